This design comes from an exercise in tuning for small area, a short achievable clock period and few clock cycles on the open sky130 flow, not from production work.
RTL that was checked went through simulation tests only; none was proved equivalent to the original.
Order is by start time. A run may have started before the one above it ended, and the first run may already hold edits.
Some runs may be left out. An edit can pass the tests and still lose a function that they never use.
The RTL of runs 3 to 6 and 9 was laid out without a check of its function.

--- design.v ---
module isb350c(input clk, input rst,
    output fetchEnable, output [15:0]fetchAddr,
    input fetchReady, input [15:0]fetchData,
    output loadEnable, output [15:0]loadAddr,
    input loadReady, input [15:0]loadData,
    output done, output [255:0]regs_out);
    localparam S_START = 3'd0, S_EXEC = 3'd1, S_LDATA = 3'd2, S_LADDR = 3'd3, S_HALT = 3'd4;
    reg [2:0]st;
    reg [9:0]pc;       
    reg [3:0]tgt;      
    reg [9:0]areg;     
    reg redirect;      
    reg [9:0]jtgt;     
    reg halted;
    reg [15:0]r[0:15];
    wire [15:0]inst = fetchData;
    wire [2:0]op = inst[14:12];
    wire [3:0]ra = inst[11:8];
    wire [3:0]rb = inst[7:4];
    wire [3:0]rt = inst[3:0];
    wire [15:0]va = r[ra];
    wire [15:0]vb = r[rb];
    wire [15:0]sum = va + vb;
    wire [9:0]pc1 = pc + 10'd1;
    wire exec = st == S_EXEC && !redirect;
    reg [9:0]req;
    always @(*) begin
        req = pc1;
        case (st)
            S_START: req = 10'd0;
            S_LADDR: req = areg;
            S_EXEC: if (redirect) req = jtgt;
                    else case (op)
                        3'd2: req = inst[9:0];         
                        3'd4: req = {2'b00, inst[11:4]};  
                        default: req = pc1;
                    endcase
            default: req = pc1;
        endcase
    end
    reg we;
    reg [3:0]wt;
    reg [15:0]wd;
    always @(*) begin
        we = 0;
        wt = rt;
        wd = sum;
        if (st == S_LDATA) begin
            we = 1;
            wt = tgt;
            wd = fetchData;
        end else if (exec) begin
            we = op == 3'd0 || op == 3'd1;
            wd = op == 3'd0 ? {8'h00, inst[11:4]} : sum;
        end
    end
    integer k;
    always @(posedge clk) begin
        for (k = 0; k < 16; k = k + 1)
            if (rst)
                r[k] <= 16'h0000;
            else if (we && wt == k)
                r[k] <= wd;
    end
    always @(posedge clk) begin
        if (rst) begin
            st <= S_START;
            redirect <= 0;
            halted <= 0;
        end else begin
            case (st)
                S_START: begin
                    st <= S_EXEC;
                    pc <= 10'd0;
                end
                S_LADDR: st <= S_LDATA;
                S_LDATA: begin
                    st <= S_EXEC;
                    pc <= pc1;
                end
                S_EXEC: begin
                    redirect <= 0;
                    if (redirect) begin
                        pc <= jtgt;
                    end else case (op)
                        3'd0, 3'd1: pc <= pc1;
                        3'd2: pc <= inst[9:0];
                        3'd3: begin st <= S_HALT; halted <= 1; end
                        3'd4: st <= S_LDATA;
                        3'd5: st <= S_LADDR;
                        3'd6: begin
                            pc <= pc1;
                            redirect <= va == vb;
                        end
                        default: ;
                    endcase
                end
                default: ;
            endcase
        end
        if (st == S_EXEC) tgt <= rt;
        areg <= sum[9:0];
        jtgt <= pc + {6'd0, inst[3:0]};
    end
    assign fetchEnable = 1'b1;
    assign fetchAddr = {6'd0, req};
    assign loadEnable = 1'b0;
    assign loadAddr = 16'h0000;
    assign done = !rst && (halted || (exec && op == 3'd3));
    genvar g;
    generate
        for (g = 0; g < 16; g = g + 1) begin : regs_out_g
            assign regs_out[16*g +: 16] = r[g];
        end
    endgenerate
endmodule
--- run.sh ---
#!/bin/bash
# synth_recipe.tcl (not shown) runs the flow's synth.tcl, then flattens the netlist and writes it again
# the make line also repeats each setting of config.mk as NAME=value (left out here)
make -C /OpenROAD-flow-scripts/flow DESIGN_CONFIG=/design/flow/config.mk WORK_HOME=/design/flow/orfs CLKGATE_MAP_FILE= SYNTH_SCRIPT=/design/flow/synth_recipe.tcl finish
--- config.mk ---
export PLATFORM = sky130hd
export DESIGN_NAME = isb350c
export DESIGN_NICKNAME = isb350c
export VERILOG_FILES = /design/flow/design.v
export SDC_FILE = /design/flow/constraint.sdc
export NUM_CORES = 4
export LEC_CHECK = 0
export CAP_MARGIN = 20
export CORE_MARGIN = 2
export CORE_UTILIZATION = 35
export SLEW_MARGIN = 20
--- constraint.sdc ---
create_clock -name core_clock -period 12.0 [get_ports {clk}]
set_input_delay 2.4000 -clock core_clock [delete_from_list [all_inputs] [get_ports {clk}]]
set_output_delay 2.4000 -clock core_clock [all_outputs]
set_load 0.01 [all_outputs]
==> flow_summary_export.csv, run 1 <==
group,metric,value,unit
status,outcome,"complete, no violations",
floorplan,coreArea,0.04646,mm^2
yosys,synthArstFlopShare,0,
worst_setup_path,path_cells,"clkdlybuf4s50_1 -> clkinv_1 -> nand2_1 -> nor2_1 -> buf_4 -> a222oi_1 -> o21ai_0 -> nor3_1 -> nor2_1 -> ha_1 -> inv_1 -> fa_1 -> nor2b_1 -> o21ai_0 -> a21boi_1 -> o31ai_1 -> a21o_1 -> nor3b_1 -> o41a_1 -> a211oi_1",
final_layout,mostFrequentLayoutCells,"285 x nand2_1, 281 x dfxtp_1, 278 x clkdlybuf4s50_1",
clock_tree,cts.sinks,295,
final_layout,final_common_cell,"nand2_1",
hold_path,hp-class,"flip-flop to flip-flop",
route,wire_per_inst,32.44,um
clock_tree,ctsHoldBuffers,0,
global_route,grtUsageTotal,0.3875,
timing,drv_slew,0,
route,route.vias.total,19570,
floorplan,start_util,0.3538,
yosys,ys_seq_area_frac,0.3678,
placement,place_hpwl,67.21,mm
route,first_pass_iters,7,
final_layout,areaGrowthSynthToFinish,28.22,%
floorplan,floorplan.die_area,0.04871,mm^2
timing,setup_viol,0,
worst_setup_path,arrival,9.21,ns
clock_tree,post_cts_buffers,0,
yosys,synthesis.area,0.01644,mm^2
worst_setup_path,path_max_fanout,16,
worst_setup_path,crit_type,"input pin to flip-flop",
worst_setup_path,cp_slowest_stage_delay,1.23,ns
floorplan,rows,79,
timing,tns,0,ns
timing,slew_headroom,0.1945,
placement,place_congestion,1.036,
floorplan,die_y,220.7,um
global_route,grt_pass1_wl,134.5,mm
worst_setup_path,crit_path_end_kind,"flip-flop",
final_layout,drive_gt1_frac,0.08084,
worst_setup_path,cp.required,12.40,ns
worst_setup_path,critPathLaunchType,"input pin",
placement,port_buffers,284,
route,drc,0,
yosys,synth-warning-count,2,
floorplan,die_width,220.7,um
global_route,grt_pass1_vias,18090,
flow_run,maxCapViolations,0,
clock_tree,ctsRootBufferMaster,"clkbuf_16",
clock_tree,cts_max_path_buffers,3,
yosys,synth_top_area_share,0.3422,
timing,timing.final.hold_violations,0,
clock_tree,htree_num_levels,2,
timing,finClkSkew,0.01349,ns
timing,post-route-min-period,8.812,ns
timing,fmax,113.5,MHz
global_route,antenna_found_initial,1,
route,drt_wl_total,96.77,mm
yosys,synth_flop_cell,"dfxtp_1",
final_layout,nets,2407,
clock_tree,tritoncts,"done",
yosys,synth_top_area_cell,"dfxtp_1",
timing,rsz0062_at_grt,"false",
yosys,ys_top_cells_by_area,"dfxtp_1 34%, a21oi_1 7.7%, nand2_1 6.5%",
yosys,synth_area_per_cell,7.681,um^2
yosys,synth_edf_count,14,
timing,worstMarginPinSlew,1.204,ns
route,drt_iter0_markers,3931,
route,vias_per_cell,6.559,
clock_tree,cts_made_buffers,35,
clock_tree,path_clk_slew,0.06,ns
yosys,ys_seq_elements,295,
global_route,grt_overflow,0,
global_route,grt_max_degree,87,
floorplan,ios,327,
worst_setup_path,crit_path_top_delay_cell,"clkdlybuf4s50_1",
timing,period_share,0.7343,
clock_tree,clock_latency,0.57,ns
clock_tree,cts-resized-gates,0,
yosys,ys_types,85,
route,postRouteAntennaNets,0,
yosys,synth_cells,2140,
cell usage after synthesis, types with 26 or more instances:
cell type and number:
mux2i_1 30, a21oi_1 254, o21ai_0 157, clkbuf_1 125, nand3_1 85, buf_4 28
a211oi_1 31, a22oi_1 97, nand2_1 285, dfxtp_1 281, inv_1 26, nor2_1 222
buf_2 32, and3_1 28
through the flow:
stage / worst slack, ns / instance area, um^2 / std cells / util / hold WS [ns]
2_1_floorplan: 5.708 / 16520 / 2162 / - / 0.4239
3_3_place_gp: 2.949 / 19730 / 2917 / 0.4248 / 0.4382
3_5_place_dp: 2.942 / 19770 / 2919 / 0.4255 / 0.4587
4_1_cts: 3.503 / 21050 / 2982 / 0.4531 / 0.4713
5_1_grt: 2.985 / 21070 / 2982 / 0.4536 / 0.4890
6_report: 3.188 / 21080 / 2983 / 0.4536 / 0.4751
critical path: cells and delay by family:
kind                     cells  cell delay (ns)
buffers and inverters        4             2.44
AO/OA/AOI/OAI                8             2.37
AND/OR/NAND/NOR              6             1.48
adder cells (fa/ha/maj)      2             0.47
worst paths after layout:
kind           startpoint         to  slack (ns)  depth (start not counted)
max          fetchData[6]  r[13][10]        3.19                         20
min                halted     halted        0.48                          2
max reg2reg       r[5][1]  r[15][15]        7.48                         15
min reg2reg        halted     halted        0.48                          2
state kept, by name (all words and copies together), names as in the netlist:
name	flops
r	256
areg	10
jtgt	10
pc	10
tgt	4
st	3
halted	1
redirect	1
layer usage:
layer	part of all wire	GRT usage
met1	0.39	0.5105
met2	0.41	0.5625
met3	0.12	0.1049
met5	0.00012	0
met4	0.075	0.2353
logic make-up after synthesis:
| logic type | count (synthesis) | synth area share |
|---|---|---|
| AO/OA/AOI/OAI | 796 | 0.3163 |
| XOR/XNOR | 24 | 0.01279 |
| adder cells (fa/ha/maj) | 22 | 0.01766 |
| buffers and inverters | 231 | 0.06341 |
| flip-flops | 295 | 0.3678 |
| multiplexers | 40 | 0.02527 |
| other | 2 | 0.0004569 |
| AND/OR/NAND/NOR | 730 | 0.1963 |
final cells by class:
cell class | count | area (um^2)
fill | 4640 | 25380
multi-input combinational | 1636 | 9542
sequential | 295 | 6046
timing repair buffer | 351 | 3329
clock buffer | 48 | 1037
tap | 607 | 759.5
clock inverter | 15 | 245.2
inverter | 30 | 113.9
antenna | 1 | 2.502
Testbench counts, summed over its fixed seeds: cycles 20,718.
Power of run 1 is not shown: the default activity estimate is doubtful for this run.
==> run 2, diff against run 1 <==
==> design.v (replaced) <==
module isb350c(input clk, input rst,
    output fetchEnable, output [15:0]fetchAddr,
    input fetchReady, input [15:0]fetchData,
    output loadEnable, output [15:0]loadAddr,
    input loadReady, input [15:0]loadData,
    output done, output [255:0]regs_out);
    localparam K_NONE = 2'd0, K_INSTR = 2'd1, K_DATA = 2'd2;
    reg [9:0]faddr;
    reg [1:0]fkind;
    reg [3:0]ftgt;
    reg [9:0]apc;
    reg [1:0]akind;
    reg [3:0]atgt;
    reg [9:0]fpc;
    reg irv;
    reg [15:0]ir;
    reg [9:0]irpc;
    reg ldv;
    reg [15:0]ldd;
    reg [3:0]ldtgt;
    reg halted;
    reg [15:0]r[0:15];
    wire [2:0]op = ir[14:12];
    wire [3:0]ra = ir[11:8];
    wire [3:0]rb = ir[7:4];
    wire [3:0]rt = ir[3:0];
    wire [15:0]va = r[ra];
    wire [15:0]vb = r[rb];
    wire [15:0]sum = va + vb;
    wire is_mov = op == 3'd0;
    wire is_add = op == 3'd1;
    wire is_hlt = op == 3'd3;
    wire is_ld  = op == 3'd4;
    wire is_ldr = op == 3'd5;
    wire is_jeq = op == 3'd6;
    wire fbusy = fkind == K_DATA;
    wire abusy = akind == K_DATA;
    wire busy_a = (fbusy && ftgt == ra) || (abusy && atgt == ra);
    wire busy_b = (fbusy && ftgt == rb) || (abusy && atgt == rb);
    wire busy_t = (fbusy && ftgt == rt) || (abusy && atgt == rt);
    wire ev = irv && !halted;
    wire hazard = ((is_add || is_ldr || is_jeq) && (busy_a || busy_b)) ||
                  ((is_mov || is_add) && busy_t);
    wire taken = is_jeq && va == vb;
    wire eredir = ev && (hazard || taken);
    wire [9:0]etarget = hazard ? irpc : irpc + {6'd0, ir[3:0]};
    wire eload = ev && !hazard && (is_ld || is_ldr);
    wire [9:0]laddr = is_ld ? {2'b00, ir[11:4]} : sum[9:0];
    wire ehalt = ev && !hazard && is_hlt;
    wire ewrite = ev && !hazard && (is_mov || is_add);
    wire aok = akind == K_INSTR && !eredir && !ehalt && !halted;
    wire djmp = aok && fetchData[14:12] == 3'd2;
    wire [9:0]jtarget = fetchData[9:0];
    wire kill = eredir || djmp || ehalt || halted;
    wire we = ldv || ewrite;
    wire [3:0]wt = ldv ? ldtgt : rt;
    wire [15:0]wd = ldv ? ldd : is_mov ? {8'h00, ir[11:4]} : sum;
    integer k;
    always @(posedge clk) begin
        for (k = 0; k < 16; k = k + 1)
            if (rst)
                r[k] <= 16'h0000;
            else if (we && wt == k)
                r[k] <= wd;
    end
    always @(posedge clk) begin
        if (rst) begin
            faddr <= 10'd0;
            fkind <= K_INSTR;
            fpc <= 10'd1;
            akind <= K_NONE;
            irv <= 0;
            ldv <= 0;
            halted <= 0;
        end else begin
            if (halted || ehalt) begin
                fkind <= K_NONE;
            end else if (eredir) begin
                faddr <= etarget;
                fkind <= K_INSTR;
                fpc <= etarget + 10'd1;
            end else if (eload) begin
                faddr <= laddr;
                fkind <= K_DATA;
                if (djmp) fpc <= jtarget;
            end else if (djmp) begin
                faddr <= jtarget;
                fkind <= K_INSTR;
                fpc <= jtarget + 10'd1;
            end else begin
                faddr <= fpc;
                fkind <= K_INSTR;
                fpc <= fpc + 10'd1;
            end
            akind <= (kill && fkind == K_INSTR) ? K_NONE : fkind;
            irv <= aok && !djmp;
            ldv <= akind == K_DATA;
            if (ehalt) halted <= 1;
        end
        ftgt <= rt;
        apc <= faddr;
        atgt <= ftgt;
        ir <= fetchData;
        irpc <= apc;
        ldd <= fetchData;
        ldtgt <= atgt;
    end
    assign fetchEnable = 1'b1;
    assign fetchAddr = {6'd0, faddr};
    assign loadEnable = 1'b0;
    assign loadAddr = 16'h0000;
    assign done = halted && !fbusy && !abusy && !ldv;
    genvar g;
    generate
        for (g = 0; g < 16; g = g + 1) begin : regs_out_g
            assign regs_out[16*g +: 16] = r[g];
        end
    endgenerate
endmodule
==> run 2 against run 1 <==
Compared with the run above:
- still clean on timing, DRC and antenna
- non-clock buffer count shrank 1
- area after synthesis grew 2.1%
- setup slack better by 2.7 ns
- hold slack got worse by 0.15 ns
- flip-flop and latch count up 36
- utilization down 0.23 points
- maximum frequency increased by 43%
- sequential share of layout area increased by 2.2 points
- die area up 2.1%
- via count decreased by 11%
- clock-buffer cell count up 4
- register-to-register slack got worse by 1.6 ns
- critical path type is now flip-flop to flip-flop
- largest cell class unchanged
==> flow_summary_export.csv, run 2 <==
group,metric,value,unit
floorplan,ios,327,
worst_setup_path,crit_path_end_kind,"flip-flop",
timing,worstMarginPinSlew,1.217,ns
yosys,synthTopCellsByCount,"331 x dfxtp_1, 303 x nor2_1, 157 x mux2i_1",
final_layout,nets,2216,
timing,timing.final.hold_violations,0,
yosys,synth_edf_count,0,
hold_path,hp-class,"flip-flop to flip-flop",
yosys,ys_types,74,
yosys,ys_seq_elements,331,
timing,finClkSkew,0.03033,ns
timing,drv_slew,0,
yosys,yosysMostFrequentCell,"dfxtp_1",
clock_tree,path_clk_slew,0.06,ns
route,drt_iter0_markers,2435,
yosys,synth_top_family_by_area,"compound AO/OA/AOI/OAI gates",
yosys,ys_seq_area_frac,0.3947,
yosys,synthXorXnorAreaFrac,0.03183,
final_layout,final_common_cell,"dfxtp_1",
placement,place_congestion,0.9773,
route,drt_wl_total,78.87,mm
placement,place_ws,6.155,ns
timing,setup_ws,5.856,ns
floorplan,die_width,223.0,um
yosys,synth-compound-area-share,0.2313,
final_layout,mostFrequentLayoutCells,"331 x dfxtp_1, 299 x nor2_1, 283 x clkdlybuf4s50_1",
floorplan,start_util,0.3531,
clock_tree,cts.sinks,331,
global_route,grt_pass1_wl,113.9,mm
route,vias_per_cell,6.217,
final_layout,areaGrowthSynthToFinish,27.85,%
yosys,synthesis.area,0.01679,mm^2
clock_tree,ctsRootBufferMaster,"clkbuf_16",
yosys,synth_top_area_cell,"dfxtp_1",
final_layout,largest_register_ffs,256,
global_route,grt_max_degree,97,
final_layout,reg_top3,"r (256), ldd (16)",
clock_tree,cts_max_path_buffers,3,
route,route.vias.total,17400,
clock_tree,htree_num_levels,2,
placement,place_hpwl,54.68,mm
worst_setup_path,path_max_fanout,17,
clock_tree,tritoncts,"done",
timing,slew_headroom,0.1859,
worst_setup_path,cp.required,12.37,ns
clock_tree,clock_latency,0.57,ns
global_route,grtUsageTotal,0.3074,
route,first_pass_iters,9,
global_route,grt_overflow,0,
worst_setup_path,critPathLaunchType,"flip-flop",
final_layout,drive_gt1_frac,0.08200,
status,outcome,"complete, no violations",
global_route,grt_pass1_vias,16300,
placement,port_buffers,284,
floorplan,die_y,223.0,um
route,postRouteAntennaNets,0,
final_layout,utilization,0.4514,
clock_tree,cts-resized-gates,0,
yosys,ys_top_cells_by_area,"dfxtp_1 39%, mux2i_1 9.4%, a22oi_1 7.0%",
floorplan,rows,80,
worst_setup_path,arrival,6.51,ns
clock_tree,cts_made_buffers,38,
yosys,synth_area_per_cell,8.734,um^2
yosys,yosys.area_share.simple,0.1716,
yosys,synth_cells,1922,
yosys,synth_mux_area_frac,0.09697,
floorplan,coreArea,0.04755,mm^2
timing,period_share,0.5120,
yosys,synthArstFlopShare,0,
timing,whs,0.3241,ns
yosys,synth_fa_ha_area_frac,0.01729,
route,wire_per_inst,28.18,um
final_layout,regMostFlops,"r",
route,drc,0,
clock_tree,ctsHoldBuffers,0,
timing,setup_viol,0,
timing,rsz0062_at_grt,"false",
yosys,synth_flop_cell,"dfxtp_1",
timing,fmax,162.8,MHz
yosys,synth-warning-count,2,
global_route,antenna_found_initial,0,
floorplan,floorplan.die_area,0.04973,mm^2
yosys,synth_top_area_share,0.3947,
worst_setup_path,crit_type,"flip-flop to flip-flop",
clock_tree,post_cts_buffers,0,
timing,tns,0,ns
timing,post-route-min-period,6.144,ns
flow_run,maxCapViolations,0,
-- run 2: cell families (layout without fill, tap and decap cells) --
logic type                 count (synthesis)  in the layout
buffers and inverters                    192            431
other                                      2             25
adders and majority gates                 22             22
DFF                                      331            331
and+or+nand+nor                          623            623
xor gates and xnor gates                  61             61
AOI/OAI and AO/OA                        529            529
muxes                                    162            162
-- run 2: metal layers --
layer | wire (um) | global-route usage | vias to the layer above
li1 | - | - | 7525
met1 | 31060 | 0.3925 | 8317
met4 | 4339 | 0.1481 | 0
met5 | 0 | 0 | -
met2 | 34560 | 0.4818 | 1254
met3 | 8904 | 0.08165 | 305
-- run 2: path summary, 6_finish.rpt --
| kind | end | slack [ns] | cells after the start | from |
|---|---|---|---|---|
| worst max-delay path | r[9][15] | 5.86 | 19 | ldd[8] |
| worst min-delay path | irpc[2] | 0.32 | 0 | apc[2] |
| worst max register to register | r[9][15] | 5.86 | 19 | ldd[8] |
| worst min register to register | irpc[2] | 0.32 | 0 | apc[2] |
-- run 2: stage by stage --
stage                     area (um^2)  std cells
final                           21460       2799
after global routing            21460       2798
after CTS                       21440       2797
after detailed placement        20210       2732
after global placement          20200       2731
after floorplan                 16870       1944
-- run 2: layout make-up --
cell class                 count  area, um^2
fill                        4586       26080
antenna                        1       2.502
clock inverter                13       168.9
timing repair buffer         350        3349
clock buffer                  52        1065
tap                          615       769.5
multi-input combinational   1421        9420
inverter                      16       60.06
sequential                   331        6626
-- run 2: critical path, stage by stage, from the launching register on --
cell,delay [ns]
dfxtp_1,0.30
buf_4,0.29
nand2b_1,0.25
nor2_1,0.87
buf_4,0.41
a22o_1,0.17
a221oi_1,0.05
nand3_1,0.20
o22a_1,0.18
ha_1,0.32
a21oi_1,0.36
o21ai_1,0.14
or4_1,0.44
a41o_1,0.30
a21oi_2,0.19
o21ai_1,0.11
o31ai_1,0.39
xnor2_1,0.14
a22oi_2,0.67
a211oi_1,0.17
Testbench counts for the RTL of run 2, summed over its fixed seeds: cycles 19,779.
Power of run 2 is not shown: the default activity estimate is doubtful for this run.
==> run 3, diff against run 2 <==
--- a/design.v
+++ b/design.v
@@ -12,5 +12,7 @@
     reg [1:0]akind;
     reg [3:0]atgt;
-    reg [9:0]fpc;
+    reg [9:0]lpc;
+    reg jv;
+    reg [9:0]jpc, jtgt;
     reg irv;
     reg [15:0]ir;
@@ -53,14 +55,15 @@
     wire [9:0]jtarget = fetchData[9:0];
     wire kill = eredir || djmp || ehalt || halted;
+    wire [9:0]seq = lpc + 10'd1;
+    wire [9:0]seqf = (jv && seq == jpc) ? jtgt : seq;
     wire we = ldv || ewrite;
     wire [3:0]wt = ldv ? ldtgt : rt;
     wire [15:0]wd = ldv ? ldd : is_mov ? {8'h00, ir[11:4]} : sum;
+    wire [15:0]wdr = rst ? 16'h0000 : wd;
     integer k;
     always @(posedge clk) begin
         for (k = 0; k < 16; k = k + 1)
-            if (rst)
-                r[k] <= 16'h0000;
-            else if (we && wt == k)
-                r[k] <= wd;
+            if (rst || (we && wt == k))
+                r[k] <= wdr;
     end
     always @(posedge clk) begin
@@ -68,5 +71,6 @@
             faddr <= 10'd0;
             fkind <= K_INSTR;
-            fpc <= 10'd1;
+            lpc <= 10'd0;
+            jv <= 0;
             akind <= K_NONE;
             irv <= 0;
@@ -79,17 +83,22 @@
                 faddr <= etarget;
                 fkind <= K_INSTR;
-                fpc <= etarget + 10'd1;
+                lpc <= etarget;
             end else if (eload) begin
                 faddr <= laddr;
                 fkind <= K_DATA;
-                if (djmp) fpc <= jtarget;
+                if (djmp) lpc <= irpc;
             end else if (djmp) begin
                 faddr <= jtarget;
                 fkind <= K_INSTR;
-                fpc <= jtarget + 10'd1;
+                lpc <= jtarget;
             end else begin
-                faddr <= fpc;
+                faddr <= seqf;
                 fkind <= K_INSTR;
-                fpc <= fpc + 10'd1;
+                lpc <= seqf;
+            end
+            if (djmp && !eload) begin
+                jv <= 1;
+                jpc <= apc;
+                jtgt <= jtarget;
             end
             akind <= (kill && fkind == K_INSTR) ? K_NONE : fkind;
--- a/config.mk
+++ b/config.mk
@@ -6,4 +6,5 @@
 export NUM_CORES = 4
 export LEC_CHECK = 0
+export ABC_CLOCK_PERIOD_IN_PS = 3000
 export CAP_MARGIN = 20
 export CORE_MARGIN = 2
==> run 3 against run 2 <==
Compared with the run above:
- flip-flop and latch count rose by 21
- still clean
- sequential share of layout area rose by 14 points
- utilization rose by 0.88 points
- clock skew rose by 0.0040 ns
- first-iteration DRC count fell by 2.3%
- register-to-register slack got worse by 0.11 ns
- hold slack improved by 0.020 ns
- largest cell class is now registers
==> flow_summary_export.csv, run 3 <==
group,metric,value,unit
timing,slew_headroom,0.2830,
floorplan,rows,80,
final_layout,antenna_cells,0,
route,drt_iter0_markers,2378,
route,vias_per_cell,6.397,
placement,place_hpwl,48.89,mm
placement,place_inst,2258,
clock_tree,path_clk_slew,0.06,ns
clock_tree,ctsHoldBuffers,0,
route,drc,0,
flow_run,maxCapViolations,0,
floorplan,coreArea,0.04755,mm^2
route,postRouteAntennaNets,0,
yosys,ys_seq_elements,352,
final_layout,regMostFlops,"r",
final_layout,areaGrowthSynthToFinish,30.19,%
yosys,synth_cells,1381,
worst_setup_path,critPathLaunchType,"flip-flop",
status,outcome,"complete, no violations",
timing,finClkSkew,0.03437,ns
timing,timing.final.hold_violations,0,
timing,setup_viol,0,
worst_setup_path,r2r_slack,5.75,ns
clock_tree,cts_made_buffers,41,
clock_tree,cts.sinks,352,
placement,place_ws,5.924,ns
clock_tree,clock_latency,0.58,ns
placement,port_buffers,284,
yosys,synth_area_per_cell,12.17,um^2
final_layout,final_cells,2334,
final_layout,reg_top3,"r (256), ldd (16)",
yosys,synth-warning-count,2,
clock_tree,post_cts_buffers,0,
yosys,ys_types,84,
worst_setup_path,cpMostUsedCell,"nor2_1",
timing,post-route-min-period,6.253,ns
worst_setup_path,worst-path-buf-inv,2,
global_route,grt_pass1_vias,14320,
route,route.vias.total,14930,
yosys,synth_edf_count,276,
yosys,synthArstFlopShare,0,
timing,fmax,159.9,MHz
clock_tree,ctsRootBufferMaster,"clkbuf_16",
worst_setup_path,crit_path_end_kind,"flip-flop",
worst_setup_path,cp.required,12.23,ns
worst_setup_path,crit_family,"compound AO/OA/AOI/OAI gates",
timing,setup_ws,5.747,ns
clock_tree,tritoncts,"done",
timing,period_share,0.5211,
floorplan,floorplan.die_area,0.04979,mm^2
yosys,yosysMostFrequentCell,"edfxtp_1",
global_route,grt_pass1_wl,102.6,mm
yosys,synth_top_area_cell,"edfxtp_1",
global_route,antenna_found_initial,0,
yosys,synthesis.area,0.01681,mm^2
yosys,ys_top_cells_by_area,"edfxtp_1 49%, dfxtp_1 9.1%, a22oi_1 6.3%",
yosys,synth_top_area_share,0.4931,
timing,rsz0062_at_grt,"false",
floorplan,ios,327,
floorplan,die_y,223.1,um
yosys,synth_flop_cell,"edfxtp_1",
final_layout,final_common_cell,"clkdlybuf4s50_1",
clock_tree,htree_num_levels,2,
yosys,ys_seq_area_frac,0.5836,
final_layout,drive_gt1_frac,0.1024,
route,wire_per_inst,31.28,um
yosys,synthTopCellsByCount,"276 x edfxtp_1, 140 x a22oi_1, 76 x dfxtp_1",
floorplan,die_width,223.1,um
route,drt_wl_total,73.01,mm
global_route,grtUsageTotal,0.2851,
worst_setup_path,path_cells,"inv_1 -> nand2_1 -> nor2_1 -> buf_4 -> a22o_1 -> a221oi_1 -> nand3_1 -> o22a_1 -> ha_1 -> fa_1 -> a21o_1 -> a21oi_1 -> nand2b_1 -> a211oi_1 -> o31ai_1 -> xnor2_1 -> a22oi_1 -> nor2_1",
final_layout,nets,1745,
worst_setup_path,crit_path_top_delay_cell,"dfxtp_1",
clock_tree,cts-resized-gates,0,
worst_setup_path,path_max_fanout,21,
hold_path,hp-class,"flip-flop to flip-flop",
timing,tns,0,ns
final_layout,largest_register_ffs,256,
global_route,grt_overflow,0,
timing,drv_slew,0,
global_route,grt_max_degree,50,
worst_setup_path,arrival,6.48,ns
placement,place_congestion,0.9002,
route,first_pass_iters,10,
timing,worstMarginPinSlew,1.075,ns
clock_tree,cts_max_path_buffers,3,
floorplan,start_util,0.3535,
worst_setup_path,crit_type,"flip-flop to flip-flop",
final_layout,mostFrequentLayoutCells,"283 x clkdlybuf4s50_1, 276 x edfxtp_1, 140 x a22oi_1",
worst_setup_path,cp_slowest_stage_delay,1.01,ns
-- run 3: worst register-to-register path, delay by kind of cell (launching register included) --
kind | cells | cell delay [ns]
flip-flops | 1 | 1.01
AND/OR/NAND/NOR | 5 | 1.52
adder cells (fa/ha/maj) | 2 | 0.77
AO/OA/AOI/OAI | 8 | 1.79
XOR/XNOR | 1 | 0.18
buffers and inverters | 2 | 0.64
-- run 3: worst paths after layout --
kind / start / endpoint / cells past startpoint
min reg2reg: apc[3] / irpc[3] / 0
max: ldd[6] / r[14][12] / 18
min: apc[3] / irpc[3] / 0
max reg2reg: ldd[6] / r[14][12] / 18
-- run 3: metal layers --
metal	part of all wire	GRT usage	vias to the layer above
li1	-	-	6104
met1	0.37	0.3704	7143
met3	0.13	0.08086	318
met4	0.058	0.1355	0
met5	0	0	-
met2	0.44	0.4396	1366
-- run 3: through the flow --
step / cell area (um^2) / hold slack (ns) / util
after floorplan: 16890 / 0.3265 / -
after global placement: 20480 / 0.3329 / 0.4308
after detailed placement: 20480 / 0.3338 / 0.4308
after CTS: 21860 / 0.3450 / 0.4598
after global routing: 21880 / 0.3559 / 0.4602
final: 21880 / 0.3443 / 0.4602
-- run 3: logic make-up after synthesis --
group	count (synthesis)	share of synthesized area
other cells	2	0.0004468
flops	352	0.5836
mux	29	0.01928
compound gates	431	0.1943
simple gates	362	0.1161
buf+inv	122	0.03633
xor+xnor	61	0.03261
fa+ha+maj	22	0.01727
-- run 3: layout make-up --
type	instances	area (um^2)
multi-input combinational	929	6554
fill	4234	25660
timing repair buffer	347	3314
sequential	352	9809
clock buffer	56	1154
tap	615	769.5
inverter	16	60.06
clock inverter	19	221.5
Power of run 3 is not shown: the default activity estimate is doubtful for this run.
==> run 4, diff against run 3 <==
==> design.v (replaced) <==
module isb350c(input clk, input rst,
    output fetchEnable, output [15:0]fetchAddr,
    input fetchReady, input [15:0]fetchData,
    output loadEnable, output [15:0]loadAddr,
    input loadReady, input [15:0]loadData,
    output done, output [255:0]regs_out);
    localparam K_NONE = 2'd0, K_INSTR = 2'd1, K_DATA = 2'd2;
    reg [9:0]faddr;
    reg [1:0]fkind;
    reg [3:0]ftgt;
    reg [9:0]npc;           
    reg jv;                 
    reg [9:0]jpc, jtgt;
    reg [9:0]apc;
    reg [1:0]akind;
    reg [3:0]atgt;
    reg irv;                
    reg irl;                
    reg [15:0]ir;
    reg [9:0]irpc;
    reg [3:0]irt;
    reg e2v;                
    reg e2w;                
    reg e2ld, e2jeq, e2hlt;
    reg [3:0]e2rt;
    reg [15:0]va, vb;
    reg [9:0]e2tgt;         
    reg halted;
    reg done_r;
    reg [15:0]r[0:15];
    wire [15:0]sum = va + vb;
    wire e2we = e2w;
    wire e2redir = e2v && e2jeq && va == vb;
    wire e2load = e2v && e2ld;
    wire e2halt = e2v && e2hlt;
    wire stop = halted || e2halt;
    wire [2:0]op = ir[14:12];
    wire [3:0]ra = ir[11:8];
    wire [3:0]rb = ir[7:4];
    wire [3:0]rt = ir[3:0];
    wire is_imm = op == 3'd0 || op == 3'd4;    
    wire rd_ab = op == 3'd1 || op == 3'd5 || op == 3'd6;    
    wire wr_t = op == 3'd0 || op == 3'd1;     
    wire p2 = e2load;
    wire pf = fkind == K_DATA;
    wire pa = akind == K_DATA;
    function pend(input [3:0]x);
        pend = (p2 && e2rt == x) || (pf && ftgt == x) || (pa && atgt == x);
    endfunction
    wire hazard = (rd_ab && (pend(ra) || pend(rb))) || (wr_t && pend(rt));
    wire e1ok = irv && !e2redir && !stop;
    wire e1replay = e1ok && hazard;
    wire e1go = e1ok && !hazard;
    wire fwd_a = e2we && e2rt == ra;
    wire fwd_b = e2we && e2rt == rb;
    wire [15:0]rva = fwd_a ? sum : r[ra];
    wire [15:0]rvb = fwd_b ? sum : r[rb];
    wire aok = akind == K_INSTR && !e2redir && !e1replay && !stop;
    wire djmp = aok && fetchData[14:12] == 3'd2;
    wire [9:0]jtarget = fetchData[9:0];
    wire kill = e2redir || e1replay || djmp || stop;
    wire [15:0]wdr = rst ? 16'h0000 : sum;
    integer k;
    always @(posedge clk) begin
        for (k = 0; k < 16; k = k + 1)
            if (rst || (e2we && e2rt == k))
                r[k] <= wdr;
    end
    wire fold = jv && npc == jpc;
    always @(posedge clk) begin
        if (rst) begin
            faddr <= 10'd0;
            fkind <= K_INSTR;
            npc <= 10'd1;
            jv <= 0;
            akind <= K_NONE;
            irv <= 0;
            irl <= 0;
            e2v <= 0;
            e2w <= 0;
            halted <= 0;
            done_r <= 0;
        end else begin
            if (stop) begin
                fkind <= K_NONE;
            end else if (e2redir) begin
                faddr <= e2tgt;
                fkind <= K_INSTR;
                npc <= e2tgt + 10'd1;
            end else if (e2load) begin
                faddr <= sum[9:0];
                fkind <= K_DATA;
                if (e1replay) npc <= irpc;
                else if (djmp) npc <= jtarget;
            end else if (e1replay) begin
                faddr <= irpc;
                fkind <= K_INSTR;
                npc <= irpc + 10'd1;
            end else if (djmp) begin
                faddr <= jtarget;
                fkind <= K_INSTR;
                npc <= jtarget + 10'd1;
            end else if (fold) begin
                faddr <= jtgt;
                fkind <= K_INSTR;
                npc <= jtgt + 10'd1;
            end else begin
                faddr <= npc;
                fkind <= K_INSTR;
                npc <= npc + 10'd1;
            end
            if (djmp) begin
                jv <= 1;
                jpc <= apc;
                jtgt <= jtarget;
            end
            akind <= (kill && fkind == K_INSTR) ? K_NONE : fkind;
            irv <= aok && !djmp;
            irl <= akind == K_DATA;
            e2v <= e1go;
            e2w <= irl || (e1go && wr_t);
            if (e2halt) halted <= 1;
            done_r <= stop && fkind != K_DATA && akind != K_DATA && !irl;
        end
        ftgt <= e2rt;
        apc <= faddr;
        atgt <= ftgt;
        ir <= fetchData;
        irpc <= apc;
        irt <= atgt;
        e2ld <= !irl && (op == 3'd4 || op == 3'd5);
        e2jeq <= !irl && op == 3'd6;
        e2hlt <= !irl && op == 3'd3;
        e2rt <= irl ? irt : rt;
        va <= irl ? ir : is_imm ? {8'h00, ir[11:4]} : rva;
        vb <= (irl || is_imm) ? 16'h0000 : rvb;
        e2tgt <= irpc + {6'd0, ir[3:0]};
    end
    assign fetchEnable = 1'b1;
    assign fetchAddr = {6'd0, faddr};
    assign loadEnable = 1'b0;
    assign loadAddr = 16'h0000;
    assign done = done_r;
    genvar g;
    generate
        for (g = 0; g < 16; g = g + 1) begin : regs_out_g
            assign regs_out[16*g +: 16] = r[g];
        end
    endgenerate
endmodule
==> flow/run.sh (new file) <==
#!/bin/bash
export SETUP_SLACK_MARGIN=8.5
export BUFFER_PORTS_ARGS="-buffer_cell sky130_fd_sc_hd__buf_1"
bash standard.sh > standard.log 2>&1
==> standard.sh (new file) <==
#!/bin/bash
# synth_recipe.tcl (not shown) runs the flow's synth.tcl, then flattens the netlist and writes it again
# the make line also repeats each setting of config.mk as NAME=value (left out here)
make -C /OpenROAD-flow-scripts/flow DESIGN_CONFIG=/design/flow/config.mk WORK_HOME=/design/flow/orfs CLKGATE_MAP_FILE= SYNTH_SCRIPT=/design/flow/synth_recipe.tcl "${@:-finish}"
--- a/config.mk
+++ b/config.mk
@@ -6,7 +6,7 @@
 export NUM_CORES = 4
 export LEC_CHECK = 0
-export ABC_CLOCK_PERIOD_IN_PS = 3000
 export CAP_MARGIN = 20
 export CORE_MARGIN = 2
 export CORE_UTILIZATION = 35
 export SLEW_MARGIN = 20
+export TNS_END_PERCENT = 0
removed: run.sh
==> run 4 against run 3 <==
Compared with the run above:
- still clean on timing, DRC and antenna
- wire length increased by 11%
- global-route usage increased by 0.77 points
- synthesized cell count increased by 11%
- area after synthesis increased by 8.1%
- die area increased by 8.0%
- critical path type is now input pin to flip-flop
- largest cell class unchanged
- highest routed layer unchanged
==> flow_summary_export.csv, run 4 <==
group,metric,value,unit
status,outcome,"complete, no violations",
worst_setup_path,crit_path_end_kind,"flip-flop",
timing,drv_slew,0,
clock_tree,cts_made_buffers,43,
floorplan,rows,83,
route,postRouteAntennaNets,0,
final_layout,areaGrowthSynthToFinish,20.36,%
final_layout,mostFrequentLayoutCells,"283 x buf_1, 276 x edfxtp_1, 138 x a22oi_1",
hold_path,hp-class,"flip-flop to flip-flop",
timing,timing.final.hold_violations,0,
clock_tree,cts_max_path_buffers,3,
clock_tree,ctsRootBufferMaster,"clkbuf_16",
yosys,yosysMostFrequentCell,"edfxtp_1",
final_layout,fin_area,0.02187,mm^2
final_layout,nets,1894,
yosys,synth_flop_cell,"edfxtp_1",
global_route,grt_max_degree,38,
worst_setup_path,cp.required,12.47,ns
route,vias_per_cell,6.474,
yosys,synth_top_family_by_area,"compound AO/OA/AOI/OAI gates",
global_route,grt_overflow,0,
floorplan,die_width,231.8,um
route,drt_iter0_markers,2510,
worst_setup_path,crit_family,"simple AND/OR/NAND/NOR gates",
final_layout,antenna_cells,0,
placement,place_hpwl,53.16,mm
worst_setup_path,cp_slowest_stage_delay,0.53,ns
yosys,synth-warning-count,2,
final_layout,largest_register_ffs,256,
global_route,grtUsageTotal,0.2928,
yosys,ys_top_cells_by_area,"edfxtp_1 46%, dfxtp_1 14%, a22oi_1 5.7%",
worst_setup_path,crit_type,"input pin to flip-flop",
yosys,synthTopCellsByCount,"276 x edfxtp_1, 138 x a22oi_1, 128 x dfxtp_1",
yosys,ys_types,73,
yosys,synth_edf_count,276,
final_layout,multi_input_area,0.007161,mm^2
yosys,synth_cells,1533,
timing,finClkSkew,0.03454,ns
placement,place_area,0.02028,mm^2
yosys,synth_top_area_share,0.4561,
placement,place_inst,2455,
yosys,ys_seq_elements,404,
worst_setup_path,critPathLaunchType,"input pin",
timing,fmax,216.8,MHz
worst_setup_path,crit_path_top_delay_cell,"or4_4",
final_layout,final_cells,2551,
flow_run,maxCapViolations,0,
floorplan,coreArea,0.05130,mm^2
yosys,synth_fa_ha_area_frac,0.01598,
worst_setup_path,arrival,5.09,ns
final_layout,fill_cells,4809,
route,route.vias.total,16520,
timing,slew_headroom,0.1878,
timing,period_share,0.3844,
floorplan,ios,327,
clock_tree,path_clk_slew,0.06,ns
timing,rsz0062_at_grt,"true",
route,first_pass_iters,9,
yosys,synth_area_per_cell,11.85,um^2
yosys,ys_seq_area_frac,0.5972,
timing,setup_viol,0,
yosys,synth-compound-area-share,0.1924,
timing,post-route-min-period,4.613,ns
worst_setup_path,path_max_fanout,5,
clock_tree,tritoncts,"done",
floorplan,floorplan.die_area,0.05375,mm^2
route,drt_wl_total,80.96,mm
route,drc,0,
global_route,grt_pass1_wl,112.8,mm
yosys,synthArstFlopShare,0,
worst_setup_path,path_cells,"buf_1 -> or3b_4 -> or3_4 -> a21o_4 -> a31oi_4 -> nand2_1 -> mux2_4 -> or4_4 -> o22ai_2 -> nor3_1 -> a32o_1",
floorplan,die_y,231.8,um
global_route,grt_pass1_vias,15640,
yosys,synth_mux_area_frac,0.01763,
timing,worstMarginPinSlew,1.214,ns
final_layout,final_common_cell,"buf_1",
clock_tree,cts.sinks,404,
global_route,antenna_found_initial,0,
yosys,synthXorXnorAreaFrac,0.03904,
yosys,synthesis.area,0.01817,mm^2
final_layout,ff_latch_area,0.01085,mm^2
yosys,yosys.area_share.simple,0.1054,
timing,tns,0,ns
clock_tree,clock_latency,0.61,ns
floorplan,start_util,0.3542,
worst_setup_path,worst-path-buf-inv,1,
final_layout,drive_gt1_frac,0.1064,
yosys,synth_top_area_cell,"edfxtp_1",
placement,port_buffers,284,
placement,place_congestion,0.9612,
route,wire_per_inst,31.74,um
clock_tree,htree_num_levels,2,
final_layout,regMostFlops,"r",
==> run 4: changes by cell type after synthesis, moves of 17 or more <==
| cell | delta |
|---|---|
| a21oi_1 | +31 |
| clkbuf_1 | +20 |
| dfxtp_1 | +52 |
| nand2_1 | +17 |
| nor2_1 | +24 |
| o21ai_0 | +28 |
| o22a_1 | -29 |
| o22ai_1 | +18 |
| xnor2_1 | +25 |
==> run 4: worst paths after layout <==
kind | start | end | slack (ns) | cells past startpoint
setup / recovery | fetchData[14] | npc[5] | 7.39 | 11
hold / removal | apc[2] | irpc[2] | 0.35 | 0
setup reg to reg | va[9] | npc[5] | 7.86 | 13
hold reg to reg | apc[2] | irpc[2] | 0.35 | 0
==> run 4: logic make-up (layout without fill, tap and decap cells) <==
logic type	after synthesis	count (layout)
fa+ha+maj	22	22
other cells	2	24
buf+inv	127	443
compound gates	493	493
flops	404	404
simple gates	374	374
xor+xnor	81	81
mux	30	30
==> run 4: what timing repair did <==
action | CTS | global route
cloned | 0 | 0
hold buffers | 0 | 0
pin swaps | 8 | 2
setup endpoints to repair | 708 | 758
resized for setup | 8 | 4
setup buffers | 12 | 4
==> run 4: final cells by class <==
class                      instances  area share
tap                              680     0.03890
clock inverter                    24     0.01156
multi-input combinational       1024      0.3274
timing repair buffer             347     0.07043
sequential                       404      0.4961
clock buffer                      56     0.05281
inverter                          16    0.002746
==> run 4: worst register-to-register path: cells and delay by family, from the launching register on <==
family / cells / cell delay [ns]
AND/OR/NAND/NOR: 6 / 1.98
adder cells (fa/ha/maj): 1 / 0.38
AO/OA/AOI/OAI: 3 / 0.50
flip-flops: 1 / 0.30
multiplexers: 1 / 0.38
buffers and inverters: 2 / 0.46
==> run 4: routing by layer <==
metal	GRT usage	vias up	wire, um
li1	-	6607	-
met1	0.3689	7952	29020
met2	0.4410	1536	34930
met3	0.09971	421	11590
met4	0.1593	0	5420
met5	0.003676	-	0
==> run 4: through the flow <==
step | util | setup WS [ns] | hold WS [ns]
floorplan | - | 6.851 | 0.3265
global placement | 0.3953 | 6.396 | 0.3320
detailed placement | 0.3954 | 6.372 | 0.3383
CTS | 0.4253 | 7.365 | 0.3514
global route | 0.4263 | 7.296 | 0.3585
finish | 0.4263 | 7.387 | 0.3522
Power of run 4 is not shown: the default activity estimate is doubtful for this run.
==> run 5, diff against run 4 <==
==> flow/run.sh (replaced) <==
#!/bin/bash
export SETUP_SLACK_MARGIN=8.5
bash standard.sh > standard.log 2>&1
==> run 5 against run 4 <==
Compared with the run above:
- clock-buffer cell count up 1
- still clean
- global-route usage increased by 0.37 points
- highest routed layer unchanged
- critical path type unchanged
- synthesized cell count is the same
==> flow_summary_export.csv, run 5 <==
group,metric,value,unit
route,wire_per_inst,32.12,um
yosys,ys_seq_elements,404,
worst_setup_path,cp_slowest_stage_delay,0.54,ns
clock_tree,ctsRootBufferMaster,"clkbuf_16",
yosys,synth_flop_cell,"edfxtp_1",
yosys,synthesis.area,0.01817,mm^2
yosys,synthArstFlopShare,0,
worst_setup_path,arrival,5.12,ns
floorplan,start_util,0.3542,
flow_run,maxCapViolations,0,
clock_tree,tritoncts,"done",
final_layout,areaGrowthSynthToFinish,30.02,%
timing,tns,0,ns
final_layout,regMostFlops,"r",
yosys,synth_area_per_cell,11.85,um^2
final_layout,fin_area,0.02362,mm^2
clock_tree,cts.sinks,404,
yosys,synth_top_area_cell,"edfxtp_1",
timing,finClkSkew,0.04767,ns
clock_tree,path_clk_slew,0.06,ns
final_layout,largest_register_ffs,256,
floorplan,die_width,231.8,um
timing,worstMarginPinSlew,1.254,ns
placement,place_area,0.02205,mm^2
placement,port_buffers,284,
yosys,synth_cells,1533,
timing,rsz0062_at_grt,"true",
final_layout,drive_gt1_frac,0.1058,
final_layout,fill_cells,4681,
floorplan,floorplan.die_area,0.05375,mm^2
yosys,ys_top_cells_by_area,"edfxtp_1 46%, dfxtp_1 14%, a22oi_1 5.7%",
route,postRouteAntennaNets,0,
clock_tree,cts_made_buffers,43,
floorplan,coreArea,0.05130,mm^2
timing,period_share,0.3884,
worst_setup_path,crit_path_end_kind,"flip-flop",
route,first_pass_iters,8,
yosys,ys_types,73,
final_layout,final_common_cell,"clkdlybuf4s50_1",
global_route,grt_overflow,0,
placement,place_ws,6.011,ns
yosys,synth_edf_count,276,
timing,whs,0.3520,ns
clock_tree,htree_num_levels,2,
final_layout,multi_input_area,0.007154,mm^2
status,outcome,"complete, no violations",
final_layout,mostFrequentLayoutCells,"280 x clkdlybuf4s50_1, 276 x edfxtp_1, 138 x a22oi_1",
yosys,ys_seq_area_frac,0.5972,
floorplan,die_y,231.8,um
worst_setup_path,path_max_fanout,5,
yosys,synth-warning-count,2,
global_route,antenna_found_initial,0,
route,vias_per_cell,6.424,
route,drt_iter0_markers,2872,
floorplan,rows,83,
route,drt_wl_total,81.97,mm
route,route.vias.total,16400,
floorplan,ios,327,
timing,setup_viol,0,
final_layout,ff_latch_area,0.01085,mm^2
yosys,yosysMostFrequentCell,"edfxtp_1",
global_route,grt_max_degree,38,
worst_setup_path,cp.required,12.46,ns
hold_path,hp-class,"flip-flop to flip-flop",
timing,setup_ws,7.340,ns
timing,drv_slew,0,
global_route,grt_pass1_vias,15970,
global_route,grtUsageTotal,0.2965,
timing,fmax,214.6,MHz
timing,post-route-min-period,4.660,ns
timing,slew_headroom,0.1606,
yosys,synth_top_area_share,0.4561,
worst_setup_path,crit_type,"input pin to flip-flop",
clock_tree,cts_max_path_buffers,3,
final_layout,antenna_cells,0,
timing,timing.final.hold_violations,0,
worst_setup_path,path_cells,"buf_6 -> or3b_4 -> or3_4 -> a21o_4 -> a31oi_4 -> o211ai_1 -> mux2_4 -> or4_4 -> o22ai_2 -> nor3_2 -> a32o_1",
placement,place_congestion,0.9260,
clock_tree,clock_latency,0.61,ns
worst_setup_path,crit_path_top_delay_cell,"or4_4",
route,drc,0,
worst_setup_path,critPathLaunchType,"input pin",
global_route,grt_pass1_wl,115.0,mm
final_layout,nets,1896,
placement,place_hpwl,53.75,mm
yosys,synthTopCellsByCount,"276 x edfxtp_1, 138 x a22oi_1, 128 x dfxtp_1",
-- run 5: logic make-up (layout without fill, tap and decap cells) --
family	after synthesis	after routing	share of synthesized area
muxes	30	30	0.01763
buffers and inverters	127	444	0.03195
adders and majority gates	22	22	0.01598
AOI/OAI and AO/OA	493	493	0.1924
xor gates and xnor gates	81	81	0.03904
other	2	24	0.0004133
and+or+nand+nor	374	374	0.1054
DFF	404	404	0.5972
-- run 5: what timing repair did --
item | CTS | global route
resized for setup | 21 | 2
setup buffers | 11 | 5
setup endpoints to repair | 675 | 762
hold buffers | 0 | 0
pin swaps | 10 | 4
-- run 5: path summary, 6_finish.rpt --
check,startpoint,slack [ns],end,depth (start not counted)
worst min register to register,apc[2],0.35,irpc[2],0
worst max register to register,va[9],7.74,npc[5],12
worst max-delay path,fetchData[14],7.34,npc[5],11
worst min-delay path,apc[2],0.35,irpc[2],0
-- run 5: critical path: cells and delay by family --
| kind | cells | cell delay [ns] |
|---|---|---|
| AOI/OAI and AO/OA | 5 | 0.93 |
| and+or+nand+nor | 4 | 1.40 |
| buffers and inverters | 1 | 0.09 |
| muxes | 1 | 0.31 |
-- run 5: metal layers --
layer | global-route usage | part of all wire | up-vias
met5 | 0 | 0 | -
met2 | 0.4571 | 0.44 | 1487
met3 | 0.09614 | 0.14 | 392
met1 | 0.3801 | 0.37 | 7895
met4 | 0.1306 | 0.057 | 0
li1 | - | - | 6621
-- run 5: metrics by stage --
stage                       util  std cells
after detailed placement  0.4299       2457
after global placement    0.4298       2457
after floorplan                -       1555
after CTS                 0.4594       2547
after global routing      0.4605       2552
final                     0.4605       2552
-- run 5: cell type report --
class,count,share of cell area
clock buffer,57,0.04820
clock inverter,22,0.01070
inverter,16,0.002542
multi-input combinational,1024,0.3028
sequential,404,0.4593
tap,680,0.03602
timing repair buffer,349,0.1404
Power of run 5 is not shown: the default activity estimate is doubtful for this run.
==> run 6, diff against run 5 <==
==> design.v (replaced) <==
module isb350c(input clk, input rst,
    output fetchEnable, output [15:0]fetchAddr,
    input fetchReady, input [15:0]fetchData,
    output loadEnable, output [15:0]loadAddr,
    input loadReady, input [15:0]loadData,
    output done, output [255:0]regs_out);
    localparam K_NONE = 2'd0, K_INSTR = 2'd1, K_DATA = 2'd2;
    reg [9:0]faddr;
    reg [1:0]fkind;
    reg [3:0]ftgt;
    reg [9:0]apc;
    reg [1:0]akind;
    reg [3:0]atgt;
    reg [9:0]lpc;
    reg jv;
    reg [9:0]jpcm1, jtgt;    
    reg irv;
    reg [15:0]ir;
    reg [9:0]irpc;
    reg ldv;
    reg [15:0]ldd;
    reg [3:0]ldtgt;
    reg halted;
    reg done_r;
    reg [15:0]r[0:15];
    wire [2:0]op = ir[14:12];
    wire [3:0]ra = ir[11:8];
    wire [3:0]rb = ir[7:4];
    wire [3:0]rt = ir[3:0];
    wire [15:0]va = r[ra];
    wire [15:0]vb = r[rb];
    wire [15:0]sum = va + vb;
    wire is_mov = op == 3'd0;
    wire is_add = op == 3'd1;
    wire is_hlt = op == 3'd3;
    wire is_ld  = op == 3'd4;
    wire is_ldr = op == 3'd5;
    wire is_jeq = op == 3'd6;
    wire fbusy = fkind == K_DATA;
    wire abusy = akind == K_DATA;
    wire busy_a = (fbusy && ftgt == ra) || (abusy && atgt == ra);
    wire busy_b = (fbusy && ftgt == rb) || (abusy && atgt == rb);
    wire busy_t = (fbusy && ftgt == rt) || (abusy && atgt == rt);
    wire ev = irv && !halted;
    wire hazard = ((is_add || is_ldr || is_jeq) && (busy_a || busy_b)) ||
                  ((is_mov || is_add) && busy_t);
    wire taken = is_jeq && va == vb;
    wire eredir = ev && (hazard || taken);
    wire [9:0]etarget = hazard ? irpc : irpc + {6'd0, ir[3:0]};
    wire eload = ev && !hazard && (is_ld || is_ldr);
    wire [9:0]laddr = is_ld ? {2'b00, ir[11:4]} : sum[9:0];
    wire ehalt = ev && !hazard && is_hlt;
    wire ewrite = ev && !hazard && (is_mov || is_add);
    wire aok = akind == K_INSTR && !eredir && !ehalt && !halted;
    wire djmp = aok && fetchData[14:12] == 3'd2;
    wire [9:0]jtarget = fetchData[9:0];
    wire kill = eredir || djmp || ehalt || halted;
    wire [9:0]seq = lpc + 10'd1;
    wire [9:0]seqf = (jv && lpc == jpcm1) ? jtgt : seq;
    wire we = ldv || ewrite;
    wire [3:0]wt = ldv ? ldtgt : rt;
    wire [15:0]wd = ldv ? ldd : is_mov ? {8'h00, ir[11:4]} : sum;
    wire [15:0]wdr = rst ? 16'h0000 : wd;
    integer k;
    always @(posedge clk) begin
        for (k = 0; k < 16; k = k + 1)
            if (rst || (we && wt == k))
                r[k] <= wdr;
    end
    always @(posedge clk) begin
        if (rst) begin
            faddr <= 10'd0;
            fkind <= K_INSTR;
            lpc <= 10'd0;
            jv <= 0;
            akind <= K_NONE;
            irv <= 0;
            ldv <= 0;
            halted <= 0;
            done_r <= 0;
        end else begin
            if (halted || ehalt) begin
                fkind <= K_NONE;
            end else if (eredir) begin
                faddr <= etarget;
                fkind <= K_INSTR;
                lpc <= etarget;
            end else if (eload) begin
                faddr <= laddr;
                fkind <= K_DATA;
                if (djmp) lpc <= irpc;
            end else if (djmp) begin
                faddr <= jtarget;
                fkind <= K_INSTR;
                lpc <= jtarget;
            end else begin
                faddr <= seqf;
                fkind <= K_INSTR;
                lpc <= seqf;
            end
            if (djmp && !eload) begin
                jv <= 1;
                jpcm1 <= apc - 10'd1;
                jtgt <= jtarget;
            end
            akind <= (kill && fkind == K_INSTR) ? K_NONE : fkind;
            irv <= aok && !djmp;
            ldv <= akind == K_DATA;
            if (ehalt) halted <= 1;
            done_r <= (halted || ehalt) && fkind != K_DATA && akind != K_DATA;
        end
        ftgt <= rt;
        apc <= faddr;
        atgt <= ftgt;
        ir <= fetchData;
        irpc <= apc;
        ldd <= fetchData;
        ldtgt <= atgt;
    end
    assign fetchEnable = 1'b1;
    assign fetchAddr = {6'd0, faddr};
    assign loadEnable = 1'b0;
    assign loadAddr = 16'h0000;
    assign done = done_r;
    genvar g;
    generate
        for (g = 0; g < 16; g = g + 1) begin : regs_out_g
            assign regs_out[16*g +: 16] = r[g];
        end
    endgenerate
endmodule
==> flow/run.sh (replaced) <==
#!/bin/bash
export SETUP_SLACK_MARGIN=8.5
export BUFFER_PORTS_ARGS="-buffer_cell sky130_fd_sc_hd__buf_1"
bash standard.sh > standard.log 2>&1
==> run 6 against run 5 <==
Compared with the run above:
- area after synthesis down 9.3%
- utilization up 1.2 points
- setup slack better by 0.34 ns
- maximum frequency up 7.8%
- first-iteration DRC count down 11%
- cell count down 4.3%
- sequential share of layout area down 1.2 points
- final area down 6.8%
- synthesized cell count down 11%
- flip-flop and latch count down 51
- highest routed layer unchanged
==> flow_summary_export.csv, run 6 <==
group,metric,value,unit
final_layout,nets,1863,
route,drt_iter0_markers,2569,
yosys,ys_top_cells_by_area,"edfxtp_1 50%, dfxtp_1 9.4%, a22oi_1 7.2%",
clock_tree,htree_num_levels,2,
global_route,grt_overflow,0,
worst_setup_path,r2r_cells,22,
final_layout,final_cells,2443,
global_route,antenna_found_initial,1,
yosys,synthTopCellsByCount,"276 x edfxtp_1, 159 x a22oi_1, 78 x nand2_1",
worst_setup_path,critPathLaunch,"ldd[7]",
yosys,synth_flop_cell,"edfxtp_1",
final_layout,areaGrowthSynthToFinish,33.52,%
worst_setup_path,timing.rr.end,"r[1][14]",
yosys,synth_cells,1367,
clock_tree,cts_max_path_buffers,3,
timing,worstMarginPinSlew,1.106,ns
yosys,ys_types,69,
placement,place_inst,2246,
worst_setup_path,worstSetupEndpoint,"r[1][14]",
worst_setup_path,cp.required,12.47,ns
global_route,grtUsageMet3,0.1001,
timing,slew_headroom,0.2616,
final_layout,antenna_cells,0,
worst_setup_path,path_max_fanout,8,
worst_setup_path,crit_type,"flip-flop to flip-flop",
timing,period_share,0.3602,
yosys,synthesis.area,0.01649,mm^2
yosys,synth-warning-count,2,
timing,setup_viol,0,
global_route,grt_pass1_vias,14970,
floorplan,start_util,0.3541,
yosys,ys_seq_area_frac,0.5962,
flow_run,maxCapViolations,0,
global_route,met1_usage,0.3787,
route,postRouteAntennaNets,0,
clock_tree,cts.sinks,353,
placement,place_congestion,0.9911,
yosys,synth_top_area_cell,"edfxtp_1",
hold_path,hp-class,"flip-flop to flip-flop",
final_layout,fill_cells,4113,
floorplan,die_width,221.0,um
worst_setup_path,r2r_slack,7.68,ns
floorplan,coreArea,0.04656,mm^2
global_route,grtUsageTotal,0.2974,
final_layout,reg_top3,"r (256), ldd (16)",
global_route,grt_pass1_wl,107.0,mm
timing,tns,0,ns
yosys,synth_edf_count,276,
route,drt_wl_total,75.24,mm
final_layout,utilization,0.4728,
final_layout,mostFrequentLayoutCells,"283 x buf_1, 276 x edfxtp_1, 151 x a22oi_1",
final_layout,final_common_cell,"buf_1",
final_layout,ff_latch_area,0.009852,mm^2
timing,timing.final.hold_violations,0,
clock_tree,path_clk_slew,0.06,ns
timing,post-route-min-period,4.322,ns
route,vias_per_cell,6.350,
placement,place_hpwl,48.21,mm
yosys,synth_area_per_cell,12.06,um^2
clock_tree,cts_made_buffers,40,
route,route.vias.total,15510,
timing,setup_ws,7.678,ns
timing,rsz0062_at_grt,"true",
timing,fmax,231.4,MHz
yosys,synthArstFlopShare,0,
route,first_pass_iters,8,
global_route,grtUsageMet2,0.4528,
timing,finClkSkew,0.05351,ns
placement,port_buffers,284,
final_layout,largest_register_ffs,256,
floorplan,die_y,221.0,um
clock_tree,tritoncts,"done",
clock_tree,ctsRootBufferMaster,"clkbuf_16",
timing,drv_slew,0,
final_layout,drive_gt1_frac,0.2162,
worst_setup_path,critPathLaunchType,"flip-flop",
hold_path,hold_depth,0,
worst_setup_path,reg2reg_from,"ldd[7]",
yosys,ys_seq_elements,353,
floorplan,rows,79,
yosys,synth_top_area_share,0.5027,
global_route,grt_max_degree,43,
clock_tree,clock_latency,0.60,ns
route,drc,0,
worst_setup_path,arrival,4.79,ns
floorplan,floorplan.die_area,0.04885,mm^2
final_layout,regMostFlops,"r",
global_route,top_usage_layer,"met2",
worst_setup_path,crit_path_end_kind,"flip-flop",
floorplan,ios,327,
clock_tree,ctsHoldBuffers,0,
yosys,yosysMostFrequentCell,"edfxtp_1",
route,wire_per_inst,30.80,um
placement,place_ws,6.215,ns
final_layout,multi_input_area,0.006902,mm^2
status,outcome,"complete, no violations",
## run 6: critical path: stages (launching register included)
cell and delay [ns]:
dfxtp_2 0.35, buf_12 0.13, nand2b_4 0.18, nor3_4 0.07
buf_12 0.15, buf_4 0.17, a21oi_1 0.18, nand4_1 0.10
o22a_1 0.25, ha_4 0.19, fa_2 0.41, a21o_1 0.18
a21oi_2 0.20, o21ai_2 0.10, a211oi_2 0.28, o21bai_1 0.11
a21oi_2 0.16, o21ai_2 0.08, xnor2_1 0.13, or3_4 0.35
a21oi_4 0.21, buf_12 0.14, buf_16 0.11
## run 6: area by class of cell
| type | instances | area share |
|---|---|---|
| tap | 607 | 0.03450 |
| sequential | 353 | 0.4476 |
| inverter | 29 | 0.005286 |
| multi-input combinational | 909 | 0.3135 |
| timing repair buffer | 471 | 0.1388 |
| clock inverter | 20 | 0.01017 |
| clock buffer | 54 | 0.05013 |
## run 6: per-layer routing
metal / wire length, um / part of all wire / vias to the layer above
li1: - / - / 6256
met1: 27510 / 0.37 / 7429
met2: 32630 / 0.43 / 1466
met3: 10460 / 0.14 / 363
met4: 4652 / 0.062 / 0
met5: 0 / 0 / -
## run 6: how the worst min path moves through the flow
stage,from,end
6_report,apc[9],irpc[9]
5_1_grt,faddr[7],apc[7]
4_1_cts,apc[9],irpc[9]
3_5_place_dp,faddr[6],apc[6]
3_3_place_gp,faddr[8],apc[8]
2_1_floorplan,apc[9],irpc[9]
## run 6: cells by family after synthesis
| kind of cell | share of synthesized area |
|---|---|
| flops | 0.5962 |
| xor+xnor | 0.03772 |
| buf+inv | 0.03893 |
| simple gates | 0.1016 |
| other cells | 0.0004555 |
| compound gates | 0.1924 |
| mux | 0.01427 |
| fa+ha+maj | 0.01837 |
## run 6: stage by stage
| stage | area [um^2] | hold WS [ns] |
|---|---|---|
| detailed placement | 18490 | 0.3597 |
| global placement | 18490 | 0.3565 |
| floorplan | 16630 | 0.3501 |
| CTS | 21710 | 0.3681 |
| finish | 22010 | 0.3646 |
| global route | 22010 | 0.3758 |
## run 6: what timing repair did
item	4_1_cts	5_1_grt
gates cloned	11	0
resized for setup	189	35
setup endpoints to repair	822	804
pin swaps	54	31
setup buffers	97	15
Power of run 6 is not shown: the default activity estimate is doubtful for this run.
==> run 7, diff against run 6 <==
==> design.v (replaced) <==
module isb350c(input clk, input rst,
    output fetchEnable, output [15:0]fetchAddr,
    input fetchReady, input [15:0]fetchData,
    output loadEnable, output [15:0]loadAddr,
    input loadReady, input [15:0]loadData,
    output done, output [255:0]regs_out);
    localparam K_NONE = 2'd0, K_INSTR = 2'd1, K_DATA = 2'd2;
    reg [9:0]faddr;
    reg [1:0]fkind;
    reg [3:0]ftgt;
    reg [9:0]lpc;           
    reg lx;                 
    reg jv;                 
    reg [9:0]jpc, jtgt;
    reg [9:0]apc;
    reg [1:0]akind;
    reg [3:0]atgt;
    reg irv;                
    reg irl;                
    reg [15:0]ir;
    reg [9:0]irpc;
    reg [3:0]irt;
    reg e2v;                
    reg e2w;                
    reg e2ld, e2jeq, e2hlt;
    reg [3:0]e2rt;
    reg [15:0]va, vb;
    reg [9:0]e2tgt;         
    reg halted;
    reg done_r;
    reg [15:0]r[0:15];
    wire [15:0]sum = va + vb;
    wire e2we = e2w;
    wire e2redir = e2v && e2jeq && va == vb;
    wire e2load = e2v && e2ld;
    wire e2halt = e2v && e2hlt;
    wire stop = halted || e2halt;
    wire [2:0]op = ir[14:12];
    wire [3:0]ra = ir[11:8];
    wire [3:0]rb = ir[7:4];
    wire [3:0]rt = ir[3:0];
    wire is_imm = op == 3'd0 || op == 3'd4;    
    wire rd_ab = op == 3'd1 || op == 3'd5 || op == 3'd6;    
    wire wr_t = op == 3'd0 || op == 3'd1;     
    wire p2 = e2load;
    wire pf = fkind == K_DATA;
    wire pa = akind == K_DATA;
    function pend(input [3:0]x);
        pend = (p2 && e2rt == x) || (pf && ftgt == x) || (pa && atgt == x);
    endfunction
    wire hazard = (rd_ab && (pend(ra) || pend(rb))) || (wr_t && pend(rt));
    wire e1ok = irv && !e2redir && !stop;
    wire e1replay = e1ok && hazard;
    wire e1go = e1ok && !hazard;
    wire fwd_a = e2we && e2rt == ra;
    wire fwd_b = e2we && e2rt == rb;
    wire [15:0]rva = fwd_a ? sum : r[ra];
    wire [15:0]rvb = fwd_b ? sum : r[rb];
    wire aok = akind == K_INSTR && !e2redir && !e1replay && !stop;
    wire djmp = aok && fetchData[14:12] == 3'd2;
    wire [9:0]jtarget = fetchData[9:0];
    wire kill = e2redir || e1replay || djmp || stop;
    wire [15:0]wdr = rst ? 16'h0000 : sum;
    integer k;
    always @(posedge clk) begin
        for (k = 0; k < 16; k = k + 1)
            if (rst || (e2we && e2rt == k))
                r[k] <= wdr;
    end
    wire [9:0]seq = lpc + {9'd0, !lx};
    wire fold = jv && seq == jpc;
    reg [9:0]oaddr, olpc;
    reg [1:0]okind;
    reg olx;
    always @(*) begin
        oaddr = seq;
        okind = K_INSTR;
        olpc = seq;
        olx = 0;
        if (stop) begin
            okind = K_NONE;
            olpc = lpc;
            olx = lx;
        end else if (e2redir) begin
            oaddr = e2tgt;
            olpc = e2tgt;
        end else if (e2load) begin
            oaddr = sum[9:0];
            okind = K_DATA;
            olpc = e1replay ? irpc : lpc;
            olx = e1replay ? 1'b1 : lx;
        end else if (e1replay) begin
            oaddr = irpc;
            olpc = irpc;
        end else if (fold) begin
            oaddr = jtgt;
            olpc = jtgt;
        end
    end
    wire jsel = djmp && !e2load;
    always @(posedge clk) begin
        if (rst) begin
            faddr <= 10'd0;
            fkind <= K_INSTR;
            lpc <= 10'd0;
            lx <= 0;
            jv <= 0;
            akind <= K_NONE;
            irv <= 0;
            irl <= 0;
            e2v <= 0;
            e2w <= 0;
            halted <= 0;
            done_r <= 0;
        end else begin
            faddr <= jsel ? jtarget : oaddr;
            fkind <= jsel ? K_INSTR : okind;
            lpc <= djmp ? jtarget : olpc;
            lx <= djmp ? e2load : olx;
            if (djmp) begin
                jv <= 1;
                jpc <= apc;
                jtgt <= jtarget;
            end
            akind <= (kill && fkind == K_INSTR) ? K_NONE : fkind;
            irv <= aok && !djmp;
            irl <= akind == K_DATA;
            e2v <= e1go;
            e2w <= irl || (e1go && wr_t);
            if (e2halt) halted <= 1;
            done_r <= stop && fkind != K_DATA && akind != K_DATA && !irl;
        end
        ftgt <= e2rt;
        apc <= faddr;
        atgt <= ftgt;
        ir <= fetchData;
        irpc <= apc;
        irt <= atgt;
        e2ld <= !irl && (op == 3'd4 || op == 3'd5);
        e2jeq <= !irl && op == 3'd6;
        e2hlt <= !irl && op == 3'd3;
        e2rt <= irl ? irt : rt;
        va <= irl ? ir : is_imm ? {8'h00, ir[11:4]} : rva;
        vb <= (irl || is_imm) ? 16'h0000 : rvb;
        e2tgt <= irpc + {6'd0, ir[3:0]};
    end
    assign fetchEnable = 1'b1;
    assign fetchAddr = {6'd0, faddr};
    assign loadEnable = 1'b0;
    assign loadAddr = 16'h0000;
    assign done = done_r;
    genvar g;
    generate
        for (g = 0; g < 16; g = g + 1) begin : regs_out_g
            assign regs_out[16*g +: 16] = r[g];
        end
    endgenerate
endmodule
==> run 7 against run 6 <==
Compared with the run above:
- flip-flop and latch count increased by 52
- area after synthesis grew 10%
- sequential share of layout area is 4.8 points higher
- cell count is 2.4% higher
- utilization shrank 4.5 points
- register-to-register slack improved by 0.80 ns
- clock-buffer cell count is 9 higher
- maximum frequency grew 16%
- global-route usage down 1.2 points
- hold slack got worse by 0.020 ns
- setup slack better by 0.59 ns
- critical path type is now input pin to flip-flop
- critical endpoint is now r[12][13]
==> flow_summary_export.csv, run 7 <==
group,metric,value,unit
worst_setup_path,critPathLaunch,"rst",
timing,whs,0.3441,ns
worst_setup_path,arrival,3.99,ns
timing,timing.final.hold_violations,0,
yosys,ys_types,83,
timing,rsz0062_at_grt,"true",
clock_tree,tritoncts,"done",
route,route.vias.total,16050,
global_route,antenna_found_initial,0,
worst_setup_path,cpMostUsedCell,"buf_4",
yosys,synth_area_per_cell,12.20,um^2
worst_setup_path,reg2reg_from,"lx",
worst_setup_path,crit_path_top_delay_cell,"buf_4",
yosys,ys_seq_area_frac,0.5987,
final_layout,fill_cells,4840,
global_route,grt_max_degree,50,
hold_path,hp-class,"flip-flop to flip-flop",
route,drc,0,
placement,port_buffers,284,
clock_tree,cts.sinks,405,
route,wire_per_inst,31.64,um
route,postRouteAntennaNets,0,
global_route,grt_pass1_vias,15350,
timing,tns,0,ns
clock_tree,clock_latency,0.61,ns
yosys,ys_top_cells_by_area,"edfxtp_1 46%, dfxtp_1 14%, a22oi_1 6.5%",
route,drt_iter0_markers,2524,
floorplan,die_width,231.8,um
timing,fmax,268.2,MHz
yosys,synthArstFlopShare,0,
worst_setup_path,path_cells,"buf_1 -> buf_4 -> inv_2 -> clkbuf_8 -> o31ai_4 -> buf_4",
global_route,grt_pass1_wl,110.1,mm
floorplan,floorplan.die_area,0.05371,mm^2
timing,setup_viol,0,
clock_tree,cts_made_buffers,45,
yosys,synth-warning-count,2,
floorplan,coreArea,0.05130,mm^2
floorplan,rows,83,
route,first_pass_iters,9,
worst_setup_path,crit_path_end_kind,"flip-flop",
yosys,synthesis.area,0.01816,mm^2
floorplan,start_util,0.3539,
timing,worstMarginPinSlew,1.191,ns
worst_setup_path,path_max_fanout,49,
yosys,synthTopCellsByCount,"276 x edfxtp_1, 156 x a22oi_1, 129 x dfxtp_1",
route,drt_wl_total,79.13,mm
yosys,synth_flop_cell,"edfxtp_1",
worst_setup_path,r2r_slack,8.48,ns
yosys,ys_seq_elements,405,
clock_tree,htree_num_levels,2,
yosys,yosysMostFrequentCell,"edfxtp_1",
worst_setup_path,timing.rr.end,"faddr[9]",
placement,place_congestion,0.9453,
clock_tree,path_clk_slew,0.06,ns
final_layout,antenna_cells,0,
final_layout,regMostFlops,"r",
clock_tree,cts_max_path_buffers,3,
placement,place_hpwl,50.74,mm
worst_setup_path,cp_slowest_stage_delay,0.38,ns
yosys,synth_top_area_share,0.4565,
final_layout,drive_gt1_frac,0.1175,
worst_setup_path,crit_type,"input pin to flip-flop",
global_route,grt_overflow,0,
flow_run,maxCapViolations,0,
timing,drv_slew,0,
final_layout,mostFrequentLayoutCells,"278 x buf_1, 276 x edfxtp_1, 156 x a22oi_1",
status,outcome,"complete, no violations",
route,vias_per_cell,6.417,
floorplan,die_y,231.8,um
final_layout,largest_register_ffs,256,
clock_tree,ctsRootBufferMaster,"clkbuf_16",
clock_tree,ctsHoldBuffers,0,
hold_path,min_from,"apc[5]",
worst_setup_path,worstSetupEndpoint,"r[12][13]",
yosys,synth_cells,1488,
hold_path,hold_depth,0,
yosys,synth_edf_count,276,
global_route,grtUsageTotal,0.2850,
final_layout,areaGrowthSynthToFinish,20.75,%
final_layout,final_common_cell,"buf_1",
floorplan,ios,327,
timing,finClkSkew,0.04388,ns
timing,period_share,0.3107,
timing,slew_headroom,0.2031,
worst_setup_path,r2r_cells,11,
worst_setup_path,critPathLaunchType,"input pin",
worst_setup_path,cp.required,12.26,ns
final_layout,nets,1844,
yosys,synth_top_area_cell,"edfxtp_1",
timing,post-route-min-period,3.728,ns
==> run 7: changes by cell type after synthesis, moves of 20 or more <==
cell      change
nor2_1       -22
o221ai_1     +34
dfxtp_1      +52
xor2_1       +20
o22a_1       -29
==> run 7: critical path, delay by kind of cell <==
| family | cells | cell delay (ns) |
|---|---|---|
| buf+inv | 5 | 1.15 |
| compound gates | 1 | 0.33 |
==> run 7: cell type report <==
class / count / area (um^2) / area share
sequential: 405 / 10870 / 0.4958
multi-input combinational: 973 / 7057 / 0.3219
timing repair buffer: 344 / 1555 / 0.07094
clock buffer: 63 / 1319 / 0.06015
tap: 680 / 850.8 / 0.03881
clock inverter: 21 / 215.2 / 0.009816
inverter: 15 / 56.30 / 0.002568
==> run 7: kinds of logic after synthesis <==
logic type                 after synthesis  synth area share
AOI/OAI and AO/OA                      461            0.1863
xor gates and xnor gates                76           0.03742
adders and majority gates               24           0.01737
buffers and inverters                  133           0.03632
DFF                                    405            0.5987
muxes                                   20           0.01199
other                                    2         0.0004136
and+or+nand+nor                        367            0.1115
==> run 7: how the worst min path moves through the flow <==
stage               slack [ns]      end
floorplan                 0.33  ftgt[2]
global placement          0.33  irpc[6]
detailed placement        0.34  irpc[8]
CTS                       0.35  irpc[5]
global route              0.36   apc[2]
finish                    0.34  irpc[5]
==> run 7: through the flow <==
| stage | cells | utilization | setup WS, ns | area (um^2) |
|---|---|---|---|---|
| floorplan | 1510 | - | 8.292 | 18380 |
| global placement | 2403 | 0.3940 | 7.487 | 20210 |
| detailed placement | 2403 | 0.3940 | 7.477 | 20210 |
| CTS | 2488 | 0.4247 | 8.303 | 21790 |
| global route | 2501 | 0.4273 | 8.300 | 21920 |
| finish | 2501 | 0.4273 | 8.272 | 21920 |
==> run 7: metal layers <==
layer	vias to the layer above	global-route usage	routed length [um]
met3	348	0.09295	11450
met4	0	0.1426	4769
met1	7773	0.3631	28340
met5	-	0	0
met2	1476	0.4341	34570
li1	6452	-	-
==> run 7: what timing repair did <==
| action | in CTS | in global routing |
|---|---|---|
| pin swaps | 1 | 2 |
| buffers inserted | 0 | 12 |
| setup endpoints to repair | 652 | 618 |
| gates resized for setup | 10 | 6 |
| cloned | 1 | 0 |
Testbench counts for the RTL of run 7, summed over its fixed seeds: cycles 18,133.
Power of run 7 is not shown: the default activity estimate is doubtful for this run.
==> run 8, diff against run 7 <==
--- a/design.v
+++ b/design.v
@@ -43,4 +43,5 @@
     wire rd_ab = op == 3'd1 || op == 3'd5 || op == 3'd6;    
     wire wr_t = op == 3'd0 || op == 3'd1;     
+    wire is_jmp = op == 3'd2;
     wire p2 = e2load;
     wire pf = fkind == K_DATA;
@@ -52,18 +53,20 @@
     wire e1ok = irv && !e2redir && !stop;
     wire e1replay = e1ok && hazard;
-    wire e1go = e1ok && !hazard;
+    wire e1jmp = e1ok && is_jmp;
+    wire e1go = e1ok && !hazard && !is_jmp;
+    wire [9:0]jtarget = ir[9:0];
     wire fwd_a = e2we && e2rt == ra;
     wire fwd_b = e2we && e2rt == rb;
     wire [15:0]rva = fwd_a ? sum : r[ra];
     wire [15:0]rvb = fwd_b ? sum : r[rb];
-    wire aok = akind == K_INSTR && !e2redir && !e1replay && !stop;
-    wire djmp = aok && fetchData[14:12] == 3'd2;
-    wire [9:0]jtarget = fetchData[9:0];
-    wire kill = e2redir || e1replay || djmp || stop;
-    wire [15:0]wdr = rst ? 16'h0000 : sum;
+    wire aok = akind == K_INSTR && !e2redir && !e1replay && !e1jmp && !stop;
+    wire kill = e2redir || e1replay || e1jmp || stop;
+    reg rst_r;
+    always @(posedge clk) rst_r <= rst;
+    wire [15:0]wdr = rst_r ? 16'h0000 : sum;
     integer k;
     always @(posedge clk) begin
         for (k = 0; k < 16; k = k + 1)
-            if (rst || (e2we && e2rt == k))
+            if (rst_r || (e2we && e2rt == k))
                 r[k] <= wdr;
     end
@@ -88,9 +91,12 @@
             oaddr = sum[9:0];
             okind = K_DATA;
-            olpc = e1replay ? irpc : lpc;
-            olx = e1replay ? 1'b1 : lx;
+            olpc = e1replay ? irpc : e1jmp ? jtarget : lpc;
+            olx = e1replay || e1jmp ? 1'b1 : lx;
         end else if (e1replay) begin
             oaddr = irpc;
             olpc = irpc;
+        end else if (e1jmp) begin
+            oaddr = jtarget;
+            olpc = jtarget;
         end else if (fold) begin
             oaddr = jtgt;
@@ -98,5 +104,4 @@
         end
     end
-    wire jsel = djmp && !e2load;
     always @(posedge clk) begin
         if (rst) begin
@@ -114,15 +119,15 @@
             done_r <= 0;
         end else begin
-            faddr <= jsel ? jtarget : oaddr;
-            fkind <= jsel ? K_INSTR : okind;
-            lpc <= djmp ? jtarget : olpc;
-            lx <= djmp ? e2load : olx;
-            if (djmp) begin
+            faddr <= oaddr;
+            fkind <= okind;
+            lpc <= olpc;
+            lx <= olx;
+            if (e1jmp) begin
                 jv <= 1;
-                jpc <= apc;
+                jpc <= irpc;
                 jtgt <= jtarget;
             end
             akind <= (kill && fkind == K_INSTR) ? K_NONE : fkind;
-            irv <= aok && !djmp;
+            irv <= aok;
             irl <= akind == K_DATA;
             e2v <= e1go;
==> run 8 against run 7 <==
Compared with the run above:
- still clean on timing, DRC and antenna
- hold slack worse by 0.019 ns
- register-to-register slack worse by 0.18 ns
- clock skew up 0.033 ns
- clock-buffer cell count unchanged
- critical path depth down 5
- cell count down 1.3%
- die area down 0.92%
- global-route usage down 0.12 points
- setup slack worse by 0.0069 ns
- non-clock buffer count up 3
- critical endpoint is now regs_out[98]
- highest routed layer unchanged
==> flow_summary_export.csv, run 8 <==
group,metric,value,unit
final_layout,mostFrequentLayoutCells,"276 x edfxtp_1, 272 x buf_1, 140 x a22oi_1",
yosys,synth-warning-count,2,
clock_tree,htree_num_levels,2,
worst_setup_path,worstSetupEndpoint,"regs_out[98]",
timing,period_share,0.3113,
route,wire_per_inst,31.49,um
hold_path,hp-class,"flip-flop to flip-flop",
route,postRouteAntennaNets,0,
yosys,ys_types,73,
yosys,synthArstFlopShare,0,
final_layout,largest_register_ffs,256,
final_layout,drive_gt1_frac,0.1197,
worst_setup_path,arrival,1.34,ns
final_layout,final_common_cell,"edfxtp_1",
clock_tree,ctsRootBufferMaster,"clkbuf_16",
final_layout,areaGrowthSynthToFinish,20.60,%
route,route.vias.total,15900,
floorplan,die_width,230.7,um
worst_setup_path,crit_path_top_delay_cell,"edfxtp_1",
floorplan,die_y,230.7,um
worst_setup_path,crit_path_end_kind,"output pin",
worst_setup_path,reg2reg_from,"va[0]",
final_layout,fill_cells,4795,
floorplan,rows,83,
worst_setup_path,critPathLaunch,"r[6][2]",
global_route,grt_overflow,0,
global_route,grt_pass1_vias,15470,
route,drc,0,
final_layout,nets,1812,
worst_setup_path,cp_slowest_stage_delay,0.42,ns
yosys,synth_area_per_cell,12.24,um^2
yosys,ys_top_cells_by_area,"edfxtp_1 46%, dfxtp_1 14%, a22oi_1 5.8%",
global_route,grt_max_degree,37,
clock_tree,cts.sinks,406,
clock_tree,ctsHoldBuffers,0,
timing,post-route-min-period,3.735,ns
yosys,synth_top_area_share,0.4608,
clock_tree,cts_max_path_buffers,3,
worst_setup_path,worstSetupPathDepth,1,
worst_setup_path,crit_type,"flip-flop to output pin",
route,first_pass_iters,8,
timing,fmax,267.7,MHz
yosys,ys_seq_area_frac,0.6055,
worst_setup_path,path_max_fanout,3,
floorplan,floorplan.die_area,0.05322,mm^2
global_route,grtUsageTotal,0.2839,
route,drt_wl_total,77.73,mm
worst_setup_path,crit_family,"flip-flops",
yosys,ys_seq_elements,406,
timing,rsz0062_at_grt,"true",
worst_setup_path,r2r_cells,8,
floorplan,ios,327,
global_route,antenna_found_initial,0,
clock_tree,path_clk_slew,0.07,ns
timing,drv_slew,0,
timing,slew_headroom,0.1116,
yosys,synthTopCellsByCount,"276 x edfxtp_1, 140 x a22oi_1, 130 x dfxtp_1",
worst_setup_path,cp.required,9.60,ns
route,vias_per_cell,6.440,
final_layout,regMostFlops,"r",
final_layout,antenna_cells,0,
yosys,synth_cells,1470,
worst_setup_path,timing.rr.end,"faddr[9]",
clock_tree,cts_made_buffers,44,
yosys,yosysMostFrequentCell,"edfxtp_1",
placement,place_congestion,0.9442,
timing,worstMarginPinSlew,1.332,ns
status,outcome,"complete, no violations",
clock_tree,tritoncts,"done",
timing,finClkSkew,0.07726,ns
worst_setup_path,critPathLaunchType,"flip-flop",
placement,place_hpwl,50.44,mm
timing,tns,0,ns
yosys,synth_edf_count,276,
placement,port_buffers,284,
timing,timing.final.hold_violations,0,
final_layout,utilization,0.4245,
worst_setup_path,r2r_slack,8.30,ns
route,drt_iter0_markers,2680,
flow_run,maxCapViolations,0,
worst_setup_path,path_cells,"buf_1",
floorplan,coreArea,0.05109,mm^2
yosys,synth_top_area_cell,"edfxtp_1",
yosys,synth_flop_cell,"edfxtp_1",
worst_setup_path,worst-path-buf-inv,1,
timing,setup_viol,0,
yosys,synthesis.area,0.01799,mm^2
floorplan,start_util,0.3520,
global_route,grt_pass1_wl,109.7,mm
clock_tree,clock_latency,0.63,ns
run 8: cell count changes after synthesis, moves of 12 or more:
cell,before,now
clkbuf_1,60,94
a22oi_1,156,140
a21oi_1,58,71
nand2_1,83,47
o221ai_1,34,11
buf_2,22,8
a22o_1,47,59
nor2_1,55,92
xnor2_1,39,51
nand3_1,60,40
run 8: metal layers:
metal  up-vias  share of wire  track usage
li1       6337              -            -
met1      7660           0.35       0.3532
met2      1494           0.43       0.4312
met3       404           0.15       0.1081
met4         0          0.064       0.1421
met5         -              0            0
run 8: kinds of logic after synthesis:
kind of cell               synth area share
other                             0.0004175
muxes                               0.01002
DFF                                  0.6055
buffers and inverters               0.03624
xor gates and xnor gates            0.04104
AOI/OAI and AO/OA                    0.1892
and+or+nand+nor                      0.1000
adders and majority gates           0.01753
run 8: worst min-delay path by stage:
stage	startpoint	to	depth (start not counted)
2_1_floorplan	apc[0]	irpc[0]	0
3_3_place_gp	apc[8]	irpc[8]	0
3_5_place_dp	apc[7]	irpc[7]	0
4_1_cts	apc[9]	irpc[9]	0
5_1_grt	apc[9]	irpc[9]	0
6_report	apc[9]	irpc[9]	0
run 8: layout make-up:
cell class / instances / area, um^2 / share of cell area
Timing Repair Buffer: 347 / 1594 / 0.07349
Sequential cell: 406 / 10890 / 0.5021
Clock buffer: 63 / 1264 / 0.05826
Tap cell: 680 / 850.8 / 0.03922
Clock inverter: 19 / 163.9 / 0.007557
Inverter: 12 / 45.04 / 0.002077
Multi-Input combinational cell: 941 / 6882 / 0.3173
run 8: worst register-to-register path: cells and delay by family (launching register included):
kind / cells / cell delay (ns)
simple gates: 3 / 1.48
compound gates: 4 / 1.33
fa+ha+maj: 1 / 0.41
flops: 1 / 0.30
run 8: what timing repair did:
action                     4_1_cts  5_1_grt
hold endpoints to repair         0        0
setup endpoints to repair      279      303
pin swaps                        0        1
setup buffers                    8        2
gates resized for setup         13        4
run 8: per-stage QoR:
stage               instances  hold slack, ns  worst slack (ns)  area, um^2
floorplan                1492          0.3096             8.655       18080
global placement         2374          0.3128             8.298       20090
detailed placement       2376          0.3164             8.269       20140
CTS                      2466          0.3286             8.317       21640
global route             2468          0.3336             8.253       21690
finish                   2468          0.3254             8.265       21690
Testbench counts for the RTL of run 8, summed over its fixed seeds: cycles 18,342.
Power of run 8 is not shown: the default activity estimate is doubtful for this run.
==> run 9, diff against run 8 <==
--- a/design.v
+++ b/design.v
@@ -26,4 +26,5 @@
     reg [3:0]e2rt;
     reg [15:0]va, vb;
+    reg e2eq;               
     reg [9:0]e2tgt;         
     reg halted;
@@ -32,5 +33,5 @@
     wire [15:0]sum = va + vb;
     wire e2we = e2w;
-    wire e2redir = e2v && e2jeq && va == vb;
+    wire e2redir = e2v && e2jeq && e2eq;
     wire e2load = e2v && e2ld;
     wire e2halt = e2v && e2hlt;
@@ -148,4 +149,5 @@
         va <= irl ? ir : is_imm ? {8'h00, ir[11:4]} : rva;
         vb <= (irl || is_imm) ? 16'h0000 : rvb;
+        e2eq <= rva == rvb;
         e2tgt <= irpc + {6'd0, ir[3:0]};
     end
--- a/config.mk
+++ b/config.mk
@@ -9,4 +9,6 @@
 export CORE_MARGIN = 2
 export CORE_UTILIZATION = 35
+export CTS_CLUSTER_DIAMETER = 100
+export CTS_CLUSTER_SIZE = 30
 export SLEW_MARGIN = 20
 export TNS_END_PERCENT = 0
==> run 9 against run 8 <==
Compared with the run above:
- area after synthesis grew 13%
- utilization decreased by 2.5 points
- flip-flop and latch count grew 1
- global-route usage is 0.093 points lower
- first-iteration DRC count is 2.5% higher
- non-clock buffer count is 9 lower
- hold slack improved by 0.011 ns
- critical path type unchanged
==> flow_summary_export.csv, run 9 <==
group,metric,value,unit
route,drc,0,
route,vias_per_cell,6.285,
yosys,synth_fa_ha_area_frac,0.01546,
status,outcome,"complete, no violations",
worst_setup_path,arrival,1.31,ns
worst_setup_path,crit_path_end_kind,"output pin",
yosys,synth_top_area_share,0.4065,
clock_tree,tritoncts,"done",
yosys,synthArstFlopShare,0,
route,drt_wl_total,88.75,mm
yosys,ys_seq_elements,407,
timing,setup_viol,0,
timing,worstMarginPinSlew,1.216,ns
worst_setup_path,worst-path-buf-inv,1,
timing,drv_slew,0,
worst_setup_path,r2r_cells,10,
final_layout,antenna_cells,0,
clock_tree,ctsRootBufferMaster,"clkbuf_16",
yosys,synthesis.area,0.02039,mm^2
clock_tree,htree_num_levels,1,
worst_setup_path,cp.required,9.60,ns
route,drt_iter0_markers,2746,
yosys,synth_flop_cell,"edfxtp_1",
timing,period_share,0.3094,
hold_path,min_from,"apc[0]",
clock_tree,path_clk_slew,0.11,ns
final_layout,nets,2073,
worst_setup_path,crit_type,"flip-flop to output pin",
global_route,grt_max_degree,67,
final_layout,drive_gt1_frac,0.1101,
route,first_pass_iters,6,
floorplan,start_util,0.3534,
timing,fmax,269.3,MHz
timing,whs,0.3368,ns
placement,place_congestion,1.004,
global_route,grt_overflow,0,
yosys,synth_mux_area_frac,0.05578,
timing,post-route-min-period,3.713,ns
worst_setup_path,path_cells,"buf_1",
hold_path,hold_depth,0,
floorplan,ios,327,
floorplan,coreArea,0.05770,mm^2
yosys,synth_top_area_cell,"edfxtp_1",
yosys,synth_edf_count,276,
floorplan,die_width,245.4,um
final_layout,mostFrequentLayoutCells,"277 x buf_1, 276 x edfxtp_1, 125 x nor2_1",
floorplan,floorplan.die_area,0.06021,mm^2
yosys,synth_cells,1789,
hold_path,hp-class,"flip-flop to flip-flop",
final_layout,areaGrowthSynthToFinish,12.98,%
floorplan,die_y,245.4,um
timing,tns,0,ns
worst_setup_path,crit_path_top_delay_cell,"edfxtp_1",
worst_setup_path,path_max_fanout,3,
final_layout,final_common_cell,"buf_1",
route,route.vias.total,17540,
yosys,synth_top_family_by_area,"compound AO/OA/AOI/OAI gates",
global_route,grt_pass1_vias,16750,
clock_tree,cts_max_path_buffers,3,
final_layout,fill_cells,5598,
yosys,synthXorXnorAreaFrac,0.04265,
worst_setup_path,critPathLaunchType,"flip-flop",
placement,port_buffers,284,
yosys,synth_area_per_cell,11.40,um^2
global_route,antenna_found_initial,1,
worst_setup_path,critPathLaunch,"r[15][14]",
timing,slew_headroom,0.1864,
flow_run,maxCapViolations,0,
yosys,synth-warning-count,2,
placement,place_hpwl,63.06,mm
clock_tree,ctsHoldBuffers,0,
timing,timing.final.hold_violations,0,
worst_setup_path,crit_family,"flip-flops",
clock_tree,cts_made_buffers,21,
yosys,ys_seq_area_frac,0.5351,
route,postRouteAntennaNets,0,
global_route,grtUsageTotal,0.2829,
route,wire_per_inst,31.81,um
yosys,yosysMostFrequentCell,"edfxtp_1",
worst_setup_path,worstSetupPathDepth,1,
clock_tree,cts.sinks,407,
timing,rsz0062_at_grt,"true",
clock_tree,clock_latency,0.58,ns
yosys,ys_top_cells_by_area,"edfxtp_1 41%, dfxtp_1 13%, mux2i_1 2.8%",
global_route,grt_pass1_wl,122.7,mm
worst_setup_path,reg2reg_from,"ir[6]",
timing,finClkSkew,0.03311,ns
yosys,ys_types,105,
yosys,synthTopCellsByCount,"276 x edfxtp_1, 132 x nor2_1, 131 x dfxtp_1",
floorplan,rows,88,
final_layout,regMostFlops,"r",
final_layout,largest_register_ffs,256,
worst_setup_path,cp_slowest_stage_delay,0.53,ns
yosys,yosys.area_share.simple,0.1198,
yosys,synth-compound-area-share,0.1824,
-- run 9: cell type report --
cell class	count	area, um^2	area share
well taps	765	957.2	0.04155
inverters	26	97.59	0.004236
clock inverters	11	198.9	0.008635
clock buffers	24	536.8	0.02330
multi-input cells	1219	8752	0.3799
flip-flops and latches	407	10930	0.4744
repair buffers	338	1565	0.06794
-- run 9: what timing repair did --
action | CTS | global route
setup buffers | 9 | 0
gates resized for setup | 26 | 14
hold endpoints to repair | 0 | 0
setup endpoints to repair | 305 | 320
-- run 9: final timing paths --
kind                   endpoint  slack (ns)
hold reg to reg         irpc[0]        0.34
hold / removal          irpc[0]        0.34
setup / recovery  regs_out[254]        8.29
setup reg to reg           e2eq        8.36
-- run 9: per-layer routing --
metal  up-vias  GRT usage  share of wire
met5         -          0              0
met4         0     0.1330          0.053
met3       270    0.06264           0.12
met2      1378     0.4474           0.45
met1      8615     0.3687           0.38
li1       7272          -              -
-- run 9: worst register-to-register path: stages, from the launching register on --
cell and delay (ns):
dfxtp_4 0.53, buf_8 0.43, nor2_1 0.45, a22o_1 0.34, a22o_1 0.17, a211oi_1 0.50
o22a_1 0.28, xor2_1 0.07, nor4_1 0.28, nand4_1 0.18, nor4_2 0.32
-- run 9: cells by family after synthesis --
| family | Yosys count |
|---|---|
| AOI/OAI and AO/OA | 501 |
| and+or+nand+nor | 477 |
| DFF | 407 |
| buffers and inverters | 185 |
| muxes | 102 |
| xor gates and xnor gates | 91 |
| adders and majority gates | 24 |
| other | 2 |
-- run 9: stage by stage --
| stage | cell area (um^2) | utilization | worst slack [ns] | instances |
|---|---|---|---|---|
| final | 23040 | 0.3993 | 8.287 | 2790 |
| after global routing | 23040 | 0.3993 | 8.233 | 2790 |
| after CTS | 22950 | 0.3978 | 8.314 | 2788 |
| after detailed placement | 22050 | 0.3823 | 7.831 | 2744 |
| after global placement | 22050 | 0.3823 | 7.810 | 2744 |
| after floorplan | 20480 | - | 8.652 | 1811 |
Power of run 9 is not shown: the default activity estimate is doubtful for this run.
==> run 10, diff against run 9 <==
--- a/design.v
+++ b/design.v
@@ -26,5 +26,4 @@
     reg [3:0]e2rt;
     reg [15:0]va, vb;
-    reg e2eq;               
     reg [9:0]e2tgt;         
     reg halted;
@@ -33,5 +32,5 @@
     wire [15:0]sum = va + vb;
     wire e2we = e2w;
-    wire e2redir = e2v && e2jeq && e2eq;
+    wire e2redir = e2v && e2jeq && va == vb;
     wire e2load = e2v && e2ld;
     wire e2halt = e2v && e2hlt;
@@ -149,5 +148,4 @@
         va <= irl ? ir : is_imm ? {8'h00, ir[11:4]} : rva;
         vb <= (irl || is_imm) ? 16'h0000 : rvb;
-        e2eq <= rva == rvb;
         e2tgt <= irpc + {6'd0, ir[3:0]};
     end
==> run 10 against run 9 <==
Compared with the run above:
- still clean
- global-route usage down 0.36 points
- area after synthesis down 12%
- non-clock buffer count up 8
- critical path type unchanged
==> flow_summary_export.csv, run 10 <==
group,metric,value,unit
yosys,ys_types,73,
hold_path,hp-class,"flip-flop to flip-flop",
timing,tns,0,ns
global_route,grt_overflow,0,
global_route,antenna_found_initial,0,
worst_setup_path,critPathLaunchType,"flip-flop",
route,maxUsedRoutingLayer,"met4",
route,wire_per_inst,31.91,um
global_route,grtUsageTotal,0.2794,
clock_tree,cts_made_buffers,18,
flow_run,maxCapViolations,0,
worst_setup_path,worst-path-buf-inv,1,
timing,worstMarginPinSlew,1.328,ns
yosys,synth_cells,1470,
route,drt_wl_total,77.13,mm
worst_setup_path,crit_path_top_delay_cell,"edfxtp_1",
final_layout,antenna_cells,0,
final_layout,final_common_cell,"edfxtp_1",
route,route.vias.total,15730,
clock_tree,ctsRootBufferMaster,"clkbuf_16",
floorplan,start_util,0.3520,
placement,place_congestion,0.9442,
worst_setup_path,worstSetupPathDepth,1,
clock_tree,ctsHoldBuffers,0,
worst_setup_path,path_max_fanout,3,
timing,rsz0062_at_grt,"true",
worst_setup_path,path_cells,"buf_1",
floorplan,floorplan.die_area,0.05322,mm^2
route,drt_iter0_markers,2677,
yosys,synth_area_per_cell,12.24,um^2
timing,drv_slew,0,
timing,fmax,265.3,MHz
final_layout,areaGrowthSynthToFinish,15.90,%
final_layout,fill_cells,4876,
yosys,ys_seq_elements,406,
floorplan,die_width,230.7,um
worst_setup_path,cp_slowest_stage_delay,0.41,ns
worst_setup_path,r2r_cells,12,
final_layout,mostFrequentLayoutCells,"276 x edfxtp_1, 272 x buf_1, 140 x a22oi_1",
route,first_pass_iters,10,
route,dr_wl_met3,11.39,mm
global_route,grt_pass1_wl,108.5,mm
placement,port_buffers,284,
floorplan,die_y,230.7,um
yosys,synthTopCellsByCount,"276 x edfxtp_1, 140 x a22oi_1, 130 x dfxtp_1",
worst_setup_path,cp.required,9.60,ns
clock_tree,cts_max_path_buffers,3,
timing,slew_headroom,0.1138,
clock_tree,clock_latency,0.61,ns
final_layout,drive_gt1_frac,0.09729,
timing,setup_ws,8.231,ns
yosys,synth_top_area_cell,"edfxtp_1",
global_route,grt_pass1_vias,15140,
timing,period_share,0.3141,
final_layout,regMostFlops,"r",
worst_setup_path,crit_type,"flip-flop to output pin",
timing,timing.final.hold_violations,0,
worst_setup_path,crit_family,"flip-flops",
worst_setup_path,arrival,1.37,ns
floorplan,ios,327,
route,drt-met1-wl,27.24,mm
timing,post-route-min-period,3.769,ns
floorplan,rows,83,
yosys,ys_top_cells_by_area,"edfxtp_1 46%, dfxtp_1 14%, a22oi_1 5.8%",
route,vias_per_cell,6.507,
timing,finClkSkew,0.07048,ns
route,drc,0,
global_route,grt_max_degree,37,
timing,setup_viol,0,
yosys,synthArstFlopShare,0,
worst_setup_path,crit_path_end_kind,"output pin",
final_layout,nets,1785,
clock_tree,tritoncts,"done",
placement,place_hpwl,50.44,mm
route,met2_length,33.82,mm
placement,place_ws,8.269,ns
clock_tree,path_clk_slew,0.12,ns
final_layout,multi_input_area,0.006884,mm^2
final_layout,ff_latch_area,0.01089,mm^2
yosys,synth-warning-count,2,
yosys,synth_flop_cell,"edfxtp_1",
floorplan,coreArea,0.05109,mm^2
hold_path,hold_depth,0,
yosys,synth_edf_count,276,
yosys,synth_top_area_share,0.4608,
yosys,ys_seq_area_frac,0.6055,
clock_tree,cts.sinks,406,
status,outcome,"complete, no violations",
clock_tree,htree_num_levels,1,
yosys,synthesis.area,0.01799,mm^2
yosys,yosysMostFrequentCell,"edfxtp_1",
route,postRouteAntennaNets,0,
final_layout,largest_register_ffs,256,
-- run 10: cell types whose count changed in the layout (fill, tap and decap cells not counted), sizes merged, moves of 27 or more --
cell and change:
nor2b -31, nand2 -41, nor2 -44, a22o +31, nand4 +35, mux2 -27, mux2i -54, a221oi +32
a22oi +82, o21ai -45, xor2 -30
-- run 10: kinds of logic (layout without fill, tap and decap cells) --
group / count (synthesis) / count (layout) / share of synthesized area
compound gates: 462 / 462 / 0.1892
flops: 406 / 406 / 0.6055
simple gates: 334 / 334 / 0.1000
buf+inv: 145 / 390 / 0.03624
xor+xnor: 81 / 81 / 0.04104
fa+ha+maj: 24 / 24 / 0.01753
mux: 16 / 16 / 0.01002
other cells: 2 / 24 / 0.0004175
-- run 10: area by class of cell --
type                       count  area share
sequential                   406      0.5225
clock buffer                  28     0.02341
tap                          680     0.04081
clock inverter                 4    0.004802
multi-input combinational    941      0.3302
inverter                      12    0.002161
timing repair buffer         346     0.07611
-- run 10: worst register-to-register path: stages (launching register included) --
cell and delay, ns:
dfxtp_1 0.35, inv_1 0.06, ha_1 0.19, ha_1 0.25
xnor3_1 0.29, nand4_1 0.11, or4_4 0.53, a2111o_1 0.36
nor3_4 0.24, buf_12 0.16, mux2_2 0.34, a221oi_2 0.29
a211oi_1 0.17
-- run 10: stage by stage --
| stage | instance area (um^2) | instances | util | hold slack, ns |
|---|---|---|---|---|
| global placement | 20090 | 2374 | 0.3933 | 0.3128 |
| finish | 20850 | 2417 | 0.4080 | 0.3389 |
| CTS | 20790 | 2415 | 0.4070 | 0.3432 |
| detailed placement | 20140 | 2376 | 0.3941 | 0.3164 |
| global route | 20850 | 2417 | 0.4080 | 0.3482 |
| floorplan | 18080 | 1492 | - | 0.3096 |
-- run 10: per-layer routing --
| layer | up-vias | track usage |
|---|---|---|
| met4 | 0 | 0.1258 |
| met2 | 1456 | 0.4343 |
| met3 | 382 | 0.1007 |
| li1 | 6267 | - |
| met5 | - | 0 |
| met1 | 7623 | 0.3484 |
-- run 10: final timing paths --
check | from | end | slack [ns]
max | r[2][2] | regs_out[34] | 8.23
min reg2reg | apc[2] | irpc[2] | 0.34
max reg2reg | lx | faddr[4] | 8.50
min | apc[2] | irpc[2] | 0.34
-- run 10: timing repair --
action | CTS | global route
resized for setup | 13 | 5
hold endpoints to repair | 0 | 0
setup buffers | 7 | 2
setup endpoints to repair | 277 | 302
pin swaps | 0 | 1
Testbench counts for the RTL of run 10, summed over its fixed seeds: cycles 18,342.
Power of run 10 is not shown: the default activity estimate is doubtful for this run.
==> run 11, diff against run 10 <==
--- a/config.mk
+++ b/config.mk
@@ -9,6 +9,6 @@
 export CORE_MARGIN = 2
 export CORE_UTILIZATION = 35
-export CTS_CLUSTER_DIAMETER = 100
-export CTS_CLUSTER_SIZE = 30
+export CTS_CLUSTER_DIAMETER = 60
+export CTS_CLUSTER_SIZE = 24
 export SLEW_MARGIN = 20
 export TNS_END_PERCENT = 0
==> run 11 against run 10 <==
Compared with the run above:
- critical endpoint is now regs_out[242]
- setup slack better by 0.049 ns
- final area rose by 2.9%
- maximum frequency increased by 1.3%
- largest cell class unchanged
- global-route usage rose by 0.40 points
- wire length is 0.56% higher
- non-clock buffer count up 1
- critical path type unchanged
==> flow_summary_export.csv, run 11 <==
group,metric,value,unit
yosys,synth_top_area_cell,"edfxtp_1",
clock_tree,ctsHoldBuffers,0,
route,postRouteAntennaNets,0,
clock_tree,cts.sinks,406,
clock_tree,cts_max_path_buffers,3,
route,dr_wl_met3,11.61,mm
yosys,synthesis.area,0.01799,mm^2
yosys,synth-warning-count,2,
route,met2_length,33.33,mm
worst_setup_path,crit_path_top_delay_cell,"edfxtp_1",
floorplan,floorplan.die_area,0.05322,mm^2
clock_tree,htree_num_levels,2,
route,route.vias.total,15910,
floorplan,die_y,230.7,um
worst_setup_path,crit_type,"flip-flop to output pin",
worst_setup_path,worstSetupPathDepth,1,
status,outcome,"complete, no violations",
global_route,grt_pass1_wl,109.1,mm
global_route,grtUsageTotal,0.2834,
route,wire_per_inst,31.68,um
route,first_pass_iters,7,
final_layout,final_common_cell,"edfxtp_1",
clock_tree,path_clk_slew,0.08,ns
timing,fmax,268.8,MHz
worst_setup_path,critPathLaunchType,"flip-flop",
yosys,synth_flop_cell,"edfxtp_1",
floorplan,ios,327,
worst_setup_path,cp_slowest_stage_delay,0.41,ns
yosys,synth_edf_count,276,
timing,timing.final.hold_violations,0,
global_route,grt_pass1_vias,15320,
placement,port_buffers,284,
global_route,antenna_found_initial,1,
final_layout,areaGrowthSynthToFinish,19.31,%
timing,period_share,0.3100,
timing,slew_headroom,0.1628,
placement,place_area,0.02014,mm^2
route,drt_iter0_markers,2652,
flow_run,maxCapViolations,0,
clock_tree,tritoncts,"done",
worst_setup_path,r2r_cells,8,
yosys,synthArstFlopShare,0,
floorplan,start_util,0.3520,
worst_setup_path,cp.required,9.60,ns
timing,finClkSkew,0.05222,ns
floorplan,coreArea,0.05109,mm^2
clock_tree,cts_made_buffers,34,
yosys,yosysMostFrequentCell,"edfxtp_1",
timing,rsz0062_at_grt,"true",
final_layout,antenna_cells,0,
route,drc,0,
clock_tree,clock_latency,0.59,ns
route,maxUsedRoutingLayer,"met5",
yosys,ys_seq_area_frac,0.6055,
floorplan,die_width,230.7,um
worst_setup_path,path_cells,"buf_1",
timing,whs,0.3138,ns
clock_tree,ctsRootBufferMaster,"clkbuf_16",
global_route,grt_max_degree,37,
worst_setup_path,arrival,1.32,ns
final_layout,drive_gt1_frac,0.1160,
timing,post-route-min-period,3.720,ns
yosys,synth_top_area_share,0.4608,
final_layout,mostFrequentLayoutCells,"276 x edfxtp_1, 273 x buf_1, 140 x a22oi_1",
final_layout,nets,1802,
route,vias_per_cell,6.498,
hold_path,hold_depth,0,
yosys,ys_seq_elements,406,
worst_setup_path,crit_path_end_kind,"output pin",
route,drt-met1-wl,27.27,mm
timing,setup_viol,0,
placement,place_congestion,0.9442,
placement,place_hpwl,50.44,mm
yosys,ys_types,73,
timing,drv_slew,0,
yosys,synth_area_per_cell,12.24,um^2
worst_setup_path,path_max_fanout,3,
timing,tns,0,ns
final_layout,regMostFlops,"r",
floorplan,rows,83,
yosys,synth_cells,1470,
yosys,ys_top_cells_by_area,"edfxtp_1 46%, dfxtp_1 14%, a22oi_1 5.8%",
yosys,synthTopCellsByCount,"276 x edfxtp_1, 140 x a22oi_1, 130 x dfxtp_1",
worst_setup_path,crit_family,"flip-flops",
final_layout,largest_register_ffs,256,
route,drt_wl_total,77.56,mm
timing,worstMarginPinSlew,1.256,ns
hold_path,hp-class,"flip-flop to flip-flop",
global_route,grt_overflow,0,
worst_setup_path,worst-path-buf-inv,1,
final_layout,fin_area,0.02146,mm^2
[run 11: final timing paths]
| check | startpoint | endpoint | slack [ns] |
|---|---|---|---|
| setup / recovery | r[15][2] | regs_out[242] | 8.28 |
| hold / removal | apc[0] | irpc[0] | 0.31 |
| hold reg to reg | apc[0] | irpc[0] | 0.31 |
| setup reg to reg | va[8] | faddr[9] | 8.42 |
[run 11: stage by stage]
step / std cells / utilization / setup WS [ns]
global placement: 2374 / 0.3933 / 8.298
CTS: 2446 / 0.4190 / 8.328
detailed placement: 2376 / 0.3941 / 8.269
finish: 2448 / 0.4200 / 8.280
floorplan: 1492 / - / 8.655
global route: 2448 / 0.4200 / 8.251
[run 11: final cells by class]
| class | instances | area, um^2 |
|---|---|---|
| fill | 4801 | 29630 |
| sequential | 406 | 10890 |
| multi-input combinational | 941 | 6883 |
| timing repair buffer | 347 | 1593 |
| clock buffer | 41 | 929.6 |
| tap | 680 | 850.8 |
| clock inverter | 21 | 266.5 |
| inverter | 12 | 45.04 |
[run 11: timing repair]
item                       in CTS  in global routing
pin swaps                       0                  1
resized for setup              12                  4
setup endpoints to repair     275                300
buffers inserted                8                  2
[run 11: per-layer routing]
metal	vias up	GRT usage
met5	-	0
met4	2	0.1528
met3	396	0.1042
met2	1499	0.4303
met1	7686	0.3507
li1	6323	-
[run 11: cell families (layout without fill, tap and decap cells)]
kind of cell             count (synthesis)  in the layout  synth area share
adder cells (fa/ha/maj)                 24             24           0.01753
AO/OA/AOI/OAI                          462            462            0.1892
other                                    2             24         0.0004175
flip-flops                             406            406            0.6055
XOR/XNOR                                81             81           0.04104
AND/OR/NAND/NOR                        334            334            0.1000
buffers and inverters                  145            421           0.03624
multiplexers                            16             16           0.01002
Power of run 11 is not shown: the default activity estimate is doubtful for this run.
==> run 12, diff against run 11 <==
--- a/design.v
+++ b/design.v
@@ -43,5 +43,4 @@
     wire rd_ab = op == 3'd1 || op == 3'd5 || op == 3'd6;    
     wire wr_t = op == 3'd0 || op == 3'd1;     
-    wire is_jmp = op == 3'd2;
     wire p2 = e2load;
     wire pf = fkind == K_DATA;
@@ -53,13 +52,13 @@
     wire e1ok = irv && !e2redir && !stop;
     wire e1replay = e1ok && hazard;
-    wire e1jmp = e1ok && is_jmp;
-    wire e1go = e1ok && !hazard && !is_jmp;
-    wire [9:0]jtarget = ir[9:0];
+    wire e1go = e1ok && !hazard;
     wire fwd_a = e2we && e2rt == ra;
     wire fwd_b = e2we && e2rt == rb;
     wire [15:0]rva = fwd_a ? sum : r[ra];
     wire [15:0]rvb = fwd_b ? sum : r[rb];
-    wire aok = akind == K_INSTR && !e2redir && !e1replay && !e1jmp && !stop;
-    wire kill = e2redir || e1replay || e1jmp || stop;
+    wire aok = akind == K_INSTR && !e2redir && !e1replay && !stop;
+    wire djmp = aok && fetchData[14:12] == 3'd2;
+    wire [9:0]jtarget = fetchData[9:0];
+    wire kill = e2redir || e1replay || djmp || stop;
     reg rst_r;
     always @(posedge clk) rst_r <= rst;
@@ -91,12 +90,9 @@
             oaddr = sum[9:0];
             okind = K_DATA;
-            olpc = e1replay ? irpc : e1jmp ? jtarget : lpc;
-            olx = e1replay || e1jmp ? 1'b1 : lx;
+            olpc = e1replay ? irpc : lpc;
+            olx = e1replay ? 1'b1 : lx;
         end else if (e1replay) begin
             oaddr = irpc;
             olpc = irpc;
-        end else if (e1jmp) begin
-            oaddr = jtarget;
-            olpc = jtarget;
         end else if (fold) begin
             oaddr = jtgt;
@@ -104,4 +100,5 @@
         end
     end
+    wire jsel = djmp && !e2load;
     always @(posedge clk) begin
         if (rst) begin
@@ -119,15 +116,15 @@
             done_r <= 0;
         end else begin
-            faddr <= oaddr;
-            fkind <= okind;
-            lpc <= olpc;
-            lx <= olx;
-            if (e1jmp) begin
+            faddr <= jsel ? jtarget : oaddr;
+            fkind <= jsel ? K_INSTR : okind;
+            lpc <= djmp ? jtarget : olpc;
+            lx <= djmp ? e2load : olx;
+            if (djmp) begin
                 jv <= 1;
-                jpc <= irpc;
+                jpc <= apc;
                 jtgt <= jtarget;
             end
             akind <= (kill && fkind == K_INSTR) ? K_NONE : fkind;
-            irv <= aok;
+            irv <= aok && !djmp;
             irl <= akind == K_DATA;
             e2v <= e1go;
==> run 12 against run 11 <==
Compared with the run above:
- area after synthesis rose by 2.1%
- largest cell class unchanged
- still clean
- die area increased by 2.0%
- final area is 1.4% higher
- non-clock buffer count decreased by 2
- clock skew up 0.0050 ns
- setup slack worse by 0.023 ns
- critical path depth is the same
==> flow_summary_export.csv, run 12 <==
group,metric,value,unit
flow_run,maxCapViolations,0,
yosys,ys_seq_area_frac,0.5932,
timing,setup_viol,0,
worst_setup_path,critPathLaunchType,"flip-flop",
yosys,yosysMostFrequentCell,"edfxtp_1",
timing,fmax,267.1,MHz
final_layout,final_cells,2503,
yosys,ys_top_cells_by_area,"edfxtp_1 45%, dfxtp_1 14%, a22oi_1 6.2%",
global_route,grt_overflow,0,
yosys,ys_seq_elements,406,
timing,worstMarginPinSlew,1.158,ns
yosys,ys_types,88,
final_layout,largest_register_ffs,256,
yosys,synth_top_area_share,0.4514,
final_layout,mostFrequentLayoutCells,"276 x edfxtp_1, 267 x buf_1, 152 x a22oi_1",
yosys,synthTopCellsByCount,"276 x edfxtp_1, 152 x a22oi_1, 130 x dfxtp_1",
timing,slew_headroom,0.2279,
timing,post-route-min-period,3.744,ns
worst_setup_path,cp_slowest_stage_delay,0.41,ns
worst_setup_path,path_cells,"buf_1",
route,route.vias.total,16220,
final_layout,areaGrowthSynthToFinish,18.57,%
worst_setup_path,crit_path_end_kind,"output pin",
worst_setup_path,path_max_fanout,3,
clock_tree,ctsRootBufferMaster,"clkbuf_16",
timing,period_share,0.3120,
clock_tree,tritoncts,"done",
worst_setup_path,crit_family,"flip-flops",
yosys,synth_cells,1527,
placement,place_congestion,0.9411,
timing,rsz0062_at_grt,"true",
yosys,synthArstFlopShare,0,
route,wire_per_inst,31.63,um
final_layout,drive_gt1_frac,0.1135,
placement,place_hpwl,51.28,mm
yosys,synthesis.area,0.01836,mm^2
final_layout,regMostFlops,"r",
floorplan,rows,83,
global_route,grt_pass1_vias,15400,
route,first_pass_iters,7,
final_layout,fill_cells,4856,
route,drt_iter0_markers,2537,
clock_tree,clock_latency,0.65,ns
yosys,synth-warning-count,2,
floorplan,start_util,0.3557,
timing,setup_ws,8.256,ns
clock_tree,cts_made_buffers,31,
final_layout,final_common_cell,"edfxtp_1",
placement,port_buffers,284,
placement,place_ws,7.667,ns
floorplan,floorplan.die_area,0.05430,mm^2
floorplan,die_width,233.0,um
worst_setup_path,arrival,1.34,ns
timing,tns,0,ns
yosys,synth_top_area_cell,"edfxtp_1",
hold_path,hp-class,"flip-flop to flip-flop",
global_route,antenna_found_initial,3,
final_layout,antenna_cells,0,
worst_setup_path,crit_path_top_delay_cell,"edfxtp_1",
floorplan,die_y,233.0,um
worst_setup_path,crit_type,"flip-flop to output pin",
route,drt_wl_total,79.17,mm
floorplan,ios,327,
final_layout,nets,1858,
clock_tree,path_clk_slew,0.09,ns
status,outcome,"complete, no violations",
placement,place_inst,2441,
floorplan,coreArea,0.05161,mm^2
worst_setup_path,cp.required,9.60,ns
global_route,grt_pass1_wl,110.4,mm
yosys,synth_area_per_cell,12.02,um^2
clock_tree,cts.sinks,406,
global_route,grtUsageTotal,0.2818,
yosys,synth_edf_count,276,
route,postRouteAntennaNets,0,
route,vias_per_cell,6.481,
timing,timing.final.hold_violations,0,
timing,finClkSkew,0.05721,ns
yosys,synth_flop_cell,"edfxtp_1",
timing,drv_slew,0,
worst_setup_path,worst-path-buf-inv,1,
clock_tree,htree_num_levels,1,
final_layout,utilization,0.4218,
global_route,grt_max_degree,32,
route,drc,0,
clock_tree,cts_max_path_buffers,3,
[run 12: metal layers]
layer / GRT usage / vias to the layer above / share of wire
met3: 0.1113 / 400 / 0.15
met2: 0.4229 / 1443 / 0.43
met4: 0.1417 / 4 / 0.066
met1: 0.3513 / 7812 / 0.35
met5: 0 / - / 0.00034
li1: - / 6564 / -
[run 12: cell families (layout without fill, tap and decap cells)]
| logic type | count (synthesis) | in the layout | synth area share |
|---|---|---|---|
| fa+ha+maj | 24 | 24 | 0.01717 |
| xor+xnor | 76 | 76 | 0.03782 |
| flops | 406 | 406 | 0.5932 |
| compound gates | 491 | 491 | 0.1944 |
| simple gates | 375 | 375 | 0.1155 |
| buf+inv | 141 | 415 | 0.03448 |
| other cells | 2 | 24 | 0.0004091 |
| mux | 12 | 12 | 0.006951 |
[run 12: area by class of cell]
type / count / area [um^2] / area share
clock buffers: 32 / 789.5 / 0.03627
clock inverters: 26 / 334.1 / 0.01535
inverters: 12 / 45.04 / 0.002069
multi-input cells: 1002 / 7301 / 0.3354
flip-flops and latches: 406 / 10890 / 0.5003
well taps: 680 / 850.8 / 0.03908
repair buffers: 345 / 1558 / 0.07156
[run 12: worst paths after layout]
path / start / to / slack, ns / cells past startpoint
worst max-delay path: r[6][14] / regs_out[110] / 8.26 / 1
worst min-delay path: faddr[1] / apc[1] / 0.35 / 0
worst max register to register: e2rt[1] / faddr[0] / 8.51 / 8
worst min register to register: faddr[1] / apc[1] / 0.35 / 0
[run 12: through the flow]
step	area (um^2)	hold slack (ns)
final	21770	0.3531
after detailed placement	20560	0.3405
after global placement	20560	0.3308
after CTS	21720	0.3550
after global routing	21770	0.3594
after floorplan	18460	0.3265
[run 12: timing repair]
item,CTS,global route
hold buffers,0,0
setup endpoints to repair,328,336
gates resized for setup,20,3
pin swaps,0,1
buffers inserted,1,2
Testbench counts for the RTL of run 12, summed over its fixed seeds: cycles 18,133.
Power of run 12 is not shown: the default activity estimate is doubtful for this run.
==> run 13, diff against run 12 <==
--- a/design.v
+++ b/design.v
@@ -43,4 +43,5 @@
     wire rd_ab = op == 3'd1 || op == 3'd5 || op == 3'd6;    
     wire wr_t = op == 3'd0 || op == 3'd1;     
+    wire is_jmp = op == 3'd2;
     wire p2 = e2load;
     wire pf = fkind == K_DATA;
@@ -52,13 +53,13 @@
     wire e1ok = irv && !e2redir && !stop;
     wire e1replay = e1ok && hazard;
-    wire e1go = e1ok && !hazard;
+    wire e1jmp = e1ok && is_jmp;
+    wire e1go = e1ok && !hazard && !is_jmp;
+    wire [9:0]jtarget = ir[9:0];
     wire fwd_a = e2we && e2rt == ra;
     wire fwd_b = e2we && e2rt == rb;
     wire [15:0]rva = fwd_a ? sum : r[ra];
     wire [15:0]rvb = fwd_b ? sum : r[rb];
-    wire aok = akind == K_INSTR && !e2redir && !e1replay && !stop;
-    wire djmp = aok && fetchData[14:12] == 3'd2;
-    wire [9:0]jtarget = fetchData[9:0];
-    wire kill = e2redir || e1replay || djmp || stop;
+    wire aok = akind == K_INSTR && !e2redir && !e1replay && !e1jmp && !stop;
+    wire kill = e2redir || e1replay || e1jmp || stop;
     reg rst_r;
     always @(posedge clk) rst_r <= rst;
@@ -90,9 +91,12 @@
             oaddr = sum[9:0];
             okind = K_DATA;
-            olpc = e1replay ? irpc : lpc;
-            olx = e1replay ? 1'b1 : lx;
+            olpc = e1replay ? irpc : e1jmp ? jtarget : lpc;
+            olx = e1replay || e1jmp ? 1'b1 : lx;
         end else if (e1replay) begin
             oaddr = irpc;
             olpc = irpc;
+        end else if (e1jmp) begin
+            oaddr = jtarget;
+            olpc = jtarget;
         end else if (fold) begin
             oaddr = jtgt;
@@ -100,5 +104,4 @@
         end
     end
-    wire jsel = djmp && !e2load;
     always @(posedge clk) begin
         if (rst) begin
@@ -116,15 +119,15 @@
             done_r <= 0;
         end else begin
-            faddr <= jsel ? jtarget : oaddr;
-            fkind <= jsel ? K_INSTR : okind;
-            lpc <= djmp ? jtarget : olpc;
-            lx <= djmp ? e2load : olx;
-            if (djmp) begin
+            faddr <= oaddr;
+            fkind <= okind;
+            lpc <= olpc;
+            lx <= olx;
+            if (e1jmp) begin
                 jv <= 1;
-                jpc <= apc;
+                jpc <= irpc;
                 jtgt <= jtarget;
             end
             akind <= (kill && fkind == K_INSTR) ? K_NONE : fkind;
-            irv <= aok && !djmp;
+            irv <= aok;
             irl <= akind == K_DATA;
             e2v <= e1go;
--- a/config.mk
+++ b/config.mk
@@ -8,5 +8,5 @@
 export CAP_MARGIN = 20
 export CORE_MARGIN = 2
-export CORE_UTILIZATION = 35
+export CORE_UTILIZATION = 50
 export CTS_CLUSTER_DIAMETER = 60
 export CTS_CLUSTER_SIZE = 24
==> run 13 against run 12 <==
Compared with the run above:
- critical path depth unchanged
- setup slack improved by 0.036 ns
- clock skew decreased by 0.026 ns
- final area decreased by 2.5%
- first-iteration DRC count decreased by 11%
- global-route usage increased by 9.6 points
- synthesized cell count decreased by 3.7%
==> flow_summary_export.csv, run 13 <==
group,metric,value,unit
route,drt_wl_total,73.21,mm
yosys,ys_seq_elements,406,
floorplan,start_util,0.5069,
worst_setup_path,crit_path_top_delay_cell,"edfxtp_1",
floorplan,coreArea,0.03548,mm^2
clock_tree,ctsRootBufferMaster,"clkbuf_16",
final_layout,regMostFlops,"r",
flow_run,maxCapViolations,0,
timing,post-route-min-period,3.708,ns
clock_tree,cts_made_buffers,31,
route,vias_per_cell,6.963,
global_route,grt_overflow,0,
timing,drv_slew,0,
yosys,synth_flop_cell,"edfxtp_1",
timing,tns,0,ns
route,postRouteAntennaNets,0,
global_route,antenna_found_initial,2,
timing,setup_viol,0,
worst_setup_path,critPathLaunchType,"flip-flop",
hold_path,hp-class,"flip-flop to flip-flop",
worst_setup_path,crit_type,"flip-flop to output pin",
final_layout,nets,1820,
placement,port_buffers,284,
route,route.vias.total,15630,
status,outcome,"complete, no violations",
route,drt_iter0_markers,2270,
yosys,ys_seq_area_frac,0.6055,
floorplan,rows,69,
route,first_pass_iters,8,
worst_setup_path,path_max_fanout,3,
worst_setup_path,arrival,1.31,ns
clock_tree,htree_num_levels,1,
final_layout,areaGrowthSynthToFinish,18.01,%
final_layout,mostFrequentLayoutCells,"276 x edfxtp_1, 271 x buf_1, 140 x a22oi_1",
timing,slew_headroom,0.1512,
clock_tree,ctsHoldBuffers,0,
timing,finClkSkew,0.03163,ns
clock_tree,clock_latency,0.61,ns
timing,timing.final.hold_violations,0,
final_layout,final_common_cell,"edfxtp_1",
clock_tree,cts_max_path_buffers,3,
timing,fmax,269.7,MHz
global_route,grt_pass1_vias,14880,
clock_tree,tritoncts,"done",
worst_setup_path,worst-path-buf-inv,1,
worst_setup_path,cp.required,9.60,ns
global_route,grt_max_degree,37,
global_route,grt_pass1_wl,103.8,mm
timing,rsz0062_at_grt,"true",
yosys,synth_top_area_cell,"edfxtp_1",
worst_setup_path,cp_slowest_stage_delay,0.40,ns
yosys,synthArstFlopShare,0,
floorplan,die_width,193.7,um
yosys,synth_edf_count,276,
yosys,ys_types,73,
yosys,synthTopCellsByCount,"276 x edfxtp_1, 140 x a22oi_1, 130 x dfxtp_1",
yosys,synth_cells,1470,
timing,period_share,0.3090,
floorplan,ios,327,
yosys,ys_top_cells_by_area,"edfxtp_1 46%, dfxtp_1 14%, a22oi_1 5.8%",
worst_setup_path,path_cells,"buf_1",
final_layout,antenna_cells,0,
yosys,synthesis.area,0.01799,mm^2
clock_tree,path_clk_slew,0.08,ns
global_route,grtUsageTotal,0.3782,
placement,place_hpwl,47.25,mm
placement,place_congestion,0.9430,
yosys,yosysMostFrequentCell,"edfxtp_1",
floorplan,floorplan.die_area,0.03750,mm^2
floorplan,die_y,193.7,um
final_layout,largest_register_ffs,256,
route,drc,0,
worst_setup_path,crit_path_end_kind,"output pin",
worst_setup_path,crit_family,"flip-flops",
clock_tree,cts.sinks,406,
yosys,synth_area_per_cell,12.24,um^2
yosys,synth_top_area_share,0.4608,
yosys,synth-warning-count,2,
final_layout,drive_gt1_frac,0.1234,
route,wire_per_inst,32.63,um
timing,worstMarginPinSlew,1.272,ns
[run 13: cell types whose count changed in the layout (fill, tap and decap cells not counted), moves of 10 or more]
cell     before  now
a22o_1       44   59
a22oi_1     152  140
buf_4        61   82
nand2_1      64   47
nand3_1      53   40
nor2_1       58   88
o21a_1       10    0
o22ai_1      28   13
xnor2_1      38   51
[run 13: metrics by stage]
step                      cell area [um^2]  hold slack [ns]  std cells  utilization  setup WS, ns
after detailed placement             19850           0.3150       2157       0.5594         8.256
final                                21230           0.3334       2244       0.5982         8.292
after CTS                            21190           0.3373       2241       0.5971         8.356
after floorplan                      18080           0.3096       1492            -         8.655
after global placement               19830           0.3127       2156       0.5590         8.307
after global routing                 21230           0.3410       2244       0.5982         8.289
[run 13: area by class of cell]
cell class,count,area (um^2)
Fill cell,2944,14260
Sequential cell,406,10890
Multi-Input combinational cell,941,6885
Timing Repair Buffer,368,1739
Clock buffer,33,783.3
Tap cell,461,576.8
Clock inverter,23,305.3
Inverter,12,45.04
[run 13: per-layer routing]
metal,share of wire,track usage,vias to the layer above
met5,0,0,-
met4,0.065,0.1931,0
met3,0.13,0.1110,355
met2,0.44,0.5872,1340
met1,0.36,0.4834,7572
li1,-,-,6358
[run 13: logic make-up (layout without fill, tap and decap cells)]
| family | after synthesis | after routing | share of synthesized area |
|---|---|---|---|
| compound gates | 462 | 462 | 0.1892 |
| xor+xnor | 81 | 81 | 0.04104 |
| fa+ha+maj | 24 | 24 | 0.01753 |
| buf+inv | 145 | 436 | 0.03624 |
| flops | 406 | 406 | 0.6055 |
| mux | 16 | 16 | 0.01002 |
| other cells | 2 | 24 | 0.0004175 |
| simple gates | 334 | 334 | 0.1000 |
[run 13: repair_timing]
action / 4_1_cts / 5_1_grt
endpoints found under the setup margin: 297 / 303
resized for setup: 16 / 2
pin swaps: 1 / 0
cloned: 0 / 0
setup buffers: 28 / 0
[run 13: worst paths after layout]
| check | slack (ns) | endpoint | start | cells after the start |
|---|---|---|---|---|
| max | 8.29 | regs_out[154] | r[9][10] | 1 |
| min | 0.33 | irpc[0] | apc[0] | 0 |
| max reg2reg | 8.46 | faddr[5] | va[0] | 8 |
| min reg2reg | 0.33 | irpc[0] | apc[0] | 0 |
Testbench counts for the RTL of run 13, summed over its fixed seeds: cycles 18,342.
Power of run 13 is not shown: the default activity estimate is doubtful for this run.
==> run 14, diff against run 13 <==
==> config.mk (replaced) <==
export PLATFORM = sky130hd
export DESIGN_NAME = isb350c
export DESIGN_NICKNAME = isb350c
export VERILOG_FILES = /design/flow/design.v
export SDC_FILE = /design/flow/constraint.sdc
export NUM_CORES = 4
export LEC_CHECK = 0
export CAP_MARGIN = 0
export CORE_MARGIN = 2
export CORE_UTILIZATION = 35
export CTS_CLUSTER_DIAMETER = 70
export CTS_CLUSTER_SIZE = 30
export SLEW_MARGIN = 0
export TNS_END_PERCENT = 0
==> run 14 against run 13 <==
Compared with the run above:
- register-to-register slack got worse by 0.03 ns
- setup slack got worse by 0.056 ns
- global-route usage fell by 9.9 points
- via count grew 0.92%
- final area decreased by 0.10%
- utilization down 18 points
- hold slack worse by 0.0012 ns
- clock-buffer cell count down 3
- clock skew grew 0.032 ns
- maximum frequency shrank 1.5%
- still clean on timing, DRC and antenna
- highest routed layer is now met5
- cell count up 8.4%
==> flow_summary_export.csv, run 14 <==
group,metric,value,unit
worst_setup_path,r2r_slack,8.43,ns
floorplan,coreArea,0.05109,mm^2
placement,place_inst,2374,
final_layout,final_cells,2432,
timing,worstMarginPinSlew,1.347,ns
timing,setup_viol,0,
worst_setup_path,crit_family,"flip-flops",
yosys,synth_cells,1470,
yosys,synthTopCellsByCount,"276 x edfxtp_1, 140 x a22oi_1, 130 x dfxtp_1",
placement,place_hpwl,50.08,mm
route,first_pass_iters,9,
worst_setup_path,cp.required,9.60,ns
route,vias_per_cell,6.484,
placement,place_congestion,0.9442,
timing,rsz0062_at_grt,"true",
route,drc,0,
final_layout,regMostFlops,"r",
hold_path,hp-class,"flip-flop to flip-flop",
yosys,synth_top_area_cell,"edfxtp_1",
route,postRouteAntennaNets,0,
clock_tree,ctsRootBufferMaster,"clkbuf_16",
final_layout,mostFrequentLayoutCells,"277 x buf_1, 276 x edfxtp_1, 140 x a22oi_1",
clock_tree,clock_latency,0.64,ns
yosys,synth_edf_count,276,
worst_setup_path,r2r_cells,11,
worst_setup_path,worst-path-buf-inv,1,
global_route,grt_overflow,0,
yosys,yosysMostFrequentCell,"edfxtp_1",
flow_run,maxCapViolations,0,
global_route,grt_max_degree,37,
final_layout,areaGrowthSynthToFinish,17.89,%
clock_tree,cts_max_path_buffers,3,
worst_setup_path,path_max_fanout,3,
floorplan,die_y,230.7,um
worst_setup_path,path_cells,"buf_1",
worst_setup_path,crit_path_end_kind,"output pin",
timing,slew_headroom,0.09896,
status,outcome,"complete, no violations",
global_route,grt_pass1_wl,108.4,mm
yosys,ys_types,73,
final_layout,largest_register_ffs,256,
yosys,synth_top_area_share,0.4608,
yosys,synth_top_family_by_area,"compound AO/OA/AOI/OAI gates",
yosys,ys_top_cells_by_area,"edfxtp_1 46%, dfxtp_1 14%, a22oi_1 5.8%",
floorplan,start_util,0.3520,
route,route.vias.total,15770,
worst_setup_path,cp_slowest_stage_delay,0.40,ns
placement,port_buffers,284,
yosys,synth_mux_area_frac,0.01002,
timing,finClkSkew,0.06324,ns
yosys,synth_area_per_cell,12.24,um^2
clock_tree,cts_made_buffers,27,
yosys,synthesis.area,0.01799,mm^2
worst_setup_path,timing.rr.end,"faddr[0]",
timing,post-route-min-period,3.764,ns
route,drt_wl_total,76.97,mm
yosys,synth-compound-area-share,0.1892,
final_layout,final_common_cell,"buf_1",
global_route,antenna_found_initial,2,
global_route,grtUsageTotal,0.2792,
timing,drv_slew,0,
clock_tree,tritoncts,"done",
clock_tree,path_clk_slew,0.11,ns
worst_setup_path,arrival,1.36,ns
worst_setup_path,reg2reg_from,"lx",
final_layout,utilization,0.4150,
floorplan,rows,83,
clock_tree,htree_num_levels,1,
floorplan,floorplan.die_area,0.05322,mm^2
route,wire_per_inst,31.65,um
hold_path,hold_depth,0,
floorplan,ios,327,
placement,place_ws,8.262,ns
timing,tns,0,ns
timing,fmax,265.7,MHz
final_layout,fill_cells,4833,
yosys,yosys.area_share.simple,0.1000,
worst_setup_path,crit_path_top_delay_cell,"edfxtp_1",
final_layout,antenna_cells,0,
worst_setup_path,crit_type,"flip-flop to output pin",
route,drt_iter0_markers,2676,
worst_setup_path,critPathLaunchType,"flip-flop",
timing,setup_ws,8.236,ns
clock_tree,cts.sinks,406,
yosys,synth-warning-count,2,
timing,period_share,0.3137,
global_route,grt_pass1_vias,15250,
yosys,synthArstFlopShare,0,
yosys,synth_flop_cell,"edfxtp_1",
yosys,ys_seq_area_frac,0.6055,
yosys,synth_fa_ha_area_frac,0.01753,
hold_path,min_from,"apc[7]",
yosys,synthXorXnorAreaFrac,0.04104,
yosys,ys_seq_elements,406,
hold_path,worstHoldEndpoint,"irpc[7]",
floorplan,die_width,230.7,um
timing,timing.final.hold_violations,0,
final_layout,nets,1791,
final_layout,drive_gt1_frac,0.1045,
## run 14: cell counts after synthesis
Identical to the previous run, type by type.
## run 14: worst max path at each step
stage | start | endpoint | slack (ns) | depth (start not counted)
floorplan | rst | jpc[0] | 8.65 | 2
finish | r[9][2] | regs_out[146] | 8.24 | 1
global placement | rst | jpc[4] | 8.30 | 3
global route | va[8] | lpc[6] | 8.21 | 11
CTS | r[1][6] | regs_out[22] | 8.29 | 1
detailed placement | rst | jtgt[2] | 8.26 | 3
## run 14: routing by layer
metal	global-route usage	routed length (um)	vias to the layer above
met5	0	18	-
met4	0.1319	4765	2
met3	0.09869	11300	391
met2	0.4310	33440	1461
met1	0.3495	27440	7621
li1	-	-	6293
## run 14: cell type report
type | instances | area, um^2 | share of cell area
timing repair buffer | 343 | 1530 | 0.07217
inverter | 12 | 45.04 | 0.002124
clock inverter | 20 | 287.8 | 0.01357
tap | 680 | 850.8 | 0.04013
multi-input combinational | 941 | 6870 | 0.3240
sequential | 406 | 10890 | 0.5137
clock buffer | 30 | 728.2 | 0.03434
## run 14: logic make-up (layout without fill, tap and decap cells)
group	count (synthesis)	count (layout)
compound gates	462	462
xor+xnor	81	81
simple gates	334	334
buf+inv	145	405
other cells	2	24
flops	406	406
fa+ha+maj	24	24
mux	16	16
## run 14: repair_timing
item	4_1_cts	5_1_grt
hold buffers	0	0
setup buffers	6	2
setup endpoints to repair	277	319
pin swaps	0	1
gates resized for setup	8	3
## run 14: metrics by stage
step	instance area, um^2	hold slack (ns)
after CTS	21160	0.3364
after detailed placement	20090	0.3121
after floorplan	18080	0.3096
after global placement	20090	0.3128
final	21200	0.3322
after global routing	21200	0.3474
Power of run 14 is not shown: the default activity estimate is doubtful for this run.
==> run 15, diff against run 14 <==
--- a/design.v
+++ b/design.v
@@ -43,5 +43,4 @@
     wire rd_ab = op == 3'd1 || op == 3'd5 || op == 3'd6;    
     wire wr_t = op == 3'd0 || op == 3'd1;     
-    wire is_jmp = op == 3'd2;
     wire p2 = e2load;
     wire pf = fkind == K_DATA;
@@ -53,13 +52,13 @@
     wire e1ok = irv && !e2redir && !stop;
     wire e1replay = e1ok && hazard;
-    wire e1jmp = e1ok && is_jmp;
-    wire e1go = e1ok && !hazard && !is_jmp;
-    wire [9:0]jtarget = ir[9:0];
+    wire e1go = e1ok && !hazard;
     wire fwd_a = e2we && e2rt == ra;
     wire fwd_b = e2we && e2rt == rb;
     wire [15:0]rva = fwd_a ? sum : r[ra];
     wire [15:0]rvb = fwd_b ? sum : r[rb];
-    wire aok = akind == K_INSTR && !e2redir && !e1replay && !e1jmp && !stop;
-    wire kill = e2redir || e1replay || e1jmp || stop;
+    wire aok = akind == K_INSTR && !e2redir && !e1replay && !stop;
+    wire djmp = aok && fetchData[14:12] == 3'd2;
+    wire [9:0]jtarget = fetchData[9:0];
+    wire kill = e2redir || e1replay || djmp || stop;
     reg rst_r;
     always @(posedge clk) rst_r <= rst;
@@ -91,12 +90,9 @@
             oaddr = sum[9:0];
             okind = K_DATA;
-            olpc = e1replay ? irpc : e1jmp ? jtarget : lpc;
-            olx = e1replay || e1jmp ? 1'b1 : lx;
+            olpc = e1replay ? irpc : lpc;
+            olx = e1replay ? 1'b1 : lx;
         end else if (e1replay) begin
             oaddr = irpc;
             olpc = irpc;
-        end else if (e1jmp) begin
-            oaddr = jtarget;
-            olpc = jtarget;
         end else if (fold) begin
             oaddr = jtgt;
@@ -104,4 +100,5 @@
         end
     end
+    wire jsel = djmp && !e2load;
     always @(posedge clk) begin
         if (rst) begin
@@ -119,15 +116,15 @@
             done_r <= 0;
         end else begin
-            faddr <= oaddr;
-            fkind <= okind;
-            lpc <= olpc;
-            lx <= olx;
-            if (e1jmp) begin
+            faddr <= jsel ? jtarget : oaddr;
+            fkind <= jsel ? K_INSTR : okind;
+            lpc <= djmp ? jtarget : olpc;
+            lx <= djmp ? e2load : olx;
+            if (djmp) begin
                 jv <= 1;
-                jpc <= irpc;
+                jpc <= apc;
                 jtgt <= jtarget;
             end
             akind <= (kill && fkind == K_INSTR) ? K_NONE : fkind;
-            irv <= aok;
+            irv <= aok && !djmp;
             irl <= akind == K_DATA;
             e2v <= e1go;
--- a/config.mk
+++ b/config.mk
@@ -6,9 +6,9 @@
 export NUM_CORES = 4
 export LEC_CHECK = 0
-export CAP_MARGIN = 0
+export CAP_MARGIN = 20
 export CORE_MARGIN = 2
 export CORE_UTILIZATION = 35
 export CTS_CLUSTER_DIAMETER = 70
 export CTS_CLUSTER_SIZE = 30
-export SLEW_MARGIN = 0
+export SLEW_MARGIN = 20
 export TNS_END_PERCENT = 0
==> run 15 against run 14 <==
Compared with the run above:
- synthesized cell count rose by 3.9%
- clock skew decreased by 0.017 ns
- die area is 2.0% higher
- final area rose by 2.1%
- setup slack improved by 0.067 ns
- clock-buffer cell count is 4 lower
- first-iteration DRC count shrank 4.4%
==> flow_summary_export.csv, run 15 <==
group,metric,value,unit
status,outcome,"complete, no violations",
yosys,synth-warning-count,2,
timing,slew_headroom,0.2194,
floorplan,rows,83,
worst_setup_path,cp.required,9.60,ns
floorplan,coreArea,0.05161,mm^2
hold_path,min_from,"faddr[1]",
placement,port_buffers,284,
worst_setup_path,crit_path_top_delay_cell,"edfxtp_1",
worst_setup_path,timing.rr.end,"r[8][15]",
clock_tree,cts_max_path_buffers,3,
worst_setup_path,critPathLaunchType,"flip-flop",
timing,finClkSkew,0.04629,ns
global_route,grt_overflow,0,
floorplan,die_y,233.0,um
yosys,ys_seq_elements,406,
final_layout,nets,1860,
worst_setup_path,crit_type,"flip-flop to output pin",
yosys,synthesis.area,0.01836,mm^2
final_layout,largest_register_ffs,256,
worst_setup_path,r2r_slack,8.52,ns
hold_path,hp-class,"flip-flop to flip-flop",
final_layout,areaGrowthSynthToFinish,17.94,%
worst_setup_path,r2r_cells,9,
yosys,yosysMostFrequentCell,"edfxtp_1",
final_layout,regMostFlops,"r",
hold_path,worstHoldEndpoint,"apc[1]",
clock_tree,ctsRootBufferMaster,"clkbuf_16",
yosys,synth_top_area_cell,"edfxtp_1",
yosys,synth_cells,1527,
route,vias_per_cell,6.525,
clock_tree,tritoncts,"done",
worst_setup_path,crit_family,"flip-flops",
route,drc,0,
timing,worstMarginPinSlew,1.171,ns
worst_setup_path,path_max_fanout,3,
global_route,grtUsageTotal,0.2820,
yosys,synth_top_area_share,0.4514,
final_layout,ff_latch_area,0.01089,mm^2
worst_setup_path,cp_slowest_stage_delay,0.40,ns
yosys,synth_flop_cell,"edfxtp_1",
final_layout,multi_input_area,0.007301,mm^2
worst_setup_path,path_cells,"buf_1",
flow_run,maxCapViolations,0,
yosys,ys_types,88,
clock_tree,cts.sinks,406,
final_layout,drive_gt1_frac,0.1220,
timing,setup_viol,0,
floorplan,start_util,0.3557,
global_route,antenna_found_initial,3,
floorplan,floorplan.die_area,0.05430,mm^2
placement,place_congestion,0.9411,
final_layout,final_common_cell,"edfxtp_1",
route,drt_iter0_markers,2557,
route,route.vias.total,16310,
yosys,synth_edf_count,276,
yosys,synth_area_per_cell,12.02,um^2
route,wire_per_inst,31.63,um
timing,rsz0062_at_grt,"true",
yosys,synthTopCellsByCount,"276 x edfxtp_1, 152 x a22oi_1, 130 x dfxtp_1",
global_route,grt_pass1_vias,15330,
yosys,synthArstFlopShare,0,
global_route,grt_max_degree,32,
worst_setup_path,arrival,1.30,ns
route,drt_wl_total,79.04,mm
floorplan,ios,327,
timing,tns,0,ns
hold_path,hold_depth,0,
timing,period_share,0.3081,
route,postRouteAntennaNets,0,
yosys,ys_top_cells_by_area,"edfxtp_1 45%, dfxtp_1 14%, a22oi_1 6.2%",
worst_setup_path,reg2reg_from,"va[4]",
placement,place_hpwl,51.28,mm
timing,post-route-min-period,3.697,ns
floorplan,die_width,233.0,um
clock_tree,cts_made_buffers,25,
clock_tree,ctsHoldBuffers,0,
yosys,ys_seq_area_frac,0.5932,
clock_tree,clock_latency,0.62,ns
route,first_pass_iters,7,
timing,drv_slew,0,
final_layout,fill_cells,4855,
clock_tree,path_clk_slew,0.10,ns
global_route,grt_pass1_wl,110.4,mm
clock_tree,htree_num_levels,1,
final_layout,antenna_cells,0,
timing,timing.final.hold_violations,0,
worst_setup_path,crit_path_end_kind,"output pin",
timing,fmax,270.5,MHz
worst_setup_path,worst-path-buf-inv,1,
final_layout,mostFrequentLayoutCells,"276 x edfxtp_1, 249 x buf_1, 152 x a22oi_1",
## run 15: cell count changes in the layout (fill, tap and decap cells not counted), sizes merged, moves of 15 or more
cell    previous run  this run
buf              343       323
o22ai             13        28
a22o              59        44
nand2             47        64
clkbuf            30        56
nor2              92        62
## run 15: area by class of cell
type                            instances  area share
Clock inverter                         20     0.01416
Sequential cell                       406      0.5031
Clock buffer                           26     0.02907
Inverter                               12    0.002080
Timing Repair Buffer                  353     0.07518
Tap cell                              680     0.03929
Multi-Input combinational cell       1002      0.3372
## run 15: worst max-delay path by stage
stage,start,endpoint,slack (ns),depth (start not counted)
global route,r[15][10],regs_out[250],8.31,1
finish,r[7][1],regs_out[113],8.30,1
detailed placement,fetchData[14],faddr[0],7.67,6
floorplan,fetchData[12],jpc[0],7.98,3
CTS,r[13][9],regs_out[217],8.30,1
global placement,fetchData[12],faddr[0],7.74,6
## run 15: logic make-up (layout without fill, tap and decap cells)
group	after synthesis	count (layout)	share of synthesized area
AND/OR/NAND/NOR	375	375	0.1155
adder cells (fa/ha/maj)	24	24	0.01717
buffers and inverters	141	411	0.03448
XOR/XNOR	76	76	0.03782
flip-flops	406	406	0.5932
multiplexers	12	12	0.006951
AO/OA/AOI/OAI	491	491	0.1944
other	2	24	0.0004091
## run 15: metal layers
layer | up-vias | GRT usage | share of wire | wire, um
met5 | - | 0 | 0.00034 | 27
met4 | 4 | 0.1445 | 0.067 | 5283
met3 | 410 | 0.1061 | 0.15 | 12180
met2 | 1528 | 0.4235 | 0.43 | 33830
met1 | 7801 | 0.3535 | 0.35 | 27730
li1 | 6564 | - | - | -
## run 15: repair_timing
item / in CTS / in global routing
endpoints found under the setup margin: 327 / 331
gates cloned: 0 / 0
buffers inserted: 2 / 9
pin swaps: 0 / 0
gates resized for setup: 6 / 34
## run 15: per-stage QoR
| stage | setup slack [ns] | hold slack [ns] | util | cells | area (um^2) |
|---|---|---|---|---|---|
| finish | 8.303 | 0.3535 | 0.4195 | 2499 | 21650 |
| global route | 8.315 | 0.3613 | 0.4195 | 2499 | 21650 |
| CTS | 8.302 | 0.3564 | 0.4170 | 2489 | 21520 |
| detailed placement | 7.667 | 0.3405 | 0.3983 | 2441 | 20560 |
| global placement | 7.737 | 0.3308 | 0.3983 | 2441 | 20560 |
| floorplan | 7.978 | 0.3265 | - | 1549 | 18460 |
Testbench counts for the RTL of run 15, summed over its fixed seeds: cycles 18,133.
Power of run 15 is not shown: the default activity estimate is doubtful for this run.
==> run 16, diff against run 15 <==
--- a/design.v
+++ b/design.v
@@ -43,4 +43,5 @@
     wire rd_ab = op == 3'd1 || op == 3'd5 || op == 3'd6;    
     wire wr_t = op == 3'd0 || op == 3'd1;     
+    wire is_jmp = op == 3'd2;
     wire p2 = e2load;
     wire pf = fkind == K_DATA;
@@ -52,13 +53,13 @@
     wire e1ok = irv && !e2redir && !stop;
     wire e1replay = e1ok && hazard;
-    wire e1go = e1ok && !hazard;
+    wire e1jmp = e1ok && is_jmp;
+    wire e1go = e1ok && !hazard && !is_jmp;
+    wire [9:0]jtarget = ir[9:0];
     wire fwd_a = e2we && e2rt == ra;
     wire fwd_b = e2we && e2rt == rb;
     wire [15:0]rva = fwd_a ? sum : r[ra];
     wire [15:0]rvb = fwd_b ? sum : r[rb];
-    wire aok = akind == K_INSTR && !e2redir && !e1replay && !stop;
-    wire djmp = aok && fetchData[14:12] == 3'd2;
-    wire [9:0]jtarget = fetchData[9:0];
-    wire kill = e2redir || e1replay || djmp || stop;
+    wire aok = akind == K_INSTR && !e2redir && !e1replay && !e1jmp && !stop;
+    wire kill = e2redir || e1replay || e1jmp || stop;
     reg rst_r;
     always @(posedge clk) rst_r <= rst;
@@ -90,9 +91,12 @@
             oaddr = sum[9:0];
             okind = K_DATA;
-            olpc = e1replay ? irpc : lpc;
-            olx = e1replay ? 1'b1 : lx;
+            olpc = e1replay ? irpc : e1jmp ? jtarget : lpc;
+            olx = e1replay || e1jmp ? 1'b1 : lx;
         end else if (e1replay) begin
             oaddr = irpc;
             olpc = irpc;
+        end else if (e1jmp) begin
+            oaddr = jtarget;
+            olpc = jtarget;
         end else if (fold) begin
             oaddr = jtgt;
@@ -100,5 +104,4 @@
         end
     end
-    wire jsel = djmp && !e2load;
     always @(posedge clk) begin
         if (rst) begin
@@ -116,15 +119,15 @@
             done_r <= 0;
         end else begin
-            faddr <= jsel ? jtarget : oaddr;
-            fkind <= jsel ? K_INSTR : okind;
-            lpc <= djmp ? jtarget : olpc;
-            lx <= djmp ? e2load : olx;
-            if (djmp) begin
+            faddr <= oaddr;
+            fkind <= okind;
+            lpc <= olpc;
+            lx <= olx;
+            if (e1jmp) begin
                 jv <= 1;
-                jpc <= apc;
+                jpc <= irpc;
                 jtgt <= jtarget;
             end
             akind <= (kill && fkind == K_INSTR) ? K_NONE : fkind;
-            irv <= aok && !djmp;
+            irv <= aok;
             irl <= akind == K_DATA;
             e2v <= e1go;
--- a/config.mk
+++ b/config.mk
@@ -8,6 +8,6 @@
 export CAP_MARGIN = 20
 export CORE_MARGIN = 2
-export CORE_UTILIZATION = 35
-export CTS_CLUSTER_DIAMETER = 70
+export CORE_UTILIZATION = 45
+export CTS_CLUSTER_DIAMETER = 100
 export CTS_CLUSTER_SIZE = 30
 export SLEW_MARGIN = 20
==> run 16 against run 15 <==
Compared with the run above:
- flip-flop and latch count is the same
- critical endpoint is now regs_out[149]
- hold slack worse by 0.025 ns
- register-to-register slack got worse by 0.07 ns
- still clean
- first-iteration DRC count decreased by 6.1%
- die area decreased by 23%
- cell count shrank 9.4%
- via count decreased by 5.5%
- clock skew down 0.0061 ns
- wire length decreased by 4.1%
- area after synthesis decreased by 2.0%
- highest routed layer is now met4
==> flow_summary_export.csv, run 16 <==
group,metric,value,unit
status,outcome,"complete, no violations",
worst_setup_path,path_cells,"buf_1",
placement,place_congestion,0.9325,
yosys,synthTopCellsByCount,"276 x edfxtp_1, 140 x a22oi_1, 130 x dfxtp_1",
timing,finClkSkew,0.04020,ns
timing,setup_viol,0,
clock_tree,ctsRootBufferMaster,"clkbuf_16",
floorplan,start_util,0.4548,
placement,place_area,0.01994,mm^2
timing,slew_headroom,0.2053,
hold_path,hp-class,"flip-flop to flip-flop",
yosys,synth_top_area_cell,"edfxtp_1",
timing,post-route-min-period,3.685,ns
global_route,grt_overflow,0,
yosys,ys_seq_elements,406,
yosys,yosysMostFrequentCell,"edfxtp_1",
route,drc,0,
timing,tns,0,ns
yosys,ys_types,73,
final_layout,largest_register_ffs,256,
global_route,grt_pass1_vias,14600,
final_layout,regMostFlops,"r",
worst_setup_path,crit_path_end_kind,"output pin",
worst_setup_path,critPathLaunchType,"flip-flop",
placement,place_hpwl,48.86,mm
final_layout,utilization,0.5212,
final_layout,areaGrowthSynthToFinish,14.61,%
yosys,synth_edf_count,276,
route,drt_iter0_markers,2401,
global_route,grt_max_degree,36,
worst_setup_path,crit_type,"flip-flop to output pin",
final_layout,mostFrequentLayoutCells,"279 x buf_1, 276 x edfxtp_1, 140 x a22oi_1",
final_layout,drive_gt1_frac,0.09488,
worst_setup_path,crit_path_top_delay_cell,"edfxtp_1",
route,vias_per_cell,6.809,
yosys,ys_top_cells_by_area,"edfxtp_1 46%, dfxtp_1 14%, a22oi_1 5.8%",
yosys,synth_flop_cell,"edfxtp_1",
placement,port_buffers,284,
timing,fmax,271.4,MHz
timing,worstMarginPinSlew,1.188,ns
worst_setup_path,cp.required,9.60,ns
clock_tree,cts_made_buffers,18,
yosys,ys_seq_area_frac,0.6055,
floorplan,rows,73,
global_route,antenna_found_initial,0,
worst_setup_path,worst-path-buf-inv,1,
global_route,grtUsageTotal,0.3559,
route,first_pass_iters,9,
clock_tree,htree_num_levels,1,
yosys,synth_area_per_cell,12.24,um^2
clock_tree,cts_max_path_buffers,3,
floorplan,die_y,203.9,um
flow_run,maxCapViolations,0,
clock_tree,path_clk_slew,0.12,ns
worst_setup_path,path_max_fanout,3,
floorplan,floorplan.die_area,0.04158,mm^2
clock_tree,cts.sinks,406,
final_layout,nets,1787,
floorplan,coreArea,0.03955,mm^2
timing,timing.final.hold_violations,0,
worst_setup_path,cp_slowest_stage_delay,0.40,ns
yosys,synth_top_area_share,0.4608,
route,wire_per_inst,33.48,um
timing,rsz0062_at_grt,"true",
final_layout,final_common_cell,"buf_1",
worst_setup_path,crit_family,"flip-flops",
worst_setup_path,arrival,1.29,ns
timing,whs,0.3281,ns
yosys,synthesis.area,0.01799,mm^2
clock_tree,clock_latency,0.57,ns
route,drt_wl_total,75.80,mm
route,route.vias.total,15420,
yosys,synth-warning-count,2,
yosys,synth_cells,1470,
floorplan,die_width,203.9,um
final_layout,fin_area,0.02061,mm^2
yosys,synthArstFlopShare,0,
global_route,grt_pass1_wl,105.9,mm
clock_tree,tritoncts,"done",
timing,period_share,0.3071,
floorplan,ios,327,
route,postRouteAntennaNets,0,
final_layout,antenna_cells,0,
timing,drv_slew,0,
run 16: what timing repair did:
item                       CTS  global route
buffers inserted             4             4
gates resized for setup      0             9
pin swaps                    1             0
hold buffers                 0             0
setup endpoints to repair  291           332
run 16: final timing paths:
check	slack [ns]	to	cells past startpoint	start
setup / recovery	8.31	regs_out[149]	1	r[9][5]
hold / removal	0.33	irpc[0]	0	apc[0]
setup reg to reg	8.45	lpc[6]	12	lx
hold reg to reg	0.33	irpc[0]	0	apc[0]
run 16: per-stage QoR:
stage | setup WS (ns) | instances
4_1_cts | 8.321 | 2260
6_report | 8.315 | 2264
5_1_grt | 8.309 | 2264
3_5_place_dp | 8.288 | 2224
3_3_place_gp | 8.287 | 2224
2_1_floorplan | 8.655 | 1492
run 16: per-layer routing:
layer  global-route usage  wire [um]
met2               0.5453      33770
met5                    0          0
met1               0.4653      27980
met3               0.1003       9747
met4               0.1726       4306
run 16: area by class of cell:
type	count	area, um^2
Multi-Input combinational cell	941	6902
Fill cell	3482	18940
Clock buffer	27	505.5
Timing Repair Buffer	348	1553
Inverter	12	45.04
Clock inverter	5	61.31
Tap cell	525	656.9
Sequential cell	406	10890
run 16: kinds of logic after synthesis:
| logic type | share of synthesized area |
|---|---|
| muxes | 0.01002 |
| other | 0.0004175 |
| buffers and inverters | 0.03624 |
| AOI/OAI and AO/OA | 0.1892 |
| and+or+nand+nor | 0.1000 |
| xor gates and xnor gates | 0.04104 |
| adders and majority gates | 0.01753 |
| DFF | 0.6055 |
Testbench counts for the RTL of run 16, summed over its fixed seeds: cycles 18,342.
Power of run 16 is not shown: the default activity estimate is doubtful for this run.
==> run 17, diff against run 16 <==
--- a/design.v
+++ b/design.v
@@ -43,5 +43,4 @@
     wire rd_ab = op == 3'd1 || op == 3'd5 || op == 3'd6;    
     wire wr_t = op == 3'd0 || op == 3'd1;     
-    wire is_jmp = op == 3'd2;
     wire p2 = e2load;
     wire pf = fkind == K_DATA;
@@ -53,13 +52,13 @@
     wire e1ok = irv && !e2redir && !stop;
     wire e1replay = e1ok && hazard;
-    wire e1jmp = e1ok && is_jmp;
-    wire e1go = e1ok && !hazard && !is_jmp;
-    wire [9:0]jtarget = ir[9:0];
+    wire e1go = e1ok && !hazard;
     wire fwd_a = e2we && e2rt == ra;
     wire fwd_b = e2we && e2rt == rb;
     wire [15:0]rva = fwd_a ? sum : r[ra];
     wire [15:0]rvb = fwd_b ? sum : r[rb];
-    wire aok = akind == K_INSTR && !e2redir && !e1replay && !e1jmp && !stop;
-    wire kill = e2redir || e1replay || e1jmp || stop;
+    wire aok = akind == K_INSTR && !e2redir && !e1replay && !stop;
+    wire djmp = aok && fetchData[14:12] == 3'd2;
+    wire [9:0]jtarget = fetchData[9:0];
+    wire kill = e2redir || e1replay || djmp || stop;
     reg rst_r;
     always @(posedge clk) rst_r <= rst;
@@ -91,12 +90,9 @@
             oaddr = sum[9:0];
             okind = K_DATA;
-            olpc = e1replay ? irpc : e1jmp ? jtarget : lpc;
-            olx = e1replay || e1jmp ? 1'b1 : lx;
+            olpc = e1replay ? irpc : lpc;
+            olx = e1replay ? 1'b1 : lx;
         end else if (e1replay) begin
             oaddr = irpc;
             olpc = irpc;
-        end else if (e1jmp) begin
-            oaddr = jtarget;
-            olpc = jtarget;
         end else if (fold) begin
             oaddr = jtgt;
@@ -104,4 +100,5 @@
         end
     end
+    wire jsel = djmp && !e2load;
     always @(posedge clk) begin
         if (rst) begin
@@ -119,15 +116,15 @@
             done_r <= 0;
         end else begin
-            faddr <= oaddr;
-            fkind <= okind;
-            lpc <= olpc;
-            lx <= olx;
-            if (e1jmp) begin
+            faddr <= jsel ? jtarget : oaddr;
+            fkind <= jsel ? K_INSTR : okind;
+            lpc <= djmp ? jtarget : olpc;
+            lx <= djmp ? e2load : olx;
+            if (djmp) begin
                 jv <= 1;
-                jpc <= irpc;
+                jpc <= apc;
                 jtgt <= jtarget;
             end
             akind <= (kill && fkind == K_INSTR) ? K_NONE : fkind;
-            irv <= aok;
+            irv <= aok && !djmp;
             irl <= akind == K_DATA;
             e2v <= e1go;
--- a/config.mk
+++ b/config.mk
@@ -8,6 +8,6 @@
 export CAP_MARGIN = 20
 export CORE_MARGIN = 2
-export CORE_UTILIZATION = 45
-export CTS_CLUSTER_DIAMETER = 100
+export CORE_UTILIZATION = 60
+export CTS_CLUSTER_DIAMETER = 60
 export CTS_CLUSTER_SIZE = 30
 export SLEW_MARGIN = 20
==> run 17 against run 16 <==
Compared with the run above:
- cell count shrank 2.0%
- sequential share of layout area decreased by 1.9 points
- utilization increased by 18 points
- die area shrank 23%
- critical path type unchanged
- critical endpoint is now regs_out[249]
==> flow_summary_export.csv, run 17 <==
group,metric,value,unit
status,outcome,"complete, no violations",
timing,tns,0,ns
route,first_pass_iters,9,
timing,period_share,0.3071,
global_route,antenna_found_initial,1,
clock_tree,tritoncts,"done",
final_layout,nets,1858,
floorplan,die_width,178.9,um
hold_path,min_from,"apc[9]",
final_layout,multi_input_area,0.007282,mm^2
timing,worstMarginPinSlew,1.259,ns
worst_setup_path,path_cells,"buf_1",
yosys,ys_types,88,
yosys,synthXorXnorAreaFrac,0.03782,
timing,slew_headroom,0.1588,
global_route,grt_overflow,0,
timing,drv_slew,0,
clock_tree,path_clk_slew,0.10,ns
route,postRouteAntennaNets,0,
worst_setup_path,critPathLaunchType,"flip-flop",
final_layout,drive_gt1_frac,0.1076,
global_route,grt_pass1_wl,101.5,mm
worst_setup_path,cp_slowest_stage_delay,0.40,ns
yosys,synth_fa_ha_area_frac,0.01717,
route,maxUsedRoutingLayer,"met5",
yosys,synth-warning-count,2,
yosys,synth_area_per_cell,12.02,um^2
yosys,synth_top_family_by_area,"compound AO/OA/AOI/OAI gates",
floorplan,coreArea,0.03035,mm^2
yosys,synth_edf_count,276,
worst_setup_path,r2r_slack,8.47,ns
timing,rsz0062_at_grt,"true",
worst_setup_path,crit_path_top_delay_cell,"edfxtp_1",
final_layout,mostFrequentLayoutCells,"277 x buf_1, 276 x edfxtp_1, 152 x a22oi_1",
yosys,ys_seq_elements,406,
clock_tree,cts.sinks,406,
worst_setup_path,path_max_fanout,3,
timing,post-route-min-period,3.685,ns
route,drc,0,
worst_setup_path,cp.required,9.60,ns
clock_tree,ctsHoldBuffers,0,
worst_setup_path,crit_type,"flip-flop to output pin",
hold_path,hold_depth,0,
clock_tree,cts_made_buffers,30,
route,drt_wl_total,72.47,mm
yosys,synth_cells,1527,
global_route,grtUsageTotal,0.4436,
worst_setup_path,timing.rr.end,"faddr[8]",
route,dr_wl_met3,11.08,mm
final_layout,ff_latch_area,0.01089,mm^2
final_layout,fill_cells,2209,
yosys,synth-compound-area-share,0.1944,
timing,setup_viol,0,
yosys,yosys.area_share.simple,0.1155,
yosys,synth_mux_area_frac,0.006952,
final_layout,final_common_cell,"buf_1",
worst_setup_path,worstSetupPathDepth,1,
worst_setup_path,worst-path-buf-inv,1,
floorplan,ios,327,
route,route.vias.total,16310,
yosys,synth_top_area_cell,"edfxtp_1",
floorplan,rows,64,
yosys,synthArstFlopShare,0,
route,met2_length,32.10,mm
route,wire_per_inst,32.66,um
yosys,synth_top_area_share,0.4514,
yosys,synth_flop_cell,"edfxtp_1",
hold_path,worstHoldEndpoint,"irpc[9]",
final_layout,largest_register_ffs,256,
worst_setup_path,arrival,1.28,ns
yosys,ys_top_cells_by_area,"edfxtp_1 45%, dfxtp_1 14%, a22oi_1 6.2%",
clock_tree,clock_latency,0.61,ns
placement,port_buffers,284,
floorplan,floorplan.die_area,0.03201,mm^2
timing,fmax,271.4,MHz
yosys,synthTopCellsByCount,"276 x edfxtp_1, 152 x a22oi_1, 130 x dfxtp_1",
timing,finClkSkew,0.02268,ns
yosys,yosysMostFrequentCell,"edfxtp_1",
worst_setup_path,crit_family,"flip-flops",
floorplan,die_y,178.9,um
global_route,grt_pass1_vias,15310,
timing,timing.final.hold_violations,0,
hold_path,hp-class,"flip-flop to flip-flop",
worst_setup_path,r2r_cells,9,
route,vias_per_cell,7.349,
global_route,grt_max_degree,32,
route,drt_iter0_markers,2763,
floorplan,start_util,0.6049,
placement,place_hpwl,46.55,mm
clock_tree,htree_num_levels,1,
clock_tree,ctsRootBufferMaster,"clkbuf_16",
clock_tree,cts_max_path_buffers,3,
final_layout,regMostFlops,"r",
yosys,ys_seq_area_frac,0.5932,
yosys,synthesis.area,0.01836,mm^2
worst_setup_path,crit_path_end_kind,"output pin",
route,drt-met1-wl,23.97,mm
worst_setup_path,reg2reg_from,"lpc[1]",
final_layout,areaGrowthSynthToFinish,16.51,%
flow_run,maxCapViolations,0,
placement,place_congestion,0.9687,
run 17: cell count changes in the layout (fill, tap and decap cells not counted), moves of 9 or more:
cell,before,now
o22ai_1,13,28
a22oi_1,140,152
nand3_1,40,52
and2_1,7,16
clkbuf_16,19,31
o21a_1,0,10
xnor2_1,51,38
nor2b_1,6,15
nand2_1,47,64
nor2_1,86,59
a22o_1,59,44
run 17: per-stage QoR:
step / util / cell area, um^2 / instances / worst slack [ns] / hold slack (ns)
after global placement: 0.6649 / 20180 / 2156 / 7.536 / 0.3286
after floorplan: - / 18460 / 1549 / 7.978 / 0.3265
final: 0.7048 / 21390 / 2219 / 8.315 / 0.3527
after detailed placement: 0.6649 / 20180 / 2156 / 7.581 / 0.3340
after CTS: 0.7029 / 21330 / 2214 / 8.336 / 0.3528
after global routing: 0.7047 / 21390 / 2218 / 8.318 / 0.3568
run 17: worst max path at each step:
| stage | endpoint | slack (ns) | startpoint |
|---|---|---|---|
| floorplan | jpc[0] | 7.98 | fetchData[12] |
| global placement | faddr[5] | 7.54 | fetchData[12] |
| detailed placement | faddr[1] | 7.58 | fetchData[12] |
| CTS | regs_out[46] | 8.34 | r[2][14] |
| global route | regs_out[47] | 8.32 | r[2][15] |
| finish | regs_out[249] | 8.32 | r[15][9] |
run 17: kinds of logic (layout without fill, tap and decap cells):
group / count (synthesis) / count (layout)
other: 2 / 25
AND/OR/NAND/NOR: 375 / 375
flip-flops: 406 / 406
buffers and inverters: 141 / 414
AO/OA/AOI/OAI: 491 / 491
multiplexers: 12 / 12
XOR/XNOR: 76 / 76
adder cells (fa/ha/maj): 24 / 24
run 17: repair_timing:
action	CTS	global route
endpoints found under the setup margin	304	350
gates resized for setup	3	10
setup buffers	2	4
pin swaps	1	1
cloned	0	0
run 17: final cells by class:
cell class / count / share of cell area
Inverter: 12 / 0.002106
Tap cell: 396 / 0.02316
Clock inverter: 24 / 0.01644
Antenna cell: 1 / 0.0001170
Sequential cell: 406 / 0.5093
Multi-Input combinational cell: 1002 / 0.3404
Timing Repair Buffer: 346 / 0.07201
Clock buffer: 32 / 0.03644
run 17: metal layers:
layer / track usage / vias to the layer above
li1: - / 6560
met1: 0.5472 / 7657
met2: 0.6854 / 1643
met3: 0.1539 / 445
met4: 0.2419 / 2
met5: 0 / -
Testbench counts for the RTL of run 17, summed over its fixed seeds: cycles 18,133.
Power of run 17 is not shown: the default activity estimate is doubtful for this run.
==> run 18, diff against run 17 <==
--- a/config.mk
+++ b/config.mk
@@ -8,6 +8,6 @@
 export CAP_MARGIN = 20
 export CORE_MARGIN = 2
-export CORE_UTILIZATION = 60
-export CTS_CLUSTER_DIAMETER = 60
+export CORE_UTILIZATION = 45
+export CTS_CLUSTER_DIAMETER = 100
 export CTS_CLUSTER_SIZE = 30
 export SLEW_MARGIN = 20
==> run 18 against run 17 <==
Compared with the run above:
- flip-flop and latch count is the same
- area after synthesis is the same
- via count shrank 2.9%
- die area grew 33%
- maximum frequency grew 0.76%
- critical path depth is the same
- clock-buffer cell count shrank 4
- first-iteration DRC count shrank 18%
- clock skew grew 0.017 ns
- setup slack gained 0.028 ns
- hold slack gained 0.0025 ns
- critical path type unchanged
- cell count grew 4.6%
- still clean on timing, DRC and antenna
==> flow_summary_export.csv, run 18 <==
group,metric,value,unit
floorplan,start_util,0.4589,
worst_setup_path,crit_type,"flip-flop to output pin",
yosys,synth-compound-area-share,0.1944,
timing,finClkSkew,0.03960,ns
timing,rsz0062_at_grt,"true",
worst_setup_path,r2r_cells,10,
timing,setup_viol,0,
final_layout,largest_register_ffs,256,
global_route,grt_pass1_vias,15200,
final_layout,drive_gt1_frac,0.1019,
timing,tns,0,ns
final_layout,mostFrequentLayoutCells,"276 x edfxtp_1, 266 x buf_1, 152 x a22oi_1",
yosys,synth_cells,1527,
final_layout,nets,1845,
worst_setup_path,timing.rr.end,"faddr[9]",
yosys,yosys.area_share.simple,0.1155,
route,drt_wl_total,75.35,mm
global_route,antenna_found_initial,0,
yosys,synth_fa_ha_area_frac,0.01717,
status,outcome,"complete, no violations",
worst_setup_path,path_max_fanout,3,
timing,slew_headroom,0.2202,
worst_setup_path,worstSetupEndpoint,"regs_out[177]",
worst_setup_path,crit_path_end_kind,"output pin",
worst_setup_path,critPathLaunchType,"flip-flop",
yosys,ys_types,88,
clock_tree,cts_made_buffers,17,
route,wire_per_inst,32.47,um
route,postRouteAntennaNets,0,
flow_run,maxCapViolations,0,
yosys,synthXorXnorAreaFrac,0.03782,
yosys,synth_top_family_by_area,"compound AO/OA/AOI/OAI gates",
clock_tree,ctsRootBufferMaster,"clkbuf_16",
clock_tree,tritoncts,"done",
hold_path,hp-class,"flip-flop to flip-flop",
worst_setup_path,worstSetupPathDepth,1,
final_layout,antenna_cells,0,
placement,port_buffers,284,
placement,place_hpwl,49.37,mm
global_route,grt_max_degree,32,
global_route,grt_overflow,0,
yosys,ys_seq_area_frac,0.5932,
yosys,synthArstFlopShare,0,
global_route,grt_pass1_wl,106.4,mm
floorplan,rows,73,
worst_setup_path,cp.required,9.60,ns
clock_tree,clock_latency,0.57,ns
route,first_pass_iters,6,
timing,fmax,273.4,MHz
timing,post-route-min-period,3.657,ns
placement,place_congestion,0.9450,
yosys,synth-warning-count,2,
global_route,grtUsageTotal,0.3488,
worst_setup_path,critPathLaunch,"r[11][1]",
final_layout,regMostFlops,"r",
yosys,synth_area_per_cell,12.02,um^2
yosys,synth_edf_count,276,
floorplan,ios,327,
placement,place_inst,2282,
route,vias_per_cell,6.822,
floorplan,floorplan.die_area,0.04243,mm^2
route,route.vias.total,15830,
worst_setup_path,reg2reg_from,"lpc[0]",
worst_setup_path,crit_path_top_delay_cell,"edfxtp_1",
clock_tree,htree_num_levels,1,
yosys,synth_top_area_cell,"edfxtp_1",
yosys,synth_top_area_share,0.4514,
timing,worstMarginPinSlew,1.165,ns
final_layout,areaGrowthSynthToFinish,14.38,%
final_layout,final_cells,2321,
timing,period_share,0.3048,
yosys,synthTopCellsByCount,"276 x edfxtp_1, 152 x a22oi_1, 130 x dfxtp_1",
worst_setup_path,cp_slowest_stage_delay,0.51,ns
final_layout,final_common_cell,"edfxtp_1",
yosys,synthesis.area,0.01836,mm^2
clock_tree,cts_max_path_buffers,3,
worst_setup_path,path_cells,"buf_1",
floorplan,coreArea,0.04001,mm^2
yosys,yosysMostFrequentCell,"edfxtp_1",
floorplan,die_width,206.0,um
yosys,ys_top_cells_by_area,"edfxtp_1 45%, dfxtp_1 14%, a22oi_1 6.2%",
floorplan,die_y,206.0,um
clock_tree,path_clk_slew,0.11,ns
yosys,synth_flop_cell,"edfxtp_1",
yosys,ys_seq_elements,406,
worst_setup_path,r2r_slack,8.54,ns
worst_setup_path,arrival,1.26,ns
timing,drv_slew,0,
route,drc,0,
timing,timing.final.hold_violations,0,
clock_tree,cts.sinks,406,
route,drt_iter0_markers,2262,
worst_setup_path,crit_family,"flip-flops",
worst_setup_path,worst-path-buf-inv,1,
yosys,synth_mux_area_frac,0.006952,
[run 18: cell type report]
cell class / instances / area [um^2]
clock inverters: 2 / 16.27
multi-input cells: 1002 / 7308
inverters: 12 / 45.04
fillers: 3562 / 19010
clock buffers: 28 / 509.2
repair buffers: 346 / 1565
flip-flops and latches: 406 / 10900
well taps: 525 / 656.9
[run 18: timing repair]
item | 4_1_cts | 5_1_grt
hold buffers | 0 | 0
resized for setup | 7 | 25
setup buffers | 2 | 5
pin swaps | 1 | 1
setup endpoints to repair | 332 | 348
[run 18: how the worst min path moves through the flow]
| stage | from | endpoint | slack (ns) | cells past startpoint |
|---|---|---|---|---|
| 6_report | faddr[1] | apc[1] | 0.36 | 0 |
| 5_1_grt | apc[2] | irpc[2] | 0.37 | 0 |
| 3_5_place_dp | faddr[6] | apc[6] | 0.34 | 0 |
| 4_1_cts | faddr[4] | apc[4] | 0.36 | 0 |
| 2_1_floorplan | apc[0] | irpc[0] | 0.33 | 0 |
| 3_3_place_gp | apc[3] | irpc[3] | 0.33 | 0 |
[run 18: kinds of logic after synthesis]
family | count (synthesis)
other cells | 2
simple gates | 375
mux | 12
flops | 406
fa+ha+maj | 24
xor+xnor | 76
compound gates | 491
buf+inv | 141
[run 18: stage by stage]
stage / area [um^2] / hold slack [ns] / util / setup WS (ns)
2_1_floorplan: 18460 / 0.3265 / - / 7.978
3_3_place_gp: 20320 / 0.3311 / 0.5079 / 7.621
3_5_place_dp: 20330 / 0.3354 / 0.5083 / 7.563
4_1_cts: 20890 / 0.3562 / 0.5223 / 8.315
5_1_grt: 21000 / 0.3650 / 0.5249 / 8.326
6_report: 21000 / 0.3552 / 0.5249 / 8.343
[run 18: per-layer routing]
metal / wire length [um] / global-route usage
met1: 27030 / 0.4398
met2: 33460 / 0.5429
met3: 10450 / 0.1168
met4: 4417 / 0.1612
met5: 0 / 0
Power of run 18 is not shown: the default activity estimate is doubtful for this run.
==> run 19, diff against run 18 <==
--- a/config.mk
+++ b/config.mk
@@ -8,6 +8,6 @@
 export CAP_MARGIN = 20
 export CORE_MARGIN = 2
-export CORE_UTILIZATION = 45
-export CTS_CLUSTER_DIAMETER = 100
+export CORE_UTILIZATION = 50
+export CTS_CLUSTER_DIAMETER = 80
 export CTS_CLUSTER_SIZE = 30
 export SLEW_MARGIN = 20
==> run 19 against run 18 <==
Compared with the run above:
- clock-buffer cell count fell by 3
- setup slack got worse by 0.037 ns
- cell count fell by 1.9%
- non-clock buffer count rose by 2
- via count rose by 1.4%
- clock skew rose by 0.013 ns
- flip-flop and latch count did not move
- final area rose by 1.0%
- register-to-register slack got worse by 0.07 ns
- synthesized cell count did not move
- global-route usage rose by 3.6 points
- largest cell class unchanged
- highest routed layer unchanged
==> flow_summary_export.csv, run 19 <==
group,metric,value,unit
worst_setup_path,critPathLaunchType,"flip-flop",
floorplan,die_y,195.6,um
route,drt_wl_total,74.99,mm
clock_tree,htree_num_levels,1,
timing,fmax,270.7,MHz
floorplan,die_width,195.6,um
worst_setup_path,worst-path-buf-inv,1,
yosys,ys_seq_elements,406,
route,drt_iter0_markers,2475,
global_route,grt_overflow,0,
yosys,synth-warning-count,2,
timing,rsz0062_at_grt,"true",
final_layout,drive_gt1_frac,0.1061,
global_route,grt_max_degree,32,
timing,post-route-min-period,3.694,ns
placement,place_congestion,0.9662,
yosys,synthArstFlopShare,0,
yosys,yosysMostFrequentCell,"edfxtp_1",
global_route,top_usage_layer,"met2",
timing,setup_viol,0,
clock_tree,cts_max_path_buffers,3,
worst_setup_path,path_cells,"buf_1",
hold_path,hp-class,"flip-flop to flip-flop",
final_layout,fill_cells,3063,
yosys,synth_edf_count,276,
worst_setup_path,crit_family,"flip-flops",
clock_tree,path_clk_slew,0.10,ns
yosys,synth_top_area_cell,"edfxtp_1",
final_layout,final_common_cell,"edfxtp_1",
worst_setup_path,path_max_fanout,3,
floorplan,floorplan.die_area,0.03827,mm^2
floorplan,ios,327,
global_route,grtUsageTotal,0.3846,
route,first_pass_iters,7,
yosys,synth_area_per_cell,12.02,um^2
floorplan,start_util,0.5051,
route,vias_per_cell,7.046,
yosys,ys_top_cells_by_area,"edfxtp_1 45%, dfxtp_1 14%, a22oi_1 6.2%",
yosys,ys_seq_area_frac,0.5932,
worst_setup_path,cp.required,9.60,ns
final_layout,largest_register_ffs,256,
final_layout,regMostFlops,"r",
clock_tree,cts_made_buffers,24,
status,outcome,"complete, no violations",
global_route,grtUsageMet2,0.6038,
timing,timing.final.hold_violations,0,
yosys,synthesis.area,0.01836,mm^2
placement,port_buffers,284,
timing,worstMarginPinSlew,1.166,ns
yosys,synth_top_area_share,0.4514,
route,postRouteAntennaNets,0,
yosys,synth_flop_cell,"edfxtp_1",
clock_tree,ctsRootBufferMaster,"clkbuf_16",
route,wire_per_inst,32.92,um
global_route,antenna_found_initial,0,
timing,finClkSkew,0.05298,ns
yosys,synth_cells,1527,
flow_run,maxCapViolations,0,
timing,period_share,0.3079,
worst_setup_path,arrival,1.29,ns
global_route,grtUsageMet3,0.1109,
timing,tns,0,ns
clock_tree,clock_latency,0.61,ns
final_layout,antenna_cells,0,
worst_setup_path,cp_slowest_stage_delay,0.52,ns
yosys,synthTopCellsByCount,"276 x edfxtp_1, 152 x a22oi_1, 130 x dfxtp_1",
worst_setup_path,crit_type,"flip-flop to output pin",
worst_setup_path,crit_path_top_delay_cell,"edfxtp_1",
worst_setup_path,crit_path_end_kind,"output pin",
floorplan,coreArea,0.03635,mm^2
route,drc,0,
final_layout,nets,1854,
timing,slew_headroom,0.2209,
floorplan,rows,70,
clock_tree,ctsHoldBuffers,0,
placement,place_hpwl,49.74,mm
global_route,met1_usage,0.4882,
yosys,ys_types,88,
clock_tree,cts.sinks,406,
timing,drv_slew,0,
route,route.vias.total,16050,
final_layout,mostFrequentLayoutCells,"276 x edfxtp_1, 272 x buf_1, 152 x a22oi_1",
final_layout,areaGrowthSynthToFinish,15.57,%
global_route,grt_pass1_vias,15270,
clock_tree,tritoncts,"done",
global_route,grt_pass1_wl,106.1,mm
## run 19: per-stage QoR
| step | utilization | setup WS (ns) | cell area (um^2) | instances | hold WS [ns] |
|---|---|---|---|---|---|
| after CTS | 0.5830 | 8.339 | 21190 | 2276 | 0.3540 |
| after detailed placement | 0.5580 | 7.421 | 20280 | 2231 | 0.3349 |
| final | 0.5838 | 8.306 | 21220 | 2278 | 0.3532 |
| after global placement | 0.5576 | 7.430 | 20270 | 2231 | 0.3333 |
| after floorplan | - | 7.978 | 18460 | 1549 | 0.3265 |
| after global routing | 0.5838 | 8.291 | 21220 | 2278 | 0.3614 |
## run 19: what timing repair did
item                                    in CTS  in global routing
setup buffers                                3                  1
hold endpoints to repair                     0                  0
endpoints found under the setup margin     328                330
pin swaps                                    1                  0
gates resized for setup                     14                  3
## run 19: cells by family after synthesis
logic type | Yosys count | share of synthesized area
xor gates and xnor gates | 76 | 0.03782
and+or+nand+nor | 375 | 0.1155
DFF | 406 | 0.5932
adders and majority gates | 24 | 0.01717
AOI/OAI and AO/OA | 491 | 0.1944
muxes | 12 | 0.006951
buffers and inverters | 141 | 0.03448
other | 2 | 0.0004091
## run 19: final timing paths
check / slack (ns) / depth (start not counted) / startpoint / end
min reg2reg: 0.35 / 0 / apc[0] / irpc[0]
min: 0.35 / 0 / apc[0] / irpc[0]
max: 8.31 / 1 / r[1][13] / regs_out[29]
max reg2reg: 8.47 / 8 / e2rt[1] / faddr[5]
## run 19: final cells by class
type	instances	area [um^2]	share of cell area
flip-flops and latches	406	10890	0.5133
multi-input cells	1002	7276	0.3429
repair buffers	348	1565	0.07377
clock buffers	25	625.6	0.02948
well taps	468	585.6	0.02760
clock inverters	17	230.2	0.01085
inverters	12	45.04	0.002123
## run 19: routing by layer
| layer | share of wire | up-vias |
|---|---|---|
| li1 | - | 6535 |
| met1 | 0.36 | 7735 |
| met2 | 0.45 | 1401 |
| met3 | 0.13 | 380 |
| met4 | 0.067 | 0 |
| met5 | 0 | - |
Power of run 19 is not shown: the default activity estimate is doubtful for this run.
==> run 20, diff against run 19 <==
==> flow/run.sh (replaced) <==
#!/bin/bash
export SETUP_SLACK_MARGIN=8.2
export BUFFER_PORTS_ARGS="-buffer_cell sky130_fd_sc_hd__buf_1"
bash standard.sh > standard.log 2>&1
--- a/config.mk
+++ b/config.mk
@@ -8,6 +8,6 @@
 export CAP_MARGIN = 20
 export CORE_MARGIN = 2
-export CORE_UTILIZATION = 50
-export CTS_CLUSTER_DIAMETER = 80
+export CORE_UTILIZATION = 45
+export CTS_CLUSTER_DIAMETER = 100
 export CTS_CLUSTER_SIZE = 30
 export SLEW_MARGIN = 20
==> run 20 against run 19 <==
Compared with the run above:
- still clean
- sequential share of layout area increased by 0.80 points
- synthesized cell count unchanged
- register-to-register slack lost 0.19 ns
- utilization decreased by 6.1 points
- clock-buffer cell count rose by 3
- first-iteration DRC count is 3.7% lower
- critical path type is now input pin to flip-flop
==> flow_summary_export.csv, run 20 <==
group,metric,value,unit
worst_setup_path,crit_path_end_kind,"flip-flop",
route,drt_iter0_markers,2383,
hold_path,worstHoldEndpoint,"apc[6]",
worst_setup_path,r2r_cells,9,
final_layout,final_common_cell,"buf_1",
clock_tree,tritoncts,"done",
floorplan,rows,73,
hold_path,hp-class,"flip-flop to flip-flop",
route,vias_per_cell,6.785,
global_route,met1_usage,0.4409,
final_layout,nets,1838,
global_route,antenna_found_initial,0,
clock_tree,ctsRootBufferMaster,"clkbuf_16",
route,drc,0,
yosys,ys_types,88,
yosys,synth-warning-count,2,
final_layout,regMostFlops,"r",
timing,post-route-min-period,3.822,ns
route,route.vias.total,15700,
timing,tns,0,ns
global_route,grtUsageMet3,0.1149,
floorplan,ios,327,
worst_setup_path,cp.required,12.41,ns
timing,slew_headroom,0.2120,
timing,rsz0062_at_grt,"true",
yosys,synth_top_area_share,0.4514,
global_route,grt_pass1_wl,106.2,mm
final_layout,final_cells,2314,
final_layout,utilization,0.5223,
yosys,synth_cells,1527,
clock_tree,cts.sinks,406,
floorplan,floorplan.die_area,0.04243,mm^2
route,wire_per_inst,32.49,um
timing,period_share,0.3185,
yosys,synth_area_per_cell,12.02,um^2
placement,place_inst,2282,
clock_tree,post_cts_buffers,0,
clock_tree,cts-resized-gates,1,
final_layout,largest_register_ffs,256,
route,first_pass_iters,7,
yosys,ys_top_cells_by_area,"edfxtp_1 45%, dfxtp_1 14%, a22oi_1 6.2%",
clock_tree,clock_latency,0.57,ns
status,outcome,"complete, no violations",
final_layout,areaGrowthSynthToFinish,13.82,%
yosys,synth_top_area_cell,"edfxtp_1",
final_layout,antenna_cells,0,
placement,port_buffers,284,
worst_setup_path,arrival,4.23,ns
route,postRouteAntennaNets,0,
timing,finClkSkew,0.03896,ns
global_route,top_usage_layer,"met2",
worst_setup_path,cp_slowest_stage_delay,0.44,ns
floorplan,die_y,206.0,um
final_layout,ff_latch_area,0.01089,mm^2
timing,worstMarginPinSlew,1.178,ns
yosys,synthesis.area,0.01836,mm^2
yosys,synthTopCellsByCount,"276 x edfxtp_1, 152 x a22oi_1, 130 x dfxtp_1",
floorplan,die_width,206.0,um
yosys,synthArstFlopShare,0,
timing,fmax,261.6,MHz
worst_setup_path,critPathLaunchType,"input pin",
worst_setup_path,path_cells,"buf_1 -> nor3b_4 -> nand4_1 -> nor3_4 -> nor2_1 -> a311oi_1",
global_route,grtUsageMet2,0.5417,
placement,place_congestion,0.9450,
worst_setup_path,r2r_slack,8.28,ns
placement,place_hpwl,49.37,mm
global_route,grt_max_degree,32,
hold_path,hold_depth,0,
clock_tree,cts_max_path_buffers,3,
yosys,synth_flop_cell,"edfxtp_1",
timing,drv_slew,0,
worst_setup_path,crit_type,"input pin to flip-flop",
yosys,ys_seq_elements,406,
timing,setup_viol,0,
floorplan,start_util,0.4589,
floorplan,coreArea,0.04001,mm^2
global_route,grt_overflow,0,
yosys,yosysMostFrequentCell,"edfxtp_1",
clock_tree,path_clk_slew,0.11,ns
timing,timing.final.hold_violations,0,
clock_tree,htree_num_levels,1,
final_layout,multi_input_area,0.007289,mm^2
clock_tree,cts_made_buffers,17,
final_layout,fill_cells,3577,
yosys,ys_seq_area_frac,0.5932,
flow_run,maxCapViolations,0,
route,drt_wl_total,75.18,mm
worst_setup_path,reg2reg_from,"va[4]",
global_route,grtUsageTotal,0.3484,
worst_setup_path,crit_path_top_delay_cell,"a311oi_1",
yosys,synth_edf_count,276,
worst_setup_path,path_max_fanout,7,
hold_path,min_from,"faddr[6]",
clock_tree,ctsHoldBuffers,0,
final_layout,drive_gt1_frac,0.08329,
global_route,grt_pass1_vias,15180,
worst_setup_path,timing.rr.end,"r[13][15]",
final_layout,mostFrequentLayoutCells,"284 x buf_1, 276 x edfxtp_1, 152 x a22oi_1",
## run 20: worst max-delay path by stage
stage / start / endpoint / slack, ns
6_report: fetchData[12] / faddr[5] / 8.18
4_1_cts: fetchData[12] / faddr[5] / 8.13
3_3_place_gp: fetchData[12] / faddr[5] / 7.62
5_1_grt: fetchData[12] / faddr[5] / 8.04
2_1_floorplan: fetchData[12] / jpc[0] / 7.98
3_5_place_dp: fetchData[12] / faddr[5] / 7.56
## run 20: cell type report
class | count | area share
Inverter | 12 | 0.002156
Clock inverter | 2 | 0.0007784
Tap cell | 525 | 0.03144
Multi-Input combinational cell | 1002 | 0.3488
Timing Repair Buffer | 339 | 0.07113
Clock buffer | 28 | 0.02437
Sequential cell | 406 | 0.5213
## run 20: cell families after synthesis
logic type               after synthesis  share of synthesized area
XOR/XNOR                              76                    0.03782
AO/OA/AOI/OAI                        491                     0.1944
AND/OR/NAND/NOR                      375                     0.1155
multiplexers                          12                   0.006951
flip-flops                           406                     0.5932
other                                  2                  0.0004091
adder cells (fa/ha/maj)               24                    0.01717
buffers and inverters                141                    0.03448
## run 20: critical path, delay by kind of cell
kind                   cells  cell delay [ns]
AND/OR/NAND/NOR            4             1.28
AO/OA/AOI/OAI              1             0.44
buffers and inverters      1             0.10
## run 20: routing by layer
metal	up-vias	wire length, um
met5	-	0
met2	1331	33260
li1	6496	-
met4	0	4521
met1	7535	27110
met3	339	10290
## run 20: metrics by stage
stage / instance area [um^2] / hold WS, ns / worst slack [ns]
after detailed placement: 20330 / 0.3354 / 7.563
final: 20900 / 0.3554 / 8.178
after floorplan: 18460 / 0.3265 / 7.978
after CTS: 20860 / 0.3562 / 8.127
after global placement: 20320 / 0.3311 / 7.621
after global routing: 20900 / 0.3650 / 8.043
Power of run 20 is not shown: the default activity estimate is doubtful for this run.
==> run 21, diff against run 20 <==
==> flow/run.sh (replaced) <==
#!/bin/bash
export SETUP_SLACK_MARGIN=8.8
export BUFFER_PORTS_ARGS="-buffer_cell sky130_fd_sc_hd__buf_1"
bash standard.sh > standard.log 2>&1
==> run 21 against run 20 <==
Compared with the run above:
- area after synthesis stayed put
- die area stayed put
- hold slack hardly changed
- global-route usage hardly changed
- final area is 1.1% higher
- clock skew is 0.0013 ns higher
- critical path type is now flip-flop to output pin
- still clean
- register-to-register slack better by 0.27 ns
- flip-flop and latch count stayed put
==> flow_summary_export.csv, run 21 <==
group,metric,value,unit
timing,whs,0.3555,ns
clock_tree,ctsHoldBuffers,0,
global_route,grtUsageMet2,0.5406,
route,first_pass_iters,6,
global_route,grt_max_degree,32,
yosys,synth_edf_count,276,
hold_path,hold_depth,0,
yosys,ys_seq_elements,406,
worst_setup_path,critPathLaunch,"r[7][14]",
floorplan,die_y,206.0,um
final_layout,drive_gt1_frac,0.1133,
route,route.vias.total,15870,
timing,period_share,0.3033,
route,wire_per_inst,32.24,um
route,drc,0,
route,vias_per_cell,6.793,
yosys,synthArstFlopShare,0,
floorplan,rows,73,
timing,fmax,274.7,MHz
worst_setup_path,crit_family,"flip-flops",
yosys,synth_area_per_cell,12.02,um^2
worst_setup_path,r2r_slack,8.55,ns
route,postRouteAntennaNets,0,
yosys,yosysMostFrequentCell,"edfxtp_1",
floorplan,ios,327,
global_route,grtUsageTotal,0.3487,
clock_tree,tritoncts,"done",
yosys,ys_seq_area_frac,0.5932,
clock_tree,cts_made_buffers,17,
yosys,synth-warning-count,2,
timing,post-route-min-period,3.640,ns
global_route,grt_pass1_wl,106.4,mm
global_route,antenna_found_initial,0,
final_layout,areaGrowthSynthToFinish,15.12,%
hold_path,hp-class,"flip-flop to flip-flop",
worst_setup_path,cp.required,9.60,ns
global_route,met1_usage,0.4422,
worst_setup_path,reg2reg_from,"lpc[0]",
status,outcome,"complete, no violations",
placement,place_hpwl,49.37,mm
route,drt_iter0_markers,2308,
yosys,synthTopCellsByCount,"276 x edfxtp_1, 152 x a22oi_1, 130 x dfxtp_1",
final_layout,mostFrequentLayoutCells,"276 x edfxtp_1, 255 x buf_1, 152 x a22oi_1",
yosys,ys_types,88,
worst_setup_path,path_cells,"buf_1",
timing,finClkSkew,0.04025,ns
placement,place_congestion,0.9450,
clock_tree,cts_max_path_buffers,3,
worst_setup_path,cp_slowest_stage_delay,0.52,ns
worst_setup_path,crit_path_end_kind,"output pin",
timing,timing.final.hold_violations,0,
worst_setup_path,r2r_cells,10,
worst_setup_path,path_max_fanout,3,
route,drt_wl_total,75.31,mm
timing,worstMarginPinSlew,1.140,ns
yosys,synth_cells,1527,
final_layout,utilization,0.5283,
clock_tree,clock_latency,0.57,ns
clock_tree,path_clk_slew,0.12,ns
worst_setup_path,arrival,1.24,ns
timing,tns,0,ns
floorplan,start_util,0.4589,
worst_setup_path,worstSetupPathDepth,1,
placement,port_buffers,284,
floorplan,floorplan.die_area,0.04243,mm^2
clock_tree,cts.sinks,406,
final_layout,nets,1859,
final_layout,largest_register_ffs,256,
worst_setup_path,worst-path-buf-inv,1,
global_route,grt_pass1_vias,15240,
timing,rsz0062_at_grt,"true",
global_route,grt_overflow,0,
worst_setup_path,crit_path_top_delay_cell,"edfxtp_1",
final_layout,final_common_cell,"edfxtp_1",
global_route,grtUsageMet3,0.1135,
final_layout,regMostFlops,"r",
yosys,synth_flop_cell,"edfxtp_1",
yosys,synth_top_area_share,0.4514,
timing,setup_viol,0,
clock_tree,ctsRootBufferMaster,"clkbuf_16",
floorplan,die_width,206.0,um
timing,slew_headroom,0.2374,
worst_setup_path,crit_type,"flip-flop to output pin",
yosys,synthesis.area,0.01836,mm^2
yosys,synth_top_area_cell,"edfxtp_1",
floorplan,coreArea,0.04001,mm^2
worst_setup_path,critPathLaunchType,"flip-flop",
flow_run,maxCapViolations,0,
hold_path,min_from,"faddr[1]",
global_route,top_usage_layer,"met2",
clock_tree,htree_num_levels,1,
yosys,ys_top_cells_by_area,"edfxtp_1 45%, dfxtp_1 14%, a22oi_1 6.2%",
timing,drv_slew,0,
[run 21: area by class of cell]
cell class | instances | area [um^2]
Inverter | 12 | 45.04
Clock buffer | 28 | 509.2
Fill cell | 3549 | 18870
Timing Repair Buffer | 360 | 1703
Multi-Input combinational cell | 1002 | 7310
Clock inverter | 2 | 16.27
Tap cell | 525 | 656.9
Sequential cell | 406 | 10890
Antenna cell | 1 | 2.502
[run 21: kinds of logic after synthesis]
family / after synthesis / share of synthesized area
simple gates: 375 / 0.1155
other cells: 2 / 0.0004091
buf+inv: 141 / 0.03448
xor+xnor: 76 / 0.03782
fa+ha+maj: 24 / 0.01717
flops: 406 / 0.5932
compound gates: 491 / 0.1944
mux: 12 / 0.006951
[run 21: layer usage]
metal	vias up	share of wire
met5	-	0
met4	0	0.062
met3	359	0.14
met2	1355	0.44
met1	7618	0.36
li1	6537	-
[run 21: path summary, 6_finish.rpt]
path | to
worst max register to register | faddr[9]
worst max-delay path | regs_out[126]
worst min-delay path | apc[1]
worst min register to register | apc[1]
[run 21: repair_timing]
item	in CTS	in global routing
buffers inserted	9	12
endpoints found under the setup margin	395	380
resized for setup	22	25
pin swaps	1	1
[run 21: worst register-to-register path, cell delays in order (launching register included)]
cell and delay [ns]:
dfxtp_1 0.42, ha_1 0.19, ha_1 0.36, xor2_1 0.34
xor2_1 0.19, nor4_1 0.41, nand4b_1 0.30, o21ba_2 0.29
or4_4 0.48, and2_4 0.15, a311oi_2 0.23
[run 21: stage by stage]
| stage | cell area, um^2 | instances | setup WS, ns |
|---|---|---|---|
| after CTS | 20970 | 2321 | 8.372 |
| after floorplan | 18460 | 1549 | 7.978 |
| after detailed placement | 20330 | 2282 | 7.563 |
| final | 21140 | 2336 | 8.360 |
| after global routing | 21130 | 2335 | 8.335 |
| after global placement | 20320 | 2281 | 7.621 |
Power of run 21 is not shown: the default activity estimate is doubtful for this run.
==> run 22, diff against run 21 <==
==> flow/run.sh (replaced) <==
#!/bin/bash
export SETUP_SLACK_MARGIN=8.5
export BUFFER_PORTS_ARGS="-buffer_cell sky130_fd_sc_hd__buf_1"
bash standard.sh > standard.log 2>&1
--- a/config.mk
+++ b/config.mk
@@ -9,5 +9,5 @@
 export CORE_MARGIN = 2
 export CORE_UTILIZATION = 45
-export CTS_CLUSTER_DIAMETER = 100
+export CTS_CLUSTER_DIAMETER = 80
 export CTS_CLUSTER_SIZE = 30
 export SLEW_MARGIN = 20
==> run 22 against run 21 <==
Compared with the run above:
- final area grew 1.4%
- hold slack lost 0.0022 ns
- clock skew grew 0.019 ns
- synthesized cell count is the same
- flip-flop and latch count is the same
- still clean on timing, DRC and antenna
- sequential share of layout area shrank 0.67 points
- setup slack lost 0.058 ns
- cell count is essentially flat
- global-route usage grew 0.12 points
- non-clock buffer count shrank 12
- first-iteration DRC count shrank 3.4%
==> flow_summary_export.csv, run 22 <==
group,metric,value,unit
route,drt_wl_total,75.14,mm
yosys,synth_edf_count,276,
route,first_pass_iters,7,
route,drc,0,
timing,worstMarginPinSlew,1.150,ns
route,vias_per_cell,6.810,
worst_setup_path,crit_type,"flip-flop to output pin",
timing,slew_headroom,0.2320,
worst_setup_path,crit_path_top_delay_cell,"edfxtp_1",
worst_setup_path,critPathLaunchType,"flip-flop",
timing,tns,0,ns
timing,fmax,270.4,MHz
global_route,grt_overflow,0,
floorplan,coreArea,0.04001,mm^2
worst_setup_path,crit_family,"flip-flops",
floorplan,floorplan.die_area,0.04243,mm^2
yosys,ys_seq_elements,406,
final_layout,largest_register_ffs,256,
placement,port_buffers,284,
worst_setup_path,arrival,1.30,ns
timing,setup_viol,0,
global_route,grtUsageTotal,0.3499,
placement,place_hpwl,49.37,mm
timing,rsz0062_at_grt,"true",
timing,post-route-min-period,3.698,ns
yosys,synth_top_area_cell,"edfxtp_1",
global_route,grt_max_degree,32,
clock_tree,tritoncts,"done",
floorplan,ios,327,
final_layout,areaGrowthSynthToFinish,16.70,%
timing,drv_slew,0,
yosys,yosysMostFrequentCell,"edfxtp_1",
final_layout,final_common_cell,"edfxtp_1",
final_layout,multi_input_area,0.007296,mm^2
timing,period_share,0.3082,
route,route.vias.total,15920,
yosys,synthArstFlopShare,0,
final_layout,mostFrequentLayoutCells,"276 x edfxtp_1, 265 x buf_1, 152 x a22oi_1",
worst_setup_path,path_cells,"buf_1",
floorplan,start_util,0.4589,
placement,place_congestion,0.9450,
yosys,ys_top_cells_by_area,"edfxtp_1 45%, dfxtp_1 14%, a22oi_1 6.2%",
worst_setup_path,cp.required,9.60,ns
yosys,synth_flop_cell,"edfxtp_1",
final_layout,fill_cells,3512,
hold_path,hp-class,"flip-flop to flip-flop",
final_layout,drive_gt1_frac,0.1148,
worst_setup_path,crit_path_end_kind,"output pin",
flow_run,maxCapViolations,0,
route,drt_iter0_markers,2229,
yosys,ys_seq_area_frac,0.5932,
yosys,synthesis.area,0.01836,mm^2
final_layout,antenna_cells,0,
clock_tree,cts_made_buffers,24,
final_layout,ff_latch_area,0.01090,mm^2
global_route,antenna_found_initial,1,
worst_setup_path,path_max_fanout,3,
route,postRouteAntennaNets,0,
yosys,synth_area_per_cell,12.02,um^2
clock_tree,htree_num_levels,1,
yosys,synth_cells,1527,
clock_tree,clock_latency,0.63,ns
yosys,ys_types,88,
global_route,grt_pass1_vias,15360,
floorplan,rows,73,
yosys,synthTopCellsByCount,"276 x edfxtp_1, 152 x a22oi_1, 130 x dfxtp_1",
clock_tree,cts_max_path_buffers,3,
final_layout,nets,1854,
timing,finClkSkew,0.05907,ns
yosys,synth_top_area_share,0.4514,
final_layout,regMostFlops,"r",
worst_setup_path,worst-path-buf-inv,1,
status,outcome,"complete, no violations",
clock_tree,cts.sinks,406,
timing,timing.final.hold_violations,0,
floorplan,die_y,206.0,um
yosys,synth-warning-count,2,
worst_setup_path,cp_slowest_stage_delay,0.41,ns
floorplan,die_width,206.0,um
global_route,grt_pass1_wl,106.9,mm
route,wire_per_inst,32.15,um
clock_tree,ctsRootBufferMaster,"clkbuf_16",
clock_tree,path_clk_slew,0.10,ns
run 22: changes by cell type in the layout (fill, tap and decap cells not counted), moves of 3 or more:
cell and change:
buf_4 -12, clkbuf_2 -12, buf_1 +10, clkbuf_1 -9, buf_2 +5, clkbuf_16 +5
clkinv_8 +5, inv_12 +5, dfxtp_1 -4, dfxtp_2 +4, buf_6 -3
run 22: routing by layer:
layer / global-route usage / vias up / share of wire
li1: - / 6552 / -
met1: 0.4384 / 7658 / 0.36
met3: 0.1244 / 356 / 0.14
met2: 0.5428 / 1350 / 0.44
met4: 0.1605 / 0 / 0.061
met5: 0 / - / 0
run 22: cell families after synthesis:
group / Yosys count / synth area share
compound gates: 491 / 0.1944
mux: 12 / 0.006951
buf+inv: 141 / 0.03448
xor+xnor: 76 / 0.03782
fa+ha+maj: 24 / 0.01717
simple gates: 375 / 0.1155
other cells: 2 / 0.0004091
flops: 406 / 0.5932
run 22: repair_timing:
| action | in CTS | in global routing |
|---|---|---|
| hold buffers | 0 | 0 |
| resized for setup | 22 | 9 |
| setup buffers | 10 | 0 |
| endpoints found under the hold margin | 0 | 0 |
| endpoints found under the setup margin | 333 | 350 |
| pin swaps | 1 | 0 |
| cloned | 0 | 0 |
run 22: worst paths after layout:
check | slack [ns] | startpoint | depth (start not counted) | end
max | 8.30 | r[3][9] | 1 | regs_out[57]
min | 0.35 | faddr[1] | 0 | apc[1]
max reg2reg | 8.41 | lpc[0] | 10 | faddr[9]
min reg2reg | 0.35 | faddr[1] | 0 | apc[1]
run 22: layout make-up:
type	count	share of cell area
Clock buffer	24	0.02803
Clock inverter	20	0.01623
Inverter	12	0.002102
Multi-Input combinational cell	1002	0.3405
Sequential cell	406	0.5086
Tap cell	525	0.03066
Timing Repair Buffer	348	0.07381
run 22: per-stage QoR:
step / util / hold WS, ns / setup WS [ns] / instances / area, um^2
floorplan: - / 0.3265 / 7.978 / 1549 / 18460
global placement: 0.5079 / 0.3311 / 7.621 / 2281 / 20320
detailed placement: 0.5083 / 0.3354 / 7.563 / 2282 / 20330
finish: 0.5356 / 0.3533 / 8.302 / 2337 / 21430
global route: 0.5356 / 0.3614 / 8.257 / 2337 / 21430
CTS: 0.5347 / 0.3540 / 8.327 / 2336 / 21390
run 22: worst reg2reg max path, cell delays in order, from the launching register on:
cell	delay [ns]
dfxtp_1	0.42
ha_1	0.18
ha_1	0.37
xor2_1	0.33
xor2_1	0.19
nor4_1	0.42
nand4b_1	0.39
o21ba_2	0.33
or4_4	0.49
and2_4	0.16
a311oi_2	0.23
Power of run 22 is not shown: the default activity estimate is doubtful for this run.
==> run 23, diff against run 22 <==
--- a/config.mk
+++ b/config.mk
@@ -8,6 +8,6 @@
 export CAP_MARGIN = 20
 export CORE_MARGIN = 2
-export CORE_UTILIZATION = 45
-export CTS_CLUSTER_DIAMETER = 80
+export CORE_UTILIZATION = 40
+export CTS_CLUSTER_DIAMETER = 100
 export CTS_CLUSTER_SIZE = 30
 export SLEW_MARGIN = 20
==> run 23 against run 22 <==
Compared with the run above:
- register-to-register slack better by 0.02 ns
- hold slack got worse by 0.023 ns
- maximum frequency shrank 0.44%
- cell count increased by 2.2%
- critical endpoint is now regs_out[185]
- highest routed layer is now met5
==> flow_summary_export.csv, run 23 <==
group,metric,value,unit
floorplan,rows,78,
final_layout,drive_gt1_frac,0.08552,
yosys,synth_flop_cell,"edfxtp_1",
final_layout,mostFrequentLayoutCells,"281 x buf_1, 276 x edfxtp_1, 152 x a22oi_1",
final_layout,nets,1838,
worst_setup_path,crit_type,"flip-flop to output pin",
worst_setup_path,cp_slowest_stage_delay,0.42,ns
clock_tree,cts_max_path_buffers,3,
timing,rsz0062_at_grt,"true",
route,drt_wl_total,76.35,mm
clock_tree,cts_made_buffers,18,
worst_setup_path,timing.rr.end,"faddr[5]",
yosys,synth_edf_count,276,
timing,tns,0,ns
placement,place_hpwl,50.70,mm
floorplan,coreArea,0.04538,mm^2
route,wire_per_inst,31.96,um
global_route,grt_overflow,0,
yosys,synthesis.area,0.01836,mm^2
final_layout,final_common_cell,"buf_1",
worst_setup_path,cp.required,9.60,ns
timing,period_share,0.3095,
timing,post-route-min-period,3.715,ns
worst_setup_path,path_max_fanout,3,
floorplan,ios,327,
yosys,synthArstFlopShare,0,
timing,drv_slew,0,
worst_setup_path,critPathLaunch,"r[11][9]",
worst_setup_path,reg2reg_from,"e2rt[1]",
flow_run,maxCapViolations,0,
route,drc,0,
final_layout,fill_cells,4189,
placement,place_congestion,0.9657,
worst_setup_path,arrival,1.31,ns
final_layout,antenna_cells,0,
timing,worstMarginPinSlew,1.214,ns
yosys,ys_seq_elements,406,
final_layout,areaGrowthSynthToFinish,14.41,%
global_route,grt_pass1_vias,15340,
clock_tree,cts.sinks,406,
clock_tree,ctsRootBufferMaster,"clkbuf_16",
final_layout,fin_area,0.02100,mm^2
clock_tree,htree_num_levels,1,
floorplan,die_y,218.2,um
yosys,synth_top_area_cell,"edfxtp_1",
route,route.vias.total,15830,
worst_setup_path,r2r_cells,8,
yosys,ys_top_cells_by_area,"edfxtp_1 45%, dfxtp_1 14%, a22oi_1 6.2%",
placement,place_ws,7.608,ns
worst_setup_path,crit_path_end_kind,"output pin",
clock_tree,ctsHoldBuffers,0,
worst_setup_path,worstSetupPathDepth,1,
floorplan,floorplan.die_area,0.04763,mm^2
worst_setup_path,critPathLaunchType,"flip-flop",
floorplan,start_util,0.4045,
yosys,synthTopCellsByCount,"276 x edfxtp_1, 152 x a22oi_1, 130 x dfxtp_1",
placement,place_area,0.02039,mm^2
timing,slew_headroom,0.1908,
timing,setup_ws,8.285,ns
global_route,grt_pass1_wl,108.6,mm
yosys,ys_types,88,
yosys,ys_seq_area_frac,0.5932,
worst_setup_path,crit_family,"flip-flops",
global_route,grt_max_degree,32,
route,first_pass_iters,7,
worst_setup_path,r2r_slack,8.43,ns
route,postRouteAntennaNets,0,
hold_path,hp-class,"flip-flop to flip-flop",
timing,fmax,269.2,MHz
route,drt_iter0_markers,2738,
global_route,antenna_found_initial,2,
worst_setup_path,worstSetupEndpoint,"regs_out[185]",
worst_setup_path,worst-path-buf-inv,1,
placement,port_buffers,284,
route,vias_per_cell,6.627,
yosys,synth-warning-count,2,
timing,finClkSkew,0.04215,ns
final_layout,regMostFlops,"r",
clock_tree,path_clk_slew,0.12,ns
floorplan,die_width,218.2,um
clock_tree,clock_latency,0.58,ns
yosys,synth_area_per_cell,12.02,um^2
global_route,grtUsageTotal,0.3130,
worst_setup_path,crit_path_top_delay_cell,"edfxtp_1",
timing,timing.final.hold_violations,0,
yosys,synth_top_area_share,0.4514,
clock_tree,tritoncts,"done",
timing,setup_viol,0,
yosys,yosysMostFrequentCell,"edfxtp_1",
final_layout,largest_register_ffs,256,
status,outcome,"complete, no violations",
worst_setup_path,path_cells,"buf_1",
yosys,synth_cells,1527,
timing,whs,0.3300,ns
[run 23: changes by cell type in the layout (fill, tap and decap cells not counted), moves of 6 or more]
| cell | change |
|---|---|
| dfxtp_2 | -6 |
| clkbuf_1 | +9 |
| buf_1 | +16 |
| buf_2 | -16 |
| dfxtp_1 | +6 |
| buf_4 | -8 |
[run 23: worst min-delay path by stage]
stage,start,endpoint,cells after the start
finish,apc[0],irpc[0],0
global route,apc[0],irpc[0],0
CTS,apc[0],irpc[0],0
floorplan,apc[0],irpc[0],0
detailed placement,faddr[3],apc[3],0
global placement,apc[8],irpc[8],0
[run 23: layer usage]
metal,global-route usage,wire length (um),share of wire
met1,0.3911,27770,0.36
met2,0.4915,33770,0.44
met3,0.1055,10180,0.13
met4,0.1404,4602,0.060
met5,0,19,0.00025
[run 23: worst reg2reg max path, stage by stage, from the launching register on]
cell      delay [ns]
dfxtp_1         0.85
xor2_1          0.14
nor4_1          0.50
o21ai_0         0.21
a31o_2          0.30
a21oi_4         0.50
nor3_4          0.10
nor2_1          0.53
a311oi_1        0.27
[run 23: repair_timing]
action | CTS | global route
gates cloned | 0 | 0
gates resized for setup | 5 | 2
pin swaps | 1 | 0
setup buffers | 3 | 0
setup endpoints to repair | 330 | 365
[run 23: kinds of logic (layout without fill, tap and decap cells)]
logic type | Yosys count | in the layout | synth area share
and+or+nand+nor | 375 | 375 | 0.1155
DFF | 406 | 406 | 0.5932
buffers and inverters | 141 | 381 | 0.03448
other | 2 | 24 | 0.0004091
AOI/OAI and AO/OA | 491 | 491 | 0.1944
adders and majority gates | 24 | 24 | 0.01717
xor gates and xnor gates | 76 | 76 | 0.03782
muxes | 12 | 12 | 0.006951
[run 23: metrics by stage]
stage                     std cells    util
final                          2389  0.4628
after global routing           2389  0.4628
after CTS                      2389  0.4626
after detailed placement       2355  0.4494
after global placement         2355  0.4493
after floorplan                1549       -
[run 23: cell type report]
class | instances | area [um^2] | share of cell area
clock inverter | 3 | 53.80 | 0.002562
tap | 600 | 750.7 | 0.03574
clock buffer | 28 | 509.2 | 0.02424
sequential | 406 | 10890 | 0.5185
inverter | 12 | 45.04 | 0.002145
timing repair buffer | 338 | 1475 | 0.07023
multi-input combinational | 1002 | 7279 | 0.3466
Power of run 23 is not shown: the default activity estimate is doubtful for this run.
==> run 24, diff against run 23 <==
--- a/config.mk
+++ b/config.mk
@@ -8,7 +8,8 @@
 export CAP_MARGIN = 20
 export CORE_MARGIN = 2
-export CORE_UTILIZATION = 40
+export CORE_UTILIZATION = 45
 export CTS_CLUSTER_DIAMETER = 100
 export CTS_CLUSTER_SIZE = 30
+export PLACE_DENSITY = 0.75
 export SLEW_MARGIN = 20
 export TNS_END_PERCENT = 0
==> run 24 against run 23 <==
Compared with the run above:
- area after synthesis unchanged
- wire length shrank 4.0%
- clock-buffer cell count increased by 1
- via count rose by 3.1%
- non-clock buffer count up 4
- setup slack better by 0.068 ns
==> flow_summary_export.csv, run 24 <==
group,metric,value,unit
status,outcome,"complete, no violations",
timing,tns,0,ns
worst_setup_path,arrival,1.25,ns
route,route.vias.total,16330,
clock_tree,cts_made_buffers,18,
floorplan,floorplan.die_area,0.04243,mm^2
timing,slew_headroom,0.07602,
floorplan,rows,73,
floorplan,die_width,206.0,um
timing,rsz0062_at_grt,"true",
final_layout,mostFrequentLayoutCells,"276 x edfxtp_1, 262 x buf_1, 152 x a22oi_1",
clock_tree,clock_latency,0.56,ns
route,first_pass_iters,12,
placement,place_congestion,0.9926,
global_route,grt_overflow,0,
timing,post-route-min-period,3.647,ns
final_layout,nets,1842,
clock_tree,tritoncts,"done",
yosys,synthArstFlopShare,0,
placement,port_buffers,284,
worst_setup_path,crit_type,"flip-flop to output pin",
hold_path,min_from,"faddr[4]",
worst_setup_path,path_max_fanout,3,
timing,finClkSkew,0.03191,ns
global_route,grt_max_degree,32,
route,drt_wl_total,73.32,mm
floorplan,start_util,0.4589,
hold_path,hp-class,"flip-flop to flip-flop",
yosys,ys_types,88,
yosys,ys_seq_elements,406,
worst_setup_path,reg2reg_from,"vb[0]",
global_route,grt_pass1_vias,15320,
yosys,ys_seq_area_frac,0.5932,
yosys,ys_top_cells_by_area,"edfxtp_1 45%, dfxtp_1 14%, a22oi_1 6.2%",
yosys,synth_top_area_cell,"edfxtp_1",
yosys,synth_cells,1527,
floorplan,ios,327,
yosys,synthTopCellsByCount,"276 x edfxtp_1, 152 x a22oi_1, 130 x dfxtp_1",
worst_setup_path,critPathLaunch,"r[12][9]",
worst_setup_path,worst-path-buf-inv,1,
timing,timing.final.hold_violations,0,
final_layout,largest_register_ffs,256,
floorplan,die_y,206.0,um
clock_tree,path_clk_slew,0.11,ns
timing,period_share,0.3039,
clock_tree,cts.sinks,406,
worst_setup_path,crit_path_end_kind,"output pin",
yosys,synth-warning-count,2,
clock_tree,htree_num_levels,1,
worst_setup_path,cp_slowest_stage_delay,0.43,ns
route,vias_per_cell,7.038,
worst_setup_path,crit_family,"flip-flops",
final_layout,areaGrowthSynthToFinish,14.21,%
timing,drv_slew,0,
yosys,yosysMostFrequentCell,"edfxtp_1",
global_route,grt_pass1_wl,103.9,mm
global_route,grtUsageTotal,0.3353,
clock_tree,cts_max_path_buffers,3,
worst_setup_path,path_cells,"buf_1",
route,drt_iter0_markers,3049,
flow_run,maxCapViolations,0,
timing,fmax,274.2,MHz
route,wire_per_inst,31.60,um
floorplan,coreArea,0.04001,mm^2
yosys,synth_edf_count,276,
yosys,synthesis.area,0.01836,mm^2
timing,setup_viol,0,
yosys,synth_top_area_share,0.4514,
clock_tree,ctsRootBufferMaster,"clkbuf_16",
final_layout,final_common_cell,"edfxtp_1",
placement,place_hpwl,48.67,mm
route,postRouteAntennaNets,0,
worst_setup_path,critPathLaunchType,"flip-flop",
route,drc,0,
final_layout,regMostFlops,"r",
worst_setup_path,cp.required,9.60,ns
yosys,synth_area_per_cell,12.02,um^2
final_layout,drive_gt1_frac,0.09922,
global_route,antenna_found_initial,0,
worst_setup_path,crit_path_top_delay_cell,"edfxtp_1",
yosys,synth_flop_cell,"edfxtp_1",
timing,worstMarginPinSlew,1.385,ns
run 24: per-stage QoR:
step / setup slack (ns) / instance area (um^2) / cells / utilization / hold slack [ns]
2_1_floorplan: 7.978 / 18460 / 1549 / - / 0.3265
3_3_place_gp: 7.809 / 20280 / 2280 / 0.5069 / 0.3337
3_5_place_dp: 7.749 / 20280 / 2280 / 0.5070 / 0.3401
4_1_cts: 8.382 / 20900 / 2315 / 0.5225 / 0.3416
5_1_grt: 8.350 / 20970 / 2319 / 0.5241 / 0.3411
6_report: 8.353 / 20970 / 2320 / 0.5241 / 0.3373
run 24: cells by family (layout without fill, tap and decap cells):
kind of cell / count (synthesis) / count (layout) / synth area share
flip-flops: 406 / 406 / 0.5932
other: 2 / 25 / 0.0004091
buffers and inverters: 141 / 386 / 0.03448
multiplexers: 12 / 12 / 0.006951
adder cells (fa/ha/maj): 24 / 24 / 0.01717
AO/OA/AOI/OAI: 491 / 491 / 0.1944
XOR/XNOR: 76 / 76 / 0.03782
AND/OR/NAND/NOR: 375 / 375 / 0.1155
run 24: repair_timing:
item | 4_1_cts | 5_1_grt
gates resized for setup | 17 | 14
gates cloned | 0 | 0
buffers inserted | 3 | 4
pin swaps | 1 | 0
endpoints found under the setup margin | 325 | 348
hold buffers | 0 | 0
run 24: cell type report:
class                      instances  area, um^2
fill                            3429       19040
sequential                       406       10890
multi-input combinational       1002        7267
timing repair buffer             342        1535
tap                              525       656.9
clock buffer                      29       513.0
clock inverter                     3       53.80
inverter                          12       45.04
antenna                            1       2.502
run 24: routing by layer:
metal  vias up  track usage  part of all wire
met2      1645       0.5108              0.43
met1      7697       0.4166              0.33
met5         -            0                 0
li1       6509            -                 -
met3       478       0.1247              0.16
met4         0       0.1737             0.076
run 24: final timing paths:
path | endpoint | slack, ns | cells after the start
worst min register to register | apc[4] | 0.34 | 0
worst max-delay path | regs_out[201] | 8.35 | 1
worst max register to register | r[1][14] | 8.54 | 10
worst min-delay path | apc[4] | 0.34 | 0
Power of run 24 is not shown: the default activity estimate is doubtful for this run.

-- re-timing with driven ports --
The flow's constraints put no driver on any port. The routed layouts listed below were extracted and timed again, unchanged, in two steps. Step 1 assumes that a clkbuf_16 drives the clock port and a buf_2 every other input. Step 2, shift: input delay + t, output delay - t, t = (earliest + latest rising clock arrival at the registers) / 2. This alone moves slack from input paths to output paths. Slacks: no drivers / after step 1 / after step 2; pairs: no drivers / after step 1.
run | shift t [ns] | slack for setup (ns) | latest minus earliest clock arrival (ns)
run 1 | 0.627 | 3.188 / 3.227 / 2.600 | 0.013 / 0.013
run 2 | 0.605 | 5.856 / 5.856 / 5.856 | 0.030 / 0.030
run 3 | 0.621 | 5.747 / 5.747 / 5.747 | 0.035 / 0.035
run 4 | 0.653 | 7.387 / 7.427 / 6.774 | 0.038 / 0.037
run 5 | 0.645 | 7.340 / 7.369 / 6.724 | 0.048 / 0.048
run 6 | 0.635 | 7.678 / 7.678 / 7.267 | 0.054 / 0.054
run 7 | 0.649 | 8.272 / 8.216 / 7.646 | 0.047 / 0.047
run 8 | 0.650 | 8.265 / 8.201 / 8.255 | 0.077 / 0.077
run 9 | 0.628 | 8.287 / 8.223 / 8.303 | 0.038 / 0.038
run 10 | 0.639 | 8.231 / 8.166 / 8.264 | 0.072 / 0.073
run 11 | 0.627 | 8.280 / 8.220 / 8.258 | 0.054 / 0.053
run 12 | 0.688 | 8.256 / 8.193 / 7.746 | 0.060 / 0.060
run 13 | 0.654 | 8.292 / 8.233 / 8.302 | 0.034 / 0.034
run 14 | 0.671 | 8.236 / 8.171 / 8.254 | 0.065 / 0.065
run 15 | 0.657 | 8.303 / 8.241 / 7.806 | 0.053 / 0.053
run 16 | 0.609 | 8.315 / 8.255 / 8.279 | 0.040 / 0.041
run 17 | 0.653 | 8.315 / 8.261 / 7.845 | 0.023 / 0.022
run 18 | 0.607 | 8.343 / 8.285 / 7.861 | 0.046 / 0.046
run 19 | 0.637 | 8.306 / 8.251 / 7.748 | 0.065 / 0.065
run 20 | 0.607 | 8.178 / 8.209 / 7.605 | 0.044 / 0.044
run 21 | 0.604 | 8.360 / 8.304 / 7.889 | 0.046 / 0.046
run 22 | 0.651 | 8.302 / 8.246 / 7.741 | 0.061 / 0.062
run 23 | 0.616 | 8.285 / 8.226 / 7.755 | 0.044 / 0.044
run 24 | 0.607 | 8.353 / 8.293 / 7.876 | 0.033 / 0.033
After both steps setup and hold are still met in every run listed. For run 7, which loses most, drivers alone change the setup slack by -0.056 ns; drivers and shift together by -0.626 ns.
